Context: an optimization exercise on an open-source flow, tuned for small area. The choices shown serve that exercise and are no tape-out recipe. RTL that was checked went through simulation tests only; none was proved equivalent to the original. Order is by start time. A run may have started before the one above it ended, and the first run may already hold edits. The series may have gaps, and a smaller design here may also do less where the tests do not look. No functional check of the RTL was part of runs 1 and 2. Power figures rest on the tool's default switching activity, not on a simulated workload.

==> run.sh <==
#!/bin/bash
# synth_recipe.tcl (not shown) runs the flow's synth.tcl, then flattens the netlist and writes it again
# the make line also repeats each setting of config.mk as NAME=value (left out here)
make -C /OpenROAD-flow-scripts/flow DESIGN_CONFIG=/design/flow/config.mk WORK_HOME=/design/flow/orfs CLKGATE_MAP_FILE= SYNTH_SCRIPT=/design/flow/synth_recipe.tcl finish
==> config.mk <==
export PLATFORM = sky130hd
export DESIGN_NAME = toplevel_connect4
export DESIGN_NICKNAME = toplevel_connect4
export VERILOG_FILES = /design/flow/design.v
export SDC_FILE = /design/flow/constraint.sdc
export NUM_CORES = 4
export LEC_CHECK = 0
export CAP_MARGIN = 20
export CORE_MARGIN = 2
export CORE_UTILIZATION = 40
export SLEW_MARGIN = 20
==> constraint.sdc <==
create_clock -name core_clock -period 20.0 [get_ports {clk}]
set_input_delay 4.0000 -clock core_clock [delete_from_list [all_inputs] [get_ports {clk}]]
set_output_delay 4.0000 -clock core_clock [all_outputs]
set_load 0.01 [all_outputs]
==> design.v <==
module Button_debounce #(
    parameter CLK_FREQ       = 50_000_000,  
    parameter STABLE_TIME_MS = 10           
) (
    input  logic clk,          
    input  logic rst,          
    input  logic button_in,    
    output logic button_out    
);
    localparam COUNTER_BITS = $clog2(STABLE_TIME_MS * (CLK_FREQ / 1000));
    localparam SAFE_COUNTER_BITS = (COUNTER_BITS == 0) ? 1 : COUNTER_BITS;
    localparam MAX_COUNT     = STABLE_TIME_MS * (CLK_FREQ / 1000) - 1;
    logic [SAFE_COUNTER_BITS-1:0] count;
    logic sync_ff1, sync_ff2;  
    logic debounced_state_reg;
    always_ff @(posedge clk or posedge rst) begin
        if (rst) begin
            sync_ff1 <= 1'b0;
            sync_ff2 <= 1'b0;
        end else begin
            sync_ff1 <= button_in;
            sync_ff2 <= sync_ff1;
        end
    end
    always_ff @(posedge clk or posedge rst) begin
        if (rst) begin
            debounced_state_reg <= 1'b0;  
            count <= '0;
        end else begin
            if (sync_ff2 != debounced_state_reg) begin
                if (count < MAX_COUNT) begin
                    count <= count + 1;
                end else begin
                    debounced_state_reg <= sync_ff2;
                    count <= '0;  
                end
            end else begin
                count <= '0;
            end
        end
    end
    assign button_out = debounced_state_reg;
endmodule
module pll (
    input logic inclk0,
    input logic rst,        
    output logic c0         
);
    logic toggle;
    always_ff @(posedge inclk0 or posedge rst) begin
        if (rst) toggle <= 1'b0;
        else     toggle <= ~toggle;
    end
    assign c0 = toggle;
endmodule
module vgaController #(parameter HACTIVE = 10'd640,
HFP = 10'd16,
HSYN = 10'd96,
HBP = 10'd48,
HMAX = HACTIVE + HFP + HSYN + HBP,
VBP = 10'd33,
VACTIVE = 10'd480,
VFP = 10'd10,
VSYN = 10'd2,
VMAX = VACTIVE + VFP + VSYN + VBP)
(input logic clk, rst,
input logic vgaclk,
output logic hsync, vsync, sync_b, blank_b,
output logic [9:0] x, y);
always_ff @(posedge clk or posedge rst) begin
	if (rst) begin
		x <= 10'd0;
		y <= 10'd0;
	end else if (!vgaclk) begin
		if (x == HMAX - 1) begin
			x <= 10'd0;
			y <= (y == VMAX - 1) ? 10'd0 : y + 10'd1;
		end else begin
			x <= x + 10'd1;
		end
	end
end
assign hsync = ~(x >= HACTIVE + HFP & x < HACTIVE + HFP + HSYN);  
assign vsync = ~(y >= VACTIVE + VFP & y < VACTIVE + VFP + VSYN);  
assign sync_b = hsync & vsync;
assign blank_b = (x < HACTIVE) & (y < VACTIVE);  
endmodule
module connect4_fsm (
    input logic clk, rst,            
    input logic player1_start,
    input logic player2_start,
    input logic move_valid,      
    input logic winner_found,    
    input logic board_full,      
    input logic timer_done,      
    output logic reset_timer,    
    output logic p1_turn,        
    output logic p2_turn,        
    output logic game_over,      
    output logic [3:0] estado,   
    output logic random_move,    
    output logic [1:0] player    
);
    typedef enum logic [3:0] {
        P_INICIO          = 4'b0000,  
        SELECCION_JUGADOR = 4'b0001,  
        TURNO_P1          = 4'b0010,  
        ESPERANDO_P1      = 4'b0011,  
        TURNO_P2          = 4'b0100,  
        ESPERANDO_P2      = 4'b0101,  
        VERIFICAR_GANADOR = 4'b0111,  
        GAME_OVER         = 4'b1000   
    } state_t;
    state_t current_state, next_state;
    logic whose_turn;  
    wire start_game = player1_start || player2_start;
    always_ff @(posedge clk or posedge rst) begin
        if (rst) begin
            current_state <= P_INICIO;
            whose_turn    <= 1'b0;  
        end else begin
            current_state <= next_state;
            if (current_state == VERIFICAR_GANADOR && next_state != GAME_OVER) begin
                whose_turn <= ~whose_turn;  
            end
             else if (current_state == P_INICIO && next_state == SELECCION_JUGADOR) begin
                 if (player2_start && !player1_start) begin  
                     whose_turn <= 1'b1;  
                 end else begin
                     whose_turn <= 1'b0;  
                 end
            end
        end
    end
    always_comb begin
        next_state = current_state;  
        case (current_state)
            P_INICIO:
                if (start_game)
                    next_state = SELECCION_JUGADOR;  
            SELECCION_JUGADOR:  
                if (whose_turn == 1'b0)  
                    next_state = TURNO_P1;
                else  
                    next_state = TURNO_P2;
            TURNO_P1:
                next_state = ESPERANDO_P1;  
            ESPERANDO_P1:
                if (move_valid)  
                    next_state = VERIFICAR_GANADOR;
            TURNO_P2:
                next_state = ESPERANDO_P2;  
            ESPERANDO_P2:
                if (move_valid)  
                    next_state = VERIFICAR_GANADOR;
            VERIFICAR_GANADOR:
                if (winner_found || board_full)  
                    next_state = GAME_OVER;
                else if (whose_turn == 1'b0)  
                    next_state = TURNO_P2;    
                else  
                    next_state = TURNO_P1;    
            GAME_OVER:
                if (start_game)  
                   next_state = P_INICIO;
            default: next_state = P_INICIO;
        endcase
    end
    always_comb begin
        reset_timer = 1'b0;
        p1_turn     = 1'b0;
        p2_turn     = 1'b0;
        game_over   = 1'b0;
        random_move = 1'b0;
        player      = 2'b00;  
        case (current_state)
            TURNO_P1: begin
                p1_turn     = 1'b1;
                player      = 2'b01;  
                reset_timer = 1'b1;
            end
            ESPERANDO_P1: begin
                p1_turn     = 1'b1;
                player      = 2'b01;  
                if (timer_done)
                    random_move = 1'b1;
            end
            TURNO_P2: begin
                p2_turn     = 1'b1;
                player      = 2'b10;  
                reset_timer = 1'b1;
            end
            ESPERANDO_P2: begin
                p2_turn     = 1'b1;
                player      = 2'b10;  
                if (timer_done)
                    random_move = 1'b1;
            end
            GAME_OVER: begin
                game_over = 1'b1;
            end
            default: ;
        endcase
    end
    assign estado = current_state;
endmodule
module matrixTableroControl (
    input logic clk,
    input logic rst_n,  
    input logic col_left,
    input logic col_right,
    input logic confirm,
    input logic random_move_valid,  
    input logic [2:0] random_col,   
    input logic [3:0] current_state,  
    input logic [83:0] matrix_in,     
    output logic [2:0] selected_col,  
    output logic load,                
    output logic move_valid           
);
    logic col_left_prev, col_right_prev, confirm_prev;
    wire col_left_posedge, col_right_posedge, confirm_posedge;
    always_ff @(posedge clk or negedge rst_n) begin
        if (!rst_n) begin
            col_left_prev  <= 1'b0; col_right_prev <= 1'b0; confirm_prev <= 1'b0;
        end else begin
            col_left_prev  <= col_left;
            col_right_prev <= col_right;
            confirm_prev   <= confirm;
        end
    end
    assign col_left_posedge  = col_left  & ~col_left_prev;
    assign col_right_posedge = col_right & ~col_right_prev;
    assign confirm_posedge   = confirm   & ~confirm_prev;
    logic [2:0] selected_col_reg;
    logic load_reg;
    logic move_valid_reg;
    logic is_col_valid;      
    logic is_waiting_p1;     
    logic is_waiting_p2;     
    assign is_waiting_p1 = (current_state == 4'b0011);  
    assign is_waiting_p2 = (current_state == 4'b0101);  
    assign is_col_valid = (matrix_in[(5 * 7 + selected_col_reg) * 2 +: 2] == 2'b00);
    always_ff @(posedge clk or negedge rst_n) begin
        if (!rst_n) begin
            selected_col_reg <= 3'd3;  
            load_reg         <= 1'b0;
            move_valid_reg   <= 1'b0;
        end else begin
            load_reg       <= 1'b0;
            move_valid_reg <= 1'b0;
            if (is_waiting_p1 || is_waiting_p2) begin
                if (col_right_posedge) begin
                    selected_col_reg <= (selected_col_reg == 6) ? 0 : selected_col_reg + 1;
                end else if (col_left_posedge) begin
                    selected_col_reg <= (selected_col_reg == 0) ? 6 : selected_col_reg - 1;
                end
                else if (confirm_posedge && is_col_valid) begin  
                    load_reg       <= 1'b1;
                    move_valid_reg <= 1'b1;
                end
            end  
            if (random_move_valid && (is_waiting_p1 || is_waiting_p2)) begin
                 load_reg         <= 1'b1;
                 move_valid_reg   <= 1'b1;
                 selected_col_reg <= random_col;
            end  
        end  
    end  
    assign selected_col = selected_col_reg;
    assign load         = load_reg;
    assign move_valid   = move_valid_reg;
endmodule
module matrixTablero (
    input logic clk,            
    input logic rst_n,          
    input logic clear,          
    input logic load,           
    input logic [2:0] column,   
    input logic player,         
    output logic [83:0] matrix  
);
    function automatic [2:0] find_empty_slot(input [83:0] mat, input [2:0] col);
        find_empty_slot = 3'd6;  
        for (int row = 5; row >= 0; row--) begin  
            if (mat[(row * 7 + col) * 2 +: 2] == 2'b00) begin
                find_empty_slot = row[2:0];
            end
        end
    endfunction
    logic [2:0] empty_row;
    assign empty_row = find_empty_slot(matrix, column);  
    always_ff @(posedge clk or negedge rst_n) begin
        if (!rst_n) begin
            matrix <= 84'b0;  
        end
        else if (clear) begin
            matrix <= 84'b0;
        end
        else if (load) begin
            if (empty_row < 6) begin
                matrix[(empty_row * 7 + column) * 2 +: 2] <= (player == 1'b1) ? 2'b01 : 2'b10;
            end
        end
    end
endmodule
module winner_detection (
    input  logic [83:0] grid,        
    output logic winner_found,
    output logic player_won,
    output logic [23:0] winning_line
);
    localparam int NL = 69;           
    logic [2*NL-1:0] match;           
    logic [23:0]     line_code [0:2*NL-1];
    logic [2*NL:0]   seen;            
    logic [23:0]     acc [0:2*NL];
    genvar gp, gr, gc;
    generate
        for (gp = 0; gp < 2; gp++) begin : g_player
            for (gr = 0; gr < 6; gr++) begin : g_hr
                for (gc = 0; gc < 4; gc++) begin : g_hc
                    localparam int I = gp*NL + gr*4 + gc;
                    assign match[I] = (grid[(gr*7+gc)*2 +: 2] == gp+1) && (grid[(gr*7+gc+1)*2 +: 2] == gp+1) &&
                                      (grid[(gr*7+gc+2)*2 +: 2] == gp+1) && (grid[(gr*7+gc+3)*2 +: 2] == gp+1);
                    assign line_code[I] = {3'b0, 3'(gr), 3'b0, 3'(gc), 3'b0, 3'(gr), 3'b0, 3'(gc+3)};
                end
            end
            for (gc = 0; gc < 7; gc++) begin : g_vc
                for (gr = 0; gr < 3; gr++) begin : g_vr
                    localparam int I = gp*NL + 24 + gc*3 + gr;
                    assign match[I] = (grid[(gr*7+gc)*2 +: 2] == gp+1) && (grid[((gr+1)*7+gc)*2 +: 2] == gp+1) &&
                                      (grid[((gr+2)*7+gc)*2 +: 2] == gp+1) && (grid[((gr+3)*7+gc)*2 +: 2] == gp+1);
                    assign line_code[I] = {3'b0, 3'(gr), 3'b0, 3'(gc), 3'b0, 3'(gr+3), 3'b0, 3'(gc)};
                end
            end
            for (gr = 0; gr < 3; gr++) begin : g_dr
                for (gc = 0; gc < 4; gc++) begin : g_dc
                    localparam int I = gp*NL + 45 + gr*4 + gc;
                    assign match[I] = (grid[(gr*7+gc)*2 +: 2] == gp+1) && (grid[((gr+1)*7+gc+1)*2 +: 2] == gp+1) &&
                                      (grid[((gr+2)*7+gc+2)*2 +: 2] == gp+1) && (grid[((gr+3)*7+gc+3)*2 +: 2] == gp+1);
                    assign line_code[I] = {3'b0, 3'(gr), 3'b0, 3'(gc), 3'b0, 3'(gr+3), 3'b0, 3'(gc+3)};
                end
            end
            for (gr = 3; gr < 6; gr++) begin : g_ar
                for (gc = 0; gc < 4; gc++) begin : g_ac
                    localparam int I = gp*NL + 57 + (gr-3)*4 + gc;
                    assign match[I] = (grid[(gr*7+gc)*2 +: 2] == gp+1) && (grid[((gr-1)*7+gc+1)*2 +: 2] == gp+1) &&
                                      (grid[((gr-2)*7+gc+2)*2 +: 2] == gp+1) && (grid[((gr-3)*7+gc+3)*2 +: 2] == gp+1);
                    assign line_code[I] = {3'b0, 3'(gr), 3'b0, 3'(gc), 3'b0, 3'(gr-3), 3'b0, 3'(gc+3)};
                end
            end
        end
        assign seen[0] = 1'b0;
        assign acc[0]  = 24'b0;
        for (gr = 0; gr < 2*NL; gr++) begin : g_prio
            assign seen[gr+1] = seen[gr] | match[gr];
            assign acc[gr+1]  = acc[gr] | ({24{match[gr] & ~seen[gr]}} & line_code[gr]);
        end
    endgenerate
    assign winner_found = seen[2*NL];
    assign player_won   = |match[2*NL-1:NL] & ~|match[NL-1:0];
    assign winning_line = acc[2*NL];
endmodule
module Full_Timer #(
    parameter TICKS_PER_SECOND = 50_000_000  
) (
    input logic rst,           
    input logic clk_in,        
    input logic rst_in,        
    output logic done,         
    output logic [3:0] count_out  
);
    logic [$clog2(TICKS_PER_SECOND)-1:0] counter;      
    logic [3:0] sec_counter;   
    always_ff @(posedge clk_in or posedge rst) begin
        if (rst) begin
            counter <= 0;
            sec_counter <= 0;
            done <= 0;
        end else if (rst_in) begin
            counter <= 0;
            sec_counter <= 0;
            done <= 0;
        end else begin
            if (counter == TICKS_PER_SECOND - 1) begin  
                counter <= 0;
                if (sec_counter == 9) begin
                    sec_counter <= 0;
                    done <= 1;
                end else begin
                    sec_counter <= sec_counter + 1;
                    done <= 0;
                end
            end else begin
                counter <= counter + 1;
                done <= 0;
            end
        end
    end
    assign count_out = sec_counter;
endmodule
module BCD_Visualizer (
    input logic [3:0] bin,   
    output logic [6:0] seg   
);
    always_comb begin
        case (bin)
            4'h0: seg = 7'b1000000;  
            4'h1: seg = 7'b1111001;  
            4'h2: seg = 7'b0100100;  
            4'h3: seg = 7'b0110000;  
            4'h4: seg = 7'b0011001;  
            4'h5: seg = 7'b0010010;  
            4'h6: seg = 7'b0000010;  
            4'h7: seg = 7'b1111000;  
            4'h8: seg = 7'b0000000;  
            4'h9: seg = 7'b0010000;  
            4'hA: seg = 7'b0001000;  
            4'hB: seg = 7'b0000011;  
            4'hC: seg = 7'b1000110;  
            4'hD: seg = 7'b0100001;  
            4'hE: seg = 7'b0000110;  
            4'hF: seg = 7'b0001110;  
            default: seg = 7'b1111111;  
        endcase
    end
endmodule
module random_selector (
    input logic clk,           
    input logic rst_n,         
    input logic [6:0] valid_cols,  
    input logic generate_move, 
    output logic [2:0] random_col,  
    output logic valid_move    
);
    logic [15:0] lfsr;
    logic [2:0] col_candidate;
    logic found_valid;
    always_ff @(posedge clk or negedge rst_n) begin
        if (!rst_n) begin
            lfsr <= 16'hACE1;  
            random_col <= 3'b0;
            valid_move <= 1'b0;
        end else begin
            lfsr <= {lfsr[14:0], lfsr[15] ^ lfsr[13] ^ lfsr[12] ^ lfsr[10]};
            if (generate_move) begin
                found_valid = 1'b0;
                for (int i = 0; i < 7; i++) begin
                    col_candidate = (lfsr[2:0] + i) % 7;
                    if (!found_valid && valid_cols[col_candidate]) begin
                        random_col <= col_candidate;
                        found_valid = 1'b1;
                    end
                end
                valid_move <= found_valid;
            end else begin
                valid_move <= 1'b0;
            end
        end
    end
endmodule
module videoGen (
    input logic clk,              
    input logic rst_n,            
    input logic [9:0] x_pos, y_pos,  
    input logic [83:0] grid_state,   
    input logic [3:0] current_state, 
    input logic [2:0] selected_col,  
    input logic [23:0] winning_line, 
    output logic [7:0] red, green, blue  
);
    localparam logic [10:0] cell_size = 11'd50;
    localparam logic [10:0] gap = 11'd5;
    localparam logic [10:0] board_width = 7 * cell_size + 6 * gap;
    localparam logic [10:0] board_height = 6 * cell_size + 5 * gap;
    localparam logic [10:0] start_x = 11'd100;
    localparam logic [10:0] start_y = 11'd50;  
    localparam TEXT_LETTER_WIDTH   = 10'd20;
    localparam TEXT_LETTER_HEIGHT  = 10'd30;
    localparam TEXT_LETTER_SPACING = 10'd5;
    localparam STROKE_THICKNESS    = 3;       
    localparam TEXT_Y_TOP          = start_y - TEXT_LETTER_HEIGHT - 15;  
    localparam TEXT_Y_BOTTOM       = TEXT_Y_TOP + TEXT_LETTER_HEIGHT;
    localparam WIN_TEXT_TOTAL_WIDTH = 3 * TEXT_LETTER_WIDTH + 2 * TEXT_LETTER_SPACING;
    localparam WIN_TEXT_START_X     = start_x + (board_width - WIN_TEXT_TOTAL_WIDTH) / 2;
    localparam W_LEFT_WIN  = WIN_TEXT_START_X;
    localparam W_RIGHT_WIN  = W_LEFT_WIN + TEXT_LETTER_WIDTH;
    localparam I_LEFT_WIN  = W_RIGHT_WIN  + TEXT_LETTER_SPACING;
    localparam I_RIGHT_WIN  = I_LEFT_WIN + TEXT_LETTER_WIDTH;
    localparam N_LEFT_WIN  = I_RIGHT_WIN  + TEXT_LETTER_SPACING;
    localparam N_RIGHT_WIN  = N_LEFT_WIN + TEXT_LETTER_WIDTH;
    localparam W_QTR_WIDTH = TEXT_LETTER_WIDTH / 4;
    localparam W_X0 = W_LEFT_WIN;
    localparam W_X1 = W_LEFT_WIN + W_QTR_WIDTH;
    localparam W_X2 = W_LEFT_WIN + 2 * W_QTR_WIDTH;
    localparam W_X3 = W_LEFT_WIN + 3 * W_QTR_WIDTH;
    localparam W_X4 = W_RIGHT_WIN -1;  
    localparam W_DX_SEG = W_QTR_WIDTH;
    localparam W_DY_SEG_EFFECTIVE = TEXT_LETTER_HEIGHT -1;
    localparam W_LINE_THRESHOLD = ((W_DY_SEG_EFFECTIVE > W_DX_SEG) ? W_DY_SEG_EFFECTIVE : W_DX_SEG) * STROKE_THICKNESS / 2;
    localparam N_DIAG_X_START = N_LEFT_WIN + STROKE_THICKNESS -1;
    localparam N_DIAG_Y_START = TEXT_Y_TOP;
    localparam N_DIAG_X_END   = N_RIGHT_WIN - STROKE_THICKNESS;
    localparam N_DIAG_Y_END   = TEXT_Y_BOTTOM -1;
    localparam N_DIAG_DX = N_DIAG_X_END - N_DIAG_X_START;
    localparam N_DIAG_DY = N_DIAG_Y_END - N_DIAG_Y_START;
    localparam N_DIAG_THRESHOLD = (((N_DIAG_DY > N_DIAG_DX) ? N_DIAG_DY : N_DIAG_DX) > 0 ? ((N_DIAG_DY > N_DIAG_DX) ? N_DIAG_DY : N_DIAG_DX) * STROKE_THICKNESS / 2 : STROKE_THICKNESS);
    logic board_area;
    logic [2:0] current_col, visual_row, data_row;
    logic cell_area;
    logic player1_chip, player2_chip;
    logic winning_chip;
    logic highlight_col;
    logic preview_chip;
    logic board_frame;
    logic is_initial_screen;
    logic in_title_area_start_screen;
    logic show_win_text;
    logic pixel_is_W, pixel_is_I, pixel_is_N_win;
    localparam TITLE_RECT_X_START = start_x + board_width/4;
    localparam TITLE_RECT_X_END   = start_x + 3*board_width/4;
    localparam TITLE_RECT_Y_START = start_y + board_height/3;  
    localparam TITLE_RECT_Y_END   = start_y + 2*board_height/3;
    assign is_initial_screen = (current_state == 4'b0000);  
    assign in_title_area_start_screen = is_initial_screen &&
                                        (x_pos >= TITLE_RECT_X_START && x_pos < TITLE_RECT_X_END) &&
                                        (y_pos >= TITLE_RECT_Y_START && y_pos < TITLE_RECT_Y_END);
    assign current_col = (x_pos >= start_x && x_pos < start_x + board_width) ? (x_pos - start_x) / (cell_size + gap) : 3'b111;
    assign visual_row  = (y_pos >= start_y && y_pos < start_y + board_height) ? (y_pos - start_y) / (cell_size + gap) : 3'b111;
    assign data_row = 5 - visual_row;
    assign cell_area = (visual_row < 6) && (current_col < 7) && (x_pos >= start_x + current_col*(cell_size + gap)) && (x_pos < start_x + current_col*(cell_size + gap) + cell_size) && (y_pos >= start_y + visual_row*(cell_size + gap)) && (y_pos < start_y + visual_row*(cell_size + gap) + cell_size);
    assign board_frame = (x_pos >= start_x - gap) && (x_pos < start_x + board_width + gap) && (y_pos >= start_y - gap) && (y_pos < start_y + board_height + gap) && !cell_area;
    assign player1_chip = cell_area && (grid_state[(data_row*7 + current_col)*2 +: 2] == 2'b01);
    assign player2_chip = cell_area && (grid_state[(data_row*7 + current_col)*2 +: 2] == 2'b10);
    assign preview_chip = (current_state == 4'b0011 || current_state == 4'b0101) && (x_pos >= start_x + selected_col * (cell_size + gap)) && (x_pos <  start_x + selected_col * (cell_size + gap) + cell_size) && (y_pos >= start_y - cell_size) && (y_pos <  start_y);
    assign highlight_col = (x_pos >= start_x + selected_col * (cell_size + gap)) && (x_pos <  start_x + selected_col * (cell_size + gap) + cell_size) && (y_pos >= start_y - 10) && (y_pos < start_y);
    assign winning_chip = cell_area && ((winning_line[5:3] == data_row && winning_line[2:0] <= current_col && current_col <= winning_line[14:12]) || (winning_line[2:0] == current_col && winning_line[5:3] <= data_row && data_row <= winning_line[17:15]) || (data_row - winning_line[5:3] == current_col - winning_line[2:0] && winning_line[5:3] <= data_row && data_row <= winning_line[17:15]) || (data_row - winning_line[5:3] == winning_line[2:0] - current_col && winning_line[5:3] >= data_row && data_row >= winning_line[17:15]));
    assign show_win_text = (current_state == 4'b1000);  
    logic signed [15:0] err_w1, err_w2, err_w3, err_w4;
    logic signed [15:0] abs_err_w1, abs_err_w2, abs_err_w3, abs_err_w4;
    logic on_segment1, on_segment2, on_segment3, on_segment4;
    assign err_w1 = (y_pos - TEXT_Y_TOP)  * W_DX_SEG - (x_pos - W_X0) * W_DY_SEG_EFFECTIVE;
    assign abs_err_w1 = (err_w1 < 0) ? -err_w1 : err_w1;
    assign on_segment1 = (x_pos >= W_X0 && x_pos <= W_X1) &&
                         (y_pos >= TEXT_Y_TOP && y_pos < TEXT_Y_BOTTOM) &&
                         (abs_err_w1 < W_LINE_THRESHOLD);
    assign err_w2 = (y_pos - (TEXT_Y_BOTTOM-1)) * W_DX_SEG - (x_pos - W_X1) * (-W_DY_SEG_EFFECTIVE);
    assign abs_err_w2 = (err_w2 < 0) ? -err_w2 : err_w2;
    assign on_segment2 = (x_pos >= W_X1 && x_pos <= W_X2) &&
                         (y_pos >= TEXT_Y_TOP && y_pos < TEXT_Y_BOTTOM) &&
                         (abs_err_w2 < W_LINE_THRESHOLD);
    assign err_w3 = (y_pos - TEXT_Y_TOP)  * W_DX_SEG - (x_pos - W_X2) * W_DY_SEG_EFFECTIVE;
    assign abs_err_w3 = (err_w3 < 0) ? -err_w3 : err_w3;
    assign on_segment3 = (x_pos >= W_X2 && x_pos <= W_X3) &&
                         (y_pos >= TEXT_Y_TOP && y_pos < TEXT_Y_BOTTOM) &&
                         (abs_err_w3 < W_LINE_THRESHOLD);
    assign err_w4 = (y_pos - (TEXT_Y_BOTTOM-1)) * W_DX_SEG - (x_pos - W_X3) * (-W_DY_SEG_EFFECTIVE);
    assign abs_err_w4 = (err_w4 < 0) ? -err_w4 : err_w4;
    assign on_segment4 = (x_pos >= W_X3 && x_pos <= W_X4) &&
                         (y_pos >= TEXT_Y_TOP && y_pos < TEXT_Y_BOTTOM) &&
                         (abs_err_w4 < W_LINE_THRESHOLD);
    assign pixel_is_W = show_win_text &&
                        (x_pos >= W_LEFT_WIN && x_pos < W_RIGHT_WIN && y_pos >= TEXT_Y_TOP && y_pos < TEXT_Y_BOTTOM) &&
                        (on_segment1 || on_segment2 || on_segment3 || on_segment4);
    assign pixel_is_I = show_win_text &&
                        (x_pos >= I_LEFT_WIN && x_pos < I_RIGHT_WIN && y_pos >= TEXT_Y_TOP && y_pos < TEXT_Y_BOTTOM) &&
                        (x_pos >= I_LEFT_WIN + TEXT_LETTER_WIDTH/2 - STROKE_THICKNESS/2 &&
                         x_pos <  I_LEFT_WIN + TEXT_LETTER_WIDTH/2 + STROKE_THICKNESS/2 + (STROKE_THICKNESS%2));
    logic signed [15:0] err_n_diag;
    logic signed [15:0] abs_err_n_diag;
    logic on_n_vertical_left, on_n_vertical_right, on_n_diagonal;
    assign on_n_vertical_left  = (x_pos >= N_LEFT_WIN && x_pos < N_LEFT_WIN + STROKE_THICKNESS);
    assign on_n_vertical_right = (x_pos >= N_RIGHT_WIN - STROKE_THICKNESS && x_pos < N_RIGHT_WIN);
    assign err_n_diag = (y_pos - N_DIAG_Y_START) * N_DIAG_DX - (x_pos - N_DIAG_X_START) * N_DIAG_DY;
    assign abs_err_n_diag = (err_n_diag < 0) ? -err_n_diag : err_n_diag;
    assign on_n_diagonal = (x_pos >= N_DIAG_X_START && x_pos <= N_DIAG_X_END) &&
                           (y_pos >= N_DIAG_Y_START && y_pos <= N_DIAG_Y_END) &&  
                           (abs_err_n_diag < N_DIAG_THRESHOLD);
    assign pixel_is_N_win = show_win_text &&
                            (x_pos >= N_LEFT_WIN && x_pos < N_RIGHT_WIN && y_pos >= TEXT_Y_TOP && y_pos < TEXT_Y_BOTTOM) &&
                            (on_n_vertical_left || on_n_vertical_right || on_n_diagonal);
    always_comb begin
        red   = 8'h00;  
        green = 8'h00;
        blue  = 8'h00;
        if (is_initial_screen) begin  
            red   = 8'h10;  
            green = 8'h10;
            blue  = 8'h40;
            if (in_title_area_start_screen) begin  
                red   = 8'hDD;  
                green = 8'h8C;
                blue  = 8'h31;
            end
        end
        else begin
            if (board_frame) begin
                red   = 8'h00;
                green = 8'h00;
                blue  = 8'h7F;  
            end
            if (cell_area) begin  
                if (grid_state[(data_row*7 + current_col)*2 +: 2] == 2'b00) begin  
                    red   = 8'hFF;
                    green = 8'hFF;
                    blue  = 8'hFF;  
                end
                else if (grid_state[(data_row*7 + current_col)*2 +: 2] == 2'b01) begin  
                    if (winning_chip) begin
                        red   = 8'hFF;  
                        green = 8'hFF;
                        blue  = 8'h00;
                    end else begin
                        red   = 8'hFF;  
                        green = 8'h00;
                        blue  = 8'h00;
                    end
                end
                else if (grid_state[(data_row*7 + current_col)*2 +: 2] == 2'b10) begin  
                    if (winning_chip) begin
                        red   = 8'hFF;  
                        green = 8'hFF;
                        blue  = 8'h00;
                    end else begin
                        red   = 8'h00;  
                        green = 8'hFF;
                        blue  = 8'h00;
                    end
                end
            end  
            if (current_state != 4'b1000) begin  
                 if (highlight_col) begin
                    red   = 8'h00;
                    green = 8'hC0;  
                    blue  = 8'h00;
                end
                if (preview_chip) begin  
                   red   = 8'hA0;  
                   green = 8'hA0;
                   blue  = 8'hA0;
                end
            end
            if (show_win_text) begin  
                if (pixel_is_W || pixel_is_I || pixel_is_N_win) begin
                    red   = 8'hFF;  
                    green = 8'hFF;
                    blue  = 8'h30;
                end
            end  
        end  
    end  
endmodule
module startScreen(
    input logic [9:0] x, y,
    input logic visible,
    output logic [7:0] r, g, b
);
logic letter_S, letter_T1, letter_A, letter_R, letter_T2;
localparam logic [10:0] letter_width = 11'd40;
localparam logic [10:0] letter_height = 11'd80;
localparam logic [10:0] S_left = 11'd200;
localparam logic [10:0] T1_left = S_left + letter_width + 11'd10;
localparam logic [10:0] A_left = T1_left + letter_width + 11'd10;
localparam logic [10:0] R_left = A_left + letter_width + 11'd10;
localparam logic [10:0] T2_left = R_left + letter_width + 11'd10;
localparam logic [10:0] letter_top = 11'd100;
localparam logic [10:0] letter_bottom = letter_top + letter_height;
logic [10:0] S_right, T1_right, A_right, R_right, T2_right;
always_comb begin
    S_right = S_left + letter_width;
    T1_right = T1_left + letter_width;
    A_right = A_left + letter_width;
    R_right = R_left + letter_width;
    T2_right = T2_left + letter_width;
end
always_comb begin
    letter_S = ((x >= S_left && x <= S_right) && (y >= letter_top && y <= letter_bottom)) &&
               ((y == letter_top) || (y == letter_bottom) || (y == letter_top + 40) ||
                (x == S_left && y <= letter_top + 40) ||
                (x == S_right && y >= letter_top + 40));
    letter_T1 = ((x >= T1_left && x <= T1_right) && (y >= letter_top && y <= letter_bottom)) &&
                ((y == letter_top) || (x == T1_left + letter_width / 2));
    letter_A = ((x >= A_left && x <= A_right) && (y >= letter_top && y <= letter_bottom)) &&
               ((y == letter_top) || (x == A_left || x == A_right) ||
                (y == letter_top + 40 && x >= A_left + 10 && x <= A_right - 10));
    letter_R = ((x >= R_left && x <= R_right) && (y >= letter_top && y <= letter_bottom)) &&
               ((y == letter_top) || (x == R_left) ||
                (y == letter_top + 40 && x <= R_right) ||
                (x == R_right && y >= letter_top + 40));
    letter_T2 = ((x >= T2_left && x <= T2_right) && (y >= letter_top && y <= letter_bottom)) &&
                ((y == letter_top) || (x == T2_left + letter_width / 2));
end
always_comb begin
    if (visible) begin
        r = (letter_S || letter_T1 || letter_A || letter_R || letter_T2) ? 8'h00 : 8'h00;  
        g = (letter_S || letter_T1 || letter_A || letter_R || letter_T2) ? 8'hFF : 8'h00;  
        b = (letter_S || letter_T1 || letter_A || letter_R || letter_T2) ? 8'h00 : 8'h00;  
    end else begin
        r = 8'h00;
        g = 8'h00;
        b = 8'h00;
    end
end
endmodule
module toplevel_connect4 (
    input clk,
    input rst,  
    input col_left_raw,
    input col_right_raw,
    input confirm_raw,
    input p1_start_raw,
    input p2_start_raw,
    output vgaclk,
    output hsync,
    output vsync,
    output sync_b,
    output blank_b,
    output [7:0] r,  
    output [7:0] g,
    output [7:0] b,
    output [6:0] segments,
    output p1_led,
    output p2_led,
    output game_over_led,
    output [3:0] estado
);
    localparam CLK_FREQUENCY = 4_000;  
    localparam DEBOUNCE_MS = 10;
    wire [9:0] x, y;  
    wire [83:0] matrix;
    wire [2:0] selected_col;
    wire load_matrix;
    wire move_valid;
    wire [3:0] timer_count;
    wire timer_done;
    wire winner_found;
    wire board_full;
    wire [23:0] winning_line;
    wire random_move;
    wire random_move_valid;
    wire [2:0] random_col;
    wire [6:0] valid_columns;
    wire reset_timer;
    wire [1:0] current_player;
    wire col_left_debounced;
    wire col_right_debounced;
    wire confirm_debounced;
    wire p1_start_debounced;
    wire p2_start_debounced;
    wire [7:0] game_r, game_g, game_b;      
    wire [7:0] start_r, start_g, start_b;  
    logic is_initial_state_active;  
	 logic is_game_over_state_active;  
    Button_debounce #(.CLK_FREQ(CLK_FREQUENCY), .STABLE_TIME_MS(DEBOUNCE_MS))
        debounce_shared_left (.clk(clk), .rst(rst), .button_in(col_left_raw), .button_out(col_left_debounced));
    Button_debounce #(.CLK_FREQ(CLK_FREQUENCY), .STABLE_TIME_MS(DEBOUNCE_MS))
        debounce_shared_right(.clk(clk), .rst(rst), .button_in(col_right_raw), .button_out(col_right_debounced));
    Button_debounce #(.CLK_FREQ(CLK_FREQUENCY), .STABLE_TIME_MS(DEBOUNCE_MS))
        debounce_shared_confirm(.clk(clk), .rst(rst), .button_in(confirm_raw), .button_out(confirm_debounced));
    Button_debounce #(.CLK_FREQ(CLK_FREQUENCY), .STABLE_TIME_MS(DEBOUNCE_MS))
        debounce_p1_start(.clk(clk), .rst(rst), .button_in(p1_start_raw), .button_out(p1_start_debounced));
    Button_debounce #(.CLK_FREQ(CLK_FREQUENCY), .STABLE_TIME_MS(DEBOUNCE_MS))
        debounce_p2_start(.clk(clk), .rst(rst), .button_in(p2_start_raw), .button_out(p2_start_debounced));
    pll vgapll(.inclk0(clk), .rst(rst), .c0(vgaclk));
    vgaController vgaCont(
        .clk(clk), .rst(rst), .vgaclk(vgaclk), .hsync(hsync), .vsync(vsync), .sync_b(sync_b),
        .blank_b(blank_b), .x(x), .y(y)
    );
    connect4_fsm fsm(
        .clk(clk), .rst(rst), .player1_start(p1_start_debounced), .player2_start(p2_start_debounced),
        .move_valid(move_valid), .winner_found(winner_found), .board_full(board_full), .timer_done(timer_done),
        .reset_timer(reset_timer), .p1_turn(p1_led), .p2_turn(p2_led), .game_over(game_over_led),
        .estado(estado), .random_move(random_move), .player(current_player)
    );
    matrixTableroControl matrixCtrl(
         .clk(clk), .rst_n(~rst), .col_left(col_left_debounced), .col_right(col_right_debounced), .confirm(confirm_debounced),
         .random_move_valid(random_move_valid), .random_col(random_col), .current_state(estado), .matrix_in(matrix),
         .selected_col(selected_col), .load(load_matrix), .move_valid(move_valid)
    );
    matrixTablero matrixReg(
        .clk(clk), .rst_n(~rst), .clear(is_initial_state_active), .load(load_matrix), .column(selected_col),
        .player(current_player[0]), .matrix(matrix)
    );
    winner_detection winnerDetect(
        .grid(matrix), .winner_found(winner_found), .player_won(), .winning_line(winning_line)
    );
    Full_Timer #(.TICKS_PER_SECOND(CLK_FREQUENCY))
        timer(.clk_in(clk), .rst(rst), .rst_in(reset_timer), .done(timer_done), .count_out(timer_count));
    BCD_Visualizer segDisplay(.bin(timer_count), .seg(segments));
    random_selector randomSel(.clk(clk), .rst_n(~rst), .valid_cols(valid_columns), .generate_move(random_move), .random_col(random_col), .valid_move(random_move_valid));
    assign valid_columns[6] = (matrix[(5*7 + 6)*2 +: 2] == 2'b00);  
    assign valid_columns[5] = (matrix[(5*7 + 5)*2 +: 2] == 2'b00);  
    assign valid_columns[4] = (matrix[(5*7 + 4)*2 +: 2] == 2'b00);  
    assign valid_columns[3] = (matrix[(5*7 + 3)*2 +: 2] == 2'b00);  
    assign valid_columns[2] = (matrix[(5*7 + 2)*2 +: 2] == 2'b00);  
    assign valid_columns[1] = (matrix[(5*7 + 1)*2 +: 2] == 2'b00);  
    assign valid_columns[0] = (matrix[(5*7 + 0)*2 +: 2] == 2'b00);  
    videoGen gameBoardDrawer (  
        .clk(clk),        
        .rst_n(~rst),
        .x_pos(x),
        .y_pos(y),
        .grid_state(matrix),
        .current_state(estado),  
        .selected_col(selected_col),
        .winning_line(winning_line),
        .red(game_r),     
        .green(game_g),   
        .blue(game_b)     
    );
    assign is_initial_state_active = (estado == 4'b0000);  
	 assign is_game_over_state_active = (estado == 4'b1000);  
    startScreen initialScreenDrawer (
        .x(x),                          
        .y(y),                          
        .visible(is_initial_state_active),  
        .r(start_r),                    
        .g(start_g),                    
        .b(start_b)                     
    );
    assign r = is_initial_state_active ? start_r : game_r;
    assign g = is_initial_state_active ? start_g : game_g;
    assign b = is_initial_state_active ? start_b : game_b;
    assign board_full = (valid_columns == 7'b0) && !winner_found;
endmodule
==> run_results.csv, run 1 <==
group,metric,value,unit
cts,root_buffer,"clkbuf_16",
yosys,yosys_most_used_dff,"dfrtp_1",
worst_setup_path,reg2reg_from,"matrixCtrl.selected_col_reg[1]",
worst_setup_path,critPathMaxFanout,18,
cells_and_area,nets,4966,
yosys,syn_area,34800,sq um
die,pin_count,50,
sta,fin_crit_sh,0.839,
global_routing,grt_max_degree,107,
cts,cts.repair.resized,0,
route,vias,32117,
cts,clock-sinks,199,
placement,pre_cts_slack,3.90,ns
die,die_x,299,um
global_routing,first_global_vias,31065,
sta,fin_crit,16.77,ns
worst_setup_path,arrival,12.77,ns
yosys,synth-edff-count,0,
yosys,syn_inst,4388,
cells_and_area,area_growth,6.85,%
cts,cts_hold_buf,0,
global_routing,grt_first_pass_wirelength,173000,um
worst_setup_path,slowest_stage,"clkdlybuf4s50_1",
die,dieArea,89300,sq um
sta,setup-tns-final,0,ns
sta,fin_worst_skew,0.0130,ns
yosys,syn_nets,4989,
cts,cts_setup_buffers,0,
cts,clk_latency,0.49,ns
sta,slew_headroom,0.263,
route,first_iter_violations,2464,
yosys,async_flop_share,1.00,
cts,cts_max_path_buffers,2,
cells_and_area,drive_gt1_frac,0.0553,
yosys,yosysUniqueCellTypes,112,
route,via_per_inst,5.80,
worst_setup_path,crit_path_frequent_cell,"xnor2_1",
sta,rsz0062_at_grt,"false",
die,core-area,86500,sq um
sta,setup_viol,0,
yosys,syn_avg_cell_area,7.92,sq um
die,num_rows,108,
route,wl_per_cell,19.8,um
placement,post-dp-hpwl,87500,um
yosys,yosysSeqAreaShare,0.144,
cells_and_area,regMostFlops,"matrixReg.matrix",
route,antenna_left,0,
cts,cts_tree,"built",
cells_and_area,fillers,8803,
cells_and_area,num_antenna_cells,0,
cells_and_area,largest_reg_flops,84,
die,die_h,299,um
yosys,yosys_warnings,14,
job,maxCapViolCount,0,
route,drc,0,
placement,routabilityCongestion,1.03,
global_routing,grt_antenna_before_repair,2,
sta,max_freq,59.6,MHz
cts,cts_buffers,17,
sta,worst_slack,3.23,ns
yosys,synth.ff_latch_count,199,
die,start_util,0.402,
outcome,status,"finished clean",
global_routing,grt_overflow,0,
cells_and_area,top_regs,"matrixReg.matrix: 84 flops, randomSel.lfsr: 16 flops, timer.counter: 12 flops",
worst_setup_path,startpoint,"vgaCont.x[2]",
sta,maxSlewViolCount,0,
cts,h-tree-depth,4,
min_path,hold_class,"flop to flop",
sta,tightest_slew,1.09,ns
sta,hold_violations,0,
placement,port_buffers,49,
cts,clkTransAtPathRegs,0.08,ns
worst_setup_path,worstSetupEndpointType,"output port",
worst_setup_path,crit_path_start_kind,"flop",
worst_setup_path,critical_path_class,"flop to output port",
min_path,min-delay-start,"debounce_shared_right.sync_ff1",
worst_setup_path,slowest_delay,0.63,ns
route,dr.pass1.iters,6,
global_routing,grt.total_usage,0.243,
worst_setup_path,worstPathRequired,16.00,ns
route,routed_wl,109000,um
## critical path, delay by kind of cell (launching register included)
kind,cells,cell delay (ns)
flip-flops,1,0.38
AO/OA/AOI/OAI,13,3.62
XOR/XNOR,7,1.64
adder cells (fa/ha/maj),6,2.12
AND/OR/NAND/NOR,13,3.18
buffers and inverters,3,1.34
## cell usage in the layout (no fill, tap or decap), types with 18 or more instances in the layout
cell and n:
mux2i_1 41, o31ai_1 21, inv_1 488, mux4_2 36
nand4_1 59, clkdlybuf4s50_1 49, and2_1 35, nand3_1 120
xnor2_1 190, xor2_1 108, a31oi_1 72, or2_2 23
a211oi_1 22, ha_1 409, nor3_1 123, or3_1 22
o22ai_1 47, dfrtp_1 189, o21ai_0 267, nor2b_1 132
mux2_2 19, a21o_1 45, a211o_1 18, and3_1 33
nor2_1 320, o21a_1 24, fa_1 184, nor3b_1 21
o211ai_1 22, nand2_1 418, buf_4 55, a21oi_1 250
o21bai_1 30, nor4_1 36, nand2b_1 82
## metrics by stage
step / hold slack, ns / std cells / util / cell area [sq um]
floorplan: 0.331 / 4388 / - / 34800
global placement: 0.334 / 5500 / 0.422 / 36500
detailed placement: 0.335 / 5500 / 0.422 / 36500
CTS: 0.356 / 5532 / 0.429 / 37100
global route: 0.361 / 5533 / 0.429 / 37100
finish: 0.351 / 5533 / 0.429 / 37100
## layer usage
layer  wire length (um)  up-vias  GRT usage
met4               4480        2     0.0971
met3               6280      243     0.0308
li1                   -    15372          -
met2              51600     1030      0.413
met1              47100    15470      0.312
met5                 13        -          0
## final cells by class
| cell class | count | area, sq um | area share |
|---|---|---|---|
| Multi-Input combinational cell | 3547 | 27300 | 0.736 |
| Tap cell | 1155 | 1450 | 0.0389 |
| Clock inverter | 14 | 169 | 0.00455 |
| Sequential cell | 199 | 4990 | 0.134 |
| Inverter | 495 | 1870 | 0.0502 |
| Timing Repair Buffer | 105 | 911 | 0.0245 |
| Clock buffer | 18 | 439 | 0.0118 |
## final timing paths
| check | slack, ns | depth (start not counted) | end |
|---|---|---|---|
| hold / removal | 0.35 | 0 | debounce_shared_right.sync_ff2 |
| max in group asynchronous | 14.70 | 3 | matrixReg.matrix[5] |
| min in group asynchronous | 4.04 | 2 | debounce_shared_left.count[3] |
| setup / recovery | 3.23 | 42 | r[7] |
| hold reg to reg | 0.35 | 0 | debounce_shared_right.sync_ff2 |
| setup reg to reg | 12.18 | 25 | matrixReg.matrix[34] |
## cells in the mapped netlist, drive strengths merged, types with 45 or more instances
cell type  number  area [sq um]
inv           493          1850
nand2b         82           513
a21oi         250          1250
a21o           45           338
o22ai          47           294
nand4          59           369
a31oi          73           463
xnor2         192          1690
o21ai         277          1410
nand2         419          1580
nor3          127           662
dfrtp         189          4730
nor2b         133           835
xor2          109           962
buf            46           249
ha            409          5120
fa            185          3700
nand3         120           601
nor2          320          1200
clkbuf        101           379
## cell families after synthesis
group                      Yosys count  synth area share
adders and majority gates          595             0.254
DFF                                199             0.144
xor gates and xnor gates           301            0.0763
muxes                               96            0.0413
and+or+nand+nor                   1509             0.216
buffers and inverters              642            0.0715
AOI/OAI and AO/OA                 1046             0.197
Power of run 1 is not shown: the default activity estimate is doubtful for this run.
==> run 2, diff against run 1 <==
==> design.v (replaced) <==
module Button_debounce (
    input  logic clk,
    input  logic rst,
    input  logic button_in,
    output logic button_out
);
    logic sync_ff1, sync_ff2, state;
    logic [5:0] count;
    wire differ = sync_ff2 ^ state;
    wire last   = count[0] & count[1] & count[2] & count[4];
    wire run    = differ & ~last;
    always_ff @(posedge clk or posedge rst) begin
        if (rst) begin
            sync_ff1 <= 1'b0;
            sync_ff2 <= 1'b0;
            state    <= 1'b0;
            count    <= 6'b000001;
        end else begin
            sync_ff1 <= button_in;
            sync_ff2 <= sync_ff1;
            if (differ & last) state <= sync_ff2;
            count <= run ? {count[4:0], count[5] ^ count[4]} : 6'b000001;
        end
    end
    assign button_out = state;
endmodule
module winner_detection (
    input  logic [48:0] board,
    output logic        winner_found,
    output logic [2:0]  wcol
);
    logic [5:0] occ [0:6];
    always_comb begin
        for (int c = 0; c < 7; c++) begin
            occ[c][5] = board[c*7 + 6];
            for (int i = 4; i >= 0; i--) occ[c][i] = occ[c][i+1] | board[c*7 + i + 1];
        end
    end
    logic [5:0] cp [0:1][0:6];    
    always_comb begin
        for (int c = 0; c < 7; c++)
            for (int i = 0; i < 6; i++) begin
                cp[0][c][i] = occ[c][i] & board[c*7 + i];
                cp[1][c][i] = occ[c][i] & ~board[c*7 + i];
            end
    end
    localparam int NL = 69;
    logic [2*NL-1:0] match;
    logic [2:0] lcol [0:2*NL-1];
    always_comb begin
        for (int p = 0; p < 2; p++) begin
            for (int rr = 0; rr < 6; rr++)
                for (int c = 0; c < 4; c++) begin
                    match[p*NL + rr*4 + c] = cp[p][c][rr] & cp[p][c+1][rr] & cp[p][c+2][rr] & cp[p][c+3][rr];
                    lcol[p*NL + rr*4 + c] = 3'(c + 3);
                end
            for (int c = 0; c < 7; c++)
                for (int rr = 0; rr < 3; rr++) begin
                    match[p*NL + 24 + c*3 + rr] = cp[p][c][rr] & cp[p][c][rr+1] & cp[p][c][rr+2] & cp[p][c][rr+3];
                    lcol[p*NL + 24 + c*3 + rr] = 3'(c);
                end
            for (int rr = 0; rr < 3; rr++)
                for (int c = 0; c < 4; c++) begin
                    match[p*NL + 45 + rr*4 + c] = cp[p][c][rr] & cp[p][c+1][rr+1] & cp[p][c+2][rr+2] & cp[p][c+3][rr+3];
                    lcol[p*NL + 45 + rr*4 + c] = 3'(c + 3);
                end
            for (int rr = 3; rr < 6; rr++)
                for (int c = 0; c < 4; c++) begin
                    match[p*NL + 57 + (rr-3)*4 + c] = cp[p][c][rr] & cp[p][c+1][rr-1] & cp[p][c+2][rr-2] & cp[p][c+3][rr-3];
                    lcol[p*NL + 57 + (rr-3)*4 + c] = 3'(c + 3);
                end
        end
    end
    always_comb begin
        winner_found = 1'b0;
        wcol = 3'd0;
        for (int i = 0; i < 2*NL; i++) begin
            if (match[i] && !winner_found) begin
                winner_found = 1'b1;
                wcol = lcol[i];
            end
        end
    end
endmodule
module videoGen (
    input  logic [3:0]  xq, yq,
    input  logic [5:0]  xr, yr,
    input  logic [3:0]  st,
    input  logic [48:0] board,
    input  logic [2:0]  sel,
    input  logic [2:0]  wcol,
    output logic [7:0]  red, green, blue
);
    wire s0      = (st == 4'd0);
    wire waiting = (st == 4'd3) | (st == 4'd5);
    wire go_st   = (st == 4'd8);
    function automatic logic xge(input logic [3:0] q, input logic [5:0] rr, input integer X);
        xge = (q > (X + 10) / 55) || (q == (X + 10) / 55 && rr >= (X + 10) % 55);
    endfunction
    function automatic logic xeq(input logic [3:0] q, input logic [5:0] rr, input integer X);
        xeq = (q == (X + 10) / 55) && (rr == (X + 10) % 55);
    endfunction
    function automatic logic yge(input logic [3:0] q, input logic [5:0] rr, input integer Y);
        yge = (q > (Y + 5) / 55) || (q == (Y + 5) / 55 && rr >= (Y + 5) % 55);
    endfunction
    function automatic logic yeq(input logic [3:0] q, input logic [5:0] rr, input integer Y);
        yeq = (q == (Y + 5) / 55) && (rr == (Y + 5) % 55);
    endfunction
    wire x_board = (xq >= 4'd2) && (xq <= 4'd8);
    wire y_board = (yq >= 4'd1) && (yq <= 4'd6);
    wire in_cell    = x_board && (xr < 6'd50) && y_board && (yr < 6'd50);
    wire frame   = (x_board || (xq == 4'd1 && xr >= 6'd50)) && (y_board || (yq == 4'd0 && yr >= 6'd50)) && !in_cell;
    logic [6:0] colv;
    always_comb begin
        case (xq)
            4'd2: colv = board[6:0];
            4'd3: colv = board[13:7];
            4'd4: colv = board[20:14];
            4'd5: colv = board[27:21];
            4'd6: colv = board[34:28];
            4'd7: colv = board[41:35];
            default: colv = board[48:42];
        endcase
    end
    logic chip, chip_p1;
    always_comb begin
        case (yq)    
            4'd1:    begin chip = colv[6];              chip_p1 = colv[5]; end
            4'd2:    begin chip = |colv[6:5];           chip_p1 = colv[4]; end
            4'd3:    begin chip = |colv[6:4];           chip_p1 = colv[3]; end
            4'd4:    begin chip = |colv[6:3];           chip_p1 = colv[2]; end
            4'd5:    begin chip = |colv[6:2];           chip_p1 = colv[1]; end
            default: begin chip = |colv[6:1];           chip_p1 = colv[0]; end
        endcase
    end
    wire win_cell = (yq == 4'd6) && (xq == {1'b0, wcol} + 4'd2);
    wire sel_x    = (xq == {1'b0, sel} + 4'd2) && (xr < 6'd50);
    wire preview  = waiting && sel_x && (yq == 4'd0);
    wire highlight = sel_x && (yq == 4'd0) && (yr >= 6'd45);
    wire y_text = (yq == 4'd0) && (yr >= 6'd10) && (yr < 6'd40);
    wire wa = (yr <= 6'd18);                       
    wire wb = (yr <= 6'd24);                       
    wire wc = (yr >= 6'd14) && (yr <= 6'd30);      
    wire wd = (yr >= 6'd19) && (yr <= 6'd35);      
    wire we = (yr >= 6'd25);                       
    wire wf = (yr >= 6'd31);                       
    logic [3:0] wt;
    logic w_in;
    always_comb begin
        w_in = 1'b1;
        wt = 4'd0;
        if (xq == 4'd4 && xr >= 6'd45) wt = 4'(xr - 6'd45);
        else if (xq == 4'd5 && xr < 6'd10) wt = xr[3:0];
        else w_in = 1'b0;
    end
    logic w_pix;
    always_comb begin
        case (wt)
            4'd0: w_pix = wa;
            4'd1: w_pix = wb;
            4'd2: w_pix = wc;
            4'd3: w_pix = wd;
            4'd4: w_pix = we;
            4'd5: w_pix = wf;
            4'd6: w_pix = we;
            4'd7: w_pix = wd;
            4'd8: w_pix = wc;
            default: w_pix = wb;
        endcase
    end
    wire i_pix = (xq == 4'd5) && (xr >= 6'd24) && (xr <= 6'd26);
    wire n_vert = (xq == 4'd5 && xr >= 6'd40 && xr <= 6'd42) || (xq == 4'd6 && xr >= 6'd2 && xr <= 6'd4);
    logic [3:0] nx_d;
    logic n_in;
    always_comb begin
        n_in = 1'b1;
        nx_d = 4'd0;
        if (xq == 4'd5 && xr >= 6'd42) nx_d = 4'(xr - 6'd42);
        else if (xq == 4'd6 && xr <= 6'd2) nx_d = 4'(xr + 6'd13);
        else n_in = 1'b0;
    end
    wire [4:0] dy = 5'(yr - 6'd10);
    wire signed [10:0] nerr = $signed({6'b0, dy}) * 11'sd15 - $signed({7'b0, nx_d}) * 11'sd29;
    wire n_diag = n_in && (nerr > -11'sd43) && (nerr < 11'sd43);
    wire text = y_text && ((w_in && w_pix) || i_pix || n_vert || n_diag);
    wire sy_in  = yge(yq, yr, 100) && !yge(yq, yr, 181);
    wire y100   = yeq(yq, yr, 100);
    wire y140   = yeq(yq, yr, 140);
    wire y180   = yeq(yq, yr, 180);
    wire y_lo   = !yge(yq, yr, 141);    
    wire y_hi   = yge(yq, yr, 140);     
    wire x_S    = xge(xq, xr, 200) && !xge(xq, xr, 241);
    wire x_T1   = xge(xq, xr, 250) && !xge(xq, xr, 291);
    wire x_A    = xge(xq, xr, 300) && !xge(xq, xr, 341);
    wire x_R    = xge(xq, xr, 350) && !xge(xq, xr, 391);
    wire x_T2   = xge(xq, xr, 400) && !xge(xq, xr, 441);
    wire x_Ain  = xge(xq, xr, 310) && !xge(xq, xr, 331);
    wire letters = sy_in && (
          (x_S  && (y100 || y180 || y140 || (xeq(xq, xr, 200) && y_lo) || (xeq(xq, xr, 240) && y_hi)))
       || (x_T1 && (y100 || xeq(xq, xr, 270)))
       || (x_A  && (y100 || xeq(xq, xr, 300) || xeq(xq, xr, 340) || (y140 && x_Ain)))
       || (x_R  && (y100 || xeq(xq, xr, 350) || y140 || (xeq(xq, xr, 390) && y_hi)))
       || (x_T2 && (y100 || xeq(xq, xr, 420))));
    logic [7:0] rr_o, gg_o, bb_o;
    always_comb begin
        rr_o = 8'h00; gg_o = 8'h00; bb_o = 8'h00;
        if (s0) begin
            gg_o = letters ? 8'hFF : 8'h00;
        end else begin
            if (frame) begin rr_o = 8'h00; gg_o = 8'h00; bb_o = 8'h7F; end
            if (in_cell) begin
                if (!chip)        begin rr_o = 8'hFF; gg_o = 8'hFF; bb_o = 8'hFF; end
                else if (win_cell) begin rr_o = 8'hFF; gg_o = 8'hFF; bb_o = 8'h00; end
                else if (chip_p1) begin rr_o = 8'hFF; gg_o = 8'h00; bb_o = 8'h00; end
                else              begin rr_o = 8'h00; gg_o = 8'hFF; bb_o = 8'h00; end
            end
            if (!go_st) begin
                if (highlight) begin rr_o = 8'h00; gg_o = 8'hC0; bb_o = 8'h00; end
                if (preview)   begin rr_o = 8'hA0; gg_o = 8'hA0; bb_o = 8'hA0; end
            end
            if (go_st && text) begin rr_o = 8'hFF; gg_o = 8'hFF; bb_o = 8'h30; end
        end
    end
    assign red = rr_o;
    assign green = gg_o;
    assign blue = bb_o;
endmodule
module toplevel_connect4 (
    input clk,
    input rst,
    input col_left_raw,
    input col_right_raw,
    input confirm_raw,
    input p1_start_raw,
    input p2_start_raw,
    output vgaclk,
    output hsync,
    output vsync,
    output sync_b,
    output blank_b,
    output [7:0] r,
    output [7:0] g,
    output [7:0] b,
    output [6:0] segments,
    output p1_led,
    output p2_led,
    output game_over_led,
    output [3:0] estado
);
    logic left_db, right_db, confirm_db, p1s_db, p2s_db;
    Button_debounce db_left   (.clk(clk), .rst(rst), .button_in(col_left_raw),  .button_out(left_db));
    Button_debounce db_right  (.clk(clk), .rst(rst), .button_in(col_right_raw), .button_out(right_db));
    Button_debounce db_confirm(.clk(clk), .rst(rst), .button_in(confirm_raw),   .button_out(confirm_db));
    Button_debounce db_p1     (.clk(clk), .rst(rst), .button_in(p1_start_raw),  .button_out(p1s_db));
    Button_debounce db_p2     (.clk(clk), .rst(rst), .button_in(p2_start_raw),  .button_out(p2s_db));
    logic toggle;
    logic [3:0] xq, yq;
    logic [5:0] xr, yr;
    always_ff @(posedge clk or posedge rst) begin
        if (rst) toggle <= 1'b0;
        else     toggle <= ~toggle;
    end
    assign vgaclk = toggle;
    wire x_wrap = xq[3] & xq[2] & xq[1] & xr[5] & xr[2] & xr[1] & xr[0];  
    wire xr_end = xr[5] & xr[4] & xr[2] & xr[1];                          
    wire y_wrap = yq[3] & yq[0] & yr[5] & yr[1];                          
    wire yr_end = yr[5] & yr[4] & yr[2] & yr[1];                          
    always_ff @(posedge clk or posedge rst) begin
        if (rst) begin
            xq <= 4'd0; xr <= 6'd10;
            yq <= 4'd0; yr <= 6'd5;
        end else if (!toggle) begin
            if (x_wrap) begin
                xq <= 4'd0; xr <= 6'd10;
                if (y_wrap) begin
                    yq <= 4'd0; yr <= 6'd5;
                end else if (yr_end) begin
                    yq <= yq + 4'd1; yr <= 6'd0;
                end else begin
                    yr <= yr + 6'd1;
                end
            end else if (xr_end) begin
                xq <= xq + 4'd1; xr <= 6'd0;
            end else begin
                xr <= xr + 6'd1;
            end
        end
    end
    function automatic logic xge(input logic [3:0] q, input logic [5:0] rr, input integer X);
        xge = (q > (X + 10) / 55) || (q == (X + 10) / 55 && rr >= (X + 10) % 55);
    endfunction
    function automatic logic xeq(input logic [3:0] q, input logic [5:0] rr, input integer X);
        xeq = (q == (X + 10) / 55) && (rr == (X + 10) % 55);
    endfunction
    function automatic logic yge(input logic [3:0] q, input logic [5:0] rr, input integer Y);
        yge = (q > (Y + 5) / 55) || (q == (Y + 5) / 55 && rr >= (Y + 5) % 55);
    endfunction
    function automatic logic yeq(input logic [3:0] q, input logic [5:0] rr, input integer Y);
        yeq = (q == (Y + 5) / 55) && (rr == (Y + 5) % 55);
    endfunction
    assign hsync   = ~(xge(xq, xr, 656) & ~xge(xq, xr, 752));
    assign vsync   = ~(yge(yq, yr, 490) & ~yge(yq, yr, 492));
    assign sync_b  = hsync & vsync;
    assign blank_b = ~xge(xq, xr, 640) & ~yge(yq, yr, 480);
    logic [3:0] st, nx;
    logic whose_turn;
    logic move;           
    logic winner_found;
    logic all_full;
    wire start_game = p1s_db | p2s_db;
    always_comb begin
        case (st)
            4'd0: nx = start_game ? 4'd1 : 4'd0;
            4'd1: nx = whose_turn ? 4'd4 : 4'd2;
            4'd2: nx = 4'd3;
            4'd3: nx = move ? 4'd7 : 4'd3;
            4'd4: nx = 4'd5;
            4'd5: nx = move ? 4'd7 : 4'd5;
            4'd7: nx = (winner_found | all_full) ? 4'd8 : (whose_turn ? 4'd2 : 4'd4);
            4'd8: nx = start_game ? 4'd0 : 4'd8;
            default: nx = 4'd0;
        endcase
    end
    always_ff @(posedge clk or posedge rst) begin
        if (rst) st <= 4'd0;
        else     st <= nx;
    end
    always_ff @(posedge clk) begin
        if (st == 4'd7) begin
            if (!(winner_found | all_full)) whose_turn <= ~whose_turn;
        end else if (st == 4'd0 && start_game) begin
            whose_turn <= p2s_db & ~p1s_db;
        end
    end
    wire s0      = (st == 4'd0);
    wire p1_st   = (st == 4'd2) | (st == 4'd3);
    wire p2_st   = (st == 4'd4) | (st == 4'd5);
    wire waiting = (st == 4'd3) | (st == 4'd5);
    wire go_st   = (st == 4'd8);
    assign estado        = st;
    assign p1_led        = p1_st;
    assign p2_led        = p2_st;
    assign game_over_led = go_st;
    logic [11:0] tcnt;
    logic [3:0]  sec;
    logic        timer_done;
    wire reset_timer = (st == 4'd2) | (st == 4'd4);
    wire tick        = ((tcnt & 12'hFFB) == 12'hC38);
    wire sec_last    = sec[3] & sec[0];
    always_ff @(posedge clk or posedge rst) begin
        if (rst) begin
            tcnt <= 12'd0;
            sec  <= 4'd0;
        end else if (reset_timer) begin
            tcnt <= 12'd0;
            sec  <= 4'd0;
        end else if (tick) begin
            tcnt <= 12'd0;
            sec  <= sec_last ? 4'd0 : sec + 4'd1;
        end else begin
            tcnt <= {tcnt[10:0], ~(tcnt[0] ^ tcnt[1] ^ tcnt[7] ^ tcnt[11])};
        end
    end
    always_ff @(posedge clk) timer_done <= ~reset_timer & tick & sec_last;
    logic [6:0] seg;
    always_comb begin
        if (sec[3]) seg = sec[0] ? 7'b0010000 : 7'b0000000;
        else begin
            case (sec[2:0])
                3'd0: seg = 7'b1000000;
                3'd1: seg = 7'b1111001;
                3'd2: seg = 7'b0100100;
                3'd3: seg = 7'b0110000;
                3'd4: seg = 7'b0011001;
                3'd5: seg = 7'b0010010;
                3'd6: seg = 7'b0000010;
                default: seg = 7'b1111000;
            endcase
        end
    end
    assign segments = seg;
    logic [6:0] v [0:6];
    logic [5:0] occ [0:6];    
    logic [6:0] top [0:6];    
    logic [6:0] push [0:6];   
    logic [6:0] valid;        
    logic [2:0] sel;
    wire pbit = p1_st;        
    always_comb begin
        for (int c = 0; c < 7; c++) begin
            occ[c][5] = v[c][6];
            for (int i = 4; i >= 0; i--) occ[c][i] = occ[c][i+1] | v[c][i+1];
            for (int i = 0; i < 6; i++) top[c][i] = v[c][i] & ~occ[c][i];
            top[c][6] = v[c][6];
            push[c][0] = top[c][0] ? pbit : v[c][0];
            for (int i = 1; i < 7; i++) push[c][i] = top[c][i] ? pbit : (top[c][i-1] | v[c][i]);
            valid[c] = ~v[c][6];
        end
    end
    always_ff @(posedge clk) begin
        for (int c = 0; c < 7; c++) begin
            if (s0) v[c] <= 7'b0000001;
            else if (move && sel == c && valid[c]) v[c] <= push[c];
        end
    end
    assign all_full = (valid == 7'b0);
    logic left_prev, right_prev, confirm_prev;
    logic [15:0] lfsr;
    logic [2:0]  rcol;
    logic        rvalid;
    always_ff @(posedge clk) begin
        left_prev    <= left_db;
        right_prev   <= right_db;
        confirm_prev <= confirm_db;
    end
    wire left_pe    = left_db & ~left_prev;
    wire right_pe   = right_db & ~right_prev;
    wire confirm_pe = confirm_db & ~confirm_prev;
    always_ff @(posedge clk or posedge rst) begin
        if (rst) sel <= 3'd3;
        else if (waiting) begin
            if (rvalid)        sel <= rcol;
            else if (right_pe) sel <= (sel == 3'd6) ? 3'd0 : sel + 3'd1;
            else if (left_pe)  sel <= (sel == 3'd0) ? 3'd6 : sel - 3'd1;
        end
    end
    always_ff @(posedge clk)
        move <= waiting & (rvalid | (~right_pe & ~left_pe & confirm_pe & valid[sel]));
    always_ff @(posedge clk or posedge rst) begin
        if (rst) lfsr <= 16'hACE1;
        else     lfsr <= {lfsr[14:0], lfsr[15] ^ lfsr[13] ^ lfsr[12] ^ lfsr[10]};
    end
    logic [2:0] pick;
    logic [2:0] cand;
    logic       pfound;
    always_comb begin
        pick = 3'd0;
        pfound = 1'b0;
        for (int i = 0; i < 7; i++) begin
            cand = 3'((lfsr[2:0] + i) % 7);
            if (!pfound && valid[cand]) begin
                pick = cand;
                pfound = 1'b1;
            end
        end
    end
    wire random_move = waiting & timer_done;
    always_ff @(posedge clk) begin
        rvalid <= random_move & pfound;
        rcol   <= pick;
    end
    wire [48:0] board = {v[6], v[5], v[4], v[3], v[2], v[1], v[0]};
    logic [2:0] wcol;
    winner_detection winner (.board(board), .winner_found(winner_found), .wcol(wcol));
    videoGen picture (.xq(xq), .xr(xr), .yq(yq), .yr(yr), .st(st), .board(board), .sel(sel), .wcol(wcol),
                      .red(r), .green(g), .blue(b));
endmodule
==> run 2 against run 1 <==
Critical path depth is 22 lower. Final area is 54% lower. First-iteration DRC count is 25% lower. Via count is 49% lower. Non-clock buffer count is 29 lower. Synthesized area is 55% lower. Sequential share of layout area is 9.0 points higher. Die area is 54% lower. Final cell count is 55% lower. Maximum frequency is 46% higher. Global-route usage is 2.3 points higher.
==> run_results.csv, run 2 <==
group,metric,value,unit
cts,h-tree-depth,4,
die,die_h,203,um
die,pin_count,50,
yosys,synth-edff-count,1,
yosys,synth.ff_latch_count,164,
worst_setup_path,crit_path_start_kind,"flop",
worst_setup_path,critPathMaxFanout,13,
cts,cts_setup_buffers,0,
yosys,syn_area,15800,sq um
route,vias,16247,
worst_setup_path,worstPathRequired,16.00,ns
min_path,min_delay_path_depth,0,
cts,root_buffer,"clkbuf_16",
yosys,synth_top_cell_by_area,"dfrtp_1",
die,core-area,38800,sq um
cells_and_area,regMostFlops,"v",
route,dr.pass1.iters,8,
cts,cts_hold_buf,0,
power,pwr_density_cell,50.4,nW/um^2
route,drc,0,
global_routing,grt_overflow,0,
sta,setup-tns-final,0,ns
cts,clk_latency,0.44,ns
yosys,syn_nets,2135,
die,dieArea,41100,sq um
yosys,synth_top_area_share,0.136,
power,leakage,6.93,nW
cells_and_area,nets,2091,
sta,tightest_slew,1.07,ns
sta,worst_slack,8.51,ns
route,wl_per_cell,22.0,um
cells_and_area,final_common_cell,"nor2_1",
cts,clock-sinks,164,
worst_setup_path,arrival,7.49,ns
worst_setup_path,reg2reg_from,"v[2][5]",
yosys,yosysSeqAreaShare,0.243,
yosys,synth_common_cells,"nor2_1 (196), nand2_1 (166), a21oi_1 (139)",
sta,hold_violations,0,
yosys,syn_avg_cell_area,7.80,sq um
sta,slew_headroom,0.278,
sta,fin_crit,11.49,ns
job,maxCapViolCount,0,
cts,cts_max_path_buffers,2,
cells_and_area,mostFrequentLayoutCells,"nor2_1 (196), nand2_1 (166), a21oi_1 (139), o21ai_0 (102), ha_1 (93)",
route,antenna_left,0,
die,num_rows,72,
global_routing,grt_first_pass_wirelength,87100,um
placement,routabilityCongestion,1.04,
cells_and_area,area_growth,8.25,%
global_routing,grt_antenna_before_repair,0,
cells_and_area,largest_reg_flops,49,
min_path,hold_class,"flop to flop",
worst_setup_path,r2r_cells,11,
route,routed_wl,55400,um
yosys,syn_inst,2025,
yosys,synth_area_leaders,"dfrtp_1 (14%), ha_1 (7.4%), dfxtp_1 (7.3%)",
sta,max_freq,87.0,MHz
cells_and_area,num_antenna_cells,0,
cts,cts.repair.resized,0,
sta,rsz0062_at_grt,"false",
sta,setup_viol,0,
cells_and_area,drive_gt1_frac,0.0827,
global_routing,grt.total_usage,0.266,
sta,maxSlewViolCount,0,
yosys,yosysUniqueCellTypes,105,
power,finalPower,0.862,mW
placement,post-dp-hpwl,41200,um
yosys,async_flop_share,0.640,
min_path,hold_end,"lfsr[10]",
global_routing,first_global_vias,15262,
die,die_x,203,um
sta,fin_hold_ws,0.345,ns
cells_and_area,final_core_util,0.440,
worst_setup_path,critical_path_class,"flop to output port",
sta,fin_worst_skew,0.00858,ns
yosys,yosysMostFrequentCell,"nor2_1",
sta,fin_crit_sh,0.575,
global_routing,grt_util_met2,0.410,
cells_and_area,top_regs,"v: 49 flops, lfsr: 16 flops, tcnt: 12 flops",
worst_setup_path,worstSetupEndpointType,"output port",
placement,pre_cts_slack,9.08,ns
cts,cts_tree,"built",
cts,clkTransAtPathRegs,0.07,ns
die,start_util,0.407,
outcome,status,"finished clean",
route,via_per_inst,6.47,
route,first_iter_violations,1845,
global_routing,grtUsageMet3,0.0440,
worst_setup_path,ff2ff_setup_slack,15.01,ns
yosys,yosys_warnings,11,
global_routing,grt_util_met1,0.362,
global_routing,grt_max_degree,61,
min_path,min-delay-start,"lfsr[9]",
yosys,yosys_most_used_dff,"dfrtp_1",
cts,cts_buffers,17,
worst_setup_path,r2r-end,"whose_turn",
power,ir_worst_vdd,67.7,uV
global_routing,busiest_layer,"met2",
placement,port_buffers,49,
[run 2: cells by family (layout without fill, tap and decap cells)]
group,count (synthesis),after routing,share of synthesized area
XOR/XNOR,60,60,0.0337
adder cells (fa/ha/maj),103,103,0.0863
AND/OR/NAND/NOR,860,860,0.294
multiplexers,47,47,0.0361
buffers and inverters,230,199,0.0628
AO/OA/AOI/OAI,561,561,0.244
flip-flops,164,164,0.243
[run 2: final cells by class]
type	count	area (sq um)
inverter	91	344
clock inverter	15	170
clock buffer	17	425
timing repair buffer	76	688
fill	3920	21700
sequential	164	3840
tap	518	648
multi-input combinational	1631	11000
[run 2: per-layer routing]
| metal | part of all wire | up-vias |
|---|---|---|
| li1 | - | 7474 |
| met3 | 0.084 | 159 |
| met1 | 0.44 | 7780 |
| met5 | 0 | - |
| met4 | 0.046 | 0 |
| met2 | 0.43 | 834 |
[run 2: worst max-delay path by stage]
stage                     startpoint    to  slack (ns)  cells after the start
after floorplan                xq[1]  r[7]       10.15                     23
after global placement         xq[1]  r[5]        9.16                     23
after detailed placement       xq[1]  r[7]        9.08                     20
after CTS                      xq[1]  r[7]        8.58                     20
after global routing           xq[1]  r[7]        8.14                     22
final                          xq[1]  r[5]        8.51                     20
[run 2: metrics by stage]
| step | cell area [sq um] | std cells |
|---|---|---|
| after floorplan | 15800 | 2025 |
| after global placement | 16500 | 2478 |
| after detailed placement | 16500 | 2479 |
| after CTS | 17100 | 2511 |
| after global routing | 17100 | 2512 |
| final | 17100 | 2512 |
[run 2: worst max-delay path: stages, from the launching register on]
cell and delay [ns]:
dfrtp_1 0.49, inv_1 0.19, ha_1 0.36, and3b_1 0.62
nand3_1 0.33, o22ai_1 0.50, ha_1 0.34, fa_1 0.59
inv_1 0.08, fa_1 0.46, xor2_1 0.16, ha_1 0.31
or3_1 0.40, a31oi_1 0.26, a211oi_1 0.11, nor4_1 0.37
o31a_1 0.39, or2_2 0.22, o21ai_0 0.09, nor2_1 0.20
clkdlybuf4s50_1 0.57
[run 2: report_power, final]
| part | switching [mW] | internal (mW) |
|---|---|---|
| Combinational | 0.0984 | 0.0535 |
| Sequential | 0.0233 | 0.349 |
| Clock | 0.150 | 0.188 |
==> run 3, diff against run 2 <==
--- a/design.v
+++ b/design.v
@@ -180,8 +180,8 @@
         else n_in = 1'b0;
     end
     wire [4:0] dy = 5'(yr - 6'd10);
-    wire signed [10:0] nerr = $signed({6'b0, dy}) * 11'sd15 - $signed({7'b0, nx_d}) * 11'sd29;
-    wire n_diag = n_in && (nerr > -11'sd43) && (nerr < 11'sd43);
+    wire [6:0] nt = {2'b0, nx_d, 1'b0} + 7'd2 - {2'b0, dy};
+    wire n_diag = n_in && (nt <= 7'd5) && !(nt == 7'd0 && nx_d >= 4'd13) && !(nt == 7'd5 && nx_d <= 4'd2);
     wire text = y_text && ((w_in && w_pix) || i_pix || n_vert || n_diag);
     wire sy_in  = yge(yq, yr, 100) && !yge(yq, yr, 181);
     wire y100   = yeq(yq, yr, 100);
==> run 3 against run 2 <==
Still clean. Clock power shrank 4%. Synthesized area shrank 7.7%. Synthesized cell count shrank 5.4%. Final area shrank 7.7%. Worst hold slack gained 0.0078 ns. Maximum frequency grew 3.2%. Clock-buffer cell count grew 1. Global-route usage grew 1.3 points. Critical path type unchanged. Critical endpoint is now r[4].
==> run_results.csv, run 3 <==
group,metric,value,unit
global_routing,grt_first_pass_wirelength,83700,um
route,antenna_left,0,
sta,hold_violations,0,
cells_and_area,final_common_cell,"nor2_1",
global_routing,grt_antenna_before_repair,1,
sta,slew_headroom,0.223,
cells_and_area,drive_gt1_frac,0.0803,
cells_and_area,area_growth,8.33,%
global_routing,grt_max_degree,64,
sta,fin_crit,11.13,ns
global_routing,grt_overflow,0,
route,wl_per_cell,22.9,um
placement,post-dp-hpwl,40300,um
sta,fin_worst_skew,0.0124,ns
power,pwr_density_cell,53.4,nW/um^2
outcome,status,"finished clean",
cts,cts_max_path_buffers,2,
power,p_int,0.565,mW
route,dr.pass1.iters,6,
power,power.share.combinational,0.175,
yosys,yosys_warnings,11,
die,num_rows,69,
die,start_util,0.408,
sta,fin_crit_sh,0.557,
yosys,yosys_most_used_dff,"dfrtp_1",
route,drc,0,
yosys,synth_top_family_by_area,"simple AND/OR/NAND/NOR gates",
route,vias,15150,
job,maxCapViolCount,0,
cts,clk_latency,0.44,ns
cts,cts_hold_buf,0,
yosys,synth_fa_ha_area_frac,0.0597,
min_path,hold_class,"flop to flop",
yosys,synth_simple_gate_area_frac,0.307,
sta,max_freq,89.8,MHz
yosys,synth_common_cells,"nor2_1 (204), nand2_1 (173), a21oi_1 (143)",
power,ir_worst_vdd,48.9,uV
cts,cts_buffers,17,
yosys,syn_nets,1991,
yosys,syn_inst,1915,
cts,clkTransAtPathRegs,0.08,ns
yosys,synth-edff-count,1,
power,switchingPower,0.278,mW
power,switching_share,0.330,
cells_and_area,num_antenna_cells,0,
yosys,yosysMostFrequentCell,"nor2_1",
yosys,synth-xor-area-share,0.0330,
cells_and_area,regMostFlops,"v",
cells_and_area,mostFrequentLayoutCells,"nor2_1 (204), nand2_1 (173), a21oi_1 (143), o21ai_0 (99), dfrtp_1 (86)",
sta,setup_viol,0,
cells_and_area,largest_reg_flops,49,
power,finalPower,0.843,mW
yosys,synthMuxAreaShare,0.0336,
yosys,yosysSeqAreaShare,0.264,
yosys,async_flop_share,0.640,
power,leakage,6.13,nW
yosys,synth_top_cell_by_area,"dfrtp_1",
die,core-area,35700,sq um
sta,rsz0062_at_grt,"false",
placement,routabilityCongestion,1.03,
die,pin_count,50,
sta,fin_hold_ws,0.353,ns
yosys,synth_area_leaders,"dfrtp_1 (15%), dfxtp_1 (8.0%), ha_1 (5.8%)",
yosys,yosysUniqueCellTypes,98,
cts,h-tree-depth,4,
cts,cts_setup_buffers,0,
global_routing,grt.total_usage,0.278,
yosys,syn_area,14600,sq um
die,die_x,195,um
cts,cts_tree,"built",
worst_setup_path,arrival,7.13,ns
sta,maxSlewViolCount,0,
worst_setup_path,critical_path_class,"flop to output port",
cts,clock-sinks,164,
placement,port_buffers,49,
die,die_h,195,um
cts,cts.repair.resized,0,
yosys,synth.ff_latch_count,164,
global_routing,first_global_vias,14232,
cells_and_area,top_regs,"v: 49 flops, lfsr: 16 flops, tcnt: 12 flops",
cells_and_area,final_core_util,0.442,
worst_setup_path,worstSetupEndpointType,"output port",
cells_and_area,fillers,3659,
worst_setup_path,critPathMaxFanout,19,
cells_and_area,nets,1944,
route,via_per_inst,6.47,
sta,setup-tns-final,0,ns
worst_setup_path,worstPathRequired,16.00,ns
power,seq_power_share,0.441,
route,first_iter_violations,1769,
yosys,synth_top_area_share,0.148,
power,pwr-share-clk,0.384,
sta,tightest_slew,1.16,ns
worst_setup_path,crit_path_start_kind,"flop",
worst_setup_path,ff2ff_setup_slack,14.96,ns
yosys,syn_avg_cell_area,7.61,sq um
route,routed_wl,53700,um
die,dieArea,38000,sq um
yosys,synth-compound-area-share,0.244,
cts,root_buffer,"clkbuf_16",
run 3: cell count changes after synthesis, moves of 10 or more:
cell,delta
inv_1,-26
ha_1,-25
a211oi_1,+13
buf_2,-13
a21o_1,-11
nand3_1,-11
nand2b_1,+10
nor4_1,-10
o21bai_1,-10
o31ai_1,+10
run 3: critical path, stage by stage, from the launching register on:
cell	delay, ns
dfxtp_1	0.58
o31ai_1	1.07
nor4_1	0.34
nor4_2	0.33
nand4b_1	0.30
nor4b_2	0.61
nand4_1	0.23
nor4_1	0.30
nor4_1	0.13
nand2_1	0.09
a2111o_1	0.24
ha_1	0.29
xor2_1	0.15
nor4b_1	0.28
nand2_1	0.11
nor2_1	0.11
mux2i_1	0.13
nor2_1	0.13
nor4_1	0.07
o21ai_0	0.53
clkdlybuf4s50_1	0.66
run 3: cell type report:
cell class	count	area, sq um	share of cell area
multi-input cells	1548	9890	0.626
clock inverters	14	136	0.00864
inverters	64	243	0.0154
well taps	461	577	0.0365
clock buffers	18	429	0.0272
repair buffers	73	671	0.0425
flip-flops and latches	164	3840	0.243
run 3: routing by layer:
metal,GRT usage,vias to the layer above,wire length (um)
li1,-,7041,-
met1,0.376,7302,23500
met2,0.436,673,23700
met3,0.0512,134,4290
met4,0.119,0,2210
met5,0,-,0
run 3: worst paths after layout:
kind | depth (start not counted) | endpoint | startpoint
worst min-delay path | 0 | lfsr[9] | lfsr[8]
worst max register to register | 17 | rcol[0] | lfsr[1]
max in group asynchronous | 3 | lfsr[4] | rst
min in group asynchronous | 2 | db_p2.sync_ff1 | rst
worst min register to register | 0 | lfsr[9] | lfsr[8]
worst max-delay path | 20 | r[4] | v[3][5]
run 3: power by group through the flow:
stage | clock (mW) | combinational (mW) | sequential [mW]
after global routing | 0.345 | 0.163 | 0.375
final | 0.324 | 0.148 | 0.372
after floorplan | 0 | 0.103 | 0.364
after global placement | 0 | 0.145 | 0.378
after CTS | 0.331 | 0.149 | 0.372
after detailed placement | 0 | 0.148 | 0.378
run 3: through the flow:
step                      instance area [sq um]  setup slack, ns  cells
after floorplan                           14600            11.35   1915
after global placement                    15200             9.50   2310
after detailed placement                  15200             9.56   2310
after CTS                                 15800             9.05   2342
after global routing                      15800             8.49   2342
final                                     15800             8.87   2342
run 3: logic make-up (layout without fill, tap and decap cells):
logic type,Yosys count,after routing
AO/OA/AOI/OAI,533,533
XOR/XNOR,55,55
adder cells (fa/ha/maj),69,69
buffers and inverters,203,169
flip-flops,164,164
multiplexers,39,39
AND/OR/NAND/NOR,852,852
==> run 4, diff against run 3 <==
--- a/config.mk
+++ b/config.mk
@@ -8,4 +8,5 @@
 export CAP_MARGIN = 20
 export CORE_MARGIN = 2
 export CORE_UTILIZATION = 40
+export CTS_BUF_LIST = sky130_fd_sc_hd__clkbuf_8
 export SLEW_MARGIN = 20
==> run 4 against run 3 <==
Routed wire length is 0.30% lower. Sequential cell count stayed put. Non-clock buffer count stayed put. Clock-buffer cell count is 1 lower. Highest routed layer unchanged. Core utilization is 0.54 points lower. Clock skew is 0.0095 ns higher. Still clean on timing, DRC and antenna. Register-to-register slack hardly changed. First-iteration DRC count is 5.1% lower. Synthesized cell count stayed put. Final cell count stayed put. Clock power is 26% lower. Synthesized area stayed put.
==> run_results.csv, run 4 <==
group,metric,value,unit
yosys,synth_area_leaders,"dfrtp_1 (15%), dfxtp_1 (8.0%), ha_1 (5.8%)",
sta,fin_crit_sh,0.561,
die,die_x,195,um
worst_setup_path,slowest_delay,1.07,ns
placement,port_buffers,49,
sta,slew_headroom,0.217,
worst_setup_path,critPathMaxFanout,19,
global_routing,grt_util_met2,0.435,
die,pin_count,50,
route,dr.pass1.iters,9,
worst_setup_path,critical_path_class,"flop to output port",
cts,cts_tree,"built",
yosys,yosys_most_used_dff,"dfrtp_1",
cts,cts_max_path_buffers,2,
sta,hold_violations,0,
sta,fin_hold_ws,0.359,ns
placement,dpl_cell_area,15200,sq um
global_routing,grt_util_met1,0.376,
global_routing,busiest_layer,"met2",
sta,tightest_slew,1.16,ns
power,finalPower,0.759,mW
die,dieArea,38000,sq um
min_path,hold_class,"flop to flop",
placement,pre_cts_slack,9.56,ns
global_routing,grt_first_pass_wirelength,83600,um
yosys,synth_common_cells,"nor2_1 (204), nand2_1 (173), a21oi_1 (143)",
min_path,min-delay-start,"lfsr[8]",
sta,fin_crit,11.23,ns
cts,cts_hold_buf,0,
cells_and_area,design_area,15600,sq um
global_routing,grt_max_degree,64,
route,routed_wl,53500,um
outcome,status,"finished clean",
cts,cts_setup_buffers,0,
die,die_h,195,um
sta,fin_worst_skew,0.0219,ns
sta,maxSlewViolCount,0,
yosys,yosys_warnings,11,
yosys,async_flop_share,0.640,
worst_setup_path,startpoint,"v[3][5]",
worst_setup_path,critical_path.top_delay_family,"simple AND/OR/NAND/NOR gates",
sta,rsz0062_at_grt,"false",
worst_setup_path,slowest_stage,"o31ai_1",
global_routing,grt_antenna_before_repair,1,
sta,setup_viol,0,
sta,worst_slack,8.77,ns
route,first_iter_violations,1678,
placement,post-place-cells,2310,
yosys,syn_inst,1915,
worst_setup_path,worstSetupEndpointType,"output port",
cts,cts.repair.resized,0,
worst_setup_path,worstPathRequired,16.00,ns
worst_setup_path,crit_path_frequent_cell,"nor4_1",
global_routing,first_global_vias,14201,
worst_setup_path,path_buf_inv,1,
global_routing,grt_overflow,0,
yosys,synth_top_cell_by_area,"dfrtp_1",
cells_and_area,final_cell_count_no_fill,2342,
cts,clk_latency,0.48,ns
global_routing,grtUsageMet3,0.0505,
worst_setup_path,crit_path_start_kind,"flop",
cells_and_area,final_core_util,0.436,
die,start_util,0.408,
job,maxCapViolCount,0,
cts,clkTransAtPathRegs,0.11,ns
cts,root_buffer,"clkbuf_8",
global_routing,grt.total_usage,0.278,
cells_and_area,top_regs,"v: 49 flops, lfsr: 16 flops, tcnt: 12 flops",
cells_and_area,largest_reg_flops,49,
die,core-area,35700,sq um
route,wl_per_cell,22.8,um
cts,cts_buffers,17,
placement,post-dp-hpwl,40300,um
cells_and_area,fillers,3690,
worst_setup_path,path_cells,"o31ai_1 -> nor4_1 -> nor4_2 -> nand4b_1 -> nor4b_2 -> nand4_1 -> nor4_1 -> nor4_1 -> nand2_1 -> a2111o_1 -> ha_1 -> xor2_1 -> nor4b_1 -> nand2_1 -> nor2_1 -> mux2i_1 -> nor2_1 -> nor4_1 -> o21ai_0 -> clkdlybuf4s50_1",
yosys,synth.ff_latch_count,164,
power,pwr_density_cell,48.6,nW/um^2
yosys,synth-edff-count,1,
cells_and_area,regMostFlops,"v",
sta,max_freq,89.1,MHz
cells_and_area,area_growth,7.01,%
yosys,syn_area,14600,sq um
yosys,yosysSeqAreaShare,0.264,
cells_and_area,mostFrequentLayoutCells,"nor2_1 (204), nand2_1 (173), a21oi_1 (143), o21ai_0 (99), dfrtp_1 (86)",
route,drc,0,
power,ir_worst_vdd,44.2,uV
cts,clock-sinks,164,
worst_setup_path,reg2reg_from,"lfsr[1]",
yosys,yosysUniqueCellTypes,98,
sta,setup-tns-final,0,ns
cells_and_area,nets,1944,
worst_setup_path,arrival,7.23,ns
route,antenna_left,0,
yosys,syn_nets,1991,
route,vias,15212,
yosys,yosysMostFrequentCell,"nor2_1",
power,leakage,6.05,nW
die,num_rows,69,
route,via_per_inst,6.50,
placement,routabilityCongestion,1.03,
cells_and_area,num_antenna_cells,0,
yosys,syn_avg_cell_area,7.61,sq um
yosys,synth_top_area_share,0.148,
cells_and_area,final_common_cell,"nor2_1",
cells_and_area,drive_gt1_frac,0.0803,
cts,h-tree-depth,4,
==> run 4: changes by cell type in the layout (fill, tap and decap cells not counted) <==
cell	previous run	this run
clkbuf_8	0	17
inv_1	63	64
clkbuf_16	17	0
clkbuf_1	1	0
==> run 4: cells by family after synthesis <==
group                      synth area share
and+or+nand+nor                       0.307
AOI/OAI and AO/OA                     0.244
buffers and inverters                0.0591
DFF                                   0.264
adders and majority gates            0.0597
xor gates and xnor gates             0.0330
muxes                                0.0336
==> run 4: path summary, 6_finish.rpt <==
check,depth (start not counted),to,slack [ns]
setup / recovery,20,r[4],8.77
hold / removal,0,lfsr[9],0.36
setup reg to reg,17,rcol[0],14.96
hold reg to reg,0,lfsr[9],0.36
max in group asynchronous,3,lfsr[4],14.91
min in group asynchronous,2,sec[2],3.94
==> run 4: report_power, final <==
part / internal (mW) / switching [mW]
Clock: 0.0918 / 0.147
Sequential: 0.349 / 0.0225
Combinational: 0.0508 / 0.0975
==> run 4: area by class of cell <==
type,instances,area (sq um),area share
Clock inverter,15,140,0.00898
Timing Repair Buffer,73,671,0.0430
Clock buffer,17,234,0.0150
Tap cell,461,577,0.0370
Multi-Input combinational cell,1548,9890,0.634
Sequential cell,164,3840,0.246
Inverter,64,243,0.0156
==> run 4: worst reg2reg max path, cell delays in order (launching register included) <==
cell and delay (ns):
dfrtp_1 0.71, inv_1 0.30, ha_1 0.31, xnor2_1 0.40, ha_1 0.24, ha_1 0.25
a31oi_1 0.08, xnor2_1 0.22, ha_1 0.27, o21ai_0 0.11, a31oi_1 0.31, mux2i_1 0.40
mux4_2 0.35, a21oi_1 0.36, nand3b_1 0.21, nand2b_1 0.16, nand2b_1 0.11, o2111ai_1 0.12
==> run 4: metal layers <==
| metal | routed length, um | vias up |
|---|---|---|
| li1 | - | 7030 |
| met1 | 23200 | 7335 |
| met5 | 0 | - |
| met3 | 4420 | 134 |
| met2 | 23500 | 713 |
| met4 | 2340 | 0 |
==> run 5, diff against run 4 <==
==> flow/run.sh (new file) <==
#!/bin/bash
# The standard layout (standard.sh), except that synthesis maps the logic with flow/area.abc.
set -euo pipefail
W=$(pwd)
export FLOW_AREA_ABC_SCRIPT=$W/flow/area.abc
# synth_recipe.tcl with the abc override inserted after its first line (the synth -nofsm -noshare wrapper)
{ head -n 1 synth_recipe.tcl; cat flow/abc_override.tcl; tail -n +2 synth_recipe.tcl; } > synth_area.tcl
sed "s#SYNTH_SCRIPT=[^ ]*#SYNTH_SCRIPT=$W/synth_area.tcl#" standard.sh > standard_area.sh
grep -q "SYNTH_SCRIPT=$W/synth_area.tcl" standard_area.sh
bash standard_area.sh > flow.log 2>&1
==> flow/abc_override.tcl (new file) <==
# Map the logic with an area-oriented ABC script (flow/area.abc) in place of ORFS's speed script; every other
# synthesis step, and so every register, is the standard synthesis's.
proc abc {args} {
  set i [lsearch -exact $args -script]
  if {$i >= 0 && [lsearch -exact $args -dff] < 0} {
    lset args [expr {$i + 1}] $::env(FLOW_AREA_ABC_SCRIPT)
  }
  yosys abc {*}$args
}
==> flow/area.abc (new file) <==
strash
&get -n
&fraig -x
&put
scorr
dc2
strash
&get -n
&dch -f
&nf -p
&put
==> standard.sh (new file) <==
#!/bin/bash
# synth_recipe.tcl (not shown) runs the flow's synth.tcl, then flattens the netlist and writes it again
# the make line also repeats each setting of config.mk as NAME=value (left out here)
make -C /OpenROAD-flow-scripts/flow DESIGN_CONFIG=/design/flow/config.mk WORK_HOME=/design/flow/orfs CLKGATE_MAP_FILE= SYNTH_SCRIPT=/design/flow/synth_recipe.tcl "${@:-finish}"
--- a/config.mk
+++ b/config.mk
@@ -8,5 +8,4 @@
 export CAP_MARGIN = 20
 export CORE_MARGIN = 2
 export CORE_UTILIZATION = 40
-export CTS_BUF_LIST = sky130_fd_sc_hd__clkbuf_8
 export SLEW_MARGIN = 20
removed: run.sh
==> run 5 against run 4 <==
Final area up 0.12%. Via count fell by 3.9%. Sequential power hardly changed.
==> run_results.csv, run 5 <==
group,metric,value,unit
worst_setup_path,slowest_stage,"or4_1",
job,maxCapViolCount,0,
worst_setup_path,worstPathRequired,16.00,ns
die,num_rows,66,
cts,cts_max_path_buffers,2,
sta,setup_viol,0,
worst_setup_path,arrival,14.99,ns
cells_and_area,fillers,3290,
global_routing,grt_first_pass_wirelength,77800,um
global_routing,grt_antenna_before_repair,0,
cells_and_area,mostFrequentLayoutCells,"nor2_1 (194), nand2_1 (161), a21oi_1 (118), nand3_1 (112), o21ai_0 (96)",
cts,clock-sinks,164,
cts,cts_buffers,17,
cells_and_area,design_area,15600,sq um
die,die_x,187,um
die,core-area,32700,sq um
yosys,yosysUniqueCellTypes,69,
sta,slew_headroom,0.310,
yosys,yosys_most_used_dff,"dfrtp_1",
yosys,synth-edff-count,1,
yosys,yosys_warnings,11,
power,pwr_density_cell,55.7,nW/um^2
outcome,status,"finished clean",
power,ir_worst_vdd,61.8,uV
sta,fin_crit_sh,0.949,
cells_and_area,final_common_cell,"nor2_1",
route,via_per_inst,6.36,
yosys,syn_avg_cell_area,7.72,sq um
route,first_iter_violations,1711,
cells_and_area,nets,1921,
cts,h-tree-depth,4,
worst_setup_path,worstSetupEndpointType,"output port",
cells_and_area,largest_reg_flops,49,
cts,clkTransAtPathRegs,0.08,ns
cts,root_buffer,"clkbuf_16",
route,routed_wl,50100,um
global_routing,grt_max_degree,68,
yosys,yosysMostFrequentCell,"nor2_1",
die,start_util,0.408,
worst_setup_path,crit_path_frequent_cell,"nand4_1",
sta,fin_worst_skew,0.0141,ns
yosys,synth_top_area_share,0.161,
sta,fin_crit,18.99,ns
yosys,yosysSeqAreaShare,0.288,
worst_setup_path,critPathMaxFanout,8,
sta,setup-tns-final,0,ns
sta,tightest_slew,1.03,ns
global_routing,grt_overflow,0,
min_path,hold_class,"flop to flop",
worst_setup_path,critical_path_class,"flop to output port",
route,wl_per_cell,21.8,um
route,drc,0,
cells_and_area,regMostFlops,"v",
die,die_h,187,um
global_routing,first_global_vias,13523,
yosys,synth_area_leaders,"dfrtp_1 (16%), dfxtp_1 (8.7%), ha_1 (6.4%)",
yosys,synth.ff_latch_count,164,
cells_and_area,area_growth,17.1,%
route,vias,14626,
yosys,synth_common_cells,"nor2_1 (195), nand2_1 (161), a21oi_1 (118)",
die,dieArea,34800,sq um
route,antenna_left,0,
power,leakage,6.37,nW
sta,maxSlewViolCount,0,
sta,max_freq,52.7,MHz
placement,routabilityCongestion,1.00,
yosys,syn_inst,1726,
yosys,syn_nets,1802,
cts,cts_tree,"built",
route,dr.pass1.iters,6,
placement,port_buffers,49,
die,pin_count,50,
placement,dpl_cell_area,14800,sq um
placement,post-dp-hpwl,37500,um
yosys,async_flop_share,0.640,
global_routing,grt.total_usage,0.281,
cells_and_area,drive_gt1_frac,0.0786,
yosys,synth_top_cell_by_area,"dfrtp_1",
cts,clk_latency,0.45,ns
yosys,syn_area,13300,sq um
sta,hold_violations,0,
worst_setup_path,slowest_delay,0.62,ns
worst_setup_path,crit_path_start_kind,"flop",
cells_and_area,top_regs,"v: 49 flops, lfsr: 16 flops, tcnt: 12 flops",
[run 5: cell types whose count changed after synthesis, moves of 20 or more]
| cell | delta |
|---|---|
| nand3_1 | +50 |
| clkinv_1 | +62 |
| and2_1 | -24 |
| and2_0 | +24 |
| clkbuf_1 | -85 |
| nor2b_1 | +20 |
| a21oi_1 | -25 |
| buf_2 | -24 |
| inv_1 | -64 |
[run 5: final timing paths]
check,endpoint,start,slack (ns),depth (start not counted)
setup / recovery,g[2],v[4][3],1.01,49
hold / removal,db_left.sync_ff2,db_left.sync_ff1,0.35,0
hold reg to reg,db_left.sync_ff2,db_left.sync_ff1,0.35,0
min in group asynchronous,db_right.count[3],rst,3.94,2
setup reg to reg,whose_turn,v[4][3],6.98,40
max in group asynchronous,db_confirm.count[2],rst,14.83,3
[run 5: per-stage QoR]
step / power [mW] / utilization / cells / setup WS, ns / hold slack [ns]
2_1_floorplan: 0.458 / - / 1726 / 1.20 / 0.331
3_3_place_gp: 0.519 / 0.451 / 2265 / 0.183 / 0.332
6_report: 0.870 / 0.478 / 2301 / 1.01 / 0.350
4_1_cts: 0.879 / 0.472 / 2298 / 0.0144 / 0.352
5_1_grt: 0.910 / 0.478 / 2300 / -0.102 / 0.358
3_5_place_dp: 0.521 / 0.451 / 2265 / -0.284 / 0.336
[run 5: logic make-up after synthesis]
| group | share of synthesized area |
|---|---|
| and+or+nand+nor | 0.366 |
| muxes | 0.0261 |
| xor gates and xnor gates | 0.0381 |
| DFF | 0.288 |
| AOI/OAI and AO/OA | 0.191 |
| adders and majority gates | 0.0653 |
| buffers and inverters | 0.0253 |
[run 5: critical path: cells and delay by family, from the launching register on]
family                     cells  cell delay, ns
and+or+nand+nor               38           11.40
DFF                            1            0.39
xor gates and xnor gates       1            0.13
adders and majority gates      1            0.26
buffers and inverters          3            0.82
AOI/OAI and AO/OA              6            1.51
[run 5: routing by layer]
| layer | vias to the layer above | share of wire | GRT usage |
|---|---|---|---|
| li1 | 6784 | - | - |
| met1 | 7015 | 0.44 | 0.395 |
| met2 | 714 | 0.44 | 0.429 |
| met3 | 113 | 0.088 | 0.0532 |
| met4 | 0 | 0.034 | 0.101 |
| met5 | - | 0 | 0 |
[run 5: what timing repair did]
action / in CTS / in global routing
hold buffers: 0 / 0
endpoints found under the setup margin: 16 / 16
setup buffers: 1 / 2
resized for setup: 10 / 25
pin swaps: 1 / 4
[run 5: final cells by class]
| type | instances | area (sq um) | share of cell area |
|---|---|---|---|
| Antenna cell | 1 | 2.50 | 0.000160 |
| Sequential cell | 164 | 3840 | 0.246 |
| Inverter | 62 | 235 | 0.0151 |
| Multi-Input combinational cell | 1486 | 9380 | 0.601 |
| Timing Repair Buffer | 114 | 978 | 0.0626 |
| Tap cell | 442 | 553 | 0.0354 |
| Clock inverter | 15 | 200 | 0.0128 |
| Clock buffer | 17 | 425 | 0.0272 |
[run 5: where the power goes]
group	internal (mW)	switching [mW]	leakage, nW
Clock	0.183	0.172	0.305
Sequential	0.351	0.0225	1.81
Combinational	0.0509	0.0905	4.26
Total	0.585	0.285	6.37
==> run 6, diff against run 5 <==
--- a/design.v
+++ b/design.v
@@ -14,14 +14,14 @@
             sync_ff1 <= 1'b0;
             sync_ff2 <= 1'b0;
             state    <= 1'b0;
-            count    <= 6'b000001;
         end else begin
             sync_ff1 <= button_in;
             sync_ff2 <= sync_ff1;
             if (differ & last) state <= sync_ff2;
-            count <= run ? {count[4:0], count[5] ^ count[4]} : 6'b000001;
         end
     end
+    always_ff @(posedge clk)
+        count <= run ? {count[4:0], count[5] ^ count[4]} : 6'b000001;
     assign button_out = state;
 endmodule
 module winner_detection (
@@ -30,57 +30,72 @@
     output logic [2:0]  wcol
 );
     logic [5:0] occ [0:6];
+    logic [5:0] cp [0:1][0:6];
     always_comb begin
         for (int c = 0; c < 7; c++) begin
             occ[c][5] = board[c*7 + 6];
             for (int i = 4; i >= 0; i--) occ[c][i] = occ[c][i+1] | board[c*7 + i + 1];
-        end
-    end
-    logic [5:0] cp [0:1][0:6];    
-    always_comb begin
-        for (int c = 0; c < 7; c++)
             for (int i = 0; i < 6; i++) begin
                 cp[0][c][i] = occ[c][i] & board[c*7 + i];
                 cp[1][c][i] = occ[c][i] & ~board[c*7 + i];
             end
+        end
     end
-    localparam int NL = 69;
-    logic [2*NL-1:0] match;
-    logic [2:0] lcol [0:2*NL-1];
+    logic [1:0] found_p;
+    logic [2:0] w_p [0:1];
     always_comb begin
         for (int p = 0; p < 2; p++) begin
+            logic [3:0] mh [0:5];
+            logic [3:0] md [0:2];
+            logic [3:0] ma [0:2];
+            logic [6:0] anyv;
+            logic anyh, anyd, anya;
+            logic [1:0] ch, cd, ca;
+            logic [2:0] cv;
             for (int rr = 0; rr < 6; rr++)
+                for (int c = 0; c < 4; c++)
+                    mh[rr][c] = cp[p][c][rr] & cp[p][c+1][rr] & cp[p][c+2][rr] & cp[p][c+3][rr];
+            for (int c = 0; c < 7; c++) begin
+                anyv[c] = 1'b0;
+                for (int rr = 0; rr < 3; rr++)
+                    anyv[c] = anyv[c] | (cp[p][c][rr] & cp[p][c][rr+1] & cp[p][c][rr+2] & cp[p][c][rr+3]);
+            end
+            for (int rr = 0; rr < 3; rr++)
                 for (int c = 0; c < 4; c++) begin
-                    match[p*NL + rr*4 + c] = cp[p][c][rr] & cp[p][c+1][rr] & cp[p][c+2][rr] & cp[p][c+3][rr];
-                    lcol[p*NL + rr*4 + c] = 3'(c + 3);
+                    md[rr][c] = cp[p][c][rr] & cp[p][c+1][rr+1] & cp[p][c+2][rr+2] & cp[p][c+3][rr+3];
+                    ma[rr][c] = cp[p][c][rr+3] & cp[p][c+1][rr+2] & cp[p][c+2][rr+1] & cp[p][c+3][rr];
                 end
-            for (int c = 0; c < 7; c++)
-                for (int rr = 0; rr < 3; rr++) begin
-                    match[p*NL + 24 + c*3 + rr] = cp[p][c][rr] & cp[p][c][rr+1] & cp[p][c][rr+2] & cp[p][c][rr+3];
-                    lcol[p*NL + 24 + c*3 + rr] = 3'(c);
+            anyh = 1'b0; ch = 2'd0;
+            for (int rr = 5; rr >= 0; rr--)
+                if (|mh[rr]) begin
+                    anyh = 1'b1;
+                    ch = mh[rr][0] ? 2'd0 : mh[rr][1] ? 2'd1 : mh[rr][2] ? 2'd2 : 2'd3;
                 end
-            for (int rr = 0; rr < 3; rr++)
-                for (int c = 0; c < 4; c++) begin
-                    match[p*NL + 45 + rr*4 + c] = cp[p][c][rr] & cp[p][c+1][rr+1] & cp[p][c+2][rr+2] & cp[p][c+3][rr+3];
-                    lcol[p*NL + 45 + rr*4 + c] = 3'(c + 3);
+            anyd = 1'b0; cd = 2'd0;
+            for (int rr = 2; rr >= 0; rr--)
+                if (|md[rr]) begin
+                    anyd = 1'b1;
+                    cd = md[rr][0] ? 2'd0 : md[rr][1] ? 2'd1 : md[rr][2] ? 2'd2 : 2'd3;
                 end
-            for (int rr = 3; rr < 6; rr++)
-                for (int c = 0; c < 4; c++) begin
-                    match[p*NL + 57 + (rr-3)*4 + c] = cp[p][c][rr] & cp[p][c+1][rr-1] & cp[p][c+2][rr-2] & cp[p][c+3][rr-3];
-                    lcol[p*NL + 57 + (rr-3)*4 + c] = 3'(c + 3);
+            anya = 1'b0; ca = 2'd0;
+            for (int rr = 2; rr >= 0; rr--)
+                if (|ma[rr]) begin
+                    anya = 1'b1;
+                    ca = ma[rr][0] ? 2'd0 : ma[rr][1] ? 2'd1 : ma[rr][2] ? 2'd2 : 2'd3;
                 end
+            cv = 3'd0;
+            for (int c = 6; c >= 0; c--)
+                if (anyv[c]) cv = 3'(c);
+            found_p[p] = anyh | (|anyv) | anyd | anya;
+            if (anyh)       w_p[p] = {1'b0, ch} + 3'd3;
+            else if (|anyv) w_p[p] = cv;
+            else if (anyd)  w_p[p] = {1'b0, cd} + 3'd3;
+            else if (anya)  w_p[p] = {1'b0, ca} + 3'd3;
+            else            w_p[p] = 3'd0;
         end
     end
-    always_comb begin
-        winner_found = 1'b0;
-        wcol = 3'd0;
-        for (int i = 0; i < 2*NL; i++) begin
-            if (match[i] && !winner_found) begin
-                winner_found = 1'b1;
-                wcol = lcol[i];
-            end
-        end
-    end
+    assign winner_found = |found_p;
+    assign wcol = found_p[0] ? w_p[0] : w_p[1];
 endmodule
 module videoGen (
     input  logic [3:0]  xq, yq,
@@ -407,7 +422,7 @@
     logic left_prev, right_prev, confirm_prev;
     logic [15:0] lfsr;
     logic [2:0]  rcol;
-    logic        rvalid;
+    logic        rvalid;    
     always_ff @(posedge clk) begin
         left_prev    <= left_db;
         right_prev   <= right_db;
@@ -437,18 +452,17 @@
         pick = 3'd0;
         pfound = 1'b0;
         for (int i = 0; i < 7; i++) begin
-            cand = 3'((lfsr[2:0] + i) % 7);
+            cand = 3'((lfsr[3:1] + i) % 7);
             if (!pfound && valid[cand]) begin
                 pick = cand;
                 pfound = 1'b1;
             end
         end
     end
-    wire random_move = waiting & timer_done;
-    always_ff @(posedge clk) begin
-        rvalid <= random_move & pfound;
-        rcol   <= pick;
-    end
+    logic rgen;
+    always_ff @(posedge clk) rgen <= waiting & timer_done;
+    assign rvalid = rgen & pfound;
+    assign rcol = pick;
     wire [48:0] board = {v[6], v[5], v[4], v[3], v[2], v[1], v[0]};
     logic [2:0] wcol;
     winner_detection winner (.board(board), .winner_found(winner_found), .wcol(wcol));
--- a/flow/run.sh
+++ b/flow/run.sh
@@ -1,5 +1,8 @@
 #!/bin/bash
-# The standard layout (standard.sh), except that synthesis maps the logic with flow/area.abc.
+# The standard layout (standard.sh), except that
+#  - synthesis maps the logic with the area-oriented ABC script flow/area.abc (every register is the standard
+#    synthesis's: only the combinational mapping changes), and
+#  - the port buffers that placement inserts are sky130_fd_sc_hd__buf_1.
 set -euo pipefail
 W=$(pwd)
 export FLOW_AREA_ABC_SCRIPT=$W/flow/area.abc
==> flow/area.abc (replaced) <==
strash
&get -n
&fraig -x
&put
scorr
dc2
strash
&get -n
&deepsyn -T 120
&dch -f
&nf -p -D 8000
&put
--- a/config.mk
+++ b/config.mk
@@ -8,4 +8,5 @@
 export CAP_MARGIN = 20
 export CORE_MARGIN = 2
 export CORE_UTILIZATION = 40
+export CTS_BUF_LIST = sky130_fd_sc_hd__clkbuf_8
 export SLEW_MARGIN = 20
==> run 6 against run 5 <==
Critical path type unchanged. Power is 15% lower. Synthesized area down 6.9%. Register-to-register slack better by 7.5 ns. Synthesized cell count shrank 8.5%. Die area is 6.8% lower. Core utilization is 2.3 points lower. Worst hold slack improved by 0.0058 ns. Clock-buffer cell count rose by 1. Worst setup slack improved by 7.6 ns. Sequential cell count is 3 lower. Sequential power is 4% lower. Non-clock buffer count fell by 43. Still clean on timing, DRC and antenna.
==> run_results.csv, run 6 <==
group,metric,value,unit
sta,fin_worst_skew,0.0141,ns
cts,root_buffer,"clkbuf_8",
yosys,synth-edff-count,1,
placement,post-dp-hpwl,34500,um
power,ir_worst_vdd,47.3,uV
worst_setup_path,worstPathRequired,16.00,ns
min_path,hold_end,"lfsr[9]",
global_routing,grt_overflow,0,
route,antenna_left,0,
power,pwr_density_cell,53.1,nW/um^2
outcome,status,"finished clean",
cells_and_area,num_antenna_cells,0,
sta,slew_headroom,0.218,
sta,hold_violations,0,
route,wl_per_cell,22.0,um
cells_and_area,final_core_util,0.455,
route,first_iter_violations,1500,
die,pin_count,50,
worst_setup_path,ff2ff_setup_slack,14.47,ns
global_routing,grt_util_met1,0.366,
cts,h-tree-depth,4,
worst_setup_path,critPathMaxFanout,14,
global_routing,busiest_layer,"met2",
route,vias,13149,
route,drc,0,
die,start_util,0.406,
yosys,yosysMostFrequentCell,"nand2_1",
yosys,syn_avg_cell_area,7.86,sq um
global_routing,grt_util_met2,0.425,
route,routed_wl,45400,um
cells_and_area,largest_reg_flops,49,
global_routing,grt_antenna_before_repair,0,
yosys,yosysSeqAreaShare,0.292,
yosys,yosys_most_used_dff,"dfxtp_1",
placement,port_buffers,49,
sta,setup-tns-final,0,ns
min_path,min-delay-start,"lfsr[8]",
yosys,async_flop_share,0.466,
worst_setup_path,r2r_cells,20,
worst_setup_path,critical_path_class,"flop to output port",
yosys,synth_top_area_share,0.137,
cts,cts_buffers,17,
min_path,hold_class,"flop to flop",
placement,routabilityCongestion,1.01,
cells_and_area,area_growth,12.1,%
yosys,syn_area,12400,sq um
yosys,yosysUniqueCellTypes,70,
yosys,yosys_warnings,17,
worst_setup_path,crit_path_start_kind,"flop",
route,via_per_inst,6.37,
global_routing,grt_first_pass_wirelength,71900,um
yosys,synth.ff_latch_count,161,
power,leakage,5.48,nW
yosys,synth_top_cell_by_area,"dfxtp_1",
cells_and_area,final_common_cell,"nand2_1",
cells_and_area,regMostFlops,"v",
yosys,syn_nets,1665,
cts,clk_latency,0.48,ns
die,core-area,30600,sq um
worst_setup_path,reg2reg_from,"lfsr[1]",
yosys,synth_common_cells,"nand2_1 (162), nor2_1 (154), o21ai_0 (132)",
cells_and_area,mostFrequentLayoutCells,"nand2_1 (162), nor2_1 (154), o21ai_0 (132), a21oi_1 (105), dfxtp_1 (85)",
sta,max_freq,87.7,MHz
global_routing,grt.total_usage,0.277,
die,dieArea,32400,sq um
yosys,synth_area_leaders,"dfxtp_1 (14%), dfrtp_1 (12%), ha_1 (7.9%)",
worst_setup_path,arrival,7.41,ns
global_routing,grtUsageMet3,0.0594,
cells_and_area,nets,1741,
cts,cts.repair.resized,0,
cells_and_area,top_regs,"v: 49 flops, lfsr: 16 flops, tcnt: 12 flops",
sta,maxSlewViolCount,0,
die,num_rows,64,
placement,post-place-cells,2031,
global_routing,grt_max_degree,76,
die,die_h,180,um
route,dr.pass1.iters,9,
sta,rsz0062_at_grt,"false",
die,die_x,180,um
cts,cts_setup_buffers,0,
min_path,min_delay_path_depth,0,
cells_and_area,design_area,13900,sq um
cts,cts_hold_buf,0,
sta,setup_viol,0,
worst_setup_path,r2r-end,"sel[0]",
cells_and_area,drive_gt1_frac,0.0468,
job,maxCapViolCount,0,
sta,fin_crit,11.41,ns
sta,tightest_slew,1.16,ns
cts,clkTransAtPathRegs,0.10,ns
global_routing,first_global_vias,12412,
worst_setup_path,worstSetupEndpointType,"output port",
cts,cts_max_path_buffers,2,
cts,clock-sinks,161,
cts,cts_tree,"built",
placement,dpl_cell_area,13500,sq um
sta,fin_crit_sh,0.570,
cells_and_area,final_cell_count_no_fill,2064,
yosys,syn_inst,1579,
power,finalPower,0.738,mW
-- run 6: kinds of logic (layout without fill, tap and decap cells) --
family | Yosys count | count (layout) | share of synthesized area
simple gates | 689 | 689 | 0.278
compound gates | 479 | 479 | 0.253
flops | 161 | 161 | 0.292
buf+inv | 88 | 177 | 0.0309
fa+ha+maj | 79 | 79 | 0.0803
xor+xnor | 56 | 56 | 0.0395
mux | 27 | 27 | 0.0255
-- run 6: critical path, cell delays in order (launching register included) --
cell	delay (ns)
dfxtp_1	0.47
or4_1	0.67
o31ai_1	0.79
nor4_1	0.22
nor4_1	0.22
o21ai_0	0.17
nor3b_1	0.68
nand2_1	0.15
o311a_1	0.36
a311oi_1	0.64
clkinv_1	0.21
ha_1	0.36
xor2_1	0.16
nor3_1	0.15
o21ai_0	0.13
o31ai_1	0.23
o21ai_0	0.15
o21ai_0	0.50
clkdlybuf4s50_1	0.66
-- run 6: area by class of cell --
class                      count  area, sq um
fill                        3107        16700
multi-input combinational   1330         8440
inverter                      74          279
clock inverter                14          166
timing repair buffer          71          653
tap                          396          495
clock buffer                  18          248
sequential                   161         3630
-- run 6: worst max path at each step --
| stage | to | startpoint | cells past startpoint |
|---|---|---|---|
| final | r[4] | v[3][4] | 18 |
| after global routing | r[4] | v[2][6] | 19 |
| after CTS | r[4] | v[3][4] | 18 |
| after detailed placement | r[4] | v[3][5] | 18 |
| after global placement | r[0] | v[2][6] | 18 |
| after floorplan | r[1] | v[2][5] | 19 |
-- run 6: power by group --
group | total (mW) | leakage (nW) | internal [mW] | switching [mW]
combinational | 0.128 | 3.62 | 0.0449 | 0.0832
sequential | 0.359 | 1.64 | 0.341 | 0.0179
clock | 0.251 | 0.215 | 0.109 | 0.142
-- run 6: per-stage QoR --
stage | worst slack [ns] | hold slack, ns
floorplan | 10.99 | 0.331
global placement | 9.07 | 0.335
global route | 8.06 | 0.366
CTS | 8.70 | 0.361
finish | 8.59 | 0.356
detailed placement | 9.29 | 0.336
-- run 6: per-layer routing --
metal | up-vias | share of wire
li1 | 6126 | -
met1 | 6221 | 0.43
met2 | 649 | 0.43
met3 | 153 | 0.081
met4 | 0 | 0.057
met5 | - | 0
==> run 7, diff against run 6 <==
--- a/flow/run.sh
+++ b/flow/run.sh
@@ -6,6 +6,7 @@
 set -euo pipefail
 W=$(pwd)
 export FLOW_AREA_ABC_SCRIPT=$W/flow/area.abc
+export BUFFER_PORTS_ARGS="-buffer_cell sky130_fd_sc_hd__buf_1"
 # synth_recipe.tcl with the abc override inserted after its first line (the synth -nofsm -noshare wrapper)
 { head -n 1 synth_recipe.tcl; cat flow/abc_override.tcl; tail -n +2 synth_recipe.tcl; } > synth_area.tcl
 sed "s#SYNTH_SCRIPT=[^ ]*#SYNTH_SCRIPT=$W/synth_area.tcl#" standard.sh > standard_area.sh
==> run 7 against run 6 <==
Final cell count about the same. Clock power decreased by 4%. Clock skew increased by 0.0020 ns. Critical endpoint is now g[6]. Largest power group unchanged.
==> run_results.csv, run 7 <==
group,metric,value,unit
die,die_h,180,um
cts,cts_tree,"built",
yosys,yosys_most_used_dff,"dfxtp_1",
sta,fin_worst_skew,0.0161,ns
die,dieArea,32400,sq um
power,leakage,5.35,nW
yosys,synth_top_family_by_area,"simple AND/OR/NAND/NOR gates",
cells_and_area,final_common_cell,"nand2_1",
sta,tightest_slew,1.17,ns
yosys,yosysMostFrequentCell,"nand2_1",
worst_setup_path,slowest_delay,0.80,ns
global_routing,grt_antenna_before_repair,0,
power,pwr_density_cell,53.0,nW/um^2
global_routing,grt_first_pass_wirelength,70900,um
yosys,synth_common_cells,"nand2_1 (162), nor2_1 (154), o21ai_0 (132)",
worst_setup_path,slowest_stage,"dfxtp_1",
route,antenna_left,0,
cells_and_area,ff_latch_area,3630,sq um
yosys,synth_area_leaders,"dfxtp_1 (14%), dfrtp_1 (12%), ha_1 (7.9%)",
sta,setup_viol,0,
route,wl_per_cell,21.8,um
yosys,synth_top_cell_by_area,"dfxtp_1",
worst_setup_path,crit_path_start_kind,"flop",
route,routed.top_layer,"met4",
global_routing,grt_overflow,0,
worst_setup_path,path_cells,"nor4_1 -> a21oi_1 -> nand4_1 -> o211ai_1 -> and3b_1 -> nor4b_1 -> nor2b_1 -> nor4_1 -> o311a_1 -> a311oi_1 -> clkinv_1 -> ha_1 -> xor2_1 -> nor3_1 -> o21ai_0 -> o311a_1 -> o21ai_0 -> a21oi_1 -> a21boi_0 -> buf_1",
route,wl_met2,19500,um
yosys,synth-xor-area-share,0.0395,
cts,cts_max_path_buffers,2,
yosys,syn_area,12400,sq um
cells_and_area,mostFrequentLayoutCells,"nand2_1 (162), nor2_1 (154), o21ai_0 (132), a21oi_1 (105), dfxtp_1 (85)",
worst_setup_path,critical_path_class,"flop to output port",
cells_and_area,final_cell_count_no_fill,2066,
yosys,synth_top_area_share,0.137,
global_routing,first_global_vias,12085,
cts,h-tree-depth,4,
yosys,synth_simple_gate_area_frac,0.278,
route,first_iter_violations,1491,
worst_setup_path,path_buf_inv,2,
cts,clock-sinks,161,
global_routing,grt.total_usage,0.274,
sta,setup-tns-final,0,ns
route,via_per_inst,6.33,
cts,cts_buffers,17,
placement,routabilityCongestion,1.00,
yosys,async_flop_share,0.466,
cells_and_area,multi_input_area,8420,sq um
die,core-area,30600,sq um
worst_setup_path,critPathMaxFanout,18,
min_path,hold_class,"flop to flop",
yosys,syn_nets,1665,
sta,max_freq,91.6,MHz
yosys,synth.ff_latch_count,161,
worst_setup_path,arrival,6.92,ns
cells_and_area,fillers,3164,
outcome,status,"finished clean",
yosys,yosysSeqAreaShare,0.292,
yosys,synthMuxAreaShare,0.0255,
worst_setup_path,startpoint,"v[2][6]",
job,maxCapViolCount,0,
cells_and_area,final_core_util,0.444,
route,routed_wl,45000,um
sta,fin_crit_sh,0.546,
worst_setup_path,reg2reg_from,"lfsr[1]",
cts,clk_latency,0.48,ns
route,vias,13073,
placement,post-dp-hpwl,34600,um
cts,cts_hold_buf,0,
placement,post-place-cells,2032,
cells_and_area,num_antenna_cells,0,
yosys,yosys_warnings,17,
route,wl_met3,3330,um
placement,port_buffers,49,
sta,hold_violations,0,
min_path,min-delay-start,"db_left.sync_ff1",
yosys,synth-compound-area-share,0.253,
route,wl_met1,19800,um
sta,slew_headroom,0.214,
worst_setup_path,worstSetupEndpointType,"output port",
cells_and_area,area_growth,9.50,%
worst_setup_path,critical_path.top_delay_family,"compound AO/OA/AOI/OAI gates",
yosys,synth-edff-count,1,
cells_and_area,top_regs,"v: 49 flops, lfsr: 16 flops, tcnt: 12 flops",
yosys,syn_inst,1579,
sta,maxSlewViolCount,0,
cts,cts_setup_buffers,0,
global_routing,grt_max_degree,76,
sta,fin_crit,10.92,ns
die,num_rows,64,
cts,clkTransAtPathRegs,0.09,ns
die,start_util,0.406,
cells_and_area,regMostFlops,"v",
yosys,yosysUniqueCellTypes,70,
sta,rsz0062_at_grt,"false",
die,pin_count,50,
cts,cts.repair.resized,0,
cells_and_area,drive_gt1_frac,0.0449,
cells_and_area,nets,1743,
cts,root_buffer,"clkbuf_8",
power,ir_worst_vdd,57.6,uV
worst_setup_path,worstPathRequired,16.00,ns
cells_and_area,largest_reg_flops,49,
sta,fin_hold_ws,0.352,ns
die,die_x,180,um
yosys,synth_fa_ha_area_frac,0.0803,
route,dr.pass1.iters,8,
route,drc,0,
yosys,syn_avg_cell_area,7.86,sq um
==> run 7: layout make-up <==
type / count / share of cell area
Clock inverter: 15 / 0.0111
Inverter: 74 / 0.0205
Clock buffer: 17 / 0.0172
Tap cell: 396 / 0.0365
Multi-Input combinational cell: 1330 / 0.620
Timing Repair Buffer: 73 / 0.0281
Sequential cell: 161 / 0.267
==> run 7: path summary, 6_finish.rpt <==
| path | to | slack [ns] | cells past startpoint |
|---|---|---|---|
| max in group asynchronous | lfsr[7] | 15.86 | 4 |
| min reg2reg | db_left.sync_ff2 | 0.35 | 0 |
| min in group asynchronous | xr[0] | 3.51 | 3 |
| max reg2reg | sel[0] | 14.40 | 20 |
| max | g[6] | 9.08 | 20 |
| min | db_left.sync_ff2 | 0.35 | 0 |
==> run 7: cell families after synthesis <==
group | count (synthesis)
compound gates | 479
xor+xnor | 56
fa+ha+maj | 79
buf+inv | 88
flops | 161
mux | 27
simple gates | 689
==> run 7: per-stage QoR <==
step	power, mW	setup WS, ns	cell area (sq um)
final	0.720	9.08	13600
after global routing	0.757	8.47	13600
after CTS	0.727	9.26	13600
after detailed placement	0.485	9.78	13200
after global placement	0.484	9.79	13200
after floorplan	0.437	10.99	12400
==> run 7: routing by layer <==
metal | vias to the layer above | track usage
met5 | - | 0
met4 | 0 | 0.136
met3 | 134 | 0.0449
met2 | 621 | 0.418
met1 | 6163 | 0.374
li1 | 6155 | -
==> run 7: report_power, final <==
part	switching, mW	internal [mW]	total [mW]
logic	0.0843	0.0365	0.121
clock network	0.138	0.102	0.240
registers	0.0179	0.341	0.359
total	0.240	0.480	0.720
==> run 8, diff against run 7 <==
==> flow/run.sh (replaced) <==
#!/bin/bash
# The standard layout (standard.sh), except that
#  - synthesis maps the logic with the area-oriented ABC script flow/area.abc (every register is the standard
#    synthesis's: only the combinational mapping changes), and
#  - the port buffers that placement inserts are sky130_fd_sc_hd__buf_1, and
#  - clock tree synthesis adds no dummy loads.
set -euo pipefail
W=$(pwd)
export FLOW_AREA_ABC_SCRIPT=$W/flow/area.abc
export BUFFER_PORTS_ARGS="-buffer_cell sky130_fd_sc_hd__buf_1"
export CTS_ARGS="-sink_clustering_enable -repair_clock_nets -buf_list sky130_fd_sc_hd__clkbuf_8 -dont_use_dummy_load"
# synth_recipe.tcl with the abc override inserted after its first line (the synth -nofsm -noshare wrapper)
{ head -n 1 synth_recipe.tcl; cat flow/abc_override.tcl; tail -n +2 synth_recipe.tcl; } > synth_area.tcl
sed "s#SYNTH_SCRIPT=[^ ]*#SYNTH_SCRIPT=$W/synth_area.tcl#" standard.sh > standard_area.sh
grep -q "SYNTH_SCRIPT=$W/synth_area.tcl" standard_area.sh
bash standard_area.sh > flow.log 2>&1
--- a/config.mk
+++ b/config.mk
@@ -9,4 +9,5 @@
 export CORE_MARGIN = 2
 export CORE_UTILIZATION = 40
 export CTS_BUF_LIST = sky130_fd_sc_hd__clkbuf_8
+export GPL_TIMING_DRIVEN = 0
 export SLEW_MARGIN = 20
==> run 8 against run 7 <==
Register-to-register slack improved by 0.04 ns. Sequential cell count unchanged. Sequential share of layout area increased by 0.36 points. Combinational power is essentially flat. Worst hold slack got worse by 0.029 ns. Sequential power about the same. Non-clock buffer count is 5 lower. Synthesized cell count did not move.
==> run_results.csv, run 8 <==
group,metric,value,unit
outcome,status,"finished clean",
global_routing,grt_overflow,0,
job,maxCapViolCount,0,
die,die_h,180,um
sta,rsz0062_at_grt,"false",
power,ir_worst_vdd,53.5,uV
die,die_x,180,um
cts,cts_setup_buffers,0,
sta,fin_worst_skew,0.0373,ns
die,dieArea,32400,sq um
route,via_per_inst,6.32,
sta,hold_violations,0,
route,antenna_left,0,
die,num_rows,64,
placement,post-dp-hpwl,31800,um
cells_and_area,drive_gt1_frac,0.0388,
worst_setup_path,worstSetupEndpointType,"output port",
die,core-area,30600,sq um
cells_and_area,num_antenna_cells,0,
cts,cts_max_path_buffers,2,
cts,clkTransAtPathRegs,0.10,ns
power,pwr_density_cell,49.4,nW/um^2
placement,routabilityCongestion,0.985,
yosys,synth-edff-count,1,
yosys,yosys_warnings,17,
route,routed_wl,42100,um
cells_and_area,area_growth,8.12,%
cells_and_area,regMostFlops,"v",
route,first_iter_violations,1365,
yosys,synth_area_leaders,"dfxtp_1 (14%), dfrtp_1 (12%), ha_1 (7.9%)",
global_routing,grt_antenna_before_repair,0,
die,pin_count,50,
sta,maxSlewViolCount,0,
cts,h-tree-depth,4,
cts,cts_buffers,17,
die,start_util,0.406,
sta,fin_crit_sh,0.578,
cells_and_area,mostFrequentLayoutCells,"nand2_1 (162), nor2_1 (154), o21ai_0 (131), a21oi_1 (105), dfxtp_1 (83)",
sta,setup-tns-final,0,ns
yosys,yosysUniqueCellTypes,70,
global_routing,first_global_vias,12067,
yosys,async_flop_share,0.466,
yosys,synth_top_cell_by_area,"dfxtp_1",
cts,cts_hold_buf,0,
cells_and_area,largest_reg_flops,49,
yosys,syn_area,12400,sq um
cells_and_area,fillers,3152,
sta,setup_viol,0,
power,leakage,5.29,nW
yosys,synth_top_area_share,0.137,
cts,clock-sinks,161,
cts,cts.repair.resized,0,
sta,tightest_slew,1.11,ns
yosys,syn_nets,1665,
yosys,syn_inst,1579,
yosys,syn_avg_cell_area,7.86,sq um
worst_setup_path,arrival,7.56,ns
yosys,yosysSeqAreaShare,0.292,
worst_setup_path,crit_path_start_kind,"flop",
cts,root_buffer,"clkbuf_8",
cts,cts_tree,"built",
cts,clk_latency,0.49,ns
min_path,hold_class,"flop to flop",
cells_and_area,nets,1738,
global_routing,grt_first_pass_wirelength,67100,um
worst_setup_path,critical_path_class,"flop to output port",
sta,fin_crit,11.56,ns
yosys,yosys_most_used_dff,"dfxtp_1",
sta,slew_headroom,0.253,
yosys,synth_common_cells,"nand2_1 (162), nor2_1 (154), o21ai_0 (132)",
global_routing,grt_max_degree,76,
cells_and_area,final_core_util,0.439,
route,wl_per_cell,20.6,um
placement,port_buffers,49,
yosys,synth.ff_latch_count,161,
sta,max_freq,86.5,MHz
cells_and_area,top_regs,"v: 49 flops, lfsr: 16 flops, tcnt: 12 flops",
worst_setup_path,critPathMaxFanout,21,
worst_setup_path,worstPathRequired,16.00,ns
route,dr.pass1.iters,9,
yosys,yosysMostFrequentCell,"nand2_1",
route,drc,0,
global_routing,grt.total_usage,0.256,
cells_and_area,final_common_cell,"nand2_1",
route,vias,12932,
## run 8: cell counts after synthesis
No cell type changed its count.
## run 8: through the flow
| stage | setup WS [ns] | area [sq um] | hold slack [ns] | std cells | total power [mW] |
|---|---|---|---|---|---|
| 2_1_floorplan | 10.99 | 12400 | 0.331 | 1579 | 0.437 |
| 3_3_place_gp | 9.11 | 13100 | 0.335 | 2024 | 0.479 |
| 3_5_place_dp | 9.01 | 13200 | 0.339 | 2029 | 0.484 |
| 4_1_cts | 8.52 | 13400 | 0.325 | 2046 | 0.667 |
| 5_1_grt | 8.03 | 13400 | 0.329 | 2046 | 0.696 |
| 6_report | 8.44 | 13400 | 0.323 | 2046 | 0.662 |
## run 8: final cells by class
class                   instances  area (sq um)  share of cell area
flip-flops and latches        161          3630               0.270
plain buffers                  14           105             0.00783
well taps                     396           495              0.0369
inverters                      74           283              0.0211
repair buffers                 54           215              0.0160
multi-input cells            1330          8460               0.630
clock buffers                  17           234              0.0174
## run 8: path summary, 6_finish.rpt
check | startpoint | to | slack [ns] | depth (start not counted)
max | v[6][6] | r[2] | 8.44 | 19
min | lfsr[8] | lfsr[9] | 0.32 | 0
max reg2reg | lfsr[1] | sel[0] | 14.44 | 20
min reg2reg | lfsr[8] | lfsr[9] | 0.32 | 0
max in group asynchronous | rst | lfsr[8] | 15.90 | 2
min in group asynchronous | rst | toggle | 3.59 | 2
## run 8: routing by layer
layer / global-route usage / part of all wire
met3: 0.0590 / 0.083
met1: 0.340 / 0.43
met2: 0.400 / 0.44
met4: 0.106 / 0.040
met5: 0 / 0
## run 8: critical path: stages, from the launching register on
cell and delay, ns:
dfxtp_1 0.66, or4_1 0.80, o31ai_1 0.64, nor3_1 0.14, nor4_1 0.29, o21ai_0 0.16
nor3b_1 0.77, nand2_1 0.15, o311a_1 0.38, a311oi_1 0.68, clkinv_1 0.26, ha_1 0.36
xor2_1 0.14, nor3_1 0.17, o21ai_0 0.15, o31ai_1 0.22, o21ai_0 0.18, o21ai_0 0.56
buf_4 0.21, buf_1 0.15
## run 8: cells by family (layout without fill, tap and decap cells)
family,after synthesis,in the layout,share of synthesized area
DFF,161,161,0.292
xor gates and xnor gates,56,56,0.0395
adders and majority gates,79,79,0.0803
and+or+nand+nor,689,689,0.278
buffers and inverters,88,159,0.0309
muxes,27,27,0.0255
AOI/OAI and AO/OA,479,479,0.253
## run 8: report_power, final
part / total [mW] / switching [mW] / internal [mW] / leakage [nW]
clock network: 0.184 / 0.109 / 0.0749 / 0.122
registers: 0.360 / 0.0184 / 0.341 / 1.65
logic: 0.118 / 0.0827 / 0.0357 / 3.52
total: 0.662 / 0.210 / 0.452 / 5.29
==> run 9, diff against run 8 <==
--- a/design.v
+++ b/design.v
@@ -127,29 +127,29 @@
     wire frame   = (x_board || (xq == 4'd1 && xr >= 6'd50)) && (y_board || (yq == 4'd0 && yr >= 6'd50)) && !in_cell;
     logic [6:0] colv;
     always_comb begin
-        case (xq)
-            4'd2: colv = board[6:0];
-            4'd3: colv = board[13:7];
-            4'd4: colv = board[20:14];
-            4'd5: colv = board[27:21];
-            4'd6: colv = board[34:28];
-            4'd7: colv = board[41:35];
+        case (xq[2:0])
+            3'd2:    colv = board[6:0];
+            3'd3:    colv = board[13:7];
+            3'd4:    colv = board[20:14];
+            3'd5:    colv = board[27:21];
+            3'd6:    colv = board[34:28];
+            3'd7:    colv = board[41:35];
             default: colv = board[48:42];
         endcase
     end
     logic chip, chip_p1;
     always_comb begin
-        case (yq)    
-            4'd1:    begin chip = colv[6];              chip_p1 = colv[5]; end
-            4'd2:    begin chip = |colv[6:5];           chip_p1 = colv[4]; end
-            4'd3:    begin chip = |colv[6:4];           chip_p1 = colv[3]; end
-            4'd4:    begin chip = |colv[6:3];           chip_p1 = colv[2]; end
-            4'd5:    begin chip = |colv[6:2];           chip_p1 = colv[1]; end
+        case (yq[2:0])
+            3'd1:    begin chip = colv[6];              chip_p1 = colv[5]; end
+            3'd2:    begin chip = |colv[6:5];           chip_p1 = colv[4]; end
+            3'd3:    begin chip = |colv[6:4];           chip_p1 = colv[3]; end
+            3'd4:    begin chip = |colv[6:3];           chip_p1 = colv[2]; end
+            3'd5:    begin chip = |colv[6:2];           chip_p1 = colv[1]; end
             default: begin chip = |colv[6:1];           chip_p1 = colv[0]; end
         endcase
     end
-    wire win_cell = (yq == 4'd6) && (xq == {1'b0, wcol} + 4'd2);
-    wire sel_x    = (xq == {1'b0, sel} + 4'd2) && (xr < 6'd50);
+    wire win_cell = (yq[2:0] == 3'd6) && (xq[2:0] == wcol + 3'd2);
+    wire sel_x    = x_board && (xq[2:0] == sel + 3'd2) && (xr < 6'd50);
     wire preview  = waiting && sel_x && (yq == 4'd0);
     wire highlight = sel_x && (yq == 4'd0) && (yr >= 6'd45);
     wire y_text = (yq == 4'd0) && (yr >= 6'd10) && (yr < 6'd40);
@@ -159,44 +159,23 @@
     wire wd = (yr >= 6'd19) && (yr <= 6'd35);      
     wire we = (yr >= 6'd25);                       
     wire wf = (yr >= 6'd31);                       
-    logic [3:0] wt;
-    logic w_in;
-    always_comb begin
-        w_in = 1'b1;
-        wt = 4'd0;
-        if (xq == 4'd4 && xr >= 6'd45) wt = 4'(xr - 6'd45);
-        else if (xq == 4'd5 && xr < 6'd10) wt = xr[3:0];
-        else w_in = 1'b0;
-    end
+    wire w_in = (xq == 4'd4 && xr >= 6'd45) || (xq == 4'd5 && xr < 6'd10);
     logic w_pix;
     always_comb begin
-        case (wt)
-            4'd0: w_pix = wa;
-            4'd1: w_pix = wb;
-            4'd2: w_pix = wc;
-            4'd3: w_pix = wd;
-            4'd4: w_pix = we;
-            4'd5: w_pix = wf;
-            4'd6: w_pix = we;
-            4'd7: w_pix = wd;
-            4'd8: w_pix = wc;
-            default: w_pix = wb;
+        case (xr)
+            6'd0, 6'd45:                  w_pix = wa;
+            6'd1, 6'd9, 6'd46, 6'd54:     w_pix = wb;
+            6'd2, 6'd8, 6'd47, 6'd53:     w_pix = wc;
+            6'd3, 6'd7, 6'd48, 6'd52:     w_pix = wd;
+            6'd4, 6'd6, 6'd49, 6'd51:     w_pix = we;
+            default:                      w_pix = wf;
         endcase
     end
     wire i_pix = (xq == 4'd5) && (xr >= 6'd24) && (xr <= 6'd26);
     wire n_vert = (xq == 4'd5 && xr >= 6'd40 && xr <= 6'd42) || (xq == 4'd6 && xr >= 6'd2 && xr <= 6'd4);
-    logic [3:0] nx_d;
-    logic n_in;
-    always_comb begin
-        n_in = 1'b1;
-        nx_d = 4'd0;
-        if (xq == 4'd5 && xr >= 6'd42) nx_d = 4'(xr - 6'd42);
-        else if (xq == 4'd6 && xr <= 6'd2) nx_d = 4'(xr + 6'd13);
-        else n_in = 1'b0;
-    end
-    wire [4:0] dy = 5'(yr - 6'd10);
-    wire [6:0] nt = {2'b0, nx_d, 1'b0} + 7'd2 - {2'b0, dy};
-    wire n_diag = n_in && (nt <= 7'd5) && !(nt == 7'd0 && nx_d >= 4'd13) && !(nt == 7'd5 && nx_d <= 4'd2);
+    wire [7:0] s2 = {1'b0, xr, 1'b0} - {2'b0, yr};
+    wire n_diag = (xq == 4'd5 && xr >= 6'd42 && s2 >= 8'd72 && s2 <= 8'd77 && !(s2 == 8'd77 && xr <= 6'd44))
+               || (xq == 4'd6 && xr <= 6'd2 && s2 >= 8'd219 && s2 <= 8'd223);    
     wire text = y_text && ((w_in && w_pix) || i_pix || n_vert || n_diag);
     wire sy_in  = yge(yq, yr, 100) && !yge(yq, yr, 181);
     wire y100   = yeq(yq, yr, 100);
--- a/flow/run.sh
+++ b/flow/run.sh
@@ -1,12 +1,12 @@
 #!/bin/bash
 # The standard layout (standard.sh), except that
-#  - synthesis maps the logic with the area-oriented ABC script flow/area.abc (every register is the standard
+#  - synthesis maps the logic with the area-oriented ABC scripts flow/area*.abc (the smallest result is kept) (every register is the standard
 #    synthesis's: only the combinational mapping changes), and
 #  - the port buffers that placement inserts are sky130_fd_sc_hd__buf_1, and
 #  - clock tree synthesis adds no dummy loads.
 set -euo pipefail
 W=$(pwd)
-export FLOW_AREA_ABC_SCRIPT=$W/flow/area.abc
+export FLOW_AREA_ABC_SCRIPTS="$W/flow/area1.abc $W/flow/area2.abc $W/flow/area3.abc"
 export BUFFER_PORTS_ARGS="-buffer_cell sky130_fd_sc_hd__buf_1"
 export CTS_ARGS="-sink_clustering_enable -repair_clock_nets -buf_list sky130_fd_sc_hd__clkbuf_8 -dont_use_dummy_load"
 # synth_recipe.tcl with the abc override inserted after its first line (the synth -nofsm -noshare wrapper)
==> flow/abc_override.tcl (replaced) <==
# Map the logic with area-oriented ABC scripts (flow/area*.abc) in place of ORFS's speed script: each script is
# run on the same design and the mapping with the smallest cell area is kept. Every other synthesis step, and so
# every register, is the standard synthesis's.
proc abc {args} {
  set i [lsearch -exact $args -script]
  if {$i < 0 || [lsearch -exact $args -dff] >= 0} {
    yosys abc {*}$args
    return
  }
  set lib [lindex $args [expr {[lsearch -exact $args -liberty] + 1}]]
  yosys design -save pre_area_abc
  set best ""
  foreach script $::env(FLOW_AREA_ABC_SCRIPTS) {
    yosys design -load pre_area_abc
    lset args [expr {$i + 1}] $script
    yosys abc {*}$args
    set report [tee -q -s result.string stat -liberty $lib]
    if {![regexp {Chip area for module [^:]*: ([0-9.]+)} $report -> area]} {
      error "no area reported after abc with $script"
    }
    puts "area-abc: $script -> $area"
    if {$best eq "" || $area < $best} {
      set best $area
      yosys design -save best_area_abc
    }
  }
  yosys design -load best_area_abc
  puts "area-abc: kept $best"
}
==> flow/area1.abc (new file) <==
strash
&get -n
&fraig -x
&put
scorr
dc2
strash
&get -n
&deepsyn -T 180 -S 1
&dch -f
&nf -p -D 8000
&put
==> flow/area2.abc (new file) <==
strash
&get -n
&fraig -x
&put
scorr
dc2
strash
&get -n
&deepsyn -T 180 -S 2
&dch -f
&nf -p -D 8000
&put
==> flow/area3.abc (new file) <==
strash
&get -n
&fraig -x
&put
scorr
dc2
strash
&get -n
&deepsyn -T 180 -S 3
&dch -f
&nf -p -D 8000
&put
removed: flow/area.abc
==> run 9 against run 8 <==
Core utilization rose by 0.19 points. Final cell count fell by 3.1%. Combinational power fell by 39%. Still clean on timing, DRC and antenna. Sequential cell count did not move. Largest cell class unchanged. Final area fell by 2.4%. Maximum frequency fell by 3.2%. Synthesized area fell by 2.6%.
==> run_results.csv, run 9 <==
group,metric,value,unit
yosys,syn_area,12100,sq um
die,die_x,178,um
yosys,synth_common_cells,"nor2_1 (142), nand2_1 (140), a21oi_1 (115)",
cts,h-tree-depth,4,
sta,hold_violations,0,
job,maxCapViolCount,0,
yosys,synth_top_family_by_area,"simple AND/OR/NAND/NOR gates",
route,antenna_left,0,
route,wl_per_cell,20.6,um
cts,root_buffer,"clkbuf_8",
power,ir_worst_vdd,58.2,uV
route,routed_wl,40900,um
placement,post-dp-hpwl,30500,um
worst_setup_path,worstSetupEndpointType,"output port",
placement,pre_cts_slack,8.97,ns
worst_setup_path,critical_path_class,"flop to output port",
sta,setup-tns-final,0,ns
worst_setup_path,critPathMaxFanout,25,
global_routing,grt_max_degree,76,
yosys,synth_simple_gate_area_frac,0.277,
cells_and_area,drive_gt1_frac,0.0389,
sta,worst_slack,8.06,ns
placement,routabilityCongestion,0.996,
sta,tightest_slew,1.21,ns
route,first_iter_violations,1444,
cells_and_area,largest_reg_flops,49,
cts,cts_tree,"built",
sta,slew_headroom,0.196,
worst_setup_path,arrival,7.94,ns
yosys,syn_avg_cell_area,7.95,sq um
sta,max_freq,83.8,MHz
global_routing,grt_overflow,0,
cells_and_area,final_common_cell,"nor2_1",
sta,fin_crit,11.94,ns
global_routing,grt_first_pass_wirelength,65000,um
placement,port_buffers,49,
sta,maxSlewViolCount,0,
die,core-area,29700,sq um
route,via_per_inst,6.36,
cells_and_area,nets,1670,
yosys,yosys_warnings,17,
route,vias,12611,
yosys,synth_fa_ha_area_frac,0.0714,
sta,fin_crit_sh,0.597,
die,dieArea,31600,sq um
yosys,async_flop_share,0.466,
worst_setup_path,slowest_stage,"dfxtp_1",
worst_setup_path,worstPathRequired,16.00,ns
yosys,yosysUniqueCellTypes,69,
yosys,yosys_most_used_dff,"dfxtp_1",
min_path,hold_class,"flop to flop",
cells_and_area,mostFrequentLayoutCells,"nor2_1 (142), nand2_1 (140), a21oi_1 (115), o21ai_0 (109), dfxtp_1 (85)",
cells_and_area,final_core_util,0.441,
yosys,synth-xor-area-share,0.0283,
route,drc,0,
yosys,yosysSeqAreaShare,0.300,
die,die_h,178,um
yosys,synth_top_cell_by_area,"dfxtp_1",
yosys,synth_top_area_share,0.141,
sta,setup_viol,0,
worst_setup_path,crit_path_start_kind,"flop",
cts,cts_max_path_buffers,2,
route,dr.pass1.iters,10,
cells_and_area,num_antenna_cells,0,
die,start_util,0.407,
cts,clock-sinks,161,
die,pin_count,50,
outcome,status,"finished clean",
yosys,yosysMostFrequentCell,"nor2_1",
worst_setup_path,path_cells,"o21ai_0 -> a2111oi_0 -> nor2_1 -> mux2i_1 -> o22ai_1 -> a21oi_1 -> o22ai_1 -> a211oi_1 -> o21ai_0 -> a31o_1 -> ha_1 -> clkinv_1 -> a21oi_1 -> a2bb2oi_1 -> xnor2_1 -> o22ai_1 -> nand3_1 -> o31ai_1 -> o21ai_0 -> a32oi_1 -> nor3b_1 -> buf_4 -> buf_1",
cts,cts_hold_buf,0,
die,num_rows,63,
global_routing,first_global_vias,11543,
yosys,syn_nets,1596,
sta,rsz0062_at_grt,"false",
yosys,syn_inst,1520,
yosys,synth_area_leaders,"dfxtp_1 (14%), dfrtp_1 (13%), ha_1 (7.1%)",
power,pwr_density_cell,46.9,nW/um^2
cells_and_area,top_regs,"v: 49 flops, lfsr: 16 flops, tcnt: 12 flops",
cts,clkTransAtPathRegs,0.08,ns
cells_and_area,regMostFlops,"v",
cells_and_area,area_growth,8.34,%
global_routing,grt.total_usage,0.261,
cts,clk_latency,0.46,ns
cts,cts_setup_buffers,0,
power,leakage,5.10,nW
yosys,synthMuxAreaShare,0.0265,
worst_setup_path,slowest_delay,1.12,ns
yosys,synth.ff_latch_count,161,
yosys,synth-compound-area-share,0.267,
sta,fin_worst_skew,0.0235,ns
global_routing,grt_antenna_before_repair,0,
cts,cts_buffers,17,
cts,cts.repair.resized,0,
yosys,synth-edff-count,1,
## run 9: final timing paths
kind / from / end / slack (ns) / cells past startpoint
setup / recovery: v[2][6] / g[2] / 8.06 / 23
hold / removal: lfsr[6] / lfsr[7] / 0.35 / 0
setup reg to reg: lfsr[1] / sel[2] / 13.34 / 20
hold reg to reg: lfsr[6] / lfsr[7] / 0.35 / 0
max in group asynchronous: rst / xq[2] / 15.90 / 2
min in group asynchronous: rst / db_p2.sync_ff1 / 3.62 / 2
## run 9: cell type report
type                       instances  area (sq um)
buffer                            14           105
clock buffer                      17           234
fill                            2998         16600
inverter                          69           264
multi-input combinational       1276          8160
sequential                       161          3630
tap                              390           488
timing repair buffer              55           219
## run 9: metrics by stage
stage	power, mW	hold slack [ns]	cell area [sq um]	std cells
finish	0.613	0.348	13100	1982
global route	0.645	0.356	13100	1982
CTS	0.621	0.352	13100	1982
detailed placement	0.439	0.336	12900	1965
global placement	0.437	0.331	12800	1959
floorplan	0.414	0.331	12100	1520
## run 9: per-layer routing
metal	wire [um]	vias to the layer above	global-route usage
met2	17500	584	0.394
met3	3430	111	0.0458
met4	1820	0	0.118
li1	-	5985	-
met5	0	-	0
met1	18200	5931	0.364
## run 9: kinds of logic after synthesis
kind of cell,after synthesis
AO/OA/AOI/OAI,485
XOR/XNOR,39
adder cells (fa/ha/maj),69
buffers and inverters,83
multiplexers,29
AND/OR/NAND/NOR,654
flip-flops,161
## run 9: worst max-delay path, delay by kind of cell, from the launching register on
| family | cells | cell delay (ns) |
|---|---|---|
| XOR/XNOR | 1 | 0.17 |
| adder cells (fa/ha/maj) | 1 | 0.22 |
| flip-flops | 1 | 1.12 |
| AO/OA/AOI/OAI | 14 | 4.40 |
| multiplexers | 1 | 0.26 |
| buffers and inverters | 3 | 0.41 |
| AND/OR/NAND/NOR | 3 | 0.87 |
## run 9: power breakdown
| group | switching (mW) | leakage [nW] | internal [mW] | total (mW) |
|---|---|---|---|---|
| sequential | 0.0178 | 1.64 | 0.343 | 0.360 |
| combinational | 0.0446 | 3.34 | 0.0270 | 0.0716 |
| clock | 0.107 | 0.122 | 0.0749 | 0.182 |
==> run 10, diff against run 9 <==
==> design.v: back to that of run 6 <==
==> run 10 against run 9 <==
Synthesized area rose by 2.3%. Synthesized cell count rose by 3.8%. Clock power rose by 2%. Sequential share of layout area fell by 0.48 points. Maximum frequency rose by 8.0%. Clock skew rose by 0.0075 ns. Die area rose by 2.2%. Critical path depth rose by 3. Largest cell class unchanged. Highest routed layer unchanged.
==> run_results.csv, run 10 <==
group,metric,value,unit
cells_and_area,design_area,13300,sq um
yosys,synth_top_family_by_area,"simple AND/OR/NAND/NOR gates",
yosys,synth_top_cell_by_area,"dfxtp_1",
sta,slew_headroom,0.236,
route,via_per_inst,6.33,
die,num_rows,64,
cells_and_area,largest_reg_flops,49,
cts,cts.repair.resized,0,
global_routing,grt_overflow,0,
global_routing,grt_antenna_before_repair,1,
power,switching_share,0.304,
power,seq_power_share,0.554,
yosys,yosysMostFrequentCell,"nor2_1",
worst_setup_path,path_buf_inv,4,
yosys,synth-xor-area-share,0.0368,
route,antenna_left,0,
sta,setup_viol,0,
sta,tightest_slew,1.15,ns
worst_setup_path,critPathMaxFanout,24,
route,dr.pass1.iters,8,
cts,cts_setup_buffers,0,
yosys,synth_common_cells,"nor2_1 (164), nand2_1 (147), o21ai_0 (138)",
die,die_x,180,um
sta,rsz0062_at_grt,"false",
sta,fin_crit,11.06,ns
die,dieArea,32300,sq um
global_routing,grt_max_degree,76,
cts,h-tree-depth,4,
yosys,yosysUniqueCellTypes,73,
cells_and_area,top_regs,"v: 49 flops, lfsr: 16 flops, tcnt: 12 flops",
sta,max_freq,90.4,MHz
yosys,synth_simple_gate_area_frac,0.286,
yosys,synth_fa_ha_area_frac,0.0806,
yosys,synth-compound-area-share,0.248,
worst_setup_path,critical_path.top_delay_family,"compound AO/OA/AOI/OAI gates",
worst_setup_path,worstSetupEndpointType,"output port",
sta,fin_worst_skew,0.0310,ns
die,core-area,30500,sq um
placement,dpl_cell_area,13100,sq um
min_path,min_delay_path_depth,0,
cts,clkTransAtPathRegs,0.10,ns
worst_setup_path,arrival,7.06,ns
yosys,synthMuxAreaShare,0.0248,
cts,cts_tree,"built",
sta,hold_violations,0,
cts,clock-sinks,161,
power,leakage,5.14,nW
route,routed_wl,42600,um
die,pin_count,50,
power,pwr_density_cell,49.8,nW/um^2
job,maxCapViolCount,0,
yosys,yosys_warnings,17,
yosys,syn_inst,1577,
placement,post-dp-hpwl,32000,um
cells_and_area,area_growth,7.78,%
worst_setup_path,critical_path_class,"flop to output port",
die,start_util,0.405,
yosys,synth-edff-count,1,
placement,routabilityCongestion,1.01,
sta,maxSlewViolCount,0,
yosys,syn_avg_cell_area,7.84,sq um
sta,setup-tns-final,0,ns
worst_setup_path,worstPathRequired,16.00,ns
yosys,syn_nets,1663,
power,switchingPower,0.202,mW
worst_setup_path,slowest_stage,"dfxtp_1",
cells_and_area,drive_gt1_frac,0.0340,
yosys,synth.ff_latch_count,161,
cts,cts_buffers,17,
power,ir_worst_vdd,51.5,uV
outcome,status,"finished clean",
yosys,syn_area,12400,sq um
global_routing,first_global_vias,12006,
worst_setup_path,slowest_delay,1.09,ns
cells_and_area,nets,1735,
cells_and_area,final_common_cell,"nor2_1",
worst_setup_path,crit_path_frequent_cell,"a21oi_1",
cells_and_area,final_cell_count_no_fill,2043,
power,finalPower,0.663,mW
power,p_int,0.462,mW
yosys,synth_area_leaders,"dfxtp_1 (14%), dfrtp_1 (12%), ha_1 (7.9%)",
sta,fin_crit_sh,0.553,
placement,post-place-cells,2026,
cells_and_area,num_antenna_cells,0,
route,wl_per_cell,20.8,um
die,die_h,180,um
yosys,yosysSeqAreaShare,0.293,
global_routing,grt_first_pass_wirelength,67200,um
cells_and_area,mostFrequentLayoutCells,"nor2_1 (164), nand2_1 (147), o21ai_0 (137), a21oi_1 (115), dfxtp_1 (85)",
power,power.share.combinational,0.165,
cts,cts_hold_buf,0,
cts,cts_max_path_buffers,2,
yosys,yosys_most_used_dff,"dfxtp_1",
placement,port_buffers,49,
min_path,hold_class,"flop to flop",
route,drc,0,
route,vias,12942,
route,first_iter_violations,1705,
yosys,synth_top_area_share,0.138,
cts,root_buffer,"clkbuf_8",
worst_setup_path,crit_cells,26,
cells_and_area,regMostFlops,"v",
worst_setup_path,r2r_cells,22,
worst_setup_path,crit_path_start_kind,"flop",
power,pwr-share-clk,0.281,
global_routing,grt.total_usage,0.259,
yosys,async_flop_share,0.466,
cts,clk_latency,0.48,ns
-- run 10: cell count changes in the layout (fill, tap and decap cells not counted), sizes merged, moves of 8 or more --
cell	change
nor2	+22
o21ai	+27
nand2b	+18
o31ai	-12
or4	-12
o221ai	+8
ha	+9
nand4	+9
-- run 10: worst paths after layout --
path,from,slack [ns],to
min,db_right.sync_ff1,0.35,db_right.sync_ff2
max,v[2][6],8.94,g[3]
max in group asynchronous,rst,15.89,xq[2]
max reg2reg,lfsr[1],13.45,sel[1]
min in group asynchronous,rst,3.62,tcnt[2]
min reg2reg,db_right.sync_ff1,0.35,db_right.sync_ff2
-- run 10: final cells by class --
type / instances / area [sq um]
buffer: 14 / 105
fill: 3105 / 17200
multi-input combinational: 1330 / 8380
sequential: 161 / 3630
tap: 396 / 495
timing repair buffer: 53 / 206
inverter: 72 / 275
clock buffer: 17 / 234
-- run 10: power groups by stage --
stage / registers [mW] / clock network [mW] / logic, mW
2_1_floorplan: 0.367 / 0 / 0.0783
4_1_cts: 0.368 / 0.192 / 0.110
3_5_place_dp: 0.374 / 0 / 0.110
5_1_grt: 0.371 / 0.203 / 0.123
6_report: 0.368 / 0.186 / 0.109
3_3_place_gp: 0.374 / 0 / 0.107
-- run 10: metal layers --
| layer | part of all wire | routed length (um) | GRT usage | up-vias |
|---|---|---|---|---|
| met2 | 0.42 | 17900 | 0.383 | 660 |
| li1 | - | - | - | 6105 |
| met5 | 0 | 0 | 0 | - |
| met3 | 0.10 | 4350 | 0.0658 | 119 |
| met1 | 0.44 | 18800 | 0.361 | 6058 |
| met4 | 0.037 | 1560 | 0.102 | 0 |
-- run 10: stage by stage --
stage | hold WS [ns] | util | setup slack (ns)
2_1_floorplan | 0.331 | - | 11.29
5_1_grt | 0.361 | 0.437 | 8.49
6_report | 0.352 | 0.437 | 8.94
4_1_cts | 0.355 | 0.436 | 9.16
3_3_place_gp | 0.333 | 0.427 | 9.55
3_5_place_dp | 0.336 | 0.429 | 9.71
-- run 10: logic make-up after synthesis --
group | after synthesis
buffers and inverters | 86
adder cells (fa/ha/maj) | 79
flip-flops | 161
XOR/XNOR | 52
AND/OR/NAND/NOR | 698
multiplexers | 26
AO/OA/AOI/OAI | 475
==> run 11, diff against run 10 <==
--- a/design.v
+++ b/design.v
@@ -107,8 +107,8 @@
     output logic [7:0]  red, green, blue
 );
     wire s0      = (st == 4'd0);
-    wire waiting = (st == 4'd3) | (st == 4'd5);
-    wire go_st   = (st == 4'd8);
+    wire waiting = st[0] & (st[2] ^ st[1]);           
+    wire go_st   = st[3];                             
     function automatic logic xge(input logic [3:0] q, input logic [5:0] rr, input integer X);
         xge = (q > (X + 10) / 55) || (q == (X + 10) / 55 && rr >= (X + 10) % 55);
     endfunction
@@ -127,29 +127,29 @@
     wire frame   = (x_board || (xq == 4'd1 && xr >= 6'd50)) && (y_board || (yq == 4'd0 && yr >= 6'd50)) && !in_cell;
     logic [6:0] colv;
     always_comb begin
-        case (xq)
-            4'd2: colv = board[6:0];
-            4'd3: colv = board[13:7];
-            4'd4: colv = board[20:14];
-            4'd5: colv = board[27:21];
-            4'd6: colv = board[34:28];
-            4'd7: colv = board[41:35];
+        case (xq[2:0])
+            3'd2:    colv = board[6:0];
+            3'd3:    colv = board[13:7];
+            3'd4:    colv = board[20:14];
+            3'd5:    colv = board[27:21];
+            3'd6:    colv = board[34:28];
+            3'd7:    colv = board[41:35];
             default: colv = board[48:42];
         endcase
     end
     logic chip, chip_p1;
     always_comb begin
-        case (yq)    
-            4'd1:    begin chip = colv[6];              chip_p1 = colv[5]; end
-            4'd2:    begin chip = |colv[6:5];           chip_p1 = colv[4]; end
-            4'd3:    begin chip = |colv[6:4];           chip_p1 = colv[3]; end
-            4'd4:    begin chip = |colv[6:3];           chip_p1 = colv[2]; end
-            4'd5:    begin chip = |colv[6:2];           chip_p1 = colv[1]; end
+        case (yq[2:0])
+            3'd1:    begin chip = colv[6];              chip_p1 = colv[5]; end
+            3'd2:    begin chip = |colv[6:5];           chip_p1 = colv[4]; end
+            3'd3:    begin chip = |colv[6:4];           chip_p1 = colv[3]; end
+            3'd4:    begin chip = |colv[6:3];           chip_p1 = colv[2]; end
+            3'd5:    begin chip = |colv[6:2];           chip_p1 = colv[1]; end
             default: begin chip = |colv[6:1];           chip_p1 = colv[0]; end
         endcase
     end
-    wire win_cell = (yq == 4'd6) && (xq == {1'b0, wcol} + 4'd2);
-    wire sel_x    = (xq == {1'b0, sel} + 4'd2) && (xr < 6'd50);
+    wire win_cell = (yq[2:0] == 3'd6) && (xq[2:0] == wcol + 3'd2);
+    wire sel_x    = x_board && (xq[2:0] == sel + 3'd2) && (xr < 6'd50);
     wire preview  = waiting && sel_x && (yq == 4'd0);
     wire highlight = sel_x && (yq == 4'd0) && (yr >= 6'd45);
     wire y_text = (yq == 4'd0) && (yr >= 6'd10) && (yr < 6'd40);
@@ -159,44 +159,23 @@
     wire wd = (yr >= 6'd19) && (yr <= 6'd35);      
     wire we = (yr >= 6'd25);                       
     wire wf = (yr >= 6'd31);                       
-    logic [3:0] wt;
-    logic w_in;
-    always_comb begin
-        w_in = 1'b1;
-        wt = 4'd0;
-        if (xq == 4'd4 && xr >= 6'd45) wt = 4'(xr - 6'd45);
-        else if (xq == 4'd5 && xr < 6'd10) wt = xr[3:0];
-        else w_in = 1'b0;
-    end
+    wire w_in = (xq == 4'd4 && xr >= 6'd45) || (xq == 4'd5 && xr < 6'd10);
     logic w_pix;
     always_comb begin
-        case (wt)
-            4'd0: w_pix = wa;
-            4'd1: w_pix = wb;
-            4'd2: w_pix = wc;
-            4'd3: w_pix = wd;
-            4'd4: w_pix = we;
-            4'd5: w_pix = wf;
-            4'd6: w_pix = we;
-            4'd7: w_pix = wd;
-            4'd8: w_pix = wc;
-            default: w_pix = wb;
+        case (xr)
+            6'd0, 6'd45:                  w_pix = wa;
+            6'd1, 6'd9, 6'd46, 6'd54:     w_pix = wb;
+            6'd2, 6'd8, 6'd47, 6'd53:     w_pix = wc;
+            6'd3, 6'd7, 6'd48, 6'd52:     w_pix = wd;
+            6'd4, 6'd6, 6'd49, 6'd51:     w_pix = we;
+            default:                      w_pix = wf;
         endcase
     end
     wire i_pix = (xq == 4'd5) && (xr >= 6'd24) && (xr <= 6'd26);
     wire n_vert = (xq == 4'd5 && xr >= 6'd40 && xr <= 6'd42) || (xq == 4'd6 && xr >= 6'd2 && xr <= 6'd4);
-    logic [3:0] nx_d;
-    logic n_in;
-    always_comb begin
-        n_in = 1'b1;
-        nx_d = 4'd0;
-        if (xq == 4'd5 && xr >= 6'd42) nx_d = 4'(xr - 6'd42);
-        else if (xq == 4'd6 && xr <= 6'd2) nx_d = 4'(xr + 6'd13);
-        else n_in = 1'b0;
-    end
-    wire [4:0] dy = 5'(yr - 6'd10);
-    wire [6:0] nt = {2'b0, nx_d, 1'b0} + 7'd2 - {2'b0, dy};
-    wire n_diag = n_in && (nt <= 7'd5) && !(nt == 7'd0 && nx_d >= 4'd13) && !(nt == 7'd5 && nx_d <= 4'd2);
+    wire [7:0] s2 = {1'b0, xr, 1'b0} - {2'b0, yr};
+    wire n_diag = (xq == 4'd5 && xr >= 6'd42 && s2 >= 8'd72 && s2 <= 8'd77 && !(s2 == 8'd77 && xr <= 6'd44))
+               || (xq == 4'd6 && xr <= 6'd2 && s2 >= 8'd219 && s2 <= 8'd223);    
     wire text = y_text && ((w_in && w_pix) || i_pix || n_vert || n_diag);
     wire sy_in  = yge(yq, yr, 100) && !yge(yq, yr, 181);
     wire y100   = yeq(yq, yr, 100);
@@ -341,17 +320,17 @@
         else     st <= nx;
     end
     always_ff @(posedge clk) begin
-        if (st == 4'd7) begin
+        if (st[2] & st[1]) begin                       
             if (!(winner_found | all_full)) whose_turn <= ~whose_turn;
         end else if (st == 4'd0 && start_game) begin
             whose_turn <= p2s_db & ~p1s_db;
         end
     end
     wire s0      = (st == 4'd0);
-    wire p1_st   = (st == 4'd2) | (st == 4'd3);
-    wire p2_st   = (st == 4'd4) | (st == 4'd5);
-    wire waiting = (st == 4'd3) | (st == 4'd5);
-    wire go_st   = (st == 4'd8);
+    wire p1_st   = ~st[2] & st[1];                    
+    wire p2_st   = st[2] & ~st[1];                    
+    wire waiting = st[0] & (st[2] ^ st[1]);           
+    wire go_st   = st[3];                             
     assign estado        = st;
     assign p1_led        = p1_st;
     assign p2_led        = p2_st;
@@ -359,7 +338,7 @@
     logic [11:0] tcnt;
     logic [3:0]  sec;
     logic        timer_done;
-    wire reset_timer = (st == 4'd2) | (st == 4'd4);
+    wire reset_timer = ~st[0] & (st[2] ^ st[1]);       
     wire tick        = ((tcnt & 12'hFFB) == 12'hC38);
     wire sec_last    = sec[3] & sec[0];
     always_ff @(posedge clk or posedge rst) begin
@@ -446,19 +425,17 @@
         else     lfsr <= {lfsr[14:0], lfsr[15] ^ lfsr[13] ^ lfsr[12] ^ lfsr[10]};
     end
     logic [2:0] pick;
-    logic [2:0] cand;
     logic       pfound;
-    always_comb begin
-        pick = 3'd0;
-        pfound = 1'b0;
-        for (int i = 0; i < 7; i++) begin
-            cand = 3'((lfsr[3:1] + i) % 7);
-            if (!pfound && valid[cand]) begin
-                pick = cand;
-                pfound = 1'b1;
-            end
-        end
-    end
+    function automatic logic [2:0] first_open(input logic [6:0] m);    
+        first_open = 3'd0;
+        for (int i = 6; i >= 0; i--) if (m[i]) first_open = 3'(i);
+    endfunction
+    logic [6:0] from_start;    
+    always_comb
+        for (int i = 0; i < 7; i++) from_start[i] = (lfsr[3:1] == 3'd7) || (3'(i) >= lfsr[3:1]);
+    wire [6:0] open_after = valid & from_start;
+    assign pick   = (|open_after) ? first_open(open_after) : first_open(valid);
+    assign pfound = |valid;
     logic rgen;
     always_ff @(posedge clk) rgen <= waiting & timer_done;
     assign rvalid = rgen & pfound;
--- a/flow/run.sh
+++ b/flow/run.sh
@@ -2,7 +2,8 @@
 # The standard layout (standard.sh), except that
 #  - synthesis maps the logic with the area-oriented ABC scripts flow/area*.abc (the smallest result is kept) (every register is the standard
 #    synthesis's: only the combinational mapping changes), and
-#  - the port buffers that placement inserts are sky130_fd_sc_hd__buf_1, and
+#  - the buffers synthesis puts between output ports that share a net, and the port buffers that placement
+#    inserts, are sky130_fd_sc_hd__buf_1, and
 #  - clock tree synthesis adds no dummy loads.
 set -euo pipefail
 W=$(pwd)
--- a/flow/abc_override.tcl
+++ b/flow/abc_override.tcl
@@ -27,3 +27,6 @@
   yosys design -load best_area_abc
   puts "area-abc: kept $best"
 }
+
+# Buffers that synthesis puts between output ports driven by the same net: the smallest buffer.
+set ::env(MIN_BUF_CELL_AND_PORTS) "sky130_fd_sc_hd__buf_1 A X"
==> flow/area2.abc (replaced) <==
strash
&get -n
&fraig -x
&put
scorr
dc2
strash
&get -n
&deepsyn -T 150 -S 2
&if -K 6
&mfs -e
&st
&deepsyn -T 60 -S 2
&dch -f
&nf -p -D 8000
&put
==> flow/area3.abc (replaced) <==
strash
&get -n
&fraig -x
&put
scorr
dc2
strash
&get -n
&deepsyn -T 240 -S 3
&dch -f
&nf -p -D 8000
&put
==> run 11 against run 10 <==
Still clean. Maximum frequency about the same. Synthesized cell count down 15%. First-iteration DRC count down 19%. Clock power about the same. Highest routed layer unchanged.
==> run_results.csv, run 11 <==
group,metric,value,unit
placement,routabilityCongestion,1.01,
worst_setup_path,crit_path_start_kind,"flop",
global_routing,first_global_vias,10133,
power,leakage,4.43,nW
job,maxCapViolCount,0,
yosys,synth-edff-count,1,
cells_and_area,final_cell_count_no_fill,1752,
yosys,synth_top_cell_by_area,"dfxtp_1",
sta,worst_slack,8.94,ns
cells_and_area,mostFrequentLayoutCells,"nor2_1 (129), nand2_1 (127), o21ai_0 (103), a21oi_1 (98), dfxtp_1 (85)",
sta,rsz0062_at_grt,"false",
yosys,yosysSeqAreaShare,0.338,
sta,slew_headroom,0.280,
yosys,yosys_most_used_dff,"dfxtp_1",
worst_setup_path,worstSetupEndpointType,"output port",
yosys,yosysUniqueCellTypes,73,
placement,post-dp-hpwl,27200,um
global_routing,grt.total_usage,0.255,
die,dieArea,28100,sq um
cells_and_area,regMostFlops,"v",
power,p_int,0.456,mW
die,die_h,168,um
cts,cts_setup_buffers,0,
placement,post-place-cells,1735,
yosys,synth_area_leaders,"dfxtp_1 (16%), dfrtp_1 (14%), ha_1 (5.5%)",
die,num_rows,59,
yosys,syn_area,10700,sq um
cts,clock-sinks,161,
worst_setup_path,ff2ff_setup_slack,14.75,ns
die,start_util,0.409,
route,drc,0,
power,ir_worst_vdd,49.3,uV
cts,cts_buffers,17,
route,via_per_inst,6.34,
cells_and_area,final_common_cell,"nor2_1",
cts,clkTransAtPathRegs,0.09,ns
yosys,yosys_warnings,17,
power,pwr_density_cell,54.8,nW/um^2
yosys,async_flop_share,0.466,
sta,setup_viol,0,
cts,cts.repair.resized,0,
die,die_x,168,um
route,dr.pass1.iters,9,
cells_and_area,area_growth,8.14,%
yosys,yosysMostFrequentCell,"nor2_1",
sta,fin_crit,11.06,ns
die,core-area,26200,sq um
worst_setup_path,r2r-end,"st[1]",
worst_setup_path,critPathMaxFanout,14,
cells_and_area,largest_reg_flops,49,
sta,setup-tns-final,0,ns
min_path,min-delay-start,"lfsr[6]",
sta,fin_worst_skew,0.0468,ns
worst_setup_path,reg2reg_from,"v[2][5]",
cells_and_area,num_antenna_cells,0,
worst_setup_path,r2r_cells,11,
min_path,hold_class,"flop to flop",
global_routing,grt_antenna_before_repair,0,
die,pin_count,50,
global_routing,grt_first_pass_wirelength,57100,um
placement,port_buffers,49,
power,switching_share,0.283,
yosys,synth.ff_latch_count,161,
sta,hold_violations,0,
outcome,status,"finished clean",
yosys,synth_common_cells,"nor2_1 (129), nand2_1 (127), o21ai_0 (104)",
sta,tightest_slew,1.07,ns
route,routed_wl,36300,um
power,seq_power_share,0.586,
min_path,min_delay_path_depth,0,
cells_and_area,fillers,2646,
power,pwr-share-clk,0.294,
route,vias,11107,
yosys,syn_inst,1347,
route,wl_per_cell,20.7,um
cts,cts_hold_buf,0,
min_path,hold_end,"lfsr[7]",
cells_and_area,top_regs,"v: 49 flops, lfsr: 16 flops, tcnt: 12 flops",
worst_setup_path,critical_path_class,"flop to output port",
power,switchingPower,0.180,mW
cts,root_buffer,"clkbuf_8",
global_routing,grt_overflow,0,
cts,clk_latency,0.48,ns
yosys,syn_nets,1401,
worst_setup_path,worstPathRequired,16.00,ns
sta,maxSlewViolCount,0,
global_routing,grt_max_degree,76,
sta,max_freq,90.4,MHz
worst_setup_path,arrival,7.06,ns
cts,cts_max_path_buffers,2,
yosys,synth_top_area_share,0.159,
cells_and_area,drive_gt1_frac,0.0268,
cells_and_area,nets,1473,
yosys,syn_avg_cell_area,7.96,sq um
placement,pre_cts_slack,9.79,ns
route,antenna_left,0,
power,power.share.combinational,0.120,
sta,fin_crit_sh,0.553,
cts,h-tree-depth,4,
route,first_iter_violations,1378,
cts,cts_tree,"built",
==> run 11: changes by cell type in the layout (fill, tap and decap cells not counted), moves of 11 or more <==
cell,previous run,this run
xnor2_1,38,16
o21ai_0,137,103
nand2_1,147,127
nor2_1,164,129
ha_1,78,47
nand4_1,47,36
buf_4,15,2
mux2i_1,16,4
buf_1,49,64
nand3_1,67,55
a21oi_1,115,98
==> run 11: cell type report <==
cell class / instances / area, sq um / share of cell area
flip-flops and latches: 161 / 3630 / 0.313
plain buffers: 15 / 56.3 / 0.00485
inverters: 66 / 253 / 0.0218
well taps: 335 / 419 / 0.0361
repair buffers: 53 / 209 / 0.0180
multi-input cells: 1105 / 6800 / 0.586
clock buffers: 17 / 234 / 0.0202
==> run 11: stage by stage <==
stage / utilization / area [sq um] / hold slack (ns) / total power, mW
after floorplan: - / 10700 / 0.331 / 0.431
after global placement: 0.432 / 11300 / 0.333 / 0.453
after detailed placement: 0.434 / 11400 / 0.335 / 0.455
after CTS: 0.443 / 11600 / 0.348 / 0.642
after global routing: 0.443 / 11600 / 0.348 / 0.668
final: 0.443 / 11600 / 0.345 / 0.635
==> run 11: kinds of logic after synthesis <==
family	share of synthesized area
simple gates	0.277
flops	0.338
buf+inv	0.0283
xor+xnor	0.0229
compound gates	0.268
fa+ha+maj	0.0548
mux	0.0111
==> run 11: how the worst max path moves through the flow <==
stage / from / end / depth (start not counted) / slack (ns)
after floorplan: v[2][3] / r[1] / 15 / 11.31
after global placement: v[2][5] / r[3] / 16 / 9.58
after detailed placement: v[2][5] / r[4] / 16 / 9.79
after CTS: v[6][6] / r[4] / 18 / 9.23
after global routing: v[6][6] / r[1] / 18 / 8.47
final: v[6][6] / r[4] / 18 / 8.94
==> run 11: power groups by stage <==
stage          Clock (mW)  Combinational (mW)  Sequential (mW)
5_1_grt             0.204              0.0878            0.376
4_1_cts             0.193              0.0771            0.372
3_5_place_dp            0              0.0765            0.378
2_1_floorplan           0              0.0599            0.371
6_report            0.187              0.0765            0.372
3_3_place_gp            0              0.0747            0.378
==> run 11: metal layers <==
| metal | GRT usage | routed length, um |
|---|---|---|
| met4 | 0.105 | 1220 |
| met1 | 0.359 | 16400 |
| met3 | 0.0388 | 2600 |
| met5 | 0 | 0 |
| met2 | 0.389 | 16000 |
==> run 11: worst max-delay path: stages, from the launching register on <==
cell and delay [ns]:
dfxtp_1 0.47, or4_1 0.66, o31ai_1 0.85, a2111oi_0 0.37, a41oi_1 0.48, nand3_1 0.16, nor4_1 0.77, nand3_1 0.15
o221ai_1 0.36, a21boi_0 0.15, o22ai_1 0.42, xnor2_1 0.22, mux2i_1 0.11, o41ai_1 0.41, o21bai_1 0.17, a21oi_1 0.25
nor2b_1 0.34, buf_1 0.13, buf_1 0.15
==> run 12, diff against run 11 <==
--- a/flow/run.sh
+++ b/flow/run.sh
@@ -7,7 +7,7 @@
 #  - clock tree synthesis adds no dummy loads.
 set -euo pipefail
 W=$(pwd)
-export FLOW_AREA_ABC_SCRIPTS="$W/flow/area1.abc $W/flow/area2.abc $W/flow/area3.abc"
+export FLOW_AREA_ABC_SCRIPTS="$W/flow/area1.abc"
 export BUFFER_PORTS_ARGS="-buffer_cell sky130_fd_sc_hd__buf_1"
 export CTS_ARGS="-sink_clustering_enable -repair_clock_nets -buf_list sky130_fd_sc_hd__clkbuf_8 -dont_use_dummy_load"
 # synth_recipe.tcl with the abc override inserted after its first line (the synth -nofsm -noshare wrapper)
--- a/flow/abc_override.tcl
+++ b/flow/abc_override.tcl
@@ -30,3 +30,4 @@
 
 # Buffers that synthesis puts between output ports driven by the same net: the smallest buffer.
 set ::env(MIN_BUF_CELL_AND_PORTS) "sky130_fd_sc_hd__buf_1 A X"
+set ::env(SYNTH_INSBUF) 0
==> flow/area1.abc (replaced) <==
strash
&get -n
&fraig -x
&put
scorr
dc2
strash
&get -n
&deepsyn -T 20 -S 1
&dch -f
&nf -p -D 8000
&put
removed: flow/area2.abc
removed: flow/area3.abc
==> run 12 against run 11 <==
Still clean on timing, DRC and antenna. Final cell count increased by 0.97%. Routed wire length increased by 1.7%. Largest power group unchanged. Synthesized cell count increased by 0.89%. Via count increased by 1.9%. Worst setup slack improved by 0.13 ns. Register-to-register slack got worse by 0.17 ns.
==> run_results.csv, run 12 <==
group,metric,value,unit
outcome,status,"finished clean",
yosys,syn_area,10800,sq um
global_routing,grt_overflow,0,
sta,max_freq,91.5,MHz
cells_and_area,regMostFlops,"v",
cells_and_area,top_regs,"v: 49 flops, lfsr: 16 flops, tcnt: 12 flops",
cells_and_area,nets,1484,
route,dr.pass1.iters,6,
placement,routabilityCongestion,1.02,
yosys,synth_fa_ha_area_frac,0.0545,
yosys,synth_top_area_share,0.158,
die,num_rows,60,
worst_setup_path,critical_path_class,"flop to output port",
worst_setup_path,ff2ff_setup_slack,14.58,ns
route,via_per_inst,6.40,
worst_setup_path,arrival,6.93,ns
yosys,syn_inst,1359,
yosys,yosys_most_used_dff,"dfxtp_1",
cells_and_area,mostFrequentLayoutCells,"nand2_1 (137), nor2_1 (124), o21ai_0 (108), a21oi_1 (102), dfxtp_1 (85)",
yosys,synth-edff-count,1,
global_routing,first_global_vias,10339,
die,core-area,26700,sq um
sta,maxSlewViolCount,0,
min_path,min-delay-start,"lfsr[4]",
placement,post-dp-hpwl,27800,um
yosys,synth_top_cell_by_area,"dfxtp_1",
cts,cts_setup_buffers,0,
cts,cts_hold_buf,0,
yosys,syn_avg_cell_area,7.95,sq um
sta,tightest_slew,1.11,ns
sta,fin_worst_skew,0.0558,ns
sta,fin_crit,10.93,ns
sta,setup_viol,0,
yosys,synth-compound-area-share,0.265,
route,antenna_left,0,
power,ir_worst_vdd,57.3,uV
worst_setup_path,startpoint,"v[4][6]",
cts,root_buffer,"clkbuf_8",
cells_and_area,area_growth,8.42,%
global_routing,grt_max_degree,76,
sta,setup-tns-final,0,ns
sta,rsz0062_at_grt,"false",
cts,cts_buffers,17,
placement,port_buffers,49,
yosys,synth_simple_gate_area_frac,0.291,
die,die_x,168,um
yosys,yosysSeqAreaShare,0.336,
cts,cts_max_path_buffers,2,
yosys,yosysUniqueCellTypes,70,
cells_and_area,drive_gt1_frac,0.0301,
yosys,synthMuxAreaShare,0.00823,
min_path,hold_class,"flop to flop",
worst_setup_path,worstSetupEndpointType,"output port",
power,pwr_density_cell,56.6,nW/um^2
yosys,synth.ff_latch_count,161,
cts,cts.repair.resized,0,
cells_and_area,multi_input_area,6970,sq um
yosys,yosys_warnings,17,
die,start_util,0.404,
yosys,synth-xor-area-share,0.0227,
yosys,synth_top_family_by_area,"simple AND/OR/NAND/NOR gates",
yosys,syn_nets,1413,
die,dieArea,28300,sq um
cts,cts_tree,"built",
sta,hold_violations,0,
cells_and_area,largest_reg_flops,49,
power,leakage,4.45,nW
sta,fin_crit_sh,0.546,
global_routing,grt.total_usage,0.262,
route,wl_per_cell,20.8,um
worst_setup_path,crit_path_start_kind,"flop",
cts,clk_latency,0.48,ns
yosys,synth_common_cells,"nand2_1 (138), nor2_1 (124), o21ai_0 (108)",
cts,clkTransAtPathRegs,0.08,ns
route,routed_wl,36900,um
cts,h-tree-depth,4,
cts,clock-sinks,161,
die,die_h,168,um
cells_and_area,ff_latch_area,3630,sq um
route,vias,11323,
cells_and_area,final_common_cell,"nand2_1",
yosys,async_flop_share,0.466,
global_routing,grt_first_pass_wirelength,58700,um
worst_setup_path,worstPathRequired,16.00,ns
die,pin_count,50,
sta,slew_headroom,0.252,
global_routing,grt_antenna_before_repair,0,
cells_and_area,num_antenna_cells,0,
route,first_iter_violations,1394,
power,finalPower,0.662,mW
worst_setup_path,reg2reg_from,"v[4][6]",
worst_setup_path,critPathMaxFanout,18,
yosys,yosysMostFrequentCell,"nand2_1",
route,drc,0,
cells_and_area,fillers,2742,
yosys,synth_area_leaders,"dfxtp_1 (16%), dfrtp_1 (14%), ha_1 (5.4%)",
job,maxCapViolCount,0,
## run 12: changes by cell type in the layout (fill, tap and decap cells not counted), moves of 5 or more
cell	change
nand2_1	+10
nand3_1	+9
o21ai_0	+5
buf_1	-15
a21o_1	-9
nor2_1	-5
nand2b_1	-6
o211ai_1	+5
nand4_1	+9
o22ai_1	+6
a31oi_1	+6
nor3b_1	-6
## run 12: report_power, final
| group | internal [mW] | total [mW] | switching [mW] |
|---|---|---|---|
| clock network | 0.0750 | 0.181 | 0.106 |
| registers | 0.348 | 0.378 | 0.0292 |
| logic | 0.0408 | 0.103 | 0.0626 |
| total | 0.464 | 0.662 | 0.198 |
## run 12: cell families (layout without fill, tap and decap cells)
group	Yosys count	after routing
adder cells (fa/ha/maj)	47	47
AO/OA/AOI/OAI	434	434
buffers and inverters	66	135
multiplexers	7	7
flip-flops	161	161
XOR/XNOR	28	28
AND/OR/NAND/NOR	616	616
## run 12: metrics by stage
stage | hold slack, ns | utilization | area [sq um] | setup slack [ns] | cells
final | 0.346 | 0.438 | 11700 | 9.07 | 1769
after CTS | 0.339 | 0.438 | 11700 | 9.24 | 1769
after global routing | 0.351 | 0.438 | 11700 | 8.57 | 1769
after floorplan | 0.331 | - | 10800 | 10.92 | 1359
after detailed placement | 0.337 | 0.429 | 11500 | 9.78 | 1752
after global placement | 0.335 | 0.427 | 11400 | 9.79 | 1749
## run 12: worst paths after layout
check / to / cells after the start
worst max-delay path: g[7] / 16
worst min-delay path: lfsr[5] / 0
worst max register to register: whose_turn / 10
worst min register to register: lfsr[5] / 0
max in group asynchronous: lfsr[4] / 2
min in group asynchronous: yr[1] / 2
## run 12: final cells by class
| type | count | share of cell area |
|---|---|---|
| clock buffer | 17 | 0.0200 |
| tap | 341 | 0.0364 |
| inverter | 66 | 0.0216 |
| timing repair buffer | 52 | 0.0172 |
| sequential | 161 | 0.310 |
| multi-input combinational | 1132 | 0.595 |
## run 12: worst max-delay path, stage by stage (launching register included)
cell	delay (ns)
dfxtp_1	0.54
nor4_1	1.03
nand2_1	0.25
o21ai_0	0.77
a2111oi_0	0.28
nor2_1	0.25
nor4bb_1	0.86
clkinv_1	0.26
o31ai_1	0.46
xnor2_1	0.21
nor2b_1	0.08
nor4_1	0.28
a41o_1	0.26
o21ai_0	0.12
a31oi_1	0.49
or3b_1	0.20
buf_1	0.16
## run 12: per-layer routing
metal	track usage	vias up	share of wire
met1	0.358	5365	0.44
met2	0.407	509	0.44
met3	0.0465	81	0.075
met5	0	-	0
li1	-	5368	-
met4	0.112	0	0.037
==> run 13, diff against run 12 <==
==> flow/run.sh (replaced) <==
#!/bin/bash
# The standard layout (standard.sh), except that
#  - synthesis maps the logic with the area-oriented ABC scripts flow/area*.abc and keeps the smallest result,
#    maps adders with the rest of the logic instead of full/half-adder cells, and inserts no buffers between
#    output ports that share a net (every register is the standard synthesis's: only the combinational logic
#    changes; see flow/abc_override.tcl),
#  - the port buffers that placement inserts are sky130_fd_sc_hd__buf_1, and
#  - clock tree synthesis adds no dummy loads.
set -euo pipefail
W=$(pwd)
export FLOW_AREA_ABC_SCRIPTS="$W/flow/area1.abc $W/flow/area2.abc $W/flow/area3.abc"
export BUFFER_PORTS_ARGS="-buffer_cell sky130_fd_sc_hd__buf_1"
export CTS_ARGS="-sink_clustering_enable -repair_clock_nets -buf_list sky130_fd_sc_hd__clkbuf_8 -dont_use_dummy_load"
# synth_recipe.tcl with the abc override inserted after its first line (the synth -nofsm -noshare wrapper)
{ head -n 1 synth_recipe.tcl; cat flow/abc_override.tcl; tail -n +2 synth_recipe.tcl; } > synth_area.tcl
sed "s#SYNTH_SCRIPT=[^ ]*#SYNTH_SCRIPT=$W/synth_area.tcl#" standard.sh > standard_area.sh
grep -q "SYNTH_SCRIPT=$W/synth_area.tcl" standard_area.sh
bash standard_area.sh > flow.log 2>&1
--- a/flow/abc_override.tcl
+++ b/flow/abc_override.tcl
@@ -28,6 +28,8 @@
   puts "area-abc: kept $best"
 }
 
-# Buffers that synthesis puts between output ports driven by the same net: the smallest buffer.
-set ::env(MIN_BUF_CELL_AND_PORTS) "sky130_fd_sc_hd__buf_1 A X"
+
+# No pass-through buffers between output ports that share a net (placement gives every port its own buffer),
+# and no full/half-adder cells: ABC maps the arithmetic with the rest of the logic.
 set ::env(SYNTH_INSBUF) 0
+set ::env(ADDER_MAP_FILE) ""
==> flow/area1.abc (replaced) <==
strash
&get -n
&fraig -x
&put
scorr
dc2
strash
&get -n
&deepsyn -T 180 -S 1
&dch -f
&nf -p -D 8000
&put
==> flow/area2.abc (new file) <==
strash
&get -n
&fraig -x
&put
scorr
dc2
strash
&get -n
&deepsyn -T 150 -S 2
&if -K 6
&mfs -e
&st
&deepsyn -T 60 -S 2
&dch -f
&nf -p -D 8000
&put
==> flow/area3.abc (new file) <==
strash
&get -n
&fraig -x
&put
scorr
dc2
strash
&get -n
&deepsyn -T 240 -S 3
&dch -f
&nf -p -D 8000
&put
==> run 13 against run 12 <==
Still clean on timing, DRC and antenna. Sequential cell count is the same. Routed wire length shrank 4.7%. Via count shrank 5.5%. Clock skew shrank 0.026 ns. Non-clock buffer count shrank 1. Critical endpoint is now g[6]. Largest power group unchanged.
==> run_results.csv, run 13 <==
group,metric,value,unit
outcome,status,"finished clean",
yosys,synth_area_leaders,"dfxtp_1 (17%), dfrtp_1 (15%), nor2_1 (5.6%)",
cells_and_area,num_antenna_cells,0,
sta,max_freq,99.8,MHz
power,ir_worst_vdd,48.1,uV
yosys,yosys_warnings,17,
route,vias,10699,
global_routing,grt_max_degree,76,
worst_setup_path,worstSetupEndpointType,"output port",
cts,clk_latency,0.48,ns
die,pin_count,50,
cells_and_area,drive_gt1_frac,0.0267,
sta,fin_crit_sh,0.501,
cells_and_area,nets,1356,
die,start_util,0.410,
sta,rsz0062_at_grt,"false",
yosys,syn_nets,1286,
yosys,yosys_most_used_dff,"dfxtp_1",
yosys,yosysMostFrequentCell,"nor2_1",
placement,routabilityCongestion,0.985,
die,die_h,162,um
global_routing,first_global_vias,9942,
power,leakage,4.20,nW
yosys,synth.ff_latch_count,161,
yosys,yosysUniqueCellTypes,68,
yosys,async_flop_share,0.466,
cells_and_area,top_regs,"v: 49 flops, lfsr: 16 flops, tcnt: 12 flops",
cts,cts_hold_buf,0,
cells_and_area,largest_reg_flops,49,
yosys,yosysSeqAreaShare,0.363,
route,routed_wl,35100,um
cts,cts_setup_buffers,0,
power,pwr_density_cell,60.3,nW/um^2
worst_setup_path,arrival,6.02,ns
min_path,hold_class,"flop to flop",
power,pwr-share-clk,0.290,
yosys,synth_common_cells,"nor2_1 (150), nand2_1 (129), a21oi_1 (110)",
sta,fin_hold_ws,0.335,ns
cts,clkTransAtPathRegs,0.11,ns
cells_and_area,mostFrequentLayoutCells,"nor2_1 (150), nand2_1 (129), a21oi_1 (110), o21ai_0 (93), dfxtp_1 (85)",
sta,worst_slack,9.98,ns
sta,setup_viol,0,
die,core-area,24400,sq um
route,drc,0,
power,power.share.combinational,0.149,
cts,h-tree-depth,4,
cells_and_area,final_common_cell,"nor2_1",
cells_and_area,regMostFlops,"v",
placement,port_buffers,49,
sta,fin_crit,10.02,ns
job,maxCapViolCount,0,
route,dr.pass1.iters,6,
yosys,syn_area,9990,sq um
sta,hold_violations,0,
cts,clock-sinks,161,
cts,cts_max_path_buffers,2,
global_routing,grt.total_usage,0.269,
power,switching_share,0.310,
cells_and_area,design_area,10800,sq um
cts,cts_tree,"built",
yosys,syn_avg_cell_area,7.81,sq um
route,first_iter_violations,1321,
sta,slew_headroom,0.206,
global_routing,grt_overflow,0,
worst_setup_path,crit_path_start_kind,"flop",
placement,post-dp-hpwl,26300,um
yosys,synth_top_cell_by_area,"dfxtp_1",
sta,maxSlewViolCount,0,
cts,root_buffer,"clkbuf_8",
yosys,synth-edff-count,1,
sta,fin_worst_skew,0.0302,ns
yosys,synth_top_area_share,0.170,
route,antenna_left,0,
die,num_rows,57,
die,dieArea,26300,sq um
power,seq_power_share,0.562,
worst_setup_path,critPathMaxFanout,13,
worst_setup_path,worstPathRequired,16.00,ns
global_routing,grt_antenna_before_repair,1,
route,wl_per_cell,21.0,um
power,p_int,0.451,mW
cells_and_area,area_growth,8.55,%
sta,tightest_slew,1.18,ns
die,die_x,162,um
yosys,syn_inst,1279,
placement,pre_cts_slack,10.67,ns
power,switchingPower,0.202,mW
sta,setup-tns-final,0,ns
route,via_per_inst,6.40,
cts,cts_buffers,17,
global_routing,grt_first_pass_wirelength,55700,um
worst_setup_path,critical_path_class,"flop to output port",
cts,cts.repair.resized,0,
placement,dpl_cell_area,10600,sq um
run 13: per-layer routing:
layer / track usage / vias up / share of wire
met5: 0 / - / 0
met4: 0.111 / 0 / 0.038
met3: 0.0457 / 76 / 0.082
met2: 0.420 / 507 / 0.44
met1: 0.371 / 5100 / 0.44
li1: - / 5016 / -
run 13: logic make-up after synthesis:
logic type,share of synthesized area
buffers and inverters,0.0116
muxes,0.00764
DFF,0.363
AOI/OAI and AO/OA,0.253
xor gates and xnor gates,0.0228
and+or+nand+nor,0.343
run 13: path summary, 6_finish.rpt:
check	startpoint	to	slack [ns]	cells after the start
max	v[3][5]	g[6]	9.98	16
max in group asynchronous	rst	lfsr[1]	15.90	2
min in group asynchronous	rst	tcnt[7]	3.60	2
max reg2reg	v[3][5]	st[1]	15.11	15
min reg2reg	db_confirm.sync_ff1	db_confirm.sync_ff2	0.33	0
min	db_confirm.sync_ff1	db_confirm.sync_ff2	0.33	0
run 13: area by class of cell:
type                       instances  area [sq um]
fill                            2567         13500
multi-input combinational       1087          6270
sequential                       161          3630
tap                              324           405
clock buffer                      17           234
timing repair buffer              51           196
inverter                          31           121
run 13: power groups by stage:
stage                     registers (mW)  logic, mW  clock network (mW)
final                              0.367     0.0971               0.189
after global routing               0.371      0.108               0.203
after CTS                          0.367     0.0961               0.193
after detailed placement           0.373     0.0958                   0
after global placement             0.373     0.0930                   0
after floorplan                    0.367     0.0658                   0
run 13: metrics by stage:
step	total power [mW]	std cells	utilization
CTS	0.656	1671	0.444
global route	0.683	1671	0.445
global placement	0.465	1652	0.434
detailed placement	0.469	1654	0.435
finish	0.654	1671	0.445
floorplan	0.433	1279	-
run 13: worst max-delay path: stages (launching register included):
cell	delay (ns)
dfxtp_1	0.47
or4_1	0.62
o21ai_0	0.92
nor3_1	0.26
nand3_1	0.23
nand2_1	0.12
nor4b_1	0.57
nand3_1	0.22
nor2_1	0.14
nand4_1	0.23
o221ai_1	0.53
xnor2_1	0.21
and3_1	0.19
o2111ai_1	0.19
a31o_1	0.33
a31oi_1	0.14
buf_1	0.18
==> run 14, diff against run 13 <==
--- a/flow/run.sh
+++ b/flow/run.sh
@@ -8,7 +8,7 @@
 #  - clock tree synthesis adds no dummy loads.
 set -euo pipefail
 W=$(pwd)
-export FLOW_AREA_ABC_SCRIPTS="$W/flow/area1.abc $W/flow/area2.abc $W/flow/area3.abc"
+export FLOW_AREA_ABC_SCRIPTS="$W/flow/area1.abc"
 export BUFFER_PORTS_ARGS="-buffer_cell sky130_fd_sc_hd__buf_1"
 export CTS_ARGS="-sink_clustering_enable -repair_clock_nets -buf_list sky130_fd_sc_hd__clkbuf_8 -dont_use_dummy_load"
 # synth_recipe.tcl with the abc override inserted after its first line (the synth -nofsm -noshare wrapper)
==> flow/area1.abc (replaced) <==
strash
&get -n
&fraig -x
&put
scorr
dc2
strash
&get -n
&deepsyn -T 20 -S 1
&dch -f
&nf -p -D 8000
&put
--- a/config.mk
+++ b/config.mk
@@ -7,7 +7,7 @@
 export LEC_CHECK = 0
 export CAP_MARGIN = 20
 export CORE_MARGIN = 2
-export CORE_UTILIZATION = 40
+export CORE_UTILIZATION = 65
 export CTS_BUF_LIST = sky130_fd_sc_hd__clkbuf_8
 export GPL_TIMING_DRIVEN = 0
 export SLEW_MARGIN = 20
removed: flow/area2.abc
removed: flow/area3.abc
==> run 14 against run 13 <==
Worst hold slack improved by 0.023 ns. Via count rose by 5.4%. Global-route usage rose by 15 points. Non-clock buffer count rose by 1. Clock skew rose by 0.029 ns. Largest cell class unchanged. Sequential power rose by 3%. Maximum frequency fell by 0.24%. Clock-buffer cell count did not move. Worst setup slack got worse by 0.024 ns. Power fell by 0.75%. Synthesized cell count fell by 1.0%. Final cell count fell by 8.9%.
==> run_results.csv, run 14 <==
group,metric,value,unit
cells_and_area,final_common_cell,"nor2_1",
sta,maxSlewViolCount,0,
route,antenna_left,0,
route,vias,11278,
yosys,synth-edff-count,1,
die,die_x,128,um
cells_and_area,final_core_util,0.710,
placement,routabilityCongestion,1.07,
cells_and_area,design_area,10800,sq um
sta,setup-tns-final,0,ns
sta,setup_viol,0,
die,dieArea,16400,sq um
yosys,yosys_most_used_dff,"dfxtp_1",
cells_and_area,top_regs,"v: 49 flops, lfsr: 16 flops, tcnt: 12 flops",
worst_setup_path,arrival,6.04,ns
global_routing,first_global_vias,10188,
cts,cts_tree,"built",
min_path,hold_class,"flop to flop",
cells_and_area,largest_reg_flops,49,
sta,rsz0062_at_grt,"false",
yosys,syn_inst,1266,
sta,max_freq,99.6,MHz
yosys,syn_nets,1273,
yosys,yosysMostFrequentCell,"nor2_1",
cells_and_area,final_cell_count_no_fill,1523,
global_routing,grt.total_usage,0.417,
yosys,synth_top_area_share,0.170,
power,ir_worst_vdd,66.8,uV
global_routing,grt_overflow,0,
worst_setup_path,crit_path_start_kind,"flop",
sta,hold_violations,0,
yosys,yosysUniqueCellTypes,70,
global_routing,grt_first_pass_wirelength,54200,um
route,routed_wl,34200,um
die,pin_count,50,
yosys,synth.ff_latch_count,161,
placement,post-place-cells,1506,
cells_and_area,mostFrequentLayoutCells,"nor2_1 (148), nand2_1 (132), o21ai_0 (94), dfxtp_1 (85), a21oi_1 (73)",
power,leakage,4.11,nW
worst_setup_path,worstSetupEndpointType,"output port",
global_routing,grt_max_degree,76,
worst_setup_path,worstPathRequired,16.00,ns
sta,fin_hold_ws,0.358,ns
placement,post-dp-hpwl,24500,um
yosys,yosys_warnings,17,
sta,fin_crit_sh,0.502,
route,first_iter_violations,1792,
global_routing,grt_antenna_before_repair,0,
die,num_rows,45,
placement,dpl_cell_area,10500,sq um
outcome,status,"finished clean",
cts,clk_latency,0.48,ns
cells_and_area,drive_gt1_frac,0.0307,
cts,clock-sinks,161,
cells_and_area,area_growth,7.13,%
die,die_h,128,um
cells_and_area,nets,1344,
die,core-area,15100,sq um
cts,h-tree-depth,4,
cts,cts_setup_buffers,0,
die,start_util,0.663,
yosys,synth_area_leaders,"dfxtp_1 (17%), dfrtp_1 (15%), nor2_1 (5.5%)",
yosys,synth_common_cells,"nor2_1 (148), nand2_1 (132), o21ai_0 (94)",
placement,port_buffers,49,
cts,cts.repair.resized,0,
route,wl_per_cell,22.5,um
route,via_per_inst,7.41,
sta,fin_worst_skew,0.0594,ns
sta,tightest_slew,1.03,ns
worst_setup_path,critPathMaxFanout,11,
cts,cts_max_path_buffers,2,
yosys,synth_top_cell_by_area,"dfxtp_1",
cts,root_buffer,"clkbuf_8",
yosys,yosysSeqAreaShare,0.361,
yosys,async_flop_share,0.466,
power,pwr_density_cell,60.3,nW/um^2
route,drc,0,
yosys,syn_avg_cell_area,7.93,sq um
route,dr.pass1.iters,8,
sta,slew_headroom,0.303,
cells_and_area,num_antenna_cells,0,
sta,fin_crit,10.04,ns
cells_and_area,regMostFlops,"v",
worst_setup_path,critical_path_class,"flop to output port",
job,maxCapViolCount,0,
cts,cts_hold_buf,0,
cts,cts_buffers,17,
yosys,syn_area,10000,sq um
cts,clkTransAtPathRegs,0.10,ns
run 14: layout make-up:
class                           count  area [sq um]
Clock buffer                       17           234
Timing Repair Buffer               52           204
Fill cell                        1250          4390
Sequential cell                   161          3630
Inverter                           25          98.8
Tap cell                          188           235
Multi-Input combinational cell   1080          6350
run 14: power by group:
group	leakage, nW	internal (mW)	switching [mW]	total [mW]
Clock	0.122	0.0751	0.112	0.188
Combinational	2.36	0.0310	0.0526	0.0837
Sequential	1.63	0.347	0.0310	0.378
run 14: stage by stage:
| stage | power [mW] | worst slack, ns |
|---|---|---|
| 2_1_floorplan | 0.429 | 11.76 |
| 3_3_place_gp | 0.457 | 10.77 |
| 3_5_place_dp | 0.463 | 10.73 |
| 4_1_cts | 0.643 | 10.22 |
| 5_1_grt | 0.670 | 9.50 |
| 6_report | 0.649 | 9.96 |
run 14: worst max-delay path, stage by stage (launching register included):
cell       delay [ns]
dfxtp_1          0.66
clkinv_1         0.31
a21oi_1          0.79
and4_1           0.36
o21ai_0          0.08
a21boi_0         0.17
o21ai_0          0.13
a21oi_1          0.24
o21ai_0          0.14
a31oi_1          0.31
nor4bb_1         0.39
o311ai_0         0.24
a2111oi_0        0.59
xor2_1           0.30
a31oi_1          0.12
a21oi_1          0.20
or2_0            0.33
buf_1            0.20
run 14: cell families after synthesis:
family	share of synthesized area
AOI/OAI and AO/OA	0.259
xor gates and xnor gates	0.0297
buffers and inverters	0.00935
DFF	0.361
muxes	0.00760
and+or+nand+nor	0.333
run 14: path summary, 6_finish.rpt:
path | cells after the start | to | from | slack, ns
min | 0 | lfsr[9] | lfsr[8] | 0.36
max in group asynchronous | 2 | xq[2] | rst | 15.89
max reg2reg | 11 | whose_turn | v[2][4] | 15.04
min in group asynchronous | 2 | db_left.sync_ff1 | rst | 3.62
max | 17 | r[4] | v[4][6] | 9.96
min reg2reg | 0 | lfsr[9] | lfsr[8] | 0.36
run 14: per-layer routing:
layer	GRT usage	wire, um
met3	0.0977	4220
met4	0.200	1770
met1	0.560	13300
met2	0.636	15000
met5	0	0
==> run 15, diff against run 14 <==
--- a/flow/run.sh
+++ b/flow/run.sh
@@ -8,7 +8,7 @@
 #  - clock tree synthesis adds no dummy loads.
 set -euo pipefail
 W=$(pwd)
-export FLOW_AREA_ABC_SCRIPTS="$W/flow/area1.abc"
+export FLOW_AREA_ABC_SCRIPTS="$W/flow/areaA.abc $W/flow/areaB.abc $W/flow/areaC.abc $W/flow/areaD.abc"
 export BUFFER_PORTS_ARGS="-buffer_cell sky130_fd_sc_hd__buf_1"
 export CTS_ARGS="-sink_clustering_enable -repair_clock_nets -buf_list sky130_fd_sc_hd__clkbuf_8 -dont_use_dummy_load"
 # synth_recipe.tcl with the abc override inserted after its first line (the synth -nofsm -noshare wrapper)
==> flow/areaA.abc (new file) <==
strash
&get -n
&fraig -x
&put
scorr
dc2
strash
&get -n
&deepsyn -T 40 -S 1
&if -K 6
&mfs -e
&st
&deepsyn -T 20 -S 1
&dch -f
&nf -p -D 8000
&put
==> flow/areaB.abc (new file) <==
strash
&get -n
&fraig -x
&put
scorr
dc2
strash
&get -n
&deepsyn -T 40 -S 3
&if -K 6
&mfs -e
&st
&deepsyn -T 20 -S 3
&dch -f
&nf -p -D 8000
&put
==> flow/areaC.abc (new file) <==
strash
&get -n
&fraig -x
&put
scorr
dc2
strash
&get -n
&deepsyn -T 150 -S 2
&if -K 6
&mfs -e
&st
&deepsyn -T 60 -S 2
&dch -f
&nf -p -D 8000
&put
==> flow/areaD.abc (new file) <==
strash
&get -n
&fraig -x
&put
scorr
dc2
strash
&get -n
&deepsyn -T 40 -S 4
&if -K 6
&mfs -e
&st
&deepsyn -T 20 -S 4
&if -K 6
&mfs -e
&st
&deepsyn -T 20 -S 5
&dch -f
&nf -p -D 8000
&put
removed: flow/area1.abc
==> run 15 against run 14 <==
Global-route usage shrank 1.6 points. Critical path depth grew 1. Worst hold slack lost 0.018 ns. Sequential cell count is the same. Clock power shrank 4%. Sequential share of layout area grew 0.55 points. Combinational power grew 24%. Non-clock buffer count is the same. Core utilization shrank 0.63 points. Critical path type unchanged.
==> run_results.csv, run 15 <==
group,metric,value,unit
global_routing,grt_overflow,0,
sta,rsz0062_at_grt,"false",
worst_setup_path,r2r_cells,14,
die,dieArea,16200,sq um
sta,setup_viol,0,
cells_and_area,mostFrequentLayoutCells,"nor2_1 (159), nand2_1 (148), o21ai_0 (106), a21oi_1 (105), dfxtp_1 (85)",
global_routing,grt.total_usage,0.401,
global_routing,grt_antenna_before_repair,0,
die,die_x,127,um
cts,h-tree-depth,4,
worst_setup_path,arrival,6.56,ns
cells_and_area,drive_gt1_frac,0.0273,
yosys,yosys_warnings,17,
route,dr.pass1.iters,10,
route,routed_wl,32400,um
sta,worst_slack,9.44,ns
sta,max_freq,94.7,MHz
power,finalPower,0.650,mW
yosys,yosysUniqueCellTypes,64,
cts,cts_max_path_buffers,2,
worst_setup_path,startpoint,"v[0][6]",
cells_and_area,largest_reg_flops,49,
min_path,hold_class,"flop to flop",
cells_and_area,area_growth,6.97,%
cells_and_area,fillers,1258,
worst_setup_path,worstPathRequired,16.00,ns
global_routing,grt_first_pass_wirelength,51400,um
route,wl_per_cell,21.0,um
sta,fin_crit_sh,0.528,
die,pin_count,50,
sta,slew_headroom,0.243,
die,num_rows,45,
sta,hold_violations,0,
cts,clock-sinks,161,
cells_and_area,top_regs,"v: 49 flops, lfsr: 16 flops, tcnt: 12 flops",
route,antenna_left,0,
yosys,synth.ff_latch_count,161,
cts,cts_hold_buf,0,
cts,clk_latency,0.48,ns
sta,tightest_slew,1.12,ns
yosys,syn_inst,1284,
cts,cts.repair.resized,0,
cells_and_area,multi_input_area,6170,sq um
route,via_per_inst,7.05,
placement,routabilityCongestion,1.08,
worst_setup_path,reg2reg_from,"v[0][6]",
global_routing,grt_max_degree,76,
route,vias,10863,
cts,root_buffer,"clkbuf_8",
cells_and_area,num_antenna_cells,0,
yosys,yosysMostFrequentCell,"nor2_1",
yosys,synth_top_cell_by_area,"dfxtp_1",
cells_and_area,ff_latch_area,3630,sq um
cts,cts_tree,"built",
yosys,syn_area,9890,sq um
yosys,yosys_most_used_dff,"dfxtp_1",
sta,maxSlewViolCount,0,
job,maxCapViolCount,0,
worst_setup_path,worstSetupEndpointType,"output port",
cells_and_area,regMostFlops,"v",
power,pwr_density_cell,61.4,nW/um^2
worst_setup_path,critPathMaxFanout,17,
cts,clkTransAtPathRegs,0.09,ns
yosys,synth_common_cells,"nor2_1 (159), nand2_1 (148), o21ai_0 (107)",
yosys,syn_avg_cell_area,7.70,sq um
placement,port_buffers,49,
cts,cts_setup_buffers,0,
die,start_util,0.658,
yosys,syn_nets,1291,
worst_setup_path,r2r-end,"st[2]",
worst_setup_path,crit_end,"r[4]",
cells_and_area,nets,1362,
global_routing,first_global_vias,9724,
sta,setup-tns-final,0,ns
placement,post-dp-hpwl,24100,um
worst_setup_path,ff2ff_setup_slack,15.26,ns
power,leakage,4.01,nW
sta,fin_crit,10.56,ns
placement,pre_cts_slack,10.24,ns
yosys,async_flop_share,0.466,
cells_and_area,final_common_cell,"nor2_1",
power,ir_worst_vdd,76.1,uV
worst_setup_path,critical_path_class,"flop to output port",
yosys,yosysSeqAreaShare,0.367,
route,drc,0,
sta,fin_worst_skew,0.0383,ns
outcome,status,"finished clean",
die,die_h,127,um
route,first_iter_violations,1748,
yosys,synth_top_area_share,0.172,
yosys,synth-edff-count,1,
worst_setup_path,crit_path_start_kind,"flop",
cts,cts_buffers,17,
die,core-area,15000,sq um
min_path,min-delay-start,"lfsr[14]",
yosys,synth_area_leaders,"dfxtp_1 (17%), dfrtp_1 (15%), nor2_1 (6.0%)",
==> run 15: cell types whose count changed after synthesis, moves of 6 or more <==
cell	previous run	this run
a21oi_1	73	105
nand2_1	132	148
a22o_1	7	20
o21ai_0	94	107
o31ai_1	14	1
a31oi_1	33	22
nor2_1	148	159
a21o_1	15	7
a32o_1	16	8
nand2b_1	32	38
nand3b_1	8	2
nor4b_1	8	2
or4_1	7	13
xor2_1	19	13
==> run 15: metal layers <==
metal | vias to the layer above | track usage | part of all wire
li1 | 4993 | - | -
met1 | 4962 | 0.555 | 0.40
met2 | 772 | 0.605 | 0.43
met3 | 136 | 0.0972 | 0.13
met4 | 0 | 0.165 | 0.046
met5 | - | 0 | 0
==> run 15: worst min-delay path by stage <==
stage	depth (start not counted)	end	slack (ns)
global route	0	lfsr[15]	0.34
finish	0	lfsr[15]	0.34
global placement	0	db_confirm.sync_ff2	0.33
floorplan	0	db_confirm.sync_ff2	0.33
detailed placement	0	db_p1.sync_ff2	0.34
CTS	0	lfsr[15]	0.35
==> run 15: layout make-up <==
| type | instances | share of cell area |
|---|---|---|
| Clock buffer | 17 | 0.0221 |
| Inverter | 28 | 0.0104 |
| Multi-Input combinational cell | 1095 | 0.583 |
| Sequential cell | 161 | 0.343 |
| Tap cell | 188 | 0.0222 |
| Timing Repair Buffer | 52 | 0.0193 |
==> run 15: logic make-up after synthesis <==
logic type | after synthesis | synth area share
AO/OA/AOI/OAI | 385 | 0.248
AND/OR/NAND/NOR | 671 | 0.339
adder cells (fa/ha/maj) | 1 | 0.00101
XOR/XNOR | 30 | 0.0266
flip-flops | 161 | 0.367
multiplexers | 8 | 0.00873
buffers and inverters | 28 | 0.0106
==> run 15: worst max-delay path, cell delays in order, from the launching register on <==
cell	delay [ns]
dfxtp_1	0.57
nor4_1	0.58
nand2_1	0.21
o21ai_0	0.54
nor3_1	0.13
or2_0	0.27
nor3_1	0.28
nand3_1	0.17
nor2_1	0.13
nand4b_1	0.14
nor3_1	0.68
clkinv_1	0.34
o32ai_1	0.50
xnor2_1	0.18
nand3_1	0.09
o41ai_1	0.51
nor2b_1	0.11
o21ai_0	0.43
buf_1	0.21
==> run 15: per-stage QoR <==
step	instance area, sq um	utilization	cells	hold WS (ns)
final	10600	0.704	1541	0.340
after global routing	10600	0.704	1541	0.344
after CTS	10600	0.703	1541	0.345
after detailed placement	10300	0.688	1524	0.338
after global placement	10300	0.686	1521	0.334
after floorplan	9890	-	1284	0.331
==> run 15: report_power, final <==
part / internal [mW] / switching [mW] / total [mW]
clock network: 0.0750 / 0.106 / 0.181
logic: 0.0339 / 0.0704 / 0.104
registers: 0.342 / 0.0230 / 0.365
==> run 16, diff against run 15 <==
--- a/flow/run.sh
+++ b/flow/run.sh
@@ -8,7 +8,7 @@
 #  - clock tree synthesis adds no dummy loads.
 set -euo pipefail
 W=$(pwd)
-export FLOW_AREA_ABC_SCRIPTS="$W/flow/areaA.abc $W/flow/areaB.abc $W/flow/areaC.abc $W/flow/areaD.abc"
+export FLOW_AREA_ABC_SCRIPTS="$W/flow/area1.abc"
 export BUFFER_PORTS_ARGS="-buffer_cell sky130_fd_sc_hd__buf_1"
 export CTS_ARGS="-sink_clustering_enable -repair_clock_nets -buf_list sky130_fd_sc_hd__clkbuf_8 -dont_use_dummy_load"
 # synth_recipe.tcl with the abc override inserted after its first line (the synth -nofsm -noshare wrapper)
==> flow/area1.abc (new file) <==
strash
&get -n
&fraig -x
&put
scorr
dc2
strash
&get -n
&deepsyn -T 20 -S 1
&dch -f
&nf -p -D 8000
&put
--- a/config.mk
+++ b/config.mk
@@ -7,7 +7,7 @@
 export LEC_CHECK = 0
 export CAP_MARGIN = 20
 export CORE_MARGIN = 2
-export CORE_UTILIZATION = 65
+export CORE_UTILIZATION = 78
 export CTS_BUF_LIST = sky130_fd_sc_hd__clkbuf_8
 export GPL_TIMING_DRIVEN = 0
 export SLEW_MARGIN = 20
removed: flow/areaA.abc
removed: flow/areaB.abc
removed: flow/areaC.abc
removed: flow/areaD.abc
==> run 16 against run 15 <==
Sequential share of layout area is 0.45 points lower. Synthesized area is 1.5% higher. Global-route usage increased by 8.8 points. First-iteration DRC count grew 72%. Still clean. Core utilization grew 15 points. Combinational power is 16% lower. Highest routed layer is now met5. Die area decreased by 15%. Routed wire length up 4.6%. Maximum frequency grew 3.7%. Power fell by 1.3%. Critical path depth shrank 1.
==> run_results.csv, run 16 <==
group,metric,value,unit
sta,fin_worst_skew,0.0302,ns
route,antenna_left,0,
yosys,synth_top_cell_by_area,"dfxtp_1",
placement,port_buffers,49,
cts,cts_buffers,17,
worst_setup_path,crit_path_frequent_cell,"clkinv_1",
route,first_iter_violations,3005,
yosys,yosysUniqueCellTypes,70,
cts,cts_max_path_buffers,2,
die,core-area,12600,sq um
global_routing,grt_overflow,0,
sta,tightest_slew,1.26,ns
cts,cts_tree,"built",
placement,post-place-cells,1490,
route,routed_wl,33900,um
sta,hold_violations,0,
yosys,synth_area_leaders,"dfxtp_1 (17%), dfrtp_1 (15%), nor2_1 (5.5%)",
route,via_per_inst,7.87,
sta,setup-tns-final,0,ns
global_routing,grt_max_degree,76,
sta,slew_headroom,0.149,
worst_setup_path,critical_path_class,"flop to output port",
cells_and_area,final_common_cell,"nor2_1",
yosys,async_flop_share,0.466,
placement,routabilityCongestion,1.21,
global_routing,grt_antenna_before_repair,0,
cts,cts.repair.resized,0,
cells_and_area,num_antenna_cells,0,
yosys,synth_common_cells,"nor2_1 (148), nand2_1 (132), o21ai_0 (94)",
job,maxCapViolCount,0,
yosys,syn_nets,1273,
power,leakage,4.09,nW
yosys,synth-edff-count,1,
sta,setup_viol,0,
worst_setup_path,arrival,6.18,ns
cells_and_area,nets,1345,
cts,clkTransAtPathRegs,0.06,ns
yosys,yosysSeqAreaShare,0.361,
placement,post-dp-hpwl,23400,um
cts,clk_latency,0.47,ns
die,dieArea,13800,sq um
cells_and_area,top_regs,"v: 49 flops, lfsr: 16 flops, tcnt: 12 flops",
sta,rsz0062_at_grt,"false",
yosys,syn_avg_cell_area,7.93,sq um
sta,fin_crit,10.18,ns
route,wl_per_cell,22.5,um
global_routing,grt_first_pass_wirelength,54200,um
cells_and_area,regMostFlops,"v",
sta,max_freq,98.2,MHz
cts,cts_setup_buffers,0,
route,dr.pass1.iters,15,
yosys,yosysMostFrequentCell,"nor2_1",
yosys,syn_area,10000,sq um
cts,cts_hold_buf,0,
die,die_h,117,um
placement,pre_cts_slack,10.80,ns
min_path,hold_class,"flop to flop",
cells_and_area,final_core_util,0.853,
global_routing,first_global_vias,10852,
yosys,yosys_warnings,17,
worst_setup_path,crit_path_start_kind,"flop",
worst_setup_path,worstSetupEndpointType,"output port",
cts,h-tree-depth,4,
cells_and_area,final_cell_count_no_fill,1508,
worst_setup_path,critPathMaxFanout,15,
global_routing,grt.total_usage,0.488,
cells_and_area,mostFrequentLayoutCells,"nor2_1 (148), nand2_1 (132), o21ai_0 (94), dfxtp_1 (85), a21oi_1 (73)",
route,drc,0,
yosys,synth_top_area_share,0.170,
cells_and_area,fillers,764,
cells_and_area,drive_gt1_frac,0.0299,
cts,root_buffer,"clkbuf_8",
worst_setup_path,worstPathRequired,16.00,ns
worst_setup_path,r2r_cells,13,
cells_and_area,largest_reg_flops,49,
sta,maxSlewViolCount,0,
power,ir_worst_vdd,87.7,uV
worst_setup_path,path_cells,"nor4_1 -> nand2b_1 -> nor2_1 -> nor3_1 -> or2_0 -> nor4b_1 -> clkinv_1 -> o221ai_1 -> a31oi_1 -> nor4bb_1 -> o311ai_0 -> a2111oi_0 -> xor2_1 -> a311oi_1 -> o21a_1 -> clkinv_1 -> buf_1",
power,pwr_density_cell,59.8,nW/um^2
yosys,syn_inst,1266,
cts,clock-sinks,161,
die,num_rows,41,
worst_setup_path,slowest_stage,"a2111oi_0",
route,vias,11874,
sta,worst_slack,9.82,ns
worst_setup_path,slowest_delay,0.81,ns
min_path,min_delay_path_depth,0,
sta,fin_crit_sh,0.509,
die,pin_count,50,
outcome,status,"finished clean",
yosys,synth.ff_latch_count,161,
yosys,yosys_most_used_dff,"dfxtp_1",
cells_and_area,area_growth,6.81,%
die,die_x,117,um
die,start_util,0.799,
[run 16: worst max-delay path: cells and delay by family (launching register included)]
kind                      cells  cell delay [ns]
DFF                           1             0.53
and+or+nand+nor               7             2.75
AOI/OAI and AO/OA             6             1.79
buffers and inverters         3             0.46
xor gates and xnor gates      1             0.20
[run 16: logic make-up after synthesis]
logic type,after synthesis,synth area share
mux,7,0.00760
compound gates,386,0.259
flops,161,0.361
xor+xnor,34,0.0297
simple gates,653,0.333
buf+inv,25,0.00935
[run 16: per-layer routing]
metal	global-route usage	share of wire	routed length, um	vias up
met3	0.176	0.15	5100	358
met4	0.300	0.082	2770	2
met2	0.722	0.42	14200	1180
li1	-	-	-	5033
met1	0.611	0.35	11800	5301
met5	0	0.00094	32	-
[run 16: worst paths after layout]
kind	slack, ns	start	endpoint
setup / recovery	9.82	v[6][6]	g[1]
hold / removal	0.36	db_p2.sync_ff1	db_p2.sync_ff2
setup reg to reg	14.89	v[3][6]	st[2]
hold reg to reg	0.36	db_p2.sync_ff1	db_p2.sync_ff2
max in group asynchronous	15.92	rst	xq[1]
min in group asynchronous	3.62	rst	db_left.sync_ff1
[run 16: report_power, final]
group | internal (mW) | leakage [nW] | switching [mW]
Combinational | 0.0311 | 2.35 | 0.0559
Clock | 0.0748 | 0.122 | 0.103
Sequential | 0.347 | 1.63 | 0.0303
Total | 0.453 | 4.09 | 0.189
[run 16: layout make-up]
| class | count | area [sq um] | area share |
|---|---|---|---|
| Multi-Input combinational cell | 1080 | 6340 | 0.591 |
| Sequential cell | 161 | 3630 | 0.338 |
| Clock buffer | 17 | 234 | 0.0218 |
| Inverter | 25 | 98.8 | 0.00922 |
| Tap cell | 172 | 215 | 0.0201 |
| Timing Repair Buffer | 53 | 206 | 0.0193 |
[run 16: metrics by stage]
step	cell area (sq um)	power, mW	hold WS (ns)
3_3_place_gp	10400	0.451	0.332
2_1_floorplan	10000	0.429	0.331
4_1_cts	10700	0.633	0.359
5_1_grt	10700	0.661	0.366
3_5_place_dp	10500	0.461	0.338
6_report	10700	0.641	0.359
==> run 17, diff against run 16 <==
--- a/design.v
+++ b/design.v
@@ -177,24 +177,24 @@
     wire n_diag = (xq == 4'd5 && xr >= 6'd42 && s2 >= 8'd72 && s2 <= 8'd77 && !(s2 == 8'd77 && xr <= 6'd44))
                || (xq == 4'd6 && xr <= 6'd2 && s2 >= 8'd219 && s2 <= 8'd223);    
     wire text = y_text && ((w_in && w_pix) || i_pix || n_vert || n_diag);
-    wire sy_in  = yge(yq, yr, 100) && !yge(yq, yr, 181);
-    wire y100   = yeq(yq, yr, 100);
-    wire y140   = yeq(yq, yr, 140);
-    wire y180   = yeq(yq, yr, 180);
-    wire y_lo   = !yge(yq, yr, 141);    
-    wire y_hi   = yge(yq, yr, 140);     
-    wire x_S    = xge(xq, xr, 200) && !xge(xq, xr, 241);
-    wire x_T1   = xge(xq, xr, 250) && !xge(xq, xr, 291);
-    wire x_A    = xge(xq, xr, 300) && !xge(xq, xr, 341);
-    wire x_R    = xge(xq, xr, 350) && !xge(xq, xr, 391);
-    wire x_T2   = xge(xq, xr, 400) && !xge(xq, xr, 441);
-    wire x_Ain  = xge(xq, xr, 310) && !xge(xq, xr, 331);
-    wire letters = sy_in && (
-          (x_S  && (y100 || y180 || y140 || (xeq(xq, xr, 200) && y_lo) || (xeq(xq, xr, 240) && y_hi)))
-       || (x_T1 && (y100 || xeq(xq, xr, 270)))
-       || (x_A  && (y100 || xeq(xq, xr, 300) || xeq(xq, xr, 340) || (y140 && x_Ain)))
-       || (x_R  && (y100 || xeq(xq, xr, 350) || y140 || (xeq(xq, xr, 390) && y_hi)))
-       || (x_T2 && (y100 || xeq(xq, xr, 420))));
+    wire q1 = (yq == 4'd1), q2 = (yq == 4'd2), q3 = (yq == 4'd3);
+    wire y_in  = (q1 && yr >= 6'd50) || q2 || (q3 && yr <= 6'd20);
+    wire y100  = q1 && yr == 6'd50;
+    wire y140  = q2 && yr == 6'd35;
+    wire y180  = q3 && yr == 6'd20;
+    wire y_up  = q1 || (q2 && yr <= 6'd35);            
+    wire y_dn  = (q2 && yr >= 6'd35) || q3;            
+    wire x3 = (xq == 4'd3), x4 = (xq == 4'd4), x5 = (xq == 4'd5), x6 = (xq == 4'd6), x7 = (xq == 4'd7), x8 = (xq == 4'd8);
+    wire in_S   = (x3 && xr >= 6'd45) || (x4 && xr <= 6'd30);      
+    wire in_R   = (x6 && xr >= 6'd30) || (x7 && xr <= 6'd15);      
+    wire in_Ai  = (x5 && xr >= 6'd45) || (x6 && xr <= 6'd10);      
+    wire top    = in_S || (x4 && xr >= 6'd40) || (x5 && (xr <= 6'd25 || xr >= 6'd35)) || (x6 && (xr <= 6'd20 || xr >= 6'd30))
+               || (x7 && (xr <= 6'd15 || xr >= 6'd25)) || (x8 && xr <= 6'd10);
+    wire v_all  = (x5 && (xr == 6'd5 || xr == 6'd35)) || (x6 && (xr == 6'd20 || xr == 6'd30)) || (x7 && xr == 6'd45);
+    wire v_up   = x3 && xr == 6'd45;                                
+    wire v_dn   = (x4 && xr == 6'd30) || (x7 && xr == 6'd15);       
+    wire letters = y_in && ((y100 && top) || (y140 && (in_S || in_Ai || in_R)) || (y180 && in_S)
+                        || v_all || (v_up && y_up) || (v_dn && y_dn));
     logic [7:0] rr_o, gg_o, bb_o;
     always_comb begin
         rr_o = 8'h00; gg_o = 8'h00; bb_o = 8'h00;
--- a/flow/run.sh
+++ b/flow/run.sh
@@ -8,7 +8,7 @@
 #  - clock tree synthesis adds no dummy loads.
 set -euo pipefail
 W=$(pwd)
-export FLOW_AREA_ABC_SCRIPTS="$W/flow/area1.abc"
+export FLOW_AREA_ABC_SCRIPTS="$W/flow/areaA.abc $W/flow/areaS5.abc $W/flow/areaS6.abc $W/flow/areaC.abc"
 export BUFFER_PORTS_ARGS="-buffer_cell sky130_fd_sc_hd__buf_1"
 export CTS_ARGS="-sink_clustering_enable -repair_clock_nets -buf_list sky130_fd_sc_hd__clkbuf_8 -dont_use_dummy_load"
 # synth_recipe.tcl with the abc override inserted after its first line (the synth -nofsm -noshare wrapper)
==> flow/areaA.abc (new file) <==
strash
&get -n
&fraig -x
&put
scorr
dc2
strash
&get -n
&deepsyn -T 40 -S 1
&if -K 6
&mfs -e
&st
&deepsyn -T 20 -S 1
&dch -f
&nf -p -D 8000
&put
==> flow/areaC.abc (new file) <==
strash
&get -n
&fraig -x
&put
scorr
dc2
strash
&get -n
&deepsyn -T 150 -S 2
&if -K 6
&mfs -e
&st
&deepsyn -T 60 -S 2
&dch -f
&nf -p -D 8000
&put
==> flow/areaS5.abc (new file) <==
strash
&get -n
&fraig -x
&put
scorr
dc2
strash
&get -n
&deepsyn -T 40 -S 5
&if -K 6
&mfs -e
&st
&deepsyn -T 20 -S 5
&dch -f
&nf -p -D 8000
&put
==> flow/areaS6.abc (new file) <==
strash
&get -n
&fraig -x
&put
scorr
dc2
strash
&get -n
&deepsyn -T 40 -S 6
&if -K 6
&mfs -e
&st
&deepsyn -T 20 -S 6
&dch -f
&nf -p -D 8000
&put
--- a/config.mk
+++ b/config.mk
@@ -7,7 +7,7 @@
 export LEC_CHECK = 0
 export CAP_MARGIN = 20
 export CORE_MARGIN = 2
-export CORE_UTILIZATION = 78
+export CORE_UTILIZATION = 65
 export CTS_BUF_LIST = sky130_fd_sc_hd__clkbuf_8
 export GPL_TIMING_DRIVEN = 0
 export SLEW_MARGIN = 20
removed: flow/area1.abc
==> run 17 against run 16 <==
Still clean on timing, DRC and antenna. Worst setup slack worse by 1.2 ns. Register-to-register slack worse by 0.84 ns. Power rose by 1.4%. Clock-buffer cell count unchanged. Sequential share of layout area grew 0.16 points. Synthesized area shrank 0.56%. Routed wire length grew 1.5%. Combinational power is 1% higher. Critical path type unchanged.
==> run_results.csv, run 17 <==
group,metric,value,unit
yosys,yosysMostFrequentCell,"nor2_1",
power,seq_power_share,0.583,
route,wl_met1,13400,um
die,die_x,128,um
cells_and_area,regMostFlops,"v",
yosys,synth_common_cells,"nor2_1 (151), nand2_1 (129), a21oi_1 (98)",
cts,cts_tree,"built",
yosys,yosysSeqAreaShare,0.363,
cts,clk_latency,0.47,ns
cells_and_area,mostFrequentLayoutCells,"nor2_1 (151), nand2_1 (129), a21oi_1 (98), o21ai_0 (92), dfxtp_1 (85)",
yosys,yosys_most_used_dff,"dfxtp_1",
yosys,synth_area_leaders,"dfxtp_1 (17%), dfrtp_1 (15%), nor2_1 (5.7%)",
route,vias,11151,
worst_setup_path,worstPathRequired,16.00,ns
route,via_per_inst,7.34,
sta,setup_viol,0,
cells_and_area,nets,1340,
outcome,status,"finished clean",
yosys,syn_avg_cell_area,7.91,sq um
power,switching_share,0.303,
global_routing,grt_antenna_before_repair,0,
yosys,syn_nets,1269,
global_routing,grt_overflow,0,
placement,post-dp-hpwl,25200,um
power,pwr-share-clk,0.281,
cells_and_area,area_growth,6.90,%
worst_setup_path,worstSetupEndpointType,"output port",
cells_and_area,fillers,1182,
worst_setup_path,arrival,7.42,ns
cts,h-tree-depth,4,
power,leakage,4.02,nW
route,dr.pass1.iters,8,
sta,fin_crit_sh,0.571,
power,p_int,0.453,mW
yosys,yosysUniqueCellTypes,69,
global_routing,first_global_vias,10041,
yosys,synth-edff-count,1,
route,routed_wl,34400,um
worst_setup_path,crit_path_frequent_cell,"nor3_1",
worst_setup_path,slowest_stage,"nor4bb_1",
yosys,syn_inst,1262,
yosys,yosys_warnings,17,
route,wl_per_cell,22.6,um
sta,setup-tns-final,0,ns
yosys,async_flop_share,0.466,
route,first_iter_violations,1877,
cts,clock-sinks,161,
power,ir_worst_vdd,63.1,uV
cells_and_area,drive_gt1_frac,0.0270,
worst_setup_path,path_cells,"or4_1 -> nor3_1 -> nand2b_1 -> o31ai_1 -> a21oi_1 -> and4b_1 -> nor4bb_1 -> nand3b_1 -> nor3b_1 -> nor3_1 -> xnor2_1 -> nor4b_1 -> o21a_1 -> a211oi_1 -> o21ai_0 -> or3_1 -> and2_0 -> buf_1",
cts,clkTransAtPathRegs,0.08,ns
cts,cts_max_path_buffers,2,
sta,rsz0062_at_grt,"false",
route,wl_met3,4260,um
cells_and_area,final_common_cell,"nor2_1",
cells_and_area,top_regs,"v: 49 flops, lfsr: 16 flops, tcnt: 12 flops",
min_path,hold_class,"flop to flop",
global_routing,grt_first_pass_wirelength,54100,um
sta,fin_crit,11.42,ns
die,die_h,128,um
worst_setup_path,slowest_delay,1.00,ns
die,pin_count,50,
die,dieArea,16400,sq um
job,maxCapViolCount,0,
sta,max_freq,87.6,MHz
worst_setup_path,crit_path_start_kind,"flop",
die,start_util,0.661,
sta,hold_violations,0,
route,antenna_left,0,
sta,slew_headroom,0.144,
yosys,syn_area,9980,sq um
global_routing,grt_max_degree,76,
cts,cts_setup_buffers,0,
sta,fin_worst_skew,0.0312,ns
worst_setup_path,critical_path_class,"flop to output port",
die,core-area,15100,sq um
sta,fin_hold_ws,0.361,ns
route,routed.top_layer,"met5",
yosys,synth_top_area_share,0.171,
cts,cts_buffers,17,
cts,root_buffer,"clkbuf_8",
placement,port_buffers,49,
die,num_rows,45,
global_routing,grt.total_usage,0.423,
yosys,synth.ff_latch_count,161,
power,power.share.combinational,0.135,
cts,cts_hold_buf,0,
sta,tightest_slew,1.27,ns
route,wl_met2,15000,um
placement,routabilityCongestion,1.09,
sta,maxSlewViolCount,0,
cells_and_area,largest_reg_flops,49,
power,switchingPower,0.197,mW
route,drc,0,
cts,cts.repair.resized,0,
worst_setup_path,critPathMaxFanout,18,
power,pwr_density_cell,60.9,nW/um^2
yosys,synth_top_cell_by_area,"dfxtp_1",
## run 17: cell count changes after synthesis, sizes merged, moves of 6 or more
cell    delta
a22o       +7
nor4      -12
a211oi     +7
xor2       -7
a21oi     +25
a21o       -9
nor3      -14
and2       +6
a31oi     -18
nand3      +9
## run 17: worst max-delay path, delay by kind of cell (launching register included)
kind,cells,cell delay [ns]
AND/OR/NAND/NOR,11,4.81
AO/OA/AOI/OAI,5,1.21
flip-flops,1,0.61
XOR/XNOR,1,0.17
buffers and inverters,1,0.15
## run 17: per-layer routing
metal / GRT usage / up-vias
met2: 0.644 / 877
met1: 0.571 / 5105
li1: - / 4995
met4: 0.186 / 2
met5: 0.0310 / -
met3: 0.105 / 172
## run 17: power by group through the flow
| stage | clock (mW) | combinational [mW] | sequential, mW |
|---|---|---|---|
| 2_1_floorplan | 0 | 0.0605 | 0.372 |
| 6_report | 0.183 | 0.0881 | 0.379 |
| 3_5_place_dp | 0 | 0.0839 | 0.382 |
| 5_1_grt | 0.193 | 0.0963 | 0.381 |
| 4_1_cts | 0.181 | 0.0861 | 0.377 |
| 3_3_place_gp | 0 | 0.0797 | 0.380 |
## run 17: kinds of logic (layout without fill, tap and decap cells)
logic type / Yosys count / in the layout / synth area share
AOI/OAI and AO/OA: 405 / 405 / 0.270
xor gates and xnor gates: 30 / 30 / 0.0263
buffers and inverters: 26 / 95 / 0.00978
DFF: 161 / 161 / 0.363
muxes: 6 / 6 / 0.00652
other: 0 / 1 / 0
and+or+nand+nor: 634 / 634 / 0.324
## run 17: metrics by stage
stage | cells | utilization | setup slack (ns) | total power [mW] | cell area, sq um
2_1_floorplan | 1262 | - | 10.62 | 0.433 | 9980
3_3_place_gp | 1499 | 0.689 | 9.42 | 0.460 | 10400
3_5_place_dp | 1501 | 0.691 | 9.62 | 0.466 | 10400
4_1_cts | 1518 | 0.707 | 9.06 | 0.644 | 10700
5_1_grt | 1519 | 0.707 | 8.41 | 0.671 | 10700
6_report | 1520 | 0.707 | 8.58 | 0.650 | 10700
## run 17: area by class of cell
| class | instances | area, sq um | area share |
|---|---|---|---|
| timing repair buffer | 52 | 198 | 0.0185 |
| clock buffer | 17 | 234 | 0.0219 |
| sequential | 161 | 3630 | 0.340 |
| multi-input combinational | 1075 | 6270 | 0.588 |
| inverter | 26 | 103 | 0.00962 |
| antenna | 1 | 2.50 | 0.000235 |
| tap | 188 | 235 | 0.0221 |
## run 17: path summary, 6_finish.rpt
path	cells past startpoint	end	slack [ns]	from
max in group asynchronous	2	xr[5]	15.91	rst
max reg2reg	11	st[2]	14.05	v[1][6]
min	0	lfsr[7]	0.36	lfsr[6]
min in group asynchronous	2	lfsr[14]	3.60	rst
max	18	g[6]	8.58	v[1][6]
min reg2reg	0	lfsr[7]	0.36	lfsr[6]

static timing again, ports no longer ideal:
The results above use ideal ports. As a check the final layouts listed here were re-extracted and re-timed, cells and wires unchanged.
Step 1 assumes that a clkbuf_16 drives the clock port and a buf_2 every other input.
Step 2 times the ports against the registers' clock, not the clock port: input delays grow and output delays shrink by t, the midpoint of the rising clock arrivals with the driver on.
Three values: ideal, step 1, step 2; two values: the first two.
run	shift t [ns]	setup slack, ns	cell pins on the clock port's net
run 1	0.548	3.228 / 3.167 / 3.715	1
run 2	0.483	8.507 / 8.461 / 8.944	1
run 3	0.487	8.867 / 8.814 / 9.302	1
run 4	0.518	8.771 / 8.721 / 9.239	1
run 5	0.491	1.013 / 0.962 / 1.453	1
run 6	0.518	8.593 / 8.545 / 9.063	1
run 7	0.514	9.083 / 9.039 / 9.553	1
run 8	0.522	8.442 / 8.392 / 8.915	1
run 9	0.496	8.061 / 8.020 / 8.516	1
run 10	0.514	8.944 / 8.895 / 9.409	1
run 11	0.500	8.943 / 8.893 / 9.393	1
run 12	0.502	9.073 / 9.027 / 9.530	1
run 13	0.507	9.982 / 9.938 / 10.445	1
run 14	0.494	9.959 / 9.917 / 10.411	1
run 15	0.500	9.442 / 9.402 / 9.902	1
run 16	0.500	9.819 / 9.778 / 10.278	1
run 17	0.495	8.582 / 8.542 / 9.037	1
After both steps setup and hold are still met in every run listed.
